Background: an optimization exercise with open tools, aiming at small area. Do not read the settings as production practice. RTL that was checked went through simulation tests only; none was proved equivalent to the original. Runs are listed by start time; runs that overlapped did not see each other's results, and the first one shown may already differ from the original design. Not every run is shown, and edits may drop behaviour that the tests do not exercise. The RTL of runs 6 to 8 was laid out without a check of its function. No activity file was given, so power comes from the tool's default toggle rates.

`flow/config.mk`:
```
export PLATFORM = sky130hd
export DESIGN_NAME = vga_controller
export DESIGN_NICKNAME = vga_controller
export VERILOG_FILES = /design/flow/design.v
export SDC_FILE = /design/flow/constraint.sdc
export NUM_CORES = 4
export LEC_CHECK = 0
export CAP_MARGIN = 20
export CORE_MARGIN = 2
export CORE_UTILIZATION = 30
export SLEW_MARGIN = 20
```
`flow/design.v`:
```
`timescale 1ns / 1ps
module vga_sync(
    input clk,
    input rst,
    output reg h_sync,
    output reg v_sync,
    output reg valid,
    output reg [10:0] x_counter,
    output reg [9:0] y_counter
    );
reg  x_rst,y_rst;
wire y_en;
always @(posedge clk)
if(rst) begin
x_counter<=11'b0;
y_counter<=10'b0;
end
else begin
if(x_rst) x_counter<=11'b0;
else      x_counter<=x_counter+11'd1;
if(y_rst) y_counter<=10'b0;
  else if(y_en) y_counter<=y_counter+10'd1;
    else           y_counter<=y_counter;
end
always @(posedge clk) 
if(rst) begin
x_rst<=1'b0;
y_rst<=1'b0;
end
else begin
x_rst<=(x_counter==11'd1586);
y_rst<=(y_counter==10'd527 && x_counter==11'd1586);
end
always @(posedge clk) 
if(rst) begin
h_sync<=1'b1;
v_sync<=1'b1;
valid<=1'b0;
end
else begin
h_sync<=~((x_counter>=11'd1304) && (x_counter<=11'd1493));
v_sync<=~((y_counter==10'd493) || (y_counter==10'd494));
valid<=((x_counter==11'd1587) || (y_counter<=10'd479 && x_counter<=11'd1287));
end
assign y_en=x_rst;
endmodule
`timescale 1ns / 1ps
module array_shifter(
    input [15:0] data,
    input en,
	input clk,
	input rst,
    output reg [287:0] SIPO
    );
always @(posedge clk)
if(rst) SIPO<=288'b0;
else if(en) begin
SIPO[287:272]<=data;
SIPO[15:0] <=SIPO[31:16];
SIPO[31:16]<=SIPO[47:32];
SIPO[47:32]<=SIPO[63:48];
SIPO[63:48]<=SIPO[79:64];
SIPO[79:64]<=SIPO[95:80];
SIPO[95:80] <=SIPO[111:96];
SIPO[111:96] <=SIPO[127:112];
SIPO[127:112]<=SIPO[143:128];
SIPO[143:128]<=SIPO[159:144];
SIPO[159:144]<=SIPO[175:160];
SIPO[175:160]<=SIPO[191:176];
SIPO[191:176]<=SIPO[207:192];
SIPO[207:192]<=SIPO[223:208];
SIPO[223:208] <=SIPO[239:224];
SIPO[239:224] <=SIPO[255:240];
SIPO[255:240]<=SIPO[271:256];
SIPO[271:256]<=SIPO[287:272];
end
endmodule
`timescale 1ns / 1ps
module char_pos(
    input clk,
    input rst,
    input [10:0] x_count,
    input [9:0] y_count,
	input [10:0] x_pos,
    input [9:0] y_pos,
    input [3:0] char_add,
    output reg char_green0
    );
reg color;
reg [63:0] char_rom;
reg [7:0] temp;
reg [2:0] incrementer;	
always @(posedge clk) begin
   if(rst) begin
      color<=1'b0;
      temp<=8'b0;
   end
   else if(x_count==x_pos) begin  
      if(y_count==y_pos) begin
         color<=1'b1;
         temp<=char_rom[63:56];
	  end
	  else if(y_count==y_pos+10'd1) begin
         color<=1'b1;
         temp<=char_rom[55:48];
	  end
	  else if(y_count==y_pos+10'd2) begin
         color<=1'b1;
         temp<=char_rom[47:40];
	  end
	  else if(y_count==y_pos+10'd3) begin
         color<=1'b1;
         temp<=char_rom[39:32];
	  end
	  else if(y_count==y_pos+10'd4) begin
         color<=1'b1;
         temp<=char_rom[31:24];
	  end
	  else if(y_count==y_pos+10'd5) begin
         color<=1'b1;
         temp<=char_rom[23:16];
	  end
	  else if(y_count==y_pos+10'd6) begin
         color<=1'b1;
         temp<=char_rom[15:8];
	  end
	  else if(y_count==y_pos+10'd7) begin
         color<=1'b1;
         temp<=char_rom[7:0];
	  end
      else 
         color<=1'b0;
   end
   else 
      color<=1'b0;
end
always@(posedge clk) begin
if(rst) begin char_green0<=1'b0;incrementer<=3'd0;end
else if((color)||(incrementer)) begin char_green0<=(temp[3'd7-incrementer]);incrementer<=incrementer+3'd1;end
else      begin char_green0<=1'b0;end
end
always @(*)
case (char_add)
4'h0: char_rom=64'b0000000000000000000000000000000000000000000110000001100000110000; 
4'h1: char_rom=64'b0001100000111100011001100111111001100110011001100110011000000000; 
4'h2: char_rom=64'b0111111001100000011000000111100001100000011000000111111000000000; 
4'h3: char_rom=64'b0011110000011000000110000001100000011000000110000011110000000000; 
4'h4: char_rom=64'b0110011001110110011111100111111001101110011001100110011000000000; 
4'h5: char_rom=64'b0011110001100110011001100110011001100110011001100011110000000000; 
4'h6: char_rom=64'b0111110001100110011001100111110001111000011011000110011000000000; 
4'h7: char_rom=64'b0011110001100110011000000011110000000110011001100011110000000000; 
4'h8: char_rom=64'b0110011001100110011001100110011001100110011001100011110000000000; 
4'h9: char_rom=64'b0110001101100011011000110110101101111111011101110110001100000000; 
4'ha: char_rom=64'b0110011001100110011001100011110000011000000110000001100000000000; 
4'hb: char_rom=64'b0000000000011000000110000000000000000000000110000001100000000000; 
default: char_rom=64'b0;
endcase	
endmodule
`timescale 1ns / 1ps
module num_pos(
    input clk,
    input rst,
    input [10:0] x_count,
    input [9:0] y_count,
	input [10:0] x_pos,
    input [9:0] y_pos,
    input [3:0] num_add,
    output reg num_green0
    );
reg color;
reg [63:0] num_rom;
reg [7:0] temp;
reg [2:0] incrementer;	
always @(posedge clk) begin
   if(rst) begin
      color<=1'b0;
      temp<=8'b0;
   end
   else if(x_count==x_pos) begin  
      if(y_count==y_pos) begin
         color<=1'b1;
         temp<=num_rom[63:56];
	  end
	  else if(y_count==y_pos+10'd1) begin
         color<=1'b1;
         temp<=num_rom[55:48];
	  end
	  else if(y_count==y_pos+10'd2) begin
         color<=1'b1;
         temp<=num_rom[47:40];
	  end
	  else if(y_count==y_pos+10'd3) begin
         color<=1'b1;
         temp<=num_rom[39:32];
	  end
	  else if(y_count==y_pos+10'd4) begin
         color<=1'b1;
         temp<=num_rom[31:24];
	  end
	  else if(y_count==y_pos+10'd5) begin
         color<=1'b1;
         temp<=num_rom[23:16];
	  end
	  else if(y_count==y_pos+10'd6) begin
         color<=1'b1;
         temp<=num_rom[15:8];
	  end
	  else if(y_count==y_pos+10'd7) begin
         color<=1'b1;
         temp<=num_rom[7:0];
	  end
      else 
         color<=1'b0;
   end
   else 
      color<=1'b0;
end
always@(posedge clk) begin
if(rst) begin num_green0<=1'b0;incrementer<=3'd0;end
else if((color)||(incrementer)) begin num_green0<=(temp[3'd7-incrementer]);incrementer<=incrementer+3'd1;end
else      num_green0<=1'b0;
end
always @(*) 
case(num_add)
4'h0:num_rom=64'b0011110001100110011001100110011001100110011001100011110000000000; 
4'h1:num_rom=64'b0001100000011000001110000001100000011000000110000111111000000000; 
4'h2:num_rom=64'b0011110001100110000001100000110000110000011000000111111000000000; 
4'h3:num_rom=64'b0011110001100110000001100001110000000110011001100011110000000000; 
4'h4:num_rom=64'b0000011000001110000111100110011001111111000001100000011000000000; 
4'h5:num_rom=64'b0111111001100000011111000000011000000110011001100011110000000000; 
4'h6:num_rom=64'b0011110001100110011000000111110001100110011001100011110000000000; 
4'h7:num_rom=64'b0111111001100110000011000001100000011000000110000001100000000000; 
4'h8:num_rom=64'b0011110001100110011001100011110001100110011001100011110000000000; 
4'h9:num_rom=64'b0011110001100110011001100011111000000110011001100011110000000000; 
4'ha:num_rom=64'b0001100000111100011001100111111001100110011001100110011000000000; 
4'hb:num_rom=64'b0111110001100110011001100111110001100110011001100111110000000000; 
4'hc:num_rom=64'b0011110001100110011000000110000001100000011001100011110000000000; 
4'hd:num_rom=64'b0111100001101100011001100110011001100110011011000111100000000000; 
4'he:num_rom=64'b0111111001100000011000000111100001100000011000000111111000000000; 
4'hf:num_rom=64'b0111111001100000011000000111100001100000011000000110000000000000; 
endcase		
endmodule
`timescale 1ns / 1ps
module vga_controller(
    input clk,
    input rst,
	input [15:0] data,
	input en,
    output h_sync,
    output v_sync,
    output red0,
    output red1,
    output green0,
    output green1,
    output blue0,
    output blue1
    );
wire [10:0] x_counter;
wire [9:0] y_counter;	
wire valid;
wire [101:0] t_green0;
wire [287:0] SIPO;
vga_sync    sync_50M(clk,rst,h_sync,v_sync,valid,x_counter,y_counter);
array_shifter  myshift(data,en,clk,rst,SIPO);
char_pos    u1(clk,rst,x_counter,y_counter,11'd114,10'd124,4'ha,t_green0[0]); 
char_pos    u2(clk,rst,x_counter,y_counter,11'd122,10'd124,4'h5,t_green0[1]); 
char_pos    u3(clk,rst,x_counter,y_counter,11'd130,10'd124,4'h8,t_green0[2]); 
char_pos    u4(clk,rst,x_counter,y_counter,11'd138,10'd124,4'h6,t_green0[3]); 
char_pos    u5(clk,rst,x_counter,y_counter,11'd154,10'd124,4'h1,t_green0[4]); 
char_pos    u6(clk,rst,x_counter,y_counter,11'd162,10'd124,4'h4,t_green0[5]); 
char_pos    u7(clk,rst,x_counter,y_counter,11'd170,10'd124,4'h7,t_green0[6]); 
char_pos    u8(clk,rst,x_counter,y_counter,11'd178,10'd124,4'h9,t_green0[7]); 
char_pos    u9(clk,rst,x_counter,y_counter,11'd186,10'd124,4'h2,t_green0[8]); 
char_pos    u10(clk,rst,x_counter,y_counter,11'd194,10'd124,4'h6,t_green0[9]); 
char_pos    u11(clk,rst,x_counter,y_counter,11'd210,10'd124,4'h3,t_green0[10]); 
char_pos    u12(clk,rst,x_counter,y_counter,11'd218,10'd124,4'h7,t_green0[11]); 
char_pos    u13(clk,rst,x_counter,y_counter,11'd226,10'd124,4'hb,t_green0[12]); 
num_pos     u14(clk,rst,x_counter,y_counter,11'd234,10'd124,SIPO[15:12],t_green0[13]); 
num_pos     u15(clk,rst,x_counter,y_counter,11'd242,10'd124,SIPO[11:8],t_green0[14]); 
num_pos     u16(clk,rst,x_counter,y_counter,11'd250,10'd124,SIPO[7:4],t_green0[15]); 
num_pos     u17(clk,rst,x_counter,y_counter,11'd258,10'd124,SIPO[3:0],t_green0[16]); 
char_pos    u18(clk,rst,x_counter,y_counter,11'd266,10'd124,4'h0,t_green0[17]); 
num_pos     u19(clk,rst,x_counter,y_counter,11'd274,10'd124,SIPO[31:28],t_green0[18]); 
num_pos     u20(clk,rst,x_counter,y_counter,11'd282,10'd124,SIPO[27:24],t_green0[19]); 
num_pos     u21(clk,rst,x_counter,y_counter,11'd290,10'd124,SIPO[23:20],t_green0[20]); 
num_pos     u22(clk,rst,x_counter,y_counter,11'd298,10'd124,SIPO[19:16],t_green0[21]); 
char_pos    u23(clk,rst,x_counter,y_counter,11'd306,10'd124,4'h0,t_green0[22]); 
num_pos     u24(clk,rst,x_counter,y_counter,11'd314,10'd124,SIPO[47:44],t_green0[23]); 
num_pos     u25(clk,rst,x_counter,y_counter,11'd322,10'd124,SIPO[43:40],t_green0[24]); 
num_pos     u26(clk,rst,x_counter,y_counter,11'd330,10'd124,SIPO[39:36],t_green0[25]); 
num_pos     u27(clk,rst,x_counter,y_counter,11'd338,10'd124,SIPO[35:32],t_green0[26]); 
char_pos    u28(clk,rst,x_counter,y_counter,11'd346,10'd124,4'h0,t_green0[27]); 
num_pos     u29(clk,rst,x_counter,y_counter,11'd354,10'd124,SIPO[63:60],t_green0[28]); 
num_pos     u30(clk,rst,x_counter,y_counter,11'd362,10'd124,SIPO[59:56],t_green0[29]); 
num_pos     u31(clk,rst,x_counter,y_counter,11'd370,10'd124,SIPO[55:52],t_green0[30]); 
num_pos     u32(clk,rst,x_counter,y_counter,11'd378,10'd124,SIPO[51:48],t_green0[31]); 
char_pos    u33(clk,rst,x_counter,y_counter,11'd386,10'd124,4'h0,t_green0[32]); 
num_pos     u34(clk,rst,x_counter,y_counter,11'd394,10'd124,SIPO[79:76],t_green0[33]); 
num_pos     u35(clk,rst,x_counter,y_counter,11'd402,10'd124,SIPO[75:72],t_green0[34]); 
num_pos     u36(clk,rst,x_counter,y_counter,11'd410,10'd124,SIPO[71:68],t_green0[35]); 
num_pos     u37(clk,rst,x_counter,y_counter,11'd418,10'd124,SIPO[67:64],t_green0[36]); 
char_pos    u38(clk,rst,x_counter,y_counter,11'd426,10'd124,4'h0,t_green0[37]); 
num_pos     u39(clk,rst,x_counter,y_counter,11'd434,10'd124,SIPO[95:92],t_green0[38]); 
num_pos     u40(clk,rst,x_counter,y_counter,11'd442,10'd124,SIPO[91:88],t_green0[39]); 
num_pos     u41(clk,rst,x_counter,y_counter,11'd450,10'd124,SIPO[87:84],t_green0[40]); 
num_pos     u42(clk,rst,x_counter,y_counter,11'd458,10'd124,SIPO[83:80],t_green0[41]); 
char_pos    u43(clk,rst,x_counter,y_counter,11'd466,10'd124,4'h0,t_green0[42]); 
num_pos     u44(clk,rst,x_counter,y_counter,11'd474,10'd124,SIPO[111:108],t_green0[43]); 
num_pos     u45(clk,rst,x_counter,y_counter,11'd482,10'd124,SIPO[107:104],t_green0[44]); 
num_pos     u46(clk,rst,x_counter,y_counter,11'd490,10'd124,SIPO[103:100],t_green0[45]); 
num_pos     u47(clk,rst,x_counter,y_counter,11'd498,10'd124,SIPO[99:96],t_green0[46]); 
char_pos    u48(clk,rst,x_counter,y_counter,11'd506,10'd124,4'h0,t_green0[47]); 
num_pos     u49(clk,rst,x_counter,y_counter,11'd514,10'd124,SIPO[127:124],t_green0[48]); 
num_pos     u50(clk,rst,x_counter,y_counter,11'd522,10'd124,SIPO[123:120],t_green0[49]); 
num_pos     u51(clk,rst,x_counter,y_counter,11'd530,10'd124,SIPO[119:116],t_green0[50]); 
num_pos     u52(clk,rst,x_counter,y_counter,11'd538,10'd124,SIPO[115:112],t_green0[51]); 
char_pos    u53(clk,rst,x_counter,y_counter,11'd546,10'd124,4'h0,t_green0[52]); 
num_pos     u54(clk,rst,x_counter,y_counter,11'd554,10'd124,SIPO[143:140],t_green0[53]); 
num_pos     u55(clk,rst,x_counter,y_counter,11'd562,10'd124,SIPO[139:136],t_green0[54]); 
num_pos     u56(clk,rst,x_counter,y_counter,11'd570,10'd124,SIPO[135:132],t_green0[55]); 
num_pos     u57(clk,rst,x_counter,y_counter,11'd578,10'd124,SIPO[131:128],t_green0[56]); 
char_pos    u58(clk,rst,x_counter,y_counter,11'd586,10'd124,4'h0,t_green0[57]); 
num_pos     u59(clk,rst,x_counter,y_counter,11'd594,10'd124,SIPO[159:156],t_green0[58]); 
num_pos     u60(clk,rst,x_counter,y_counter,11'd602,10'd124,SIPO[155:152],t_green0[59]); 
num_pos     u61(clk,rst,x_counter,y_counter,11'd610,10'd124,SIPO[151:148],t_green0[60]); 
num_pos     u62(clk,rst,x_counter,y_counter,11'd618,10'd124,SIPO[147:144],t_green0[61]); 
char_pos    u63(clk,rst,x_counter,y_counter,11'd626,10'd124,4'h0,t_green0[62]); 
num_pos     u64(clk,rst,x_counter,y_counter,11'd634,10'd124,SIPO[175:172],t_green0[63]); 
num_pos     u65(clk,rst,x_counter,y_counter,11'd642,10'd124,SIPO[171:168],t_green0[64]); 
num_pos     u66(clk,rst,x_counter,y_counter,11'd650,10'd124,SIPO[167:164],t_green0[65]); 
num_pos     u67(clk,rst,x_counter,y_counter,11'd658,10'd124,SIPO[163:160],t_green0[66]); 
char_pos    u68(clk,rst,x_counter,y_counter,11'd666,10'd124,4'h0,t_green0[67]); 
num_pos     u69(clk,rst,x_counter,y_counter,11'd674,10'd124,SIPO[191:188],t_green0[68]); 
num_pos     u70(clk,rst,x_counter,y_counter,11'd682,10'd124,SIPO[187:184],t_green0[69]); 
num_pos     u71(clk,rst,x_counter,y_counter,11'd690,10'd124,SIPO[183:180],t_green0[70]); 
num_pos     u72(clk,rst,x_counter,y_counter,11'd698,10'd124,SIPO[179:176],t_green0[71]); 
char_pos    u73(clk,rst,x_counter,y_counter,11'd706,10'd124,4'h0,t_green0[72]); 
num_pos     u74(clk,rst,x_counter,y_counter,11'd714,10'd124,SIPO[207:204],t_green0[73]); 
num_pos     u75(clk,rst,x_counter,y_counter,11'd722,10'd124,SIPO[203:200],t_green0[74]); 
num_pos     u76(clk,rst,x_counter,y_counter,11'd730,10'd124,SIPO[199:196],t_green0[75]); 
num_pos     u77(clk,rst,x_counter,y_counter,11'd738,10'd124,SIPO[195:192],t_green0[76]); 
char_pos    u78(clk,rst,x_counter,y_counter,11'd746,10'd124,4'h0,t_green0[77]); 
num_pos     u79(clk,rst,x_counter,y_counter,11'd754,10'd124,SIPO[223:220],t_green0[78]); 
num_pos     u80(clk,rst,x_counter,y_counter,11'd762,10'd124,SIPO[219:216],t_green0[79]); 
num_pos     u81(clk,rst,x_counter,y_counter,11'd770,10'd124,SIPO[215:212],t_green0[80]); 
num_pos     u82(clk,rst,x_counter,y_counter,11'd778,10'd124,SIPO[211:208],t_green0[81]); 
char_pos    u83(clk,rst,x_counter,y_counter,11'd786,10'd124,4'h0,t_green0[82]); 
num_pos     u84(clk,rst,x_counter,y_counter,11'd794,10'd124,SIPO[239:236],t_green0[83]); 
num_pos     u85(clk,rst,x_counter,y_counter,11'd802,10'd124,SIPO[235:232],t_green0[84]); 
num_pos     u86(clk,rst,x_counter,y_counter,11'd810,10'd124,SIPO[231:228],t_green0[85]); 
num_pos     u87(clk,rst,x_counter,y_counter,11'd818,10'd124,SIPO[227:224],t_green0[86]); 
char_pos    u88(clk,rst,x_counter,y_counter,11'd826,10'd124,4'h0,t_green0[87]); 
num_pos     u89(clk,rst,x_counter,y_counter,11'd834,10'd124,SIPO[255:252],t_green0[88]); 
num_pos     u90(clk,rst,x_counter,y_counter,11'd842,10'd124,SIPO[251:248],t_green0[89]); 
num_pos     u91(clk,rst,x_counter,y_counter,11'd850,10'd124,SIPO[247:244],t_green0[90]); 
num_pos     u92(clk,rst,x_counter,y_counter,11'd858,10'd124,SIPO[243:240],t_green0[91]); 
char_pos    u93(clk,rst,x_counter,y_counter,11'd866,10'd124,4'h0,t_green0[92]); 
num_pos     u94(clk,rst,x_counter,y_counter,11'd874,10'd124,SIPO[271:268],t_green0[93]); 
num_pos     u95(clk,rst,x_counter,y_counter,11'd882,10'd124,SIPO[267:264],t_green0[94]); 
num_pos     u96(clk,rst,x_counter,y_counter,11'd890,10'd124,SIPO[263:260],t_green0[95]); 
num_pos     u97(clk,rst,x_counter,y_counter,11'd898,10'd124,SIPO[259:256],t_green0[96]); 
char_pos    u98(clk,rst,x_counter,y_counter,11'd906,10'd124,4'h0,t_green0[97]); 
num_pos     u99(clk,rst,x_counter,y_counter,11'd914,10'd124,SIPO[287:284],t_green0[98]); 
num_pos     u100(clk,rst,x_counter,y_counter,11'd922,10'd124,SIPO[283:280],t_green0[99]); 
num_pos     u101(clk,rst,x_counter,y_counter,11'd930,10'd124,SIPO[279:276],t_green0[100]); 
num_pos     u102(clk,rst,x_counter,y_counter,11'd938,10'd124,SIPO[275:272],t_green0[101]); 
assign red1=1'b0;
assign green1=1'b0;
assign blue1=1'b0;
assign green0=((|t_green0) & valid);
assign red0=1'b0;
assign blue0=1'b0;
endmodule
```
`flow/run.sh`:
```
#!/bin/bash
# synth_recipe.tcl (not shown) runs the flow's synth.tcl, then flattens the netlist and writes it again
# the make line also repeats each setting of config.mk as NAME=value (left out here)
make -C /OpenROAD-flow-scripts/flow DESIGN_CONFIG=/design/flow/config.mk WORK_HOME=/design/flow/orfs CLKGATE_MAP_FILE= SYNTH_SCRIPT=/design/flow/synth_recipe.tcl finish
```
`flow/constraint.sdc`:
```
create_clock -name core_clock -period 10.0 [get_ports {clk}]
set_input_delay 2.0000 -clock core_clock [delete_from_list [all_inputs] [get_ports {clk}]]
set_output_delay 2.0000 -clock core_clock [all_outputs]
set_load 0.01 [all_outputs]
```
==> results.yml, run 1 <==
critical_path:
  critPathLaunchType: "flop"
  worst_ep_required_time_ps: 8000
  cp_max_fo: 1
  worstSetupPathType: "flop to output port"
  arrival_ps: 4100
  crit_path_end_kind: "output port"
clock_tree:
  numClockSinks: 4159
  tritoncts: "built"
  h-tree-depth: 5
  post_cts_buffers: 0
  clkTransAtPathRegs_ps: 60
  clk_latency_ps: 1030
  post_cts_resized: 0
  hold_buffers: 0
  clockBufferDepth: 4
  cts_root_buf: "clkbuf_16"
  numCtsBuffers: 433
drt:
  vias_per_cell: 5.50
  finalWirelength_um: 656000
  drt_iter0_drc: 17505
  drc: 0
  wl_per_cell_um: 22.7
  dr.pass1.iters: 7
  via_count: 158940
  ant_nets: 0
final_layout:
  area_delta_synth_final_pct: 11.3
  fill_cells: 63302
  largest_reg_flops: 288
  final_cell_area_mm2: 0.205
  top_register: "myshift.SIPO"
  layout-drive-gt1-share_pct: 8.71
  fin_nets: 21215
yosys:
  synth_area_leaders: "dfxtp_1 (45%), a21oi_1 (5.7%), nand2_1 (5.5%)"
  syn_avg_cell_area_um2: 8.62
  synth_ff_type: "dfxtp_1"
  synth-edff-count: 0
  synth_top_area_share_pct: 45.1
  synth_seq_cells: 4159
  ys_seq_area_share_pct: 45.1
  syn_area_mm2: 0.184
  ys_async_sr_fraction_pct: 0
  yosysWarnings: 4
  synthCells: 21402
  synth_top_area_cell: "dfxtp_1"
  synthDistinctLibCells: 102
timing:
  fin_setup_tns_ps: 0
  rsz0062_at_grt: "no"
  max_freq_mhz: 164
  min_period_ps: 6100
  tightestPinTransition_ps: 1270
  hold_viol_final: 0
  finalCritPeriodShare_pct: 61.0
  drv_slew: 0
  skew_ps: 60.8
  slew_headroom_pct: 15.6
  report.final.setup_viol: 0
die:
  core_area_mm2: 0.614
  rows: 288
  die_w_um: 788
  die-area_mm2: 0.621
  fp.dieH_um: 788
  start_util_pct: 30.0
  io-pin-count: 27
placement:
  gp_congestion: 0.908
  io_buffer_count: 21
  postPlaceCellArea_mm2: 0.190
  dp_hpwl_um: 410000
power:
  cellLeakagePower_nw: 78.5
  power_density_mw_per_mm2: 172
  ir_drop_mv: 0.153
global_routing:
  grt_pass1_vias: 148245
  grt_pass1_wl_um: 966000
  track_usage_pct: 19.9
  antenna_found_initial: 36
  grt-ovfl-total: 0
  grt_max_degree: 152
hold_path:
  worstHoldPathType: "flop to flop"
run:
  cap_violations: 0
outcome:
  status: "no timing/DRC/antenna violations"
[through the flow]
stage	util, %	worst slack, ps	hold slack [ps]	power (mW)	std cells
2_1_floorplan	-	5350	422	18.4	21406
3_3_place_gp	31.0	4300	435	18.7	28089
3_5_place_dp	31.0	4230	439	18.7	28093
4_1_cts	33.4	3850	426	35.4	28889
5_1_grt	33.4	3990	456	36.3	28891
6_report	33.4	3900	429	35.2	28897
[placed cells by master (no fill, tap or decap), types with 155 or more instances in the layout]
master     instances
a31oi_1          188
nand2_1         2719
buf_4            208
ha_1             784
or2_2            342
o22ai_1          350
nor2_1          1988
nor3_1           265
clkbuf_16        440
o211ai_1         177
nand3_1          378
o21ai_0         1248
nand2b_1         199
a22oi_1          267
dfxtp_1         4159
inv_1            733
a221oi_1         363
xnor2_1          198
mux2_2           155
a21oi_1         2087
mux2i_1          506
[routing by layer]
| metal | up-vias | GRT usage, % | share of wire (%) |
|---|---|---|---|
| met4 | 18 | 8.48 | 4.7 |
| met2 | 6739 | 31.2 | 44 |
| met5 | - | 0 | 0.019 |
| li1 | 73488 | - | - |
| met1 | 77321 | 26.8 | 43 |
| met3 | 1374 | 3.52 | 8.3 |
[critical path, stage by stage (launching register included)]
cell             delay, ps
dfxtp_1                330
nor4_1                 960
nand4_1                430
nor3_1                 510
a21boi_1               140
buf_4                  220
clkdlybuf4s50_1        490
[cells in the mapped netlist (126+ instances only)]
cell / instances
and3_1: 153
inv_1: 734
a21boi_0: 126
o22ai_1: 351
ha_1: 788
nand2b_1: 202
o21ai_0: 1249
dfxtp_1: 4159
mux2_2: 155
a31oi_1: 188
nand2_1: 2723
a21oi_1: 2087
a221oi_1: 363
mux2i_1: 506
xnor2_1: 198
a211oi_1: 136
or2_2: 345
nor3_1: 272
clkbuf_1: 1196
buf_2: 334
a22oi_1: 267
a22o_1: 154
o221ai_1: 138
nand3_1: 384
nor2_1: 1991
o211ai_1: 177
[path summary, 6_finish.rpt]
kind,cells after the start,from,to,slack [ps]
setup / recovery,6,u35.num_green0$_SDFF_PP0_,green0,3900
hold / removal,2,u64.num_rom[24]$_SDFF_PP0_,u64.temp[0]$_SDFFE_PP0P_,430
setup reg to reg,9,sync_50M.y_counter[0]$_SDFFE_PP0P_,u30.temp[3]$_SDFFE_PP0P_,4690
hold reg to reg,2,u64.num_rom[24]$_SDFF_PP0_,u64.temp[0]$_SDFFE_PP0P_,430
[power breakdown]
group	total, mW	leakage [nW]	switching (mW)	internal, mW
clock	16.8	7.29	6.98	9.85
combinational	1.34	37.6	0.798	0.540
sequential	17.1	33.6	0.235	16.8
total	35.2	78.5	8.02	27.2
[final cells by class]
class	instances	area, um2	share of cell area (%)
diodes	8	20.0	0.00975
clock buffers	626	12700	6.17
flip-flops and latches	4159	83300	40.6
inverters	781	2970	1.45
multi-input cells	14770	91600	44.6
repair buffers	263	2480	1.21
well taps	8120	10200	4.95
clock inverters	170	2160	1.05
[cells by family (layout without fill, tap and decap cells)]
family,after synthesis,count (layout),share of synthesized area (%)
xor+xnor,209,209,0.992
buf+inv,2477,1840,5.42
fa+ha+maj,788,788,5.34
other cells,1,13,0.00203
mux,736,736,4.60
simple gates,6832,6832,17.0
compound gates,6200,6200,21.5
flops,4159,4159,45.1
==> run 2: changes to the inputs <==
==> flow/design.v (replaced) <==
module vga_sync(
    input clk,
    input rst,
    output reg h_sync,
    output reg v_sync,
    output reg valid,
    output reg [10:0] x_counter,
    output reg [9:0] y_counter
    );
wire x_end = (x_counter == 11'd1587);
wire y_end = (y_counter == 10'd527);
always @(posedge clk)
  if (rst) begin
    x_counter <= 11'd0;
    y_counter <= 10'd0;
    h_sync <= 1'b1;
    v_sync <= 1'b1;
    valid <= 1'b0;
  end else begin
    x_counter <= x_end ? 11'd0 : x_counter + 11'd1;
    if (x_end) y_counter <= y_end ? 10'd0 : y_counter + 10'd1;
    h_sync <= ~((x_counter >= 11'd1304) && (x_counter <= 11'd1493));
    v_sync <= ~((y_counter == 10'd493) || (y_counter == 10'd494));
    valid <= x_end || (y_counter <= 10'd479 && x_counter <= 11'd1287);
  end
endmodule
module array_shifter(
    input [15:0] data,
    input en,
    input clk,
    input rst,
    output reg [287:0] SIPO,
    output reg [4:0] cnt
    );
always @(posedge clk)
  if (en) SIPO <= {data, SIPO[287:16]};
always @(posedge clk)
  if (rst) cnt <= 5'd0;
  else if (en && cnt != 5'd18) cnt <= cnt + 5'd1;
endmodule
module char_pos(input [3:0] c, input [2:0] r, output reg [6:0] g);
always @*
  case ({c, r})
    7'd0: g = 7'b0000000;
    7'd1: g = 7'b0000000;
    7'd2: g = 7'b0000000;
    7'd3: g = 7'b0000000;
    7'd4: g = 7'b0000000;
    7'd5: g = 7'b0011000;
    7'd6: g = 7'b0011000;
    7'd7: g = 7'b0110000;
    7'd8: g = 7'b0011000;
    7'd9: g = 7'b0111100;
    7'd10: g = 7'b1100110;
    7'd11: g = 7'b1111110;
    7'd12: g = 7'b1100110;
    7'd13: g = 7'b1100110;
    7'd14: g = 7'b1100110;
    7'd15: g = 7'b0000000;
    7'd16: g = 7'b1111110;
    7'd17: g = 7'b1100000;
    7'd18: g = 7'b1100000;
    7'd19: g = 7'b1111000;
    7'd20: g = 7'b1100000;
    7'd21: g = 7'b1100000;
    7'd22: g = 7'b1111110;
    7'd23: g = 7'b0000000;
    7'd24: g = 7'b0111100;
    7'd25: g = 7'b0011000;
    7'd26: g = 7'b0011000;
    7'd27: g = 7'b0011000;
    7'd28: g = 7'b0011000;
    7'd29: g = 7'b0011000;
    7'd30: g = 7'b0111100;
    7'd31: g = 7'b0000000;
    7'd32: g = 7'b1100110;
    7'd33: g = 7'b1110110;
    7'd34: g = 7'b1111110;
    7'd35: g = 7'b1111110;
    7'd36: g = 7'b1101110;
    7'd37: g = 7'b1100110;
    7'd38: g = 7'b1100110;
    7'd39: g = 7'b0000000;
    7'd40: g = 7'b0111100;
    7'd41: g = 7'b1100110;
    7'd42: g = 7'b1100110;
    7'd43: g = 7'b1100110;
    7'd44: g = 7'b1100110;
    7'd45: g = 7'b1100110;
    7'd46: g = 7'b0111100;
    7'd47: g = 7'b0000000;
    7'd48: g = 7'b1111100;
    7'd49: g = 7'b1100110;
    7'd50: g = 7'b1100110;
    7'd51: g = 7'b1111100;
    7'd52: g = 7'b1111000;
    7'd53: g = 7'b1101100;
    7'd54: g = 7'b1100110;
    7'd55: g = 7'b0000000;
    7'd56: g = 7'b0111100;
    7'd57: g = 7'b1100110;
    7'd58: g = 7'b1100000;
    7'd59: g = 7'b0111100;
    7'd60: g = 7'b0000110;
    7'd61: g = 7'b1100110;
    7'd62: g = 7'b0111100;
    7'd63: g = 7'b0000000;
    7'd64: g = 7'b1100110;
    7'd65: g = 7'b1100110;
    7'd66: g = 7'b1100110;
    7'd67: g = 7'b1100110;
    7'd68: g = 7'b1100110;
    7'd69: g = 7'b1100110;
    7'd70: g = 7'b0111100;
    7'd71: g = 7'b0000000;
    7'd72: g = 7'b1100011;
    7'd73: g = 7'b1100011;
    7'd74: g = 7'b1100011;
    7'd75: g = 7'b1101011;
    7'd76: g = 7'b1111111;
    7'd77: g = 7'b1110111;
    7'd78: g = 7'b1100011;
    7'd79: g = 7'b0000000;
    7'd80: g = 7'b1100110;
    7'd81: g = 7'b1100110;
    7'd82: g = 7'b1100110;
    7'd83: g = 7'b0111100;
    7'd84: g = 7'b0011000;
    7'd85: g = 7'b0011000;
    7'd86: g = 7'b0011000;
    7'd87: g = 7'b0000000;
    7'd88: g = 7'b0000000;
    7'd89: g = 7'b0011000;
    7'd90: g = 7'b0011000;
    7'd91: g = 7'b0000000;
    7'd92: g = 7'b0000000;
    7'd93: g = 7'b0011000;
    7'd94: g = 7'b0011000;
    7'd95: g = 7'b0000000;
    default: g = 7'b0;
  endcase
endmodule
module num_pos(input [3:0] n, input [2:0] r, output reg [6:0] g);
always @*
  case ({n, r})
    7'd0: g = 7'b0111100;
    7'd1: g = 7'b1100110;
    7'd2: g = 7'b1100110;
    7'd3: g = 7'b1100110;
    7'd4: g = 7'b1100110;
    7'd5: g = 7'b1100110;
    7'd6: g = 7'b0111100;
    7'd7: g = 7'b0000000;
    7'd8: g = 7'b0011000;
    7'd9: g = 7'b0011000;
    7'd10: g = 7'b0111000;
    7'd11: g = 7'b0011000;
    7'd12: g = 7'b0011000;
    7'd13: g = 7'b0011000;
    7'd14: g = 7'b1111110;
    7'd15: g = 7'b0000000;
    7'd16: g = 7'b0111100;
    7'd17: g = 7'b1100110;
    7'd18: g = 7'b0000110;
    7'd19: g = 7'b0001100;
    7'd20: g = 7'b0110000;
    7'd21: g = 7'b1100000;
    7'd22: g = 7'b1111110;
    7'd23: g = 7'b0000000;
    7'd24: g = 7'b0111100;
    7'd25: g = 7'b1100110;
    7'd26: g = 7'b0000110;
    7'd27: g = 7'b0011100;
    7'd28: g = 7'b0000110;
    7'd29: g = 7'b1100110;
    7'd30: g = 7'b0111100;
    7'd31: g = 7'b0000000;
    7'd32: g = 7'b0000110;
    7'd33: g = 7'b0001110;
    7'd34: g = 7'b0011110;
    7'd35: g = 7'b1100110;
    7'd36: g = 7'b1111111;
    7'd37: g = 7'b0000110;
    7'd38: g = 7'b0000110;
    7'd39: g = 7'b0000000;
    7'd40: g = 7'b1111110;
    7'd41: g = 7'b1100000;
    7'd42: g = 7'b1111100;
    7'd43: g = 7'b0000110;
    7'd44: g = 7'b0000110;
    7'd45: g = 7'b1100110;
    7'd46: g = 7'b0111100;
    7'd47: g = 7'b0000000;
    7'd48: g = 7'b0111100;
    7'd49: g = 7'b1100110;
    7'd50: g = 7'b1100000;
    7'd51: g = 7'b1111100;
    7'd52: g = 7'b1100110;
    7'd53: g = 7'b1100110;
    7'd54: g = 7'b0111100;
    7'd55: g = 7'b0000000;
    7'd56: g = 7'b1111110;
    7'd57: g = 7'b1100110;
    7'd58: g = 7'b0001100;
    7'd59: g = 7'b0011000;
    7'd60: g = 7'b0011000;
    7'd61: g = 7'b0011000;
    7'd62: g = 7'b0011000;
    7'd63: g = 7'b0000000;
    7'd64: g = 7'b0111100;
    7'd65: g = 7'b1100110;
    7'd66: g = 7'b1100110;
    7'd67: g = 7'b0111100;
    7'd68: g = 7'b1100110;
    7'd69: g = 7'b1100110;
    7'd70: g = 7'b0111100;
    7'd71: g = 7'b0000000;
    7'd72: g = 7'b0111100;
    7'd73: g = 7'b1100110;
    7'd74: g = 7'b1100110;
    7'd75: g = 7'b0111110;
    7'd76: g = 7'b0000110;
    7'd77: g = 7'b1100110;
    7'd78: g = 7'b0111100;
    7'd79: g = 7'b0000000;
    7'd80: g = 7'b0011000;
    7'd81: g = 7'b0111100;
    7'd82: g = 7'b1100110;
    7'd83: g = 7'b1111110;
    7'd84: g = 7'b1100110;
    7'd85: g = 7'b1100110;
    7'd86: g = 7'b1100110;
    7'd87: g = 7'b0000000;
    7'd88: g = 7'b1111100;
    7'd89: g = 7'b1100110;
    7'd90: g = 7'b1100110;
    7'd91: g = 7'b1111100;
    7'd92: g = 7'b1100110;
    7'd93: g = 7'b1100110;
    7'd94: g = 7'b1111100;
    7'd95: g = 7'b0000000;
    7'd96: g = 7'b0111100;
    7'd97: g = 7'b1100110;
    7'd98: g = 7'b1100000;
    7'd99: g = 7'b1100000;
    7'd100: g = 7'b1100000;
    7'd101: g = 7'b1100110;
    7'd102: g = 7'b0111100;
    7'd103: g = 7'b0000000;
    7'd104: g = 7'b1111000;
    7'd105: g = 7'b1101100;
    7'd106: g = 7'b1100110;
    7'd107: g = 7'b1100110;
    7'd108: g = 7'b1100110;
    7'd109: g = 7'b1101100;
    7'd110: g = 7'b1111000;
    7'd111: g = 7'b0000000;
    7'd112: g = 7'b1111110;
    7'd113: g = 7'b1100000;
    7'd114: g = 7'b1100000;
    7'd115: g = 7'b1111000;
    7'd116: g = 7'b1100000;
    7'd117: g = 7'b1100000;
    7'd118: g = 7'b1111110;
    7'd119: g = 7'b0000000;
    7'd120: g = 7'b1111110;
    7'd121: g = 7'b1100000;
    7'd122: g = 7'b1100000;
    7'd123: g = 7'b1111000;
    7'd124: g = 7'b1100000;
    7'd125: g = 7'b1100000;
    7'd126: g = 7'b1100000;
    7'd127: g = 7'b0000000;
    default: g = 7'b0;
  endcase
endmodule
module vga_controller(
    input clk,
    input rst,
    input [15:0] data,
    input en,
    output h_sync,
    output v_sync,
    output red0,
    output red1,
    output green0,
    output green1,
    output blue0,
    output blue1
    );
wire [10:0] x;
wire [9:0] y;
wire valid;
wire [287:0] SIPO;
wire [4:0] cnt;
vga_sync sync_50M(.clk(clk), .rst(rst), .h_sync(h_sync), .v_sync(v_sync), .valid(valid),
                  .x_counter(x), .y_counter(y));
array_shifter myshift(.data(data), .en(en), .clk(clk), .rst(rst), .SIPO(SIPO), .cnt(cnt));
wire [17:0] wv;
genvar k;
generate for (k = 0; k < 18; k = k + 1) begin : g_wv
  assign wv[k] = (cnt >= 5'd18 - k);
end endgenerate
wire [7:0] q = x[10:3];           
wire [2:0] r = {~y[2], y[1:0]};   
wire text_row = (y >= 10'd124) && (y <= 10'd131);
wire [17:0] ws;   
wire [3:0] js;    
assign ws[0] = (q >= 8'd29) && (q <= 8'd32);
assign ws[1] = (q >= 8'd34) && (q <= 8'd37);
assign ws[2] = (q >= 8'd39) && (q <= 8'd42);
assign ws[3] = (q >= 8'd44) && (q <= 8'd47);
assign ws[4] = (q >= 8'd49) && (q <= 8'd52);
assign ws[5] = (q >= 8'd54) && (q <= 8'd57);
assign ws[6] = (q >= 8'd59) && (q <= 8'd62);
assign ws[7] = (q >= 8'd64) && (q <= 8'd67);
assign ws[8] = (q >= 8'd69) && (q <= 8'd72);
assign ws[9] = (q >= 8'd74) && (q <= 8'd77);
assign ws[10] = (q >= 8'd79) && (q <= 8'd82);
assign ws[11] = (q >= 8'd84) && (q <= 8'd87);
assign ws[12] = (q >= 8'd89) && (q <= 8'd92);
assign ws[13] = (q >= 8'd94) && (q <= 8'd97);
assign ws[14] = (q >= 8'd99) && (q <= 8'd102);
assign ws[15] = (q >= 8'd104) && (q <= 8'd107);
assign ws[16] = (q >= 8'd109) && (q <= 8'd112);
assign ws[17] = (q >= 8'd114) && (q <= 8'd117);
assign js[0] = (q == 8'd29) || (q == 8'd34) || (q == 8'd39) || (q == 8'd44) || (q == 8'd49) || (q == 8'd54) || (q == 8'd59) || (q == 8'd64) || (q == 8'd69) || (q == 8'd74) || (q == 8'd79) || (q == 8'd84) || (q == 8'd89) || (q == 8'd94) || (q == 8'd99) || (q == 8'd104) || (q == 8'd109) || (q == 8'd114);
assign js[1] = (q == 8'd30) || (q == 8'd35) || (q == 8'd40) || (q == 8'd45) || (q == 8'd50) || (q == 8'd55) || (q == 8'd60) || (q == 8'd65) || (q == 8'd70) || (q == 8'd75) || (q == 8'd80) || (q == 8'd85) || (q == 8'd90) || (q == 8'd95) || (q == 8'd100) || (q == 8'd105) || (q == 8'd110) || (q == 8'd115);
assign js[2] = (q == 8'd31) || (q == 8'd36) || (q == 8'd41) || (q == 8'd46) || (q == 8'd51) || (q == 8'd56) || (q == 8'd61) || (q == 8'd66) || (q == 8'd71) || (q == 8'd76) || (q == 8'd81) || (q == 8'd86) || (q == 8'd91) || (q == 8'd96) || (q == 8'd101) || (q == 8'd106) || (q == 8'd111) || (q == 8'd116);
assign js[3] = (q == 8'd32) || (q == 8'd37) || (q == 8'd42) || (q == 8'd47) || (q == 8'd52) || (q == 8'd57) || (q == 8'd62) || (q == 8'd67) || (q == 8'd72) || (q == 8'd77) || (q == 8'd82) || (q == 8'd87) || (q == 8'd92) || (q == 8'd97) || (q == 8'd102) || (q == 8'd107) || (q == 8'd112) || (q == 8'd117);
wire is_num = js[0] || js[1] || js[2] || js[3];
wire is_chr = (q == 8'd14) || (q == 8'd15) || (q == 8'd16) || (q == 8'd17) || (q == 8'd19) || (q == 8'd20) || (q == 8'd21) || (q == 8'd22) || (q == 8'd23) || (q == 8'd24) || (q == 8'd26) || (q == 8'd27) || (q == 8'd28) || (q == 8'd33) || (q == 8'd38) || (q == 8'd43) || (q == 8'd48) || (q == 8'd53) || (q == 8'd58) || (q == 8'd63) || (q == 8'd68) || (q == 8'd73) || (q == 8'd78) || (q == 8'd83) || (q == 8'd88) || (q == 8'd93) || (q == 8'd98) || (q == 8'd103) || (q == 8'd108) || (q == 8'd113);
reg [3:0] fc;    
always @* begin
  fc = 4'h0;
  if (q == 8'd14) fc = 4'ha;
  if (q == 8'd15) fc = 4'h5;
  if (q == 8'd16) fc = 4'h8;
  if (q == 8'd17) fc = 4'h6;
  if (q == 8'd19) fc = 4'h1;
  if (q == 8'd20) fc = 4'h4;
  if (q == 8'd21) fc = 4'h7;
  if (q == 8'd22) fc = 4'h9;
  if (q == 8'd23) fc = 4'h2;
  if (q == 8'd24) fc = 4'h6;
  if (q == 8'd26) fc = 4'h3;
  if (q == 8'd27) fc = 4'h7;
  if (q == 8'd28) fc = 4'hb;
  if (q == 8'd33) fc = 4'h0;
  if (q == 8'd38) fc = 4'h0;
  if (q == 8'd43) fc = 4'h0;
  if (q == 8'd48) fc = 4'h0;
  if (q == 8'd53) fc = 4'h0;
  if (q == 8'd58) fc = 4'h0;
  if (q == 8'd63) fc = 4'h0;
  if (q == 8'd68) fc = 4'h0;
  if (q == 8'd73) fc = 4'h0;
  if (q == 8'd78) fc = 4'h0;
  if (q == 8'd83) fc = 4'h0;
  if (q == 8'd88) fc = 4'h0;
  if (q == 8'd93) fc = 4'h0;
  if (q == 8'd98) fc = 4'h0;
  if (q == 8'd103) fc = 4'h0;
  if (q == 8'd108) fc = 4'h0;
  if (q == 8'd113) fc = 4'h0;
end
reg [15:0] wd;
integer i;
always @* begin
  wd = 16'd0;
  for (i = 0; i < 18; i = i + 1)
    wd = wd | (SIPO[16*i +: 16] & {16{ws[i] & wv[i]}});
end
wire [3:0] nib = (wd[15:12] & {4{js[0]}}) | (wd[11:8] & {4{js[1]}}) |
                 (wd[7:4] & {4{js[2]}}) | (wd[3:0] & {4{js[3]}});
wire [6:0] g_num, g_chr;
num_pos u_num(.n(nib), .r(r), .g(g_num));
char_pos u_chr(.c(fc), .r(r), .g(g_chr));
wire load = text_row && (x[2:0] == 3'd2) && (is_num || is_chr);
wire [6:0] g = is_num ? g_num : g_chr;
reg [6:0] s;
reg s7, pix;
always @(posedge clk)
  if (rst) begin
    s <= 7'd0; s7 <= 1'b0; pix <= 1'b0;
  end else begin
    pix <= s7;
    s7 <= ~load & s[6];
    s <= load ? g : {s[5:0], 1'b0};
  end
assign green0 = pix & valid;
assign red0 = 1'b0;
assign red1 = 1'b0;
assign green1 = 1'b0;
assign blue0 = 1'b0;
assign blue1 = 1'b0;
endmodule
==> run 2 against run 1 <==
Sequential share of layout area up 12 points. Area after synthesis decreased by 91%. Non-clock buffer count shrank 210. Critical endpoint is now s[2]$_SDFF_PP0_. Routed wire length decreased by 93%. Power is 91% lower. Via count decreased by 93%.
==> results.yml, run 2 <==
power:
  cellLeakagePower_nw: 5.75
  ir_drop_mv: 0.120
  total_power_mw: 3.12
  power_density_mw_per_mm2: 175
global_routing:
  grt_pass1_wl_um: 66700
  track_usage_pct: 15.9
  antenna_found_initial: 0
  grt_max_degree: 92
  grt_pass1_vias: 10925
  grt-ovfl-total: 0
final_layout:
  insertedDiodeCount: 0
  area_delta_synth_final_pct: 13.1
  mostFrequentLayoutCell: "edfxtp_1"
  final-instance-count-excl-fill: 2006
  fill_cells: 5088
  reg_top3: "myshift.SIPO: 288 flops, sync_50M.x_counter: 11 flops, sync_50M.y_counter: 10 flops"
  layout-drive-gt1-share_pct: 10.3
  fin_util_pct: 34.1
  largest_reg_flops: 288
  fin_nets: 1325
  top_register: "myshift.SIPO"
  layout_common_cells: "edfxtp_1 (288), nor2_1 (101), nand2_1 (94), a22oi_1 (66), a21oi_1 (59)"
yosys:
  synth_compound_area_share_pct: 18.2
  ys_seq_area_share_pct: 59.7
  yosysMostFrequentCell: "edfxtp_1"
  synthCells: 1305
  ys_async_sr_fraction_pct: 0
  syn_area_mm2: 0.0158
  syn_avg_cell_area_um2: 12.1
  synthTopCellsByCount: "edfxtp_1 (288), nor2_1 (101), nand2_1 (94), a22oi_1 (66), a21oi_1 (60)"
  synth-edff-count: 288
  synth_top_family_by_area: "compound AO/OA/AOI/OAI gates"
  yosys.area_share.xor_xnor_pct: 1.44
  synth_ff_type: "edfxtp_1"
  muxShareOfSynthArea_pct: 1.38
  synth_top_area_cell: "edfxtp_1"
  synth_fa_ha_area_share_pct: 1.35
  synth_seq_cells: 326
  synth_area_leaders: "edfxtp_1 (55%), dfxtp_1 (4.8%), a22oi_1 (3.1%)"
  yosys.area_share.simple_pct: 13.5
  synthDistinctLibCells: 101
  synth_top_area_share_pct: 54.9
  yosysWarnings: 5
die:
  die_w_um: 233
  core_area_mm2: 0.0522
  fp.dieH_um: 233
  start_util_pct: 30.2
  io-pin-count: 27
  die-area_mm2: 0.0544
  rows: 84
drt:
  wl_per_cell_um: 21.8
  drc: 0
  drt_iter0_drc: 1609
  dr.max_layer_used: "met4"
  dr_wl_met3_um: 3870
  ant_nets: 0
  finalWirelength_um: 43700
  dr.pass1.iters: 7
  via_count: 11534
  wl_met1_um: 18600
  met2_length_um: 19900
  vias_per_cell: 5.75
critical_path:
  crit_start: "sync_50M.x_counter[10]$_SDFF_PP0_"
  r2r_slack_ps: 4650
  reg2reg_depth: 12
  crit_path_end_kind: "flop"
  worstSetupPathType: "flop to flop"
  arrival_ps: 5790
  r2r_start: "sync_50M.x_counter[10]$_SDFF_PP0_"
  critPathLaunchType: "flop"
  crit_path_end: "s[2]$_SDFF_PP0_"
  cp_max_fo: 29
  worstReg2RegEnd: "s[2]$_SDFF_PP0_"
  worst_ep_required_time_ps: 10450
run:
  cap_violations: 0
placement:
  dp_hpwl_um: 27000
  gp_congestion: 0.931
  dp_cells: 1937
  io_buffer_count: 21
  dp_slack_ps: 4870
timing:
  hold_viol_final: 0
  finalWorstSetupSlack_ps: 4650
  tightestPinTransition_ps: 1120
  min_period_ps: 5350
  report.final.setup_viol: 0
  drv_slew: 0
  finalCritPeriodShare_pct: 53.5
  max_freq_mhz: 187
  skew_ps: 19.9
  slew_headroom_pct: 25.1
  fin_setup_tns_ps: 0
  rsz0062_at_grt: "no"
clock_tree:
  clkTransAtPathRegs_ps: 60
  clockBufferDepth: 3
  numCtsBuffers: 38
  tritoncts: "built"
  post_cts_buffers: 0
  cts_root_buf: "clkbuf_16"
  hold_buffers: 0
  clk_latency_ps: 550
  numClockSinks: 326
  post_cts_resized: 0
  h-tree-depth: 2
hold_path:
  worstHoldPathType: "flop to flop"
outcome:
  status: "no timing/DRC/antenna violations"
## run 2: critical path: stages (launching register included)
cell	delay (ps)
dfxtp_1	970
nand4bb_1	510
nor2_1	200
and2_1	510
a22oi_1	290
nand4_1	160
o31ai_2	410
and4_1	900
nand2_1	180
and3_1	230
a22o_1	180
or4_1	480
a311oi_2	230
## run 2: cell families (layout without fill, tap and decap cells)
kind of cell | Yosys count | in the layout
compound gates | 374 | 374
mux | 20 | 20
other cells | 1 | 5
simple gates | 405 | 405
buf+inv | 137 | 146
xor+xnor | 25 | 25
flops | 326 | 326
fa+ha+maj | 17 | 17
## run 2: cell type report
type / count / area (um2) / area share (%)
flip-flops and latches: 326 / 9410 / 52.8
multi-input cells: 846 / 5700 / 32.0
clock buffers: 43 / 991 / 5.56
well taps: 688 / 861 / 4.83
repair buffers: 53 / 459 / 2.58
clock inverters: 26 / 314 / 1.76
inverters: 24 / 90.1 / 0.505
## run 2: metrics by stage
step | cell area (um2) | hold WS, ps
6_report | 17800 | 429
5_1_grt | 17800 | 443
4_1_cts | 17800 | 437
3_5_place_dp | 16500 | 430
3_3_place_gp | 16500 | 426
2_1_floorplan | 15800 | 401
## run 2: routing by layer
layer	up-vias	global-route usage, %
li1	5119	-
met1	5684	22.0
met2	646	24.6
met3	85	2.88
met4	0	5.99
met5	-	0
## run 2: worst min-delay path by stage
stage / from / to / slack (ps) / cells past startpoint
detailed placement: s[0]$_SDFF_PP0_ / s[1]$_SDFF_PP0_ / 430 / 2
global placement: s7$_SDFF_PP0_ / pix$_SDFF_PP0_ / 430 / 1
floorplan: s[0]$_SDFF_PP0_ / s[1]$_SDFF_PP0_ / 400 / 2
finish: s[3]$_SDFF_PP0_ / s[4]$_SDFF_PP0_ / 430 / 2
CTS: s[3]$_SDFF_PP0_ / s[4]$_SDFF_PP0_ / 440 / 2
global route: myshift.SIPO[29]$_DFFE_PP_ / myshift.SIPO[13]$_DFFE_PP_ / 440 / 0
## run 2: report_power, final
| part | switching (mW) | internal, mW | leakage, nW |
|---|---|---|---|
| clock network | 0.576 | 0.874 | 0.625 |
| registers | 0.0465 | 1.57 | 3.13 |
| logic | 0.0406 | 0.0159 | 2.00 |
==> run 3: changes to the inputs <==
==> flow/design.v (replaced) <==
module vga_sync(
    input clk,
    input rst,
    output reg h_sync,
    output reg v_sync,
    output reg valid,
    output reg [5:0] a,
    output reg [2:0] b,
    output reg [2:0] p,
    output reg [9:0] y_counter
    );
wire [11:0] xc = {a, b, p};
wire x_end = a[5] & a[2] & a[1] & a[0] & b[2] & ~p[2] & p[1] & p[0];    
wire y_end = y_counter[9] & y_counter[3] & y_counter[2] & y_counter[1] & y_counter[0];   
always @(posedge clk)
  if (rst) begin
    a <= 6'd0; b <= 3'd1; p <= 3'd0;
    y_counter <= 10'd0;
    h_sync <= 1'b1;
    v_sync <= 1'b1;
    valid <= 1'b0;
  end else begin
    if (x_end) begin
      a <= 6'd0; b <= 3'd1; p <= 3'd0;
      y_counter <= y_end ? 10'd0 : y_counter + 10'd1;
    end else begin
      p <= p + 3'd1;
      if (p == 3'd7) begin
        if (b[2]) begin b <= 3'd0; a <= a + 6'd1; end
        else b <= b + 3'd1;
      end
    end
    h_sync <= ~((xc >= 12'd2080) && (xc <= 12'd2389));
    v_sync <= ~((y_counter == 10'd493) || (y_counter == 10'd494));
    valid <= x_end || (y_counter <= 10'd479 && xc <= 12'd2063);
  end
endmodule
module array_shifter(
    input [15:0] data,
    input en,
    input clk,
    input rst,
    output reg [287:0] SIPO,
    output reg [4:0] lim
    );
always @(posedge clk)
  if (en) SIPO <= {data, SIPO[287:16]};
always @(posedge clk)
  if (rst) lim <= 5'd24;
  else if (en && lim != 5'd6) lim <= lim - 5'd1;
endmodule
module char_pos(input [1:0] a, input [2:0] b, output [4:0] code);
assign code[0] = (b[1] & a[1]) | (~b[0] & ~b[2] & a[0]) | (b[2] & a[1]) | (~b[1] & ~b[2] & a[0] & ~a[1]);
assign code[1] = (b[0] & ~a[0]) | (b[0] & b[1] & a[1]) | (~b[1] & ~b[2] & ~a[1]) | (~b[0] & ~b[1] & a[1]) | (b[2] & ~a[0]);
assign code[2] = (b[1] & ~a[0]) | (b[2] & ~a[0]) | (b[0] & a[0] & ~a[1]) | (~b[0] & a[1]);
assign code[3] = (~b[0] & ~b[1] & ~a[0]) | (b[0] & ~b[1] & a[0] & ~a[1]) | (b[2]);
assign code[4] = (b[1]) | (~b[0] & a[0]) | (b[0] & ~a[1]);
endmodule
module num_pos(input [4:0] code, input [2:0] r, input [2:0] c, output pix);
reg [7:0] row;
always @*
  case ({code, r})
    8'd0: row = 8'b00111100;
    8'd1: row = 8'b01100110;
    8'd2: row = 8'b01100110;
    8'd3: row = 8'b01100110;
    8'd4: row = 8'b01100110;
    8'd5: row = 8'b01100110;
    8'd6: row = 8'b00111100;
    8'd7: row = 8'b00000000;
    8'd8: row = 8'b00011000;
    8'd9: row = 8'b00011000;
    8'd10: row = 8'b00111000;
    8'd11: row = 8'b00011000;
    8'd12: row = 8'b00011000;
    8'd13: row = 8'b00011000;
    8'd14: row = 8'b01111110;
    8'd15: row = 8'b00000000;
    8'd16: row = 8'b00111100;
    8'd17: row = 8'b01100110;
    8'd18: row = 8'b00000110;
    8'd19: row = 8'b00001100;
    8'd20: row = 8'b00110000;
    8'd21: row = 8'b01100000;
    8'd22: row = 8'b01111110;
    8'd23: row = 8'b00000000;
    8'd24: row = 8'b00111100;
    8'd25: row = 8'b01100110;
    8'd26: row = 8'b00000110;
    8'd27: row = 8'b00011100;
    8'd28: row = 8'b00000110;
    8'd29: row = 8'b01100110;
    8'd30: row = 8'b00111100;
    8'd31: row = 8'b00000000;
    8'd32: row = 8'b00000110;
    8'd33: row = 8'b00001110;
    8'd34: row = 8'b00011110;
    8'd35: row = 8'b01100110;
    8'd36: row = 8'b01111111;
    8'd37: row = 8'b00000110;
    8'd38: row = 8'b00000110;
    8'd39: row = 8'b00000000;
    8'd40: row = 8'b01111110;
    8'd41: row = 8'b01100000;
    8'd42: row = 8'b01111100;
    8'd43: row = 8'b00000110;
    8'd44: row = 8'b00000110;
    8'd45: row = 8'b01100110;
    8'd46: row = 8'b00111100;
    8'd47: row = 8'b00000000;
    8'd48: row = 8'b00111100;
    8'd49: row = 8'b01100110;
    8'd50: row = 8'b01100000;
    8'd51: row = 8'b01111100;
    8'd52: row = 8'b01100110;
    8'd53: row = 8'b01100110;
    8'd54: row = 8'b00111100;
    8'd55: row = 8'b00000000;
    8'd56: row = 8'b01111110;
    8'd57: row = 8'b01100110;
    8'd58: row = 8'b00001100;
    8'd59: row = 8'b00011000;
    8'd60: row = 8'b00011000;
    8'd61: row = 8'b00011000;
    8'd62: row = 8'b00011000;
    8'd63: row = 8'b00000000;
    8'd64: row = 8'b00111100;
    8'd65: row = 8'b01100110;
    8'd66: row = 8'b01100110;
    8'd67: row = 8'b00111100;
    8'd68: row = 8'b01100110;
    8'd69: row = 8'b01100110;
    8'd70: row = 8'b00111100;
    8'd71: row = 8'b00000000;
    8'd72: row = 8'b00111100;
    8'd73: row = 8'b01100110;
    8'd74: row = 8'b01100110;
    8'd75: row = 8'b00111110;
    8'd76: row = 8'b00000110;
    8'd77: row = 8'b01100110;
    8'd78: row = 8'b00111100;
    8'd79: row = 8'b00000000;
    8'd80: row = 8'b00011000;
    8'd81: row = 8'b00111100;
    8'd82: row = 8'b01100110;
    8'd83: row = 8'b01111110;
    8'd84: row = 8'b01100110;
    8'd85: row = 8'b01100110;
    8'd86: row = 8'b01100110;
    8'd87: row = 8'b00000000;
    8'd88: row = 8'b01111100;
    8'd89: row = 8'b01100110;
    8'd90: row = 8'b01100110;
    8'd91: row = 8'b01111100;
    8'd92: row = 8'b01100110;
    8'd93: row = 8'b01100110;
    8'd94: row = 8'b01111100;
    8'd95: row = 8'b00000000;
    8'd96: row = 8'b00111100;
    8'd97: row = 8'b01100110;
    8'd98: row = 8'b01100000;
    8'd99: row = 8'b01100000;
    8'd100: row = 8'b01100000;
    8'd101: row = 8'b01100110;
    8'd102: row = 8'b00111100;
    8'd103: row = 8'b00000000;
    8'd104: row = 8'b01111000;
    8'd105: row = 8'b01101100;
    8'd106: row = 8'b01100110;
    8'd107: row = 8'b01100110;
    8'd108: row = 8'b01100110;
    8'd109: row = 8'b01101100;
    8'd110: row = 8'b01111000;
    8'd111: row = 8'b00000000;
    8'd112: row = 8'b01111110;
    8'd113: row = 8'b01100000;
    8'd114: row = 8'b01100000;
    8'd115: row = 8'b01111000;
    8'd116: row = 8'b01100000;
    8'd117: row = 8'b01100000;
    8'd118: row = 8'b01111110;
    8'd119: row = 8'b00000000;
    8'd120: row = 8'b01111110;
    8'd121: row = 8'b01100000;
    8'd122: row = 8'b01100000;
    8'd123: row = 8'b01111000;
    8'd124: row = 8'b01100000;
    8'd125: row = 8'b01100000;
    8'd126: row = 8'b01100000;
    8'd127: row = 8'b00000000;
    8'd128: row = 8'b00000000;
    8'd129: row = 8'b00000000;
    8'd130: row = 8'b00000000;
    8'd131: row = 8'b00000000;
    8'd132: row = 8'b00000000;
    8'd133: row = 8'b00011000;
    8'd134: row = 8'b00011000;
    8'd135: row = 8'b00110000;
    8'd136: row = 8'b00111100;
    8'd137: row = 8'b00011000;
    8'd138: row = 8'b00011000;
    8'd139: row = 8'b00011000;
    8'd140: row = 8'b00011000;
    8'd141: row = 8'b00011000;
    8'd142: row = 8'b00111100;
    8'd143: row = 8'b00000000;
    8'd144: row = 8'b01100110;
    8'd145: row = 8'b01110110;
    8'd146: row = 8'b01111110;
    8'd147: row = 8'b01111110;
    8'd148: row = 8'b01101110;
    8'd149: row = 8'b01100110;
    8'd150: row = 8'b01100110;
    8'd151: row = 8'b00000000;
    8'd152: row = 8'b01111100;
    8'd153: row = 8'b01100110;
    8'd154: row = 8'b01100110;
    8'd155: row = 8'b01111100;
    8'd156: row = 8'b01111000;
    8'd157: row = 8'b01101100;
    8'd158: row = 8'b01100110;
    8'd159: row = 8'b00000000;
    8'd160: row = 8'b00111100;
    8'd161: row = 8'b01100110;
    8'd162: row = 8'b01100000;
    8'd163: row = 8'b00111100;
    8'd164: row = 8'b00000110;
    8'd165: row = 8'b01100110;
    8'd166: row = 8'b00111100;
    8'd167: row = 8'b00000000;
    8'd168: row = 8'b01100110;
    8'd169: row = 8'b01100110;
    8'd170: row = 8'b01100110;
    8'd171: row = 8'b01100110;
    8'd172: row = 8'b01100110;
    8'd173: row = 8'b01100110;
    8'd174: row = 8'b00111100;
    8'd175: row = 8'b00000000;
    8'd176: row = 8'b01100011;
    8'd177: row = 8'b01100011;
    8'd178: row = 8'b01100011;
    8'd179: row = 8'b01101011;
    8'd180: row = 8'b01111111;
    8'd181: row = 8'b01110111;
    8'd182: row = 8'b01100011;
    8'd183: row = 8'b00000000;
    8'd184: row = 8'b01100110;
    8'd185: row = 8'b01100110;
    8'd186: row = 8'b01100110;
    8'd187: row = 8'b00111100;
    8'd188: row = 8'b00011000;
    8'd189: row = 8'b00011000;
    8'd190: row = 8'b00011000;
    8'd191: row = 8'b00000000;
    8'd192: row = 8'b00000000;
    8'd193: row = 8'b00011000;
    8'd194: row = 8'b00011000;
    8'd195: row = 8'b00000000;
    8'd196: row = 8'b00000000;
    8'd197: row = 8'b00011000;
    8'd198: row = 8'b00011000;
    8'd199: row = 8'b00000000;
    default: row = 8'b0;
  endcase
assign pix = row[3'd7 - c];
endmodule
module vga_controller(
    input clk,
    input rst,
    input [15:0] data,
    input en,
    output h_sync,
    output v_sync,
    output red0,
    output red1,
    output green0,
    output green1,
    output blue0,
    output blue1
    );
wire [5:0] a;
wire [2:0] b, p;
wire [9:0] y;
wire valid;
wire [287:0] SIPO;
wire [4:0] lim;
vga_sync sync_50M(.clk(clk), .rst(rst), .h_sync(h_sync), .v_sync(v_sync), .valid(valid),
                  .a(a), .b(b), .p(p), .y_counter(y));
array_shifter myshift(.data(data), .en(en), .clk(clk), .rst(rst), .SIPO(SIPO), .lim(lim));
wire text_row = (y >= 10'd124) && (y <= 10'd131);
wire [2:0] r = {~y[2], y[1:0]};   
wire [2:0] c = p - 3'd3;          
wire [17:0] ws;
genvar k;
generate for (k = 0; k < 18; k = k + 1) begin : g_ws
  assign ws[k] = (a == k + 6);
end endgenerate
reg [15:0] wd;
integer i;
always @* begin
  wd = 16'd0;
  for (i = 0; i < 18; i = i + 1)
    wd = wd | (SIPO[16*i +: 16] & {16{ws[i]}});
end
wire [3:0] nib = ((wd[15:12] & {4{b == 3'd0}}) | (wd[11:8] & {4{b == 3'd1}}) |
                  (wd[7:4] & {4{b == 3'd2}}) | (wd[3:0] & {4{b == 3'd3}})) & {4{{1'b0, a} >= lim}};
wire [4:0] fcode;
char_pos u_chr(.a(a[1:0]), .b(b), .code(fcode));
wire in_digits = (a >= 6'd6) && (a <= 6'd23);
wire is_comma = b[2];
wire in_fixed = (a >= 6'd3) && (a <= 6'd5);
wire [4:0] ncode = !text_row ? 5'd31 :
                   in_digits ? (!is_comma ? {1'b0, nib} : (a != 6'd23) ? 5'd16 : 5'd31) :
                   in_fixed ? fcode : 5'd31;
reg [4:0] code;
reg pix;
wire gpix;
num_pos u_num(.code(code), .r(r), .c(c), .pix(gpix));
always @(posedge clk)
  if (rst) begin
    code <= 5'd31; pix <= 1'b0;
  end else begin
    if (p == 3'd2) code <= ncode;
    pix <= gpix;
  end
assign green0 = pix & valid;
assign red0 = 1'b0;
assign red1 = 1'b0;
assign green1 = 1'b0;
assign blue0 = 1'b0;
assign blue1 = 1'b0;
endmodule
==> run 3 against run 2 <==
Still clean on timing, DRC and antenna. Combinational power rose by 9.9%. Critical path depth is 3 lower. Synthesized cell count decreased by 17%. Sequential share of layout area is 5.3 points higher. Area after synthesis decreased by 9.3%. Global-route usage fell by 0.97 points. Flip-flop and latch count shrank 2. Utilization rose by 0.38 points. Largest cell class unchanged.
==> results.yml, run 3 <==
outcome:
  status: "no timing/DRC/antenna violations"
drt:
  dr.pass1.iters: 7
  met2_length_um: 17100
  finalWirelength_um: 37600
  drt_iter0_drc: 1218
  ant_nets: 0
  via_count: 9694
  wl_per_cell_um: 21.9
  vias_per_cell: 5.65
  drc: 0
  wl_met1_um: 16900
  dr.max_layer_used: "met4"
  dr_wl_met3_um: 2590
critical_path:
  worstPathCellList: "inv_1, ha_1, buf_4, and2_1, a22o_1, a221oi_1, nand4_1, a221oi_1, a31oi_1"
  cp_max_fo: 13
  worstSetupPathType: "flop to flop"
  slowest_stage: "dfxtp_1"
  critPathLaunchType: "flop"
  arrival_ps: 4020
  worst_path_most_repeated_cell: "a221oi_1"
  crit_path_end_kind: "flop"
  max_stage_delay_ps: 580
  worst_ep_required_time_ps: 10390
clock_tree:
  numClockSinks: 324
  clk_latency_ps: 530
  h-tree-depth: 2
  post_cts_resized: 0
  clockBufferDepth: 3
  numCtsBuffers: 36
  tritoncts: "built"
  clkTransAtPathRegs_ps: 60
  hold_buffers: 0
  post_cts_buffers: 0
  cts_root_buf: "clkbuf_16"
yosys:
  syn_area_mm2: 0.0143
  synthTopCellsByCount: "edfxtp_1 (288), a22oi_1 (74), nor2_1 (68), nand2_1 (57), a21oi_1 (48)"
  syn_avg_cell_area_um2: 13.2
  yosysWarnings: 4
  synthCells: 1084
  synth_top_area_share_pct: 60.5
  ys_async_sr_fraction_pct: 0
  synth_ff_type: "edfxtp_1"
  synth-edff-count: 288
  synth_area_leaders: "edfxtp_1 (60%), dfxtp_1 (5.0%), a22oi_1 (3.9%)"
  yosysMostFrequentCell: "edfxtp_1"
  synthDistinctLibCells: 77
  synth_top_area_cell: "edfxtp_1"
  synth_seq_cells: 324
  ys_seq_area_share_pct: 65.5
die:
  start_util_pct: 30.6
  core_area_mm2: 0.0468
  rows: 79
  die_w_um: 222
  die-area_mm2: 0.0494
  io-pin-count: 27
  fp.dieH_um: 222
placement:
  dp_slack_ps: 6080
  dp_hpwl_um: 23000
  io_buffer_count: 21
  gp_congestion: 0.898
global_routing:
  grt-ovfl-total: 0
  grt_pass1_vias: 9340
  grt_max_degree: 172
  antenna_found_initial: 0
  track_usage_pct: 14.9
  grt_pass1_wl_um: 57600
final_layout:
  mostFrequentLayoutCell: "edfxtp_1"
  layout-drive-gt1-share_pct: 6.58
  top_register: "myshift.SIPO"
  insertedDiodeCount: 0
  fin_util_pct: 34.5
  reg_top3: "myshift.SIPO: 288 flops, sync_50M.y_counter: 10 flops, sync_50M.a: 6 flops"
  largest_reg_flops: 288
  area_delta_synth_final_pct: 12.9
  fin_nets: 1137
  layout_common_cells: "edfxtp_1 (288), a22oi_1 (74), nor2_1 (67), nand2_1 (57), a21oi_1 (48)"
timing:
  slew_headroom_pct: 33.7
  min_period_ps: 3630
  hold_viol_final: 0
  fin_setup_tns_ps: 0
  tightestPinTransition_ps: 994
  skew_ps: 15.1
  finalWorstSetupSlack_ps: 6370
  finalCritPeriodShare_pct: 36.3
  max_freq_mhz: 275
  drv_slew: 0
  rsz0062_at_grt: "no"
  report.final.setup_viol: 0
power:
  ir_drop_mv: 0.127
  cellLeakagePower_nw: 5.44
  power_density_mw_per_mm2: 180
run:
  cap_violations: 0
hold_path:
  worstHoldPathType: "flop to flop"
## run 3: cell types whose count changed after synthesis, sizes merged, moves of 14 or more
cell and delta:
a222oi -14, nand2 -38, buf -37, nor2 -33
ha +15, and3 -15
## run 3: cells by family (layout without fill, tap and decap cells)
| logic type | Yosys count | in the layout | share of synthesized area [%] |
|---|---|---|---|
| AOI/OAI and AO/OA | 310 | 310 | 16.0 |
| xor gates and xnor gates | 18 | 18 | 1.10 |
| adders and majority gates | 32 | 32 | 2.80 |
| buffers and inverters | 98 | 120 | 3.05 |
| DFF | 324 | 324 | 65.5 |
| muxes | 12 | 12 | 0.840 |
| other | 1 | 5 | 0.0262 |
| and+or+nand+nor | 289 | 289 | 10.6 |
## run 3: per-layer routing
layer / up-vias / global-route usage, %
li1: 4313 / -
met3: 71 / 2.26
met1: 4871 / 21.5
met5: - / 0
met2: 439 / 23.1
met4: 0 / 4.45
## run 3: power by group
| part | total, mW | switching, mW | leakage (nW) | internal, mW |
|---|---|---|---|---|
| sequential | 1.60 | 0.0435 | 3.11 | 1.56 |
| combinational | 0.0620 | 0.0408 | 1.80 | 0.0213 |
| clock | 1.24 | 0.533 | 0.526 | 0.704 |
## run 3: critical path, delay by kind of cell (launching register included)
family | cells | cell delay (ps)
compound gates | 4 | 1220
simple gates | 2 | 700
flops | 1 | 580
buf+inv | 2 | 520
fa+ha+maj | 1 | 470
## run 3: final timing paths
check | from | slack (ps) | depth (start not counted) | end
worst min register to register | myshift.SIPO[262]$_DFFE_PP_ | 440 | 0 | myshift.SIPO[246]$_DFFE_PP_
worst max register to register | sync_50M.a[1]$_SDFFE_PP0P_ | 6370 | 9 | code[1]$_SDFFE_PP1N_
worst min-delay path | myshift.SIPO[262]$_DFFE_PP_ | 440 | 0 | myshift.SIPO[246]$_DFFE_PP_
worst max-delay path | sync_50M.a[1]$_SDFFE_PP0P_ | 6370 | 9 | code[1]$_SDFFE_PP1N_
## run 3: area by class of cell
class                   count  area (um2)
clock buffers              46         958
clock inverters            16         115
fillers                  4540       30600
inverters                  22        82.6
multi-input cells         666        4510
flip-flops and latches    324        9370
well taps                 607         759
repair buffers             36         340
## run 3: per-stage QoR
| step | instances | power (mW) | cell area, um2 | hold slack, ps |
|---|---|---|---|---|
| final | 1717 | 2.90 | 16100 | 441 |
| after floorplan | 1088 | 1.64 | 14300 | 418 |
| after global routing | 1717 | 2.99 | 16100 | 444 |
| after CTS | 1717 | 2.93 | 16100 | 439 |
| after global placement | 1655 | 1.69 | 15100 | 425 |
| after detailed placement | 1655 | 1.69 | 15100 | 424 |
==> run 4: changes to the inputs <==
--- a/flow/config.mk
+++ b/flow/config.mk
@@ -9,3 +9,4 @@
 export CORE_MARGIN = 2
 export CORE_UTILIZATION = 30
+export CTS_BUF_LIST = sky130_fd_sc_hd__clkbuf_4
 export SLEW_MARGIN = 20
==> run 4 against run 3 <==
Still clean. Clock skew increased by 36 ps. Combinational power about the same. Global-route usage increased by 0.31 points. Sequential share of layout area increased by 0.10 points. Non-clock buffer count unchanged. Flip-flop and latch count unchanged. Utilization decreased by 0.059 points. Clock-buffer cell count increased by 70. Design area decreased by 0.17%. Die area unchanged. Routed wire length increased by 1.5%.
==> results.yml, run 4 <==
power:
  cellLeakagePower_nw: 5.53
  ir_drop_mv: 0.0809
  total_power_mw: 2.80
  power_density_mw_per_mm2: 174
yosys:
  yosysWarnings: 4
  synth-edff-count: 288
  yosysMostFrequentCell: "edfxtp_1"
  syn_area_mm2: 0.0143
  synth_seq_cells: 324
  ys_seq_area_share_pct: 65.5
  synth_top_area_cell: "edfxtp_1"
  synthTopCellsByCount: "edfxtp_1 (288), a22oi_1 (74), nor2_1 (68), nand2_1 (57), a21oi_1 (48)"
  synthCells: 1084
  synthDistinctLibCells: 77
  ys_async_sr_fraction_pct: 0
  syn_avg_cell_area_um2: 13.2
  synth_top_area_share_pct: 60.5
  synth_ff_type: "edfxtp_1"
  synth_area_leaders: "edfxtp_1 (60%), dfxtp_1 (5.0%), a22oi_1 (3.9%)"
critical_path:
  arrival_ps: 1730
  critPathBufInv: 1
  r2r_start: "sync_50M.a[1]$_SDFFE_PP0P_"
  max_stage_delay_ps: 530
  worstPathCellList: "and2_1, clkdlybuf4s50_1"
  worstSetupPathType: "flop to output port"
  worst_ep_required_time_ps: 8000
  critPathTopFamily: "buffers and inverters"
  slowest_stage: "clkdlybuf4s50_1"
  worstReg2RegEnd: "code[1]$_SDFFE_PP1N_"
  critPathLaunchType: "flop"
  r2r_slack_ps: 6430
  cp_max_fo: 1
  crit_path_end_kind: "output port"
  reg2reg_depth: 9
die:
  die-area_mm2: 0.0494
  rows: 79
  core_area_mm2: 0.0468
  io-pin-count: 27
  die_w_um: 222
  start_util_pct: 30.6
  fp.dieH_um: 222
drt:
  dr.pass1.iters: 9
  via_count: 10043
  finalWirelength_um: 38200
  ant_nets: 0
  drt_iter0_drc: 1238
  vias_per_cell: 5.56
  drc: 0
  wl_per_cell_um: 21.1
final_layout:
  final_cell_area_mm2: 0.0161
  top_register: "myshift.SIPO"
  largest_reg_flops: 288
  reg_top3: "myshift.SIPO: 288 flops, sync_50M.y_counter: 10 flops, sync_50M.a: 6 flops"
  layout-drive-gt1-share_pct: 12.8
  fill_cells: 4549
  fin_nets: 1186
  layout_common_cells: "edfxtp_1 (288), clkbuf_4 (116), a22oi_1 (74), nor2_1 (67), nand2_1 (57)"
  mostFrequentLayoutCell: "edfxtp_1"
  area_delta_synth_final_pct: 12.7
global_routing:
  grt_pass1_wl_um: 58500
  antenna_found_initial: 1
  grt_max_degree: 172
  track_usage_pct: 15.2
  grt_pass1_vias: 9813
  grt-ovfl-total: 0
clock_tree:
  post_cts_buffers: 0
  numCtsBuffers: 85
  numClockSinks: 324
  h-tree-depth: 3
  post_cts_resized: 0
  clkTransAtPathRegs_ps: 70
  clockBufferDepth: 3
  cts_root_buf: "clkbuf_4"
  clk_latency_ps: 750
  hold_buffers: 0
  tritoncts: "built"
timing:
  finalCritPeriodShare_pct: 37.3
  tightestPinTransition_ps: 1030
  finalWorstSetupSlack_ps: 6270
  report.final.setup_viol: 0
  max_freq_mhz: 268
  min_period_ps: 3730
  drv_slew: 0
  hold_viol_final: 0
  skew_ps: 51.4
  fin_setup_tns_ps: 0
  rsz0062_at_grt: "no"
  slew_headroom_pct: 31.2
placement:
  postPlaceCellArea_mm2: 0.0151
  io_buffer_count: 21
  gp_congestion: 0.898
  dp_hpwl_um: 23000
  dp_slack_ps: 6080
hold_path:
  holdPathStages: 0
  min_to: "myshift.SIPO[13]$_DFFE_PP_"
  worstHoldPathType: "flop to flop"
  hp-start: "myshift.SIPO[29]$_DFFE_PP_"
outcome:
  status: "no timing/DRC/antenna violations"
run:
  cap_violations: 0
-- run 4: cell counts after synthesis --
No cell type changed its count.
-- run 4: per-layer routing --
metal,global-route usage (%),up-vias,routed length [um]
met3,3.57,82,3070
met2,23.1,508,17200
li1,-,4451,-
met5,0,-,0
met1,21.3,5002,16900
met4,4.93,0,908
-- run 4: worst max-delay path by stage --
stage,startpoint,endpoint,cells after the start,slack [ps]
after floorplan,rst,code[0]$_SDFFE_PP1N_,5,7080
after global placement,en,myshift.SIPO[217]$_DFFE_PP_,2,6130
after detailed placement,en,myshift.SIPO[249]$_DFFE_PP_,2,6080
after CTS,pix$_SDFF_PP0_,green0,2,6220
after global routing,pix$_SDFF_PP0_,green0,2,6180
final,pix$_SDFF_PP0_,green0,2,6270
-- run 4: cell families after synthesis --
| logic type | after synthesis | synth area share, % |
|---|---|---|
| buffers and inverters | 98 | 3.05 |
| adder cells (fa/ha/maj) | 32 | 2.80 |
| multiplexers | 12 | 0.840 |
| flip-flops | 324 | 65.5 |
| other | 1 | 0.0262 |
| AO/OA/AOI/OAI | 310 | 16.0 |
| XOR/XNOR | 18 | 1.10 |
| AND/OR/NAND/NOR | 289 | 10.6 |
-- run 4: final cells by class --
class,count,area [um2],share of cell area (%)
multi-input cells,666,4510,28.0
inverters,22,82.6,0.513
clock buffers,116,871,5.41
well taps,607,759,4.72
clock inverters,33,173,1.07
repair buffers,36,340,2.11
flip-flops and latches,324,9370,58.2
diodes,1,2.50,0.0155
-- run 4: where the power goes --
part | total (mW) | switching (mW) | internal (mW)
Sequential | 1.60 | 0.0437 | 1.56
Clock | 1.14 | 0.567 | 0.568
Combinational | 0.0621 | 0.0408 | 0.0213
Total | 2.80 | 0.652 | 2.15
-- run 4: per-stage QoR --
stage / cells / hold slack (ps) / util [%]
detailed placement: 1655 / 424 / 32.2
global route: 1805 / 451 / 34.4
floorplan: 1088 / 418 / -
CTS: 1804 / 435 / 34.4
finish: 1805 / 432 / 34.4
global placement: 1655 / 425 / 32.2
==> run 5: changes to the inputs <==
==> flow/flow/run.sh (new file) <==
#!/bin/bash
# Own flow: the standard layout (standard.sh), except that synthesis maps the logic with
# an area-oriented ABC script. Everything before ABC, and so every register, is the standard
# synthesis's. Each tool's log stays under orfs/logs/; make's output goes to flow_make.log.
set -euo pipefail
W=$PWD
F=$(cd "$(dirname "${BASH_SOURCE[0]}")" && pwd)
export MY_ABC_SCRIPT=$F/abc_area.script
{
  head -n 1 synth_recipe.tcl
  cat <<'TCL'
proc abc {args} {
  set i [lsearch -exact $args -script]
  if {$i >= 0} { set args [lreplace $args [expr {$i + 1}] [expr {$i + 1}] $::env(MY_ABC_SCRIPT)] }
  yosys abc {*}$args
}
TCL
  tail -n +2 synth_recipe.tcl
} > "$W/area_synth.tcl"
sed "s#SYNTH_SCRIPT=[^ ]*#SYNTH_SCRIPT=$W/area_synth.tcl#" standard.sh > "$W/area_standard.sh"
grep -q "SYNTH_SCRIPT=$W/area_synth.tcl" "$W/area_standard.sh"
bash "$W/area_standard.sh" finish > "$W/flow_make.log" 2>&1
test -s out/final.def
==> flow/flow/abc_area.script (new file) <==
&get -n
&st
&dch
&nf -R 1000
&put
==> flow/standard.sh (new file) <==
#!/bin/bash
# synth_recipe.tcl (not shown) runs the flow's synth.tcl, then flattens the netlist and writes it again
# the make line also repeats each setting of config.mk as NAME=value (left out here)
make -C /OpenROAD-flow-scripts/flow DESIGN_CONFIG=/design/flow/config.mk WORK_HOME=/design/flow/orfs CLKGATE_MAP_FILE= SYNTH_SCRIPT=/design/flow/synth_recipe.tcl "${@:-finish}"
removed: flow/run.sh
==> run 5 against run 4 <==
Global-route usage down 1.1 points. Clock skew up 9.8 ps. Clock power about the same. Largest power group unchanged. Highest routed layer unchanged.
==> results.yml, run 5 <==
drt:
  dr.pass1.iters: 7
  dr.max_layer_used: "met4"
  dr_wl_met3_um: 2550
  drc: 0
  vias_per_cell: 5.33
  via_count: 9245
  wl_met1_um: 14100
  drt_iter0_drc: 1302
  finalWirelength_um: 33200
  wl_per_cell_um: 19.1
  ant_nets: 0
  met2_length_um: 15900
die:
  io-pin-count: 27
  rows: 77
  core_area_mm2: 0.0441
  die-area_mm2: 0.0464
  start_util_pct: 30.4
  die_w_um: 215
  fp.dieH_um: 215
yosys:
  synth_top_area_share_pct: 64.6
  yosysWarnings: 4
  synth_ff_type: "edfxtp_1"
  synth-edff-count: 288
  ys_async_sr_fraction_pct: 0
  ys_seq_area_share_pct: 69.9
  synthTopCellsByCount: "edfxtp_1 (288), nand2_1 (97), nor2_1 (77), a222oi_1 (72), o21ai_0 (70)"
  syn_avg_cell_area_um2: 13.8
  synthCells: 968
  synth_seq_cells: 324
  yosysMostFrequentCell: "edfxtp_1"
  synthDistinctLibCells: 53
  synth_top_area_cell: "edfxtp_1"
  syn_area_mm2: 0.0134
  synth_area_leaders: "edfxtp_1 (65%), a222oi_1 (5.4%), dfxtp_1 (5.4%)"
final_layout:
  fin_util_pct: 35.1
  reg_top3: "myshift.SIPO: 288 flops, sync_50M.y_counter: 10 flops, sync_50M.a: 6 flops"
  largest_reg_flops: 288
  top_register: "myshift.SIPO"
  area_delta_synth_final_pct: 15.8
  fin_nets: 1131
  final-instance-count-excl-fill: 1734
  mostFrequentLayoutCell: "edfxtp_1"
  layout_common_cells: "edfxtp_1 (288), clkbuf_4 (121), nand2_1 (97), nor2_1 (73), a222oi_1 (72)"
  layout-drive-gt1-share_pct: 13.1
  fill_cells: 4396
critical_path:
  worstPathCellList: "clkinv_1, ha_1, and3_1, a222oi_1, a21boi_0, nand4_1, o21ai_0, o21ai_0, nor2_1, o21ai_0, nand2_1, o21ai_0, nor3_1, o21ai_0"
  reg2reg_depth: 14
  critPathLaunchType: "flop"
  crit_path_end_kind: "flop"
  max_stage_delay_ps: 560
  crit_start: "sync_50M.a[1]$_SDFFE_PP0P_"
  slowest_stage: "dfxtp_1"
  worstSetupPathType: "flop to flop"
  worst_ep_required_time_ps: 10570
  cp_max_fo: 16
  r2r_start: "sync_50M.a[1]$_SDFFE_PP0P_"
  worst_path_most_repeated_cell: "o21ai_0"
  arrival_ps: 4520
timing:
  slew_headroom_pct: 29.2
  finalWorstSetupSlack_ps: 6050
  hold_viol_final: 0
  drv_slew: 0
  finalCritPeriodShare_pct: 39.5
  max_freq_mhz: 253
  tightestPinTransition_ps: 1060
  skew_ps: 61.3
  rsz0062_at_grt: "no"
  fin_setup_tns_ps: 0
  min_period_ps: 3950
  report.final.setup_viol: 0
hold_path:
  hp-start: "myshift.SIPO[194]$_DFFE_PP_"
  holdPathStages: 0
  worstHoldPathType: "flop to flop"
global_routing:
  grt_max_degree: 169
  track_usage_pct: 14.1
  grt_pass1_wl_um: 52200
  grt_pass1_vias: 9137
  grt-ovfl-total: 0
  antenna_found_initial: 2
clock_tree:
  clk_latency_ps: 720
  hold_buffers: 0
  cts_root_buf: "clkbuf_4"
  numClockSinks: 324
  clockBufferDepth: 3
  post_cts_buffers: 0
  tritoncts: "built"
  numCtsBuffers: 77
  clkTransAtPathRegs_ps: 70
  h-tree-depth: 3
  post_cts_resized: 0
power:
  internal_power_mw: 2.17
  switchingPower_mw: 0.647
  pwr-share-comb_pct: 3.9
  total_power_mw: 2.82
  ir_drop_mv: 0.118
  cellLeakagePower_nw: 5.32
  clock_power_share_pct: 39.3
  p_sw_share_pct: 22.9
  power_frac_seq_pct: 56.9
  power_density_mw_per_mm2: 182
placement:
  gp_congestion: 0.896
  dp_hpwl_um: 20100
  dp_cells: 1593
  dp_slack_ps: 6030
  io_buffer_count: 21
outcome:
  status: "no timing/DRC/antenna violations"
run:
  cap_violations: 0
run 5: changes by cell type after synthesis, sizes merged, moves of 17 or more:
cell    delta
a221oi    -17
nand3     -17
clkinv    +21
buf       -31
inv       -21
a222oi    +60
clkbuf    -40
nand2     +40
a22oi     -52
o21ai     +40
run 5: critical path, delay by kind of cell, from the launching register on:
family / cells / cell delay (ps)
AOI/OAI and AO/OA: 7 / 1470
and+or+nand+nor: 5 / 1160
DFF: 1 / 560
adders and majority gates: 1 / 330
buffers and inverters: 1 / 280
run 5: worst paths after layout:
path | end | slack [ps]
worst max-delay path | code[0]$_SDFFE_PP1N_ | 6050
worst min-delay path | myshift.SIPO[178]$_DFFE_PP_ | 410
worst max register to register | code[0]$_SDFFE_PP1N_ | 6050
worst min register to register | myshift.SIPO[178]$_DFFE_PP_ | 410
run 5: logic make-up (layout without fill, tap and decap cells):
logic type | after synthesis | after routing | share of synthesized area (%)
XOR/XNOR | 8 | 8 | 0.523
buffers and inverters | 27 | 194 | 0.897
AO/OA/AOI/OAI | 297 | 297 | 15.9
flip-flops | 324 | 324 | 69.9
adder cells (fa/ha/maj) | 32 | 32 | 2.99
multiplexers | 1 | 1 | 0.0841
other | 1 | 8 | 0.0280
AND/OR/NAND/NOR | 278 | 278 | 9.63
run 5: power by group through the flow:
stage / logic, mW / registers, mW / clock network [mW]
final: 0.109 / 1.60 / 1.11
after global routing: 0.121 / 1.61 / 1.20
after CTS: 0.108 / 1.60 / 1.13
after detailed placement: 0.108 / 1.63 / 0
after global placement: 0.106 / 1.63 / 0
after floorplan: 0.0510 / 1.62 / 0
run 5: metal layers:
metal  GRT usage (%)  up-vias
li1                -     4247
met1            19.3     4513
met2            22.5      424
met3            2.26       61
met4            5.40        0
met5               0        -
run 5: per-stage QoR:
| stage | instance area (um2) | hold WS, ps |
|---|---|---|
| after CTS | 15500 | 402 |
| after global routing | 15500 | 411 |
| after floorplan | 13400 | 421 |
| after detailed placement | 14500 | 434 |
| final | 15500 | 409 |
| after global placement | 14500 | 428 |
run 5: layout make-up:
| cell class | instances | area, um2 | area share (%) |
|---|---|---|---|
| Antenna cell | 3 | 7.51 | 0.0484 |
| Multi-Input combinational cell | 621 | 3970 | 25.6 |
| Inverter | 22 | 82.6 | 0.532 |
| Sequential cell | 324 | 9370 | 60.4 |
| Tap cell | 592 | 741 | 4.78 |
| Clock buffer | 121 | 908 | 5.86 |
| Clock inverter | 17 | 105 | 0.678 |
| Timing Repair Buffer | 34 | 325 | 2.10 |
==> run 6: changes to the inputs <==
==> flow/design.v (replaced) <==
module vga_sync(
    input clk,
    input rst,
    output reg h_sync,
    output reg v_sync,
    output reg valid,
    output reg [5:0] a,
    output reg [2:0] b,
    output reg [2:0] p,
    output reg [9:0] y_counter
    );
wire [11:0] xc = {a, b, p};
wire x_end = a[5] & a[2] & a[1] & a[0] & b[2] & ~p[2] & p[1] & p[0];    
wire y_end = y_counter[9] & y_counter[3] & y_counter[2] & y_counter[1] & y_counter[0];   
always @(posedge clk)
  if (rst) begin
    a <= 6'd0; b <= 3'd1; p <= 3'd0;
    y_counter <= 10'd0;
    h_sync <= 1'b1;
    v_sync <= 1'b1;
    valid <= 1'b0;
  end else begin
    if (x_end) begin
      a <= 6'd0; b <= 3'd1; p <= 3'd0;
      y_counter <= y_end ? 10'd0 : y_counter + 10'd1;
    end else begin
      p <= p + 3'd1;
      if (p == 3'd7) begin
        if (b[2]) begin b <= 3'd0; a <= a + 6'd1; end
        else b <= b + 3'd1;
      end
    end
    h_sync <= ~((xc >= 12'd2080) && (xc <= 12'd2389));
    v_sync <= ~((y_counter == 10'd493) || (y_counter == 10'd494));
    valid <= x_end || (y_counter <= 10'd479 && xc <= 12'd2063);
  end
endmodule
module array_shifter(
    input [15:0] data,
    input en,
    input clk,
    input rst,
    output reg [287:0] SIPO,
    output reg [4:0] lim
    );
always @(posedge clk)
  if (en) SIPO <= {data, SIPO[287:16]};
always @(posedge clk)
  if (rst) lim <= 5'd24;
  else if (en && lim != 5'd6) lim <= lim - 5'd1;
endmodule
module char_pos(input [1:0] a, input [2:0] b, output [4:0] code);
assign code[0] = (b[1] & a[1]) | (~b[0] & ~b[2] & a[0]) | (b[2] & a[1]) | (~b[1] & ~b[2] & a[0] & ~a[1]);
assign code[1] = (b[0] & ~a[0]) | (b[0] & b[1] & a[1]) | (~b[1] & ~b[2] & ~a[1]) | (~b[0] & ~b[1] & a[1]) | (b[2] & ~a[0]);
assign code[2] = (b[1] & ~a[0]) | (b[2] & ~a[0]) | (b[0] & a[0] & ~a[1]) | (~b[0] & a[1]);
assign code[3] = (~b[0] & ~b[1] & ~a[0]) | (b[0] & ~b[1] & a[0] & ~a[1]) | (b[2]);
assign code[4] = (b[1]) | (~b[0] & a[0]) | (b[0] & ~a[1]);
endmodule
module num_pos(input [4:0] code, input [2:0] yl, input [2:0] pp, output pix);
reg [7:0] row;
always @*
  case ({code, yl})
    8'd0: row = 8'b00110011;
    8'd1: row = 8'b00110011;
    8'd2: row = 8'b11100001;
    8'd3: row = 8'b00000000;
    8'd4: row = 8'b11100001;
    8'd5: row = 8'b00110011;
    8'd6: row = 8'b00110011;
    8'd7: row = 8'b00110011;
    8'd8: row = 8'b11000000;
    8'd9: row = 8'b11000000;
    8'd10: row = 8'b11110011;
    8'd11: row = 8'b00000000;
    8'd12: row = 8'b11000000;
    8'd13: row = 8'b11000000;
    8'd14: row = 8'b11100000;
    8'd15: row = 8'b11000000;
    8'd16: row = 8'b01100000;
    8'd17: row = 8'b00110000;
    8'd18: row = 8'b11110011;
    8'd19: row = 8'b00000000;
    8'd20: row = 8'b11100001;
    8'd21: row = 8'b00110011;
    8'd22: row = 8'b00000011;
    8'd23: row = 8'b10000001;
    8'd24: row = 8'b00000011;
    8'd25: row = 8'b00110011;
    8'd26: row = 8'b11100001;
    8'd27: row = 8'b00000000;
    8'd28: row = 8'b11100001;
    8'd29: row = 8'b00110011;
    8'd30: row = 8'b00000011;
    8'd31: row = 8'b11000001;
    8'd32: row = 8'b11110111;
    8'd33: row = 8'b00000011;
    8'd34: row = 8'b00000011;
    8'd35: row = 8'b00000000;
    8'd36: row = 8'b00000011;
    8'd37: row = 8'b10000011;
    8'd38: row = 8'b11000011;
    8'd39: row = 8'b00110011;
    8'd40: row = 8'b00000011;
    8'd41: row = 8'b00110011;
    8'd42: row = 8'b11100001;
    8'd43: row = 8'b00000000;
    8'd44: row = 8'b11110011;
    8'd45: row = 8'b00110000;
    8'd46: row = 8'b11110001;
    8'd47: row = 8'b00000011;
    8'd48: row = 8'b00110011;
    8'd49: row = 8'b00110011;
    8'd50: row = 8'b11100001;
    8'd51: row = 8'b00000000;
    8'd52: row = 8'b11100001;
    8'd53: row = 8'b00110011;
    8'd54: row = 8'b00110000;
    8'd55: row = 8'b11110001;
    8'd56: row = 8'b11000000;
    8'd57: row = 8'b11000000;
    8'd58: row = 8'b11000000;
    8'd59: row = 8'b00000000;
    8'd60: row = 8'b11110011;
    8'd61: row = 8'b00110011;
    8'd62: row = 8'b10000001;
    8'd63: row = 8'b11000000;
    8'd64: row = 8'b00110011;
    8'd65: row = 8'b00110011;
    8'd66: row = 8'b11100001;
    8'd67: row = 8'b00000000;
    8'd68: row = 8'b11100001;
    8'd69: row = 8'b00110011;
    8'd70: row = 8'b00110011;
    8'd71: row = 8'b11100001;
    8'd72: row = 8'b00000011;
    8'd73: row = 8'b00110011;
    8'd74: row = 8'b11100001;
    8'd75: row = 8'b00000000;
    8'd76: row = 8'b11100001;
    8'd77: row = 8'b00110011;
    8'd78: row = 8'b00110011;
    8'd79: row = 8'b11100011;
    8'd80: row = 8'b00110011;
    8'd81: row = 8'b00110011;
    8'd82: row = 8'b00110011;
    8'd83: row = 8'b00000000;
    8'd84: row = 8'b11000000;
    8'd85: row = 8'b11100001;
    8'd86: row = 8'b00110011;
    8'd87: row = 8'b11110011;
    8'd88: row = 8'b00110011;
    8'd89: row = 8'b00110011;
    8'd90: row = 8'b11110001;
    8'd91: row = 8'b00000000;
    8'd92: row = 8'b11110001;
    8'd93: row = 8'b00110011;
    8'd94: row = 8'b00110011;
    8'd95: row = 8'b11110001;
    8'd96: row = 8'b00110000;
    8'd97: row = 8'b00110011;
    8'd98: row = 8'b11100001;
    8'd99: row = 8'b00000000;
    8'd100: row = 8'b11100001;
    8'd101: row = 8'b00110011;
    8'd102: row = 8'b00110000;
    8'd103: row = 8'b00110000;
    8'd104: row = 8'b00110011;
    8'd105: row = 8'b10110001;
    8'd106: row = 8'b11110000;
    8'd107: row = 8'b00000000;
    8'd108: row = 8'b11110000;
    8'd109: row = 8'b10110001;
    8'd110: row = 8'b00110011;
    8'd111: row = 8'b00110011;
    8'd112: row = 8'b00110000;
    8'd113: row = 8'b00110000;
    8'd114: row = 8'b11110011;
    8'd115: row = 8'b00000000;
    8'd116: row = 8'b11110011;
    8'd117: row = 8'b00110000;
    8'd118: row = 8'b00110000;
    8'd119: row = 8'b11110000;
    8'd120: row = 8'b00110000;
    8'd121: row = 8'b00110000;
    8'd122: row = 8'b00110000;
    8'd123: row = 8'b00000000;
    8'd124: row = 8'b11110011;
    8'd125: row = 8'b00110000;
    8'd126: row = 8'b00110000;
    8'd127: row = 8'b11110000;
    8'd128: row = 8'b00000000;
    8'd129: row = 8'b11000000;
    8'd130: row = 8'b11000000;
    8'd131: row = 8'b01100000;
    8'd132: row = 8'b00000000;
    8'd133: row = 8'b00000000;
    8'd134: row = 8'b00000000;
    8'd135: row = 8'b00000000;
    8'd136: row = 8'b11000000;
    8'd137: row = 8'b11000000;
    8'd138: row = 8'b11100001;
    8'd139: row = 8'b00000000;
    8'd140: row = 8'b11100001;
    8'd141: row = 8'b11000000;
    8'd142: row = 8'b11000000;
    8'd143: row = 8'b11000000;
    8'd144: row = 8'b10110011;
    8'd145: row = 8'b00110011;
    8'd146: row = 8'b00110011;
    8'd147: row = 8'b00000000;
    8'd148: row = 8'b00110011;
    8'd149: row = 8'b01110011;
    8'd150: row = 8'b11110011;
    8'd151: row = 8'b11110011;
    8'd152: row = 8'b11110000;
    8'd153: row = 8'b10110001;
    8'd154: row = 8'b00110011;
    8'd155: row = 8'b00000000;
    8'd156: row = 8'b11110001;
    8'd157: row = 8'b00110011;
    8'd158: row = 8'b00110011;
    8'd159: row = 8'b11110001;
    8'd160: row = 8'b00000011;
    8'd161: row = 8'b00110011;
    8'd162: row = 8'b11100001;
    8'd163: row = 8'b00000000;
    8'd164: row = 8'b11100001;
    8'd165: row = 8'b00110011;
    8'd166: row = 8'b00110000;
    8'd167: row = 8'b11100001;
    8'd168: row = 8'b00110011;
    8'd169: row = 8'b00110011;
    8'd170: row = 8'b11100001;
    8'd171: row = 8'b00000000;
    8'd172: row = 8'b00110011;
    8'd173: row = 8'b00110011;
    8'd174: row = 8'b00110011;
    8'd175: row = 8'b00110011;
    8'd176: row = 8'b11110111;
    8'd177: row = 8'b01110111;
    8'd178: row = 8'b00110110;
    8'd179: row = 8'b00000000;
    8'd180: row = 8'b00110110;
    8'd181: row = 8'b00110110;
    8'd182: row = 8'b00110110;
    8'd183: row = 8'b10110110;
    8'd184: row = 8'b11000000;
    8'd185: row = 8'b11000000;
    8'd186: row = 8'b11000000;
    8'd187: row = 8'b00000000;
    8'd188: row = 8'b00110011;
    8'd189: row = 8'b00110011;
    8'd190: row = 8'b00110011;
    8'd191: row = 8'b11100001;
    8'd192: row = 8'b00000000;
    8'd193: row = 8'b11000000;
    8'd194: row = 8'b11000000;
    8'd195: row = 8'b00000000;
    8'd196: row = 8'b00000000;
    8'd197: row = 8'b11000000;
    8'd198: row = 8'b11000000;
    8'd199: row = 8'b00000000;
    default: row = 8'b0;
  endcase
assign pix = row[pp];
endmodule
module vga_controller(
    input clk,
    input rst,
    input [15:0] data,
    input en,
    output h_sync,
    output v_sync,
    output red0,
    output red1,
    output green0,
    output green1,
    output blue0,
    output blue1
    );
wire [5:0] a;
wire [2:0] b, p;
wire [9:0] y;
wire valid;
wire [287:0] SIPO;
wire [4:0] lim;
vga_sync sync_50M(.clk(clk), .rst(rst), .h_sync(h_sync), .v_sync(v_sync), .valid(valid),
                  .a(a), .b(b), .p(p), .y_counter(y));
array_shifter myshift(.data(data), .en(en), .clk(clk), .rst(rst), .SIPO(SIPO), .lim(lim));
wire text_row = (y >= 10'd124) && (y <= 10'd131);
wire [17:0] ws;
genvar k;
generate for (k = 0; k < 18; k = k + 1) begin : g_ws
  assign ws[k] = (a == k + 6);
end endgenerate
reg [15:0] wd;
integer i;
always @* begin
  wd = 16'd0;
  for (i = 0; i < 18; i = i + 1)
    wd = wd | (SIPO[16*i +: 16] & {16{ws[i]}});
end
wire [3:0] nib = ((wd[15:12] & {4{b == 3'd0}}) | (wd[11:8] & {4{b == 3'd1}}) |
                  (wd[7:4] & {4{b == 3'd2}}) | (wd[3:0] & {4{b == 3'd3}})) & {4{{1'b0, a} >= lim}};
wire [4:0] fcode;
char_pos u_chr(.a(a[1:0]), .b(b), .code(fcode));
wire in_digits = (a >= 6'd6) && (a <= 6'd23);
wire is_comma = b[2];
wire in_fixed = (a >= 6'd3) && (a <= 6'd5);
wire [4:0] ncode = !text_row ? 5'd31 :
                   in_digits ? (!is_comma ? {1'b0, nib} : (a != 6'd23) ? 5'd16 : 5'd31) :
                   in_fixed ? fcode : 5'd31;
reg [4:0] code;
reg pix;
wire gpix;
num_pos u_num(.code(code), .yl(y[2:0]), .pp(p), .pix(gpix));
always @(posedge clk)
  if (rst) begin
    code <= 5'd31; pix <= 1'b0;
  end else begin
    if (p == 3'd2) code <= ncode;
    pix <= gpix;
  end
assign green0 = pix & valid;
assign red0 = 1'b0;
assign red1 = 1'b0;
assign green1 = 1'b0;
assign blue0 = 1'b0;
assign blue1 = 1'b0;
endmodule
--- a/flow/flow/run.sh
+++ b/flow/flow/run.sh
@@ -18,5 +18,5 @@
   tail -n +2 synth_recipe.tcl
 } > "$W/area_synth.tcl"
-sed "s#SYNTH_SCRIPT=[^ ]*#SYNTH_SCRIPT=$W/area_synth.tcl#" standard.sh > "$W/area_standard.sh"
+sed "s#SYNTH_SCRIPT=[^ ]*#SYNTH_SCRIPT=$W/area_synth.tcl ADDER_MAP_FILE=#" standard.sh > "$W/area_standard.sh"
 grep -q "SYNTH_SCRIPT=$W/area_synth.tcl" "$W/area_standard.sh"
 bash "$W/area_standard.sh" finish > "$W/flow_make.log" 2>&1
==> flow/flow/abc_area.script (replaced) <==
&get -n
&st
&dc2
&dch
&nf -R 1000
&put
--- a/flow/config.mk
+++ b/flow/config.mk
@@ -9,4 +9,6 @@
 export CORE_MARGIN = 2
 export CORE_UTILIZATION = 30
-export CTS_BUF_LIST = sky130_fd_sc_hd__clkbuf_4
+export CTS_BUF_LIST = sky130_fd_sc_hd__clkbuf_16
+export CTS_CLUSTER_DIAMETER = 120
+export CTS_CLUSTER_SIZE = 30
 export SLEW_MARGIN = 20
==> run 6 against run 5 <==
Still clean on timing, DRC and antenna. Via count down 7.4%. Critical path depth decreased by 2. Register-to-register slack gained 360 ps. Design area fell by 7.3%. Critical endpoint is now code[2]$_SDFFE_PP1N_.
==> results.yml, run 6 <==
placement:
  postPlaceCellArea_mm2: 0.0140
  gp_congestion: 0.914
  dp_slack_ps: 6060
  dp_hpwl_um: 19500
  io_buffer_count: 21
final_layout:
  layout-drive-gt1-share_pct: 5.02
  largest_reg_flops: 288
  fin_util_pct: 34.1
  layout.area.seq_mm2: 0.00937
  insertedDiodeCount: 0
  multi_input_area_mm2: 0.00347
  final_cell_area_mm2: 0.0144
  layout_common_cells: "edfxtp_1 (288), nor2_1 (78), nand2_1 (76), o21ai_0 (50), a222oi_1 (48)"
  reg_top3: "myshift.SIPO: 288 flops, sync_50M.y_counter: 10 flops, sync_50M.a: 6 flops"
  fin_nets: 988
  mostFrequentLayoutCell: "edfxtp_1"
  area_delta_synth_final_pct: 11.7
  top_register: "myshift.SIPO"
  fill_cells: 4047
die:
  start_util_pct: 30.5
  io-pin-count: 27
  die_w_um: 211
  core_area_mm2: 0.0421
  fp.dieH_um: 211
  rows: 75
  die-area_mm2: 0.0445
critical_path:
  cp_max_fo: 16
  slowest_stage: "dfxtp_1"
  max_stage_delay_ps: 660
  critPathTopFamily: "compound AO/OA/AOI/OAI gates"
  worst_ep_required_time_ps: 10400
  worstSetupPathType: "flop to flop"
  critPathLaunchType: "flop"
  r2r_slack_ps: 6420
  arrival_ps: 3980
  crit_path_end_kind: "flop"
  critPathBufInv: 2
  worstPathCellList: "clkinv_1, nand2_1, nor3_2, buf_4, a22o_1, a221oi_1, nand4_1, nor2_1, o22ai_1, o21ai_0, a31oi_1, a211o_1"
yosys:
  synth_top_family_by_area: "compound AO/OA/AOI/OAI gates"
  yosys.area_share.simple_pct: 10.5
  synth_fa_ha_area_share_pct: 0.156
  ys_seq_area_share_pct: 72.8
  muxShareOfSynthArea_pct: 0
  synth_ff_type: "edfxtp_1"
  synth_top_area_share_pct: 67.2
  yosysWarnings: 4
  synth_top_area_cell: "edfxtp_1"
  synthTopCellsByCount: "edfxtp_1 (288), nor2_1 (80), nand2_1 (76), o21ai_0 (50), a222oi_1 (48)"
  synthDistinctLibCells: 47
  synthCells: 910
  yosys.area_share.xor_xnor_pct: 0.341
  syn_avg_cell_area_um2: 14.1
  syn_area_mm2: 0.0129
  synth-edff-count: 288
  synth_seq_cells: 324
  synth_compound_area_share_pct: 15.5
  ys_async_sr_fraction_pct: 0
  yosysMostFrequentCell: "edfxtp_1"
  synth_area_leaders: "edfxtp_1 (67%), dfxtp_1 (5.6%), a222oi_1 (3.7%)"
timing:
  max_freq_mhz: 279
  min_period_ps: 3580
  hold_viol_final: 0
  skew_ps: 15.9
  rsz0062_at_grt: "no"
  tightestPinTransition_ps: 1110
  slew_headroom_pct: 25.7
  fin_setup_tns_ps: 0
  drv_slew: 0
  report.final.setup_viol: 0
  finalWorstSetupSlack_ps: 6420
  finalCritPeriodShare_pct: 35.8
global_routing:
  grt-ovfl-total: 0
  antenna_found_initial: 0
  track_usage_pct: 14.1
  grt_max_degree: 192
  grt_pass1_wl_um: 48800
  grt_pass1_vias: 8107
drt:
  drt_iter0_drc: 1365
  finalWirelength_um: 32300
  vias_per_cell: 5.65
  via_count: 8561
  dr.pass1.iters: 8
  drc: 0
  ant_nets: 0
  wl_per_cell_um: 21.3
clock_tree:
  clkTransAtPathRegs_ps: 120
  clockBufferDepth: 3
  tritoncts: "built"
  clk_latency_ps: 500
  hold_buffers: 0
  numClockSinks: 324
  h-tree-depth: 1
  cts_root_buf: "clkbuf_16"
  numCtsBuffers: 14
  post_cts_resized: 0
  post_cts_buffers: 0
power:
  ir_drop_mv: 0.143
  power_density_mw_per_mm2: 165
  cellLeakagePower_nw: 4.66
outcome:
  status: "no timing/DRC/antenna violations"
run:
  cap_violations: 0
hold_path:
  worstHoldPathType: "flop to flop"
==> run 6: layout make-up <==
type	instances	share of cell area, %
clock buffers	15	2.61
flip-flops and latches	324	65.2
inverters	10	0.261
clock inverters	9	0.270
well taps	539	4.69
multi-input cells	575	24.2
repair buffers	44	2.79
==> run 6: power by group <==
part / internal [mW] / switching (mW) / total, mW
registers: 1.56 / 0.0477 / 1.61
logic: 0.0290 / 0.0591 / 0.0882
clock network: 0.278 / 0.403 / 0.680
total: 1.86 / 0.509 / 2.37
==> run 6: cell families after synthesis <==
logic type	Yosys count
DFF	324
adders and majority gates	2
AOI/OAI and AO/OA	276
and+or+nand+nor	287
buffers and inverters	15
xor gates and xnor gates	5
other	1
==> run 6: final timing paths <==
check,start,depth (start not counted),endpoint
setup / recovery,sync_50M.a[1]$_SDFFE_PP0P_,12,code[2]$_SDFFE_PP1N_
hold / removal,myshift.SIPO[53]$_DFFE_PP_,0,myshift.SIPO[37]$_DFFE_PP_
setup reg to reg,sync_50M.a[1]$_SDFFE_PP0P_,12,code[2]$_SDFFE_PP1N_
hold reg to reg,myshift.SIPO[53]$_DFFE_PP_,0,myshift.SIPO[37]$_DFFE_PP_
==> run 6: through the flow <==
| step | total power, mW | std cells | hold WS, ps |
|---|---|---|---|
| 3_3_place_gp | 1.72 | 1492 | 429 |
| 2_1_floorplan | 1.66 | 914 | 425 |
| 4_1_cts | 2.39 | 1516 | 449 |
| 3_5_place_dp | 1.72 | 1492 | 435 |
| 5_1_grt | 2.45 | 1516 | 455 |
| 6_report | 2.37 | 1516 | 449 |
==> run 6: per-layer routing <==
| metal | vias to the layer above | track usage (%) | wire length [um] |
|---|---|---|---|
| met5 | - | 0 | 0 |
| met4 | 0 | 2.84 | 523 |
| met3 | 47 | 2.14 | 2510 |
| met2 | 380 | 22.2 | 14900 |
| met1 | 4277 | 20.6 | 14300 |
| li1 | 3857 | - | - |
==> run 7: changes to the inputs <==
==> flow/flow/run.sh (replaced) <==
#!/bin/bash
# Own flow: the standard layout (standard.sh) with three changes:
#  - synthesis maps the logic with an area-oriented ABC script (abc_area.script) and without
#    Yosys's adder extraction; everything before ABC, and so every register, is the standard
#    synthesis's;
#  - clock tree: smaller clusters of clkbuf cells and no dummy loads (cts.args);
#  - port buffers: the cell named in port_buffer.txt.
# Each tool's log stays under orfs/logs/; make's output goes to flow_make.log.
set -euo pipefail
W=$PWD
F=$(cd "$(dirname "${BASH_SOURCE[0]}")" && pwd)
export MY_ABC_SCRIPT=$F/abc_area.script
export CTS_ARGS="$(cat "$F/cts.args")"
export BUFFER_PORTS_ARGS="-buffer_cell $(cat "$F/port_buffer.txt")"
{
  head -n 1 synth_recipe.tcl
  cat <<'TCL'
proc abc {args} {
  set i [lsearch -exact $args -script]
  if {$i >= 0} { set args [lreplace $args [expr {$i + 1}] [expr {$i + 1}] $::env(MY_ABC_SCRIPT)] }
  yosys abc {*}$args
}
TCL
  tail -n +2 synth_recipe.tcl
} > "$W/area_synth.tcl"
sed "s#SYNTH_SCRIPT=[^ ]*#SYNTH_SCRIPT=$W/area_synth.tcl ADDER_MAP_FILE=#" standard.sh > "$W/area_standard.sh"
grep -q "SYNTH_SCRIPT=$W/area_synth.tcl ADDER_MAP_FILE=" "$W/area_standard.sh"
bash "$W/area_standard.sh" finish > "$W/flow_make.log" 2>&1
test -s out/final.def
==> flow/flow/cts.args (new file) <==
-sink_clustering_enable -repair_clock_nets -dont_use_dummy_load -buf_list sky130_fd_sc_hd__clkbuf_4 -sink_clustering_size 10 -sink_clustering_max_diameter 60
==> flow/flow/port_buffer.txt (new file) <==
sky130_fd_sc_hd__buf_2
--- a/flow/config.mk
+++ b/flow/config.mk
@@ -9,6 +9,3 @@
 export CORE_MARGIN = 2
 export CORE_UTILIZATION = 30
-export CTS_BUF_LIST = sky130_fd_sc_hd__clkbuf_16
-export CTS_CLUSTER_DIAMETER = 120
-export CTS_CLUSTER_SIZE = 30
 export SLEW_MARGIN = 20
==> run 7 against run 6 <==
Still clean on timing, DRC and antenna. Power is 4.2% lower. Clock power down 14%. Cell count rose by 1.3%. Critical endpoint is now myshift.SIPO[209]$_DFFE_PP_. Utilization is 0.51 points lower. Largest cell class unchanged. Design area is 1.5% lower. Largest power group unchanged.
==> results.yml, run 7 <==
final_layout:
  final_cell_area_mm2: 0.0142
  reg_top3: "myshift.SIPO: 288 flops, sync_50M.y_counter: 10 flops, sync_50M.a: 6 flops"
  fin_util_pct: 33.6
  mostFrequentLayoutCell: "edfxtp_1"
  layout-drive-gt1-share_pct: 9.36
  top_register: "myshift.SIPO"
  largest_reg_flops: 288
  layout_common_cells: "edfxtp_1 (288), nor2_1 (79), nand2_1 (76), o21ai_0 (50), a222oi_1 (48)"
  area_delta_synth_final_pct: 10.0
  fin_nets: 1015
clock_tree:
  clk_latency_ps: 690
  tritoncts: "built"
  cts_root_buf: "clkbuf_4"
  clockBufferDepth: 3
  clkTransAtPathRegs_ps: 110
  post_cts_buffers: 0
  post_cts_resized: 0
  h-tree-depth: 2
  numCtsBuffers: 38
  hold_buffers: 0
  numClockSinks: 324
timing:
  finalCritPeriodShare_pct: 38.1
  rsz0062_at_grt: "no"
  hold_viol_final: 0
  tightestPinTransition_ps: 1030
  slew_headroom_pct: 31.3
  skew_ps: 70.5
  finalWorstSetupSlack_ps: 6190
  drv_slew: 0
  min_period_ps: 3810
  max_freq_mhz: 262
  fin_setup_tns_ps: 0
  report.final.setup_viol: 0
yosys:
  yosys.area_share.xor_xnor_pct: 0.341
  synth_top_area_share_pct: 67.2
  synth_top_family_by_area: "compound AO/OA/AOI/OAI gates"
  synth_top_area_cell: "edfxtp_1"
  synth_fa_ha_area_share_pct: 0.156
  synthCells: 910
  ys_async_sr_fraction_pct: 0
  synthTopCellsByCount: "edfxtp_1 (288), nor2_1 (80), nand2_1 (76), o21ai_0 (50), a222oi_1 (48)"
  synth_area_leaders: "edfxtp_1 (67%), dfxtp_1 (5.6%), a222oi_1 (3.7%)"
  muxShareOfSynthArea_pct: 0
  synth-edff-count: 288
  synth_compound_area_share_pct: 15.5
  yosysWarnings: 4
  synth_seq_cells: 324
  synth_ff_type: "edfxtp_1"
  syn_avg_cell_area_um2: 14.1
  yosysMostFrequentCell: "edfxtp_1"
  synthDistinctLibCells: 47
  ys_seq_area_share_pct: 72.8
  yosys.area_share.simple_pct: 10.5
  syn_area_mm2: 0.0129
global_routing:
  grt_pass1_vias: 8189
  grt_max_degree: 86
  grt_pass1_wl_um: 49600
  track_usage_pct: 14.5
  antenna_found_initial: 1
  grt-ovfl-total: 0
die:
  core_area_mm2: 0.0421
  io-pin-count: 27
  die-area_mm2: 0.0445
  rows: 75
  start_util_pct: 30.5
  die_w_um: 211
  fp.dieH_um: 211
critical_path:
  r2r_start: "sync_50M.y_counter[0]$_SDFFE_PP0P_"
  critPathBufInv: 3
  worstSetupPathType: "primary input to flop"
  worst_path_most_repeated_cell: "buf_4"
  crit_cells: 3
  worstReg2RegEnd: "pix$_SDFF_PP0_"
  worstPathCellList: "buf_8, buf_4, buf_4"
  r2r_slack_ps: 6580
  worst_ep_required_time_ps: 10250
  critPathLaunchType: "primary input"
  crit_start: "en"
  max_stage_delay_ps: 820
  cp_max_fo: 74
  crit_path_end: "myshift.SIPO[209]$_DFFE_PP_"
  critPathTopFamily: "buffers and inverters"
  arrival_ps: 4070
  reg2reg_depth: 11
  slowest_stage: "buf_4"
  crit_path_end_kind: "flop"
power:
  pwr-share-comb_pct: 3.8
  ir_drop_mv: 0.0873
  total_power_mw: 2.27
  power_frac_seq_pct: 70.6
  internal_power_mw: 1.76
  switchingPower_mw: 0.514
  power_density_mw_per_mm2: 161
  clock_power_share_pct: 25.7
  cellLeakagePower_nw: 4.61
  p_sw_share_pct: 22.6
hold_path:
  worstHoldPathType: "flop to flop"
  hp-start: "myshift.SIPO[259]$_DFFE_PP_"
drt:
  wl_per_cell_um: 21.4
  ant_nets: 0
  vias_per_cell: 5.68
  via_count: 8722
  finalWirelength_um: 32800
  drc: 0
  dr.pass1.iters: 7
  drt_iter0_drc: 1473
placement:
  dp_hpwl_um: 19600
  postPlaceCellArea_mm2: 0.0139
  gp_congestion: 0.938
  dp_slack_ps: 5540
  io_buffer_count: 21
run:
  cap_violations: 0
outcome:
  status: "no timing/DRC/antenna violations"
## run 7: through the flow
stage | hold slack (ps) | cells
after floorplan | 425 | 914
after global routing | 410 | 1535
after global placement | 430 | 1495
after CTS | 395 | 1533
final | 406 | 1535
after detailed placement | 433 | 1495
## run 7: layout make-up
| type | instances | area, um2 |
|---|---|---|
| multi-input cells | 575 | 3470 |
| well taps | 539 | 674 |
| inverters | 10 | 37.5 |
| repair buffers | 47 | 310 |
| fillers | 4126 | 28000 |
| diodes | 2 | 5.00 |
| clock buffers | 38 | 285 |
| flip-flops and latches | 324 | 9370 |
## run 7: worst min-delay path by stage
stage / endpoint / slack, ps / cells past startpoint
6_report: myshift.SIPO[243]$_DFFE_PP_ / 410 / 0
5_1_grt: myshift.SIPO[168]$_DFFE_PP_ / 410 / 0
4_1_cts: myshift.SIPO[243]$_DFFE_PP_ / 390 / 0
3_5_place_dp: myshift.SIPO[148]$_DFFE_PP_ / 430 / 0
3_3_place_gp: myshift.SIPO[176]$_DFFE_PP_ / 430 / 0
2_1_floorplan: myshift.SIPO[101]$_DFFE_PP_ / 430 / 0
## run 7: kinds of logic (layout without fill, tap and decap cells)
kind of cell    Yosys count  after routing
compound gates          276            276
xor+xnor                  5              5
simple gates            287            287
flops                   324            324
other cells               1              7
buf+inv                  15             95
fa+ha+maj                 2              2
## run 7: power groups by stage
stage	logic (mW)	clock network, mW	registers, mW
floorplan	0.0407	0	1.62
global placement	0.0841	0	1.63
detailed placement	0.0848	0	1.63
CTS	0.0851	0.603	1.61
global route	0.0950	0.652	1.61
finish	0.0857	0.584	1.60
## run 7: worst reg2reg max path: cells and delay by family (launching register included)
family / cells / cell delay (ps)
and+or+nand+nor: 7 / 1690
AOI/OAI and AO/OA: 4 / 790
DFF: 1 / 800
## run 7: layer usage
metal,up-vias,routed length (um),GRT usage (%)
met5,-,0,0
met4,0,700,3.98
met3,55,2800,2.41
met2,414,14900,22.2
met1,4343,14500,21.3
li1,3910,-,-
==> run 8: changes to the inputs <==
==> flow/flow/cts.args (replaced) <==
-sink_clustering_enable -repair_clock_nets -dont_use_dummy_load -buf_list sky130_fd_sc_hd__clkbuf_8 -sink_clustering_size 16 -sink_clustering_max_diameter 80
==> flow/flow/port_buffer.txt (replaced) <==
sky130_fd_sc_hd__buf_1
==> run 8 against run 7 <==
Still clean on timing, DRC and antenna. Sequential power barely moved. Critical path depth unchanged. Routed wire length up 0.93%. Cell count decreased by 0.98%. Combinational power down 2%. Via count is 0.29% lower. Design area increased by 0.11%. First-iteration DRC count shrank 8.4%. Critical path type unchanged. Largest power group unchanged.
==> results.yml, run 8 <==
outcome:
  status: "no timing/DRC/antenna violations"
clock_tree:
  tritoncts: "built"
  h-tree-depth: 1
  post_cts_resized: 0
  clk_latency_ps: 580
  cts_root_buf: "clkbuf_8"
  numCtsBuffers: 24
  post_cts_buffers: 0
  hold_buffers: 0
  numClockSinks: 324
  clockBufferDepth: 3
  clkTransAtPathRegs_ps: 90
yosys:
  synthDistinctLibCells: 47
  synthTopCellsByCount: "edfxtp_1 (288), nor2_1 (80), nand2_1 (76), o21ai_0 (50), a222oi_1 (48)"
  synth_top_area_share_pct: 67.2
  synth_ff_type: "edfxtp_1"
  ys_seq_area_share_pct: 72.8
  synth_top_area_cell: "edfxtp_1"
  ys_async_sr_fraction_pct: 0
  synth-edff-count: 288
  syn_avg_cell_area_um2: 14.1
  syn_area_mm2: 0.0129
  yosysMostFrequentCell: "edfxtp_1"
  synthCells: 910
  yosysWarnings: 4
  synth_area_leaders: "edfxtp_1 (67%), dfxtp_1 (5.6%), a222oi_1 (3.7%)"
  synth_seq_cells: 324
final_layout:
  layout_common_cells: "edfxtp_1 (288), nor2_1 (79), nand2_1 (76), o21ai_0 (50), a222oi_1 (48)"
  area_delta_synth_final_pct: 10.2
  fill_cells: 4048
  multi_input_area_mm2: 0.00347
  insertedDiodeCount: 0
  mostFrequentLayoutCell: "edfxtp_1"
  layout-drive-gt1-share_pct: 6.12
  layout.area.seq_mm2: 0.00937
  final_cell_area_mm2: 0.0142
  largest_reg_flops: 288
  fin_nets: 1002
  top_register: "myshift.SIPO"
  reg_top3: "myshift.SIPO: 288 flops, sync_50M.y_counter: 10 flops, sync_50M.a: 6 flops"
critical_path:
  worst_ep_required_time_ps: 10130
  crit_path_end_kind: "flop"
  cp_max_fo: 85
  arrival_ps: 3990
  worstSetupPathType: "primary input to flop"
  critPathLaunchType: "primary input"
global_routing:
  grt_use_met1_pct: 21.5
  busiest_layer: "met2"
  grtUsageMet2_pct: 22.3
  grt-ovfl-total: 0
  grt_pass1_wl_um: 50300
  antenna_found_initial: 0
  track_usage_pct: 14.5
  grt_max_degree: 86
  grt_pass1_vias: 8135
  use_met3_pct: 2.16
power:
  ir_drop_mv: 0.0802
  clock_power_share_pct: 26.5
  switchingPower_mw: 0.504
  p_sw_share_pct: 21.9
  power_frac_seq_pct: 69.8
  power_density_mw_per_mm2: 163
  pwr-share-comb_pct: 3.7
  cellLeakagePower_nw: 4.56
  internal_power_mw: 1.80
placement:
  dp_hpwl_um: 19900
  postPlaceCellArea_mm2: 0.0138
  gp_congestion: 0.928
  io_buffer_count: 21
hold_path:
  worstHoldPathType: "flop to flop"
timing:
  skew_ps: 60.7
  min_period_ps: 3860
  worst_hold_slack_ps: 414
  drv_slew: 0
  finalCritPeriodShare_pct: 38.6
  tightestPinTransition_ps: 1090
  report.final.setup_viol: 0
  hold_viol_final: 0
  rsz0062_at_grt: "no"
  slew_headroom_pct: 27.4
  fin_setup_tns_ps: 0
  max_freq_mhz: 259
die:
  start_util_pct: 30.5
  die_w_um: 211
  rows: 75
  io-pin-count: 27
  fp.dieH_um: 211
  die-area_mm2: 0.0445
  core_area_mm2: 0.0421
drt:
  ant_nets: 0
  wl_per_cell_um: 21.8
  vias_per_cell: 5.72
  dr.pass1.iters: 7
  drt_iter0_drc: 1350
  finalWirelength_um: 33100
  via_count: 8697
  drc: 0
run:
  cap_violations: 0
[run 8: cell counts after synthesis]
Identical to the previous run, type by type.
[run 8: critical path: stages]
cell      delay [ps]
clkbuf_4         160
buf_4            820
buf_4            940
[run 8: stage by stage]
stage,setup slack [ps],std cells,total power [mW],utilization (%)
after global placement,5650,1496,1.72,32.8
after detailed placement,5570,1496,1.72,32.8
final,6140,1520,2.30,33.6
after CTS,6140,1520,2.32,33.6
after floorplan,6970,914,1.66,-
after global routing,5960,1520,2.39,33.6
[run 8: power by group through the flow]
stage	clock network [mW]	registers, mW	logic (mW)
6_report	0.611	1.61	0.0842
5_1_grt	0.679	1.62	0.0940
4_1_cts	0.631	1.61	0.0834
3_5_place_dp	0	1.64	0.0829
3_3_place_gp	0	1.63	0.0822
2_1_floorplan	0	1.62	0.0407
[run 8: cell type report]
class                           count  area share (%)
Sequential cell                   324            66.1
Multi-Input combinational cell    575            24.5
Tap cell                          539            4.76
Clock buffer                       24            2.33
Timing Repair Buffer               48            2.01
Inverter                           10           0.265
[run 8: path summary, 6_finish.rpt]
path	endpoint	start	depth (start not counted)	slack (ps)
worst max-delay path	myshift.SIPO[261]$_DFFE_PP_	en	3	6140
worst min-delay path	myshift.SIPO[69]$_DFFE_PP_	myshift.SIPO[85]$_DFFE_PP_	0	410
worst max register to register	code[1]$_SDFFE_PP1N_	sync_50M.a[1]$_SDFFE_PP0P_	11	6370
worst min register to register	myshift.SIPO[69]$_DFFE_PP_	myshift.SIPO[85]$_DFFE_PP_	0	410
[run 8: cell families (layout without fill, tap and decap cells)]
| group | after synthesis | count (layout) | synth area share, % |
|---|---|---|---|
| AO/OA/AOI/OAI | 276 | 276 | 15.5 |
| XOR/XNOR | 5 | 5 | 0.340 |
| adder cells (fa/ha/maj) | 2 | 2 | 0.156 |
| buffers and inverters | 15 | 82 | 0.584 |
| flip-flops | 324 | 324 | 72.8 |
| other | 1 | 5 | 0.0292 |
| AND/OR/NAND/NOR | 287 | 287 | 10.5 |
[run 8: metal layers]
metal  part of all wire (%)  up-vias
li1                       -     3875
met1                     44     4308
met2                     45      460
met3                    8.8       54
met4                    2.0        0
met5                      0        -
==> run 9: changes to the inputs <==
--- a/flow/design.v
+++ b/flow/design.v
@@ -4,5 +4,4 @@
     output reg h_sync,
     output reg v_sync,
-    output reg valid,
     output reg [5:0] a,
     output reg [2:0] b,
@@ -19,5 +18,4 @@
     h_sync <= 1'b1;
     v_sync <= 1'b1;
-    valid <= 1'b0;
   end else begin
     if (x_end) begin
@@ -33,5 +31,4 @@
     h_sync <= ~((xc >= 12'd2080) && (xc <= 12'd2389));
     v_sync <= ~((y_counter == 10'd493) || (y_counter == 10'd494));
-    valid <= x_end || (y_counter <= 10'd479 && xc <= 12'd2063);
   end
 endmodule
@@ -282,8 +279,7 @@
 wire [2:0] b, p;
 wire [9:0] y;
-wire valid;
 wire [287:0] SIPO;
 wire [4:0] lim;
-vga_sync sync_50M(.clk(clk), .rst(rst), .h_sync(h_sync), .v_sync(v_sync), .valid(valid),
+vga_sync sync_50M(.clk(clk), .rst(rst), .h_sync(h_sync), .v_sync(v_sync),
                   .a(a), .b(b), .p(p), .y_counter(y));
 array_shifter myshift(.data(data), .en(en), .clk(clk), .rst(rst), .SIPO(SIPO), .lim(lim));
@@ -322,5 +318,5 @@
     pix <= gpix;
   end
-assign green0 = pix & valid;
+assign green0 = pix;
 assign red0 = 1'b0;
 assign red1 = 1'b0;
--- a/flow/config.mk
+++ b/flow/config.mk
@@ -6,6 +6,6 @@
 export NUM_CORES = 4
 export LEC_CHECK = 0
-export CAP_MARGIN = 20
+export CAP_MARGIN = 10
 export CORE_MARGIN = 2
 export CORE_UTILIZATION = 30
-export SLEW_MARGIN = 20
+export SLEW_MARGIN = 10
==> run 9 against run 8 <==
Die area shrank 0.44%. Still clean. Global-route usage shrank 0.37 points. Clock skew grew 23 ps. Largest cell class unchanged. Routed wire length shrank 3.5%. Flip-flop and latch count shrank 1. Non-clock buffer count shrank 1. Largest power group unchanged.
==> results.yml, run 9 <==
yosys:
  synth_seq_cells: 323
  syn_avg_cell_area_um2: 14.3
  synthTopCellsByCount: "edfxtp_1 (288), nor2_1 (82), nand2_1 (64), a222oi_1 (48), a21oi_1 (37)"
  ys_seq_area_share_pct: 73.0
  synthCells: 893
  synth_area_leaders: "edfxtp_1 (68%), dfxtp_1 (5.5%), a222oi_1 (3.8%)"
  yosysMostFrequentCell: "edfxtp_1"
  synth_top_area_cell: "edfxtp_1"
  syn_area_mm2: 0.0128
  synth_ff_type: "edfxtp_1"
  synth_top_area_share_pct: 67.5
  synth-edff-count: 288
  synthDistinctLibCells: 51
  ys_async_sr_fraction_pct: 0
  yosysWarnings: 4
timing:
  max_freq_mhz: 253
  finalCritPeriodShare_pct: 39.5
  finalWorstSetupSlack_ps: 6050
  min_period_ps: 3950
  rsz0062_at_grt: "no"
  drv_slew: 0
  fin_setup_tns_ps: 0
  slew_headroom_pct: 31.6
  hold_viol_final: 0
  skew_ps: 83.3
  tightestPinTransition_ps: 1020
  report.final.setup_viol: 0
final_layout:
  top_register: "myshift.SIPO"
  mostFrequentLayoutCell: "edfxtp_1"
  insertedDiodeCount: 0
  layout-drive-gt1-share_pct: 6.13
  area_delta_synth_final_pct: 10.2
  fin_nets: 984
  layout_common_cells: "edfxtp_1 (288), nor2_1 (81), nand2_1 (64), a222oi_1 (48), a21oi_1 (37)"
  reg_top3: "myshift.SIPO: 288 flops, sync_50M.y_counter: 10 flops, sync_50M.a: 6 flops"
  largest_reg_flops: 288
drt:
  drt_iter0_drc: 1209
  ant_nets: 0
  wl_per_cell_um: 21.3
  vias_per_cell: 5.64
  finalWirelength_um: 32000
  drc: 0
  dr.pass1.iters: 5
  via_count: 8469
clock_tree:
  post_cts_resized: 0
  tritoncts: "built"
  hold_buffers: 0
  clkTransAtPathRegs_ps: 100
  numClockSinks: 323
  cts_root_buf: "clkbuf_8"
  clk_latency_ps: 600
  clockBufferDepth: 3
  numCtsBuffers: 24
  post_cts_buffers: 0
  h-tree-depth: 1
critical_path:
  crit_path_end_kind: "flop"
  cp_max_fo: 194
  max_stage_delay_ps: 790
  worstSetupPathType: "primary input to flop"
  critPathBufInv: 3
  critPathTopFamily: "buffers and inverters"
  slowest_stage: "buf_12"
  arrival_ps: 4100
  worstPathCellList: "clkbuf_4, buf_4, buf_12"
  critPathLaunchType: "primary input"
  worst_ep_required_time_ps: 10160
power:
  total_power_mw: 2.29
  power_density_mw_per_mm2: 163
  ir_drop_mv: 0.118
  cellLeakagePower_nw: 4.49
global_routing:
  grt_max_degree: 195
  track_usage_pct: 14.2
  antenna_found_initial: 0
  grt_pass1_vias: 8169
  grt_pass1_wl_um: 49000
  grt-ovfl-total: 0
die:
  fp.dieH_um: 211
  io-pin-count: 27
  start_util_pct: 30.5
  die_w_um: 211
  core_area_mm2: 0.0420
  rows: 75
  die-area_mm2: 0.0443
placement:
  gp_congestion: 0.872
  dp_slack_ps: 5500
  io_buffer_count: 21
  dp_hpwl_um: 18900
outcome:
  status: "no timing/DRC/antenna violations"
hold_path:
  worstHoldPathType: "flop to flop"
run:
  cap_violations: 0
[run 9: changes by cell type after synthesis, moves of 6 or more]
cell,delta
a21oi_1,-7
and2_0,-6
nand2_1,-12
nor3_1,+6
o211ai_1,-7
o21ai_0,-16
o22ai_1,+7
[run 9: report_power, final]
| part | switching (mW) | internal (mW) |
|---|---|---|
| registers | 0.0455 | 1.55 |
| clock network | 0.394 | 0.215 |
| logic | 0.0597 | 0.0249 |
| total | 0.500 | 1.79 |
[run 9: path summary, 6_finish.rpt]
path                            slack, ps                  startpoint  cells after the start                          to
worst max register to register       6470  sync_50M.a[5]$_SDFFE_PP0P_                     12        code[2]$_SDFFE_PP1N_
worst min-delay path                  380  myshift.SIPO[55]$_DFFE_PP_                      0  myshift.SIPO[39]$_DFFE_PP_
worst max-delay path                 6050                          en                      3  myshift.SIPO[18]$_DFFE_PP_
worst min register to register        380  myshift.SIPO[55]$_DFFE_PP_                      0  myshift.SIPO[39]$_DFFE_PP_
[run 9: cell type report]
type / instances / area [um2]
inverter: 13 / 48.8
multi-input combinational: 556 / 3420
clock buffer: 24 / 330
fill: 4115 / 27900
sequential: 323 / 9350
tap: 539 / 674
timing repair buffer: 47 / 290
[run 9: metrics by stage]
stage,area (um2),std cells,hold WS (ps),util [%]
final,14100,1502,382,33.6
after global routing,14100,1502,401,33.6
after CTS,14100,1502,392,33.6
after detailed placement,13800,1478,433,32.8
after global placement,13800,1478,430,32.8
after floorplan,12800,897,425,-
[run 9: routing by layer]
| layer | track usage [%] | vias up | routed length (um) |
|---|---|---|---|
| met5 | 0 | - | 0 |
| met4 | 3.91 | 0 | 850 |
| met3 | 1.68 | 62 | 2550 |
| met2 | 21.5 | 382 | 14300 |
| met1 | 21.4 | 4175 | 14300 |
| li1 | - | 3850 | - |
[run 9: cell families after synthesis]
logic type                 count (synthesis)  synth area share [%]
buffers and inverters                     18                 0.674
AOI/OAI and AO/OA                        269                  15.7
and+or+nand+nor                          278                  10.3
adders and majority gates                  2                 0.156
other                                      1                0.0293
xor gates and xnor gates                   2                 0.137
DFF                                      323                  73.0
[run 9: worst reg2reg max path: stages, from the launching register on]
cell and delay [ps]:
dfxtp_1 460, or2_0 570, or2_0 250, nor2_1 90, buf_4 250, a22o_1 260, a221oi_1 280, nand4_1 130
nor2_1 180, o22ai_1 110, o21ai_0 400, a31oi_1 160, a211o_1 280
==> run 10: changes to the inputs <==
--- a/flow/config.mk
+++ b/flow/config.mk
@@ -6,6 +6,7 @@
 export NUM_CORES = 4
 export LEC_CHECK = 0
-export CAP_MARGIN = 10
+export CAP_MARGIN = 20
 export CORE_MARGIN = 2
-export CORE_UTILIZATION = 30
-export SLEW_MARGIN = 10
+export CORE_UTILIZATION = 55
+export PLACE_DENSITY = 0.7
+export SLEW_MARGIN = 20
==> run 10 against run 9 <==
Still clean on timing, DRC and antenna. Maximum frequency fell by 1.6%. Global-route usage rose by 11 points. Die area down 45%. Via count increased by 1.3%. Non-clock buffer count is the same. Sequential share of layout area rose by 1.4 points. Flip-flop and latch count unchanged. Clock power shrank 1%. Critical path type unchanged. Largest cell class unchanged. Highest routed layer unchanged.
==> results.yml, run 10 <==
outcome:
  status: "no timing/DRC/antenna violations"
final_layout:
  layout-drive-gt1-share_pct: 6.13
  largest_reg_flops: 288
  top_register: "myshift.SIPO"
  final-instance-count-excl-fill: 1276
  reg_top3: "myshift.SIPO: 288 flops, sync_50M.y_counter: 10 flops, sync_50M.a: 6 flops"
  layout_common_cells: "edfxtp_1 (288), nor2_1 (81), nand2_1 (64), a222oi_1 (48), a21oi_1 (37)"
  final_cell_area_mm2: 0.0138
  mostFrequentLayoutCell: "edfxtp_1"
  area_delta_synth_final_pct: 7.93
  insertedDiodeCount: 0
  fin_nets: 984
  fin_util_pct: 60.7
drt:
  ant_nets: 0
  drc: 0
  dr.pass1.iters: 7
  drt_iter0_drc: 1451
  via_count: 8580
  finalWirelength_um: 30200
  wl_per_cell_um: 23.6
  vias_per_cell: 6.72
timing:
  fin_setup_tns_ps: 0
  slew_headroom_pct: 23.4
  skew_ps: 92.4
  report.final.setup_viol: 0
  finalCritPeriodShare_pct: 40.1
  tightestPinTransition_ps: 1150
  hold_viol_final: 0
  max_freq_mhz: 249
  rsz0062_at_grt: "no"
  min_period_ps: 4010
  drv_slew: 0
critical_path:
  max_stage_delay_ps: 870
  worst_path_most_repeated_cell: "buf_4"
  crit_cells: 3
  worst_ep_required_time_ps: 10150
  slowest_stage: "buf_4"
  critPathLaunchType: "primary input"
  arrival_ps: 4160
  worstPathCellList: "clkbuf_4, buf_4, buf_4"
  worstSetupPathType: "primary input to flop"
  reg2reg_depth: 12
  critPathBufInv: 3
  critPathTopFamily: "buffers and inverters"
  cp_max_fo: 76
  crit_path_end_kind: "flop"
yosys:
  syn_area_mm2: 0.0128
  synth_ff_type: "edfxtp_1"
  yosysMostFrequentCell: "edfxtp_1"
  syn_avg_cell_area_um2: 14.3
  synth_area_leaders: "edfxtp_1 (68%), dfxtp_1 (5.5%), a222oi_1 (3.8%)"
  synth_top_area_cell: "edfxtp_1"
  ys_async_sr_fraction_pct: 0
  synthDistinctLibCells: 51
  synth_seq_cells: 323
  synth-edff-count: 288
  synth_top_area_share_pct: 67.5
  synthTopCellsByCount: "edfxtp_1 (288), nor2_1 (82), nand2_1 (64), a222oi_1 (48), a21oi_1 (37)"
  ys_seq_area_share_pct: 73.0
  yosysWarnings: 4
  synthCells: 893
clock_tree:
  clockBufferDepth: 3
  clk_latency_ps: 590
  post_cts_buffers: 0
  hold_buffers: 0
  numClockSinks: 323
  cts_root_buf: "clkbuf_8"
  post_cts_resized: 0
  tritoncts: "built"
  h-tree-depth: 1
  numCtsBuffers: 24
  clkTransAtPathRegs_ps: 100
die:
  die-area_mm2: 0.0245
  fp.dieH_um: 157
  core_area_mm2: 0.0228
  die_w_um: 157
  rows: 55
  io-pin-count: 27
  start_util_pct: 56.2
power:
  power_density_mw_per_mm2: 166
  total_power_mw: 2.29
  cellLeakagePower_nw: 4.48
  ir_drop_mv: 0.171
global_routing:
  grt_pass1_wl_um: 46500
  grt_max_degree: 77
  antenna_found_initial: 0
  track_usage_pct: 25.1
  grt_pass1_vias: 7989
  grt-ovfl-total: 0
hold_path:
  worstHoldPathType: "flop to flop"
  holdPathStages: 0
placement:
  postPlaceCellArea_mm2: 0.0135
  gp_congestion: 0.970
  dp_cells: 1252
  dp_hpwl_um: 18100
  io_buffer_count: 21
run:
  cap_violations: 0
-- run 10: cell counts after synthesis --
No cell type changed its count.
-- run 10: final cells by class --
class	count	area [um2]
clock buffer	24	330
fill	1773	8960
inverter	13	48.8
multi-input combinational	556	3420
sequential	323	9350
tap	313	392
timing repair buffer	47	278
-- run 10: worst paths after layout --
kind / to / start / slack [ps]
min reg2reg: myshift.SIPO[252]$_DFFE_PP_ / myshift.SIPO[268]$_DFFE_PP_ / 380
max reg2reg: code[2]$_SDFFE_PP1N_ / sync_50M.a[4]$_SDFFE_PP0P_ / 6370
min: myshift.SIPO[252]$_DFFE_PP_ / myshift.SIPO[268]$_DFFE_PP_ / 380
max: myshift.SIPO[19]$_DFFE_PP_ / en / 5990
-- run 10: cell families after synthesis --
logic type                 Yosys count  share of synthesized area, %
other                                1                        0.0293
and+or+nand+nor                    278                          10.3
DFF                                323                          73.0
xor gates and xnor gates             2                         0.137
adders and majority gates            2                         0.156
buffers and inverters               18                         0.674
AOI/OAI and AO/OA                  269                          15.7
-- run 10: through the flow --
| stage | setup slack, ps | hold slack (ps) |
|---|---|---|
| 3_5_place_dp | 5450 | 434 |
| 4_1_cts | 6020 | 377 |
| 6_report | 5990 | 381 |
| 2_1_floorplan | 7220 | 425 |
| 5_1_grt | 5820 | 392 |
| 3_3_place_gp | 5510 | 428 |
-- run 10: where the power goes --
group / internal [mW] / leakage (nW) / switching, mW
Clock: 0.215 / 0.173 / 0.389
Sequential: 1.55 / 3.10 / 0.0465
Combinational: 0.0248 / 1.21 / 0.0585
Total: 1.79 / 4.48 / 0.494
-- run 10: layer usage --
layer	up-vias	part of all wire (%)	GRT usage, %
met5	-	0	0
met4	0	2.2	6.16
met3	52	11	3.68
met2	521	45	36.9
met1	4160	42	39.7
li1	3847	-	-
==> run 11: changes to the inputs <==
--- a/flow/config.mk
+++ b/flow/config.mk
@@ -8,5 +8,4 @@
 export CAP_MARGIN = 20
 export CORE_MARGIN = 2
-export CORE_UTILIZATION = 55
-export PLACE_DENSITY = 0.7
+export CORE_UTILIZATION = 30
 export SLEW_MARGIN = 20
==> run 11 against run 10 <==
Still clean on timing, DRC and antenna. First-iteration DRC count down 17%. Synthesized cell count unchanged. Cell count up 18%. Clock power up 1%. Flip-flop and latch count unchanged.
==> results.yml, run 11 <==
die:
  fp.dieH_um: 211
  core_area_mm2: 0.0420
  start_util_pct: 30.5
  rows: 75
  io-pin-count: 27
  die-area_mm2: 0.0443
  die_w_um: 211
timing:
  hold_viol_final: 0
  report.final.setup_viol: 0
  max_freq_mhz: 253
  drv_slew: 0
  fin_setup_tns_ps: 0
  min_period_ps: 3950
  tightestPinTransition_ps: 1020
  rsz0062_at_grt: "no"
  finalCritPeriodShare_pct: 39.5
  skew_ps: 83.3
  slew_headroom_pct: 31.6
yosys:
  synth-edff-count: 288
  synth_top_area_cell: "edfxtp_1"
  yosysMostFrequentCell: "edfxtp_1"
  ys_seq_area_share_pct: 73.0
  synth_ff_type: "edfxtp_1"
  synth_top_area_share_pct: 67.5
  synthTopCellsByCount: "edfxtp_1 (288), nor2_1 (82), nand2_1 (64), a222oi_1 (48), a21oi_1 (37)"
  synth_seq_cells: 323
  synthCells: 893
  yosysWarnings: 4
  syn_area_mm2: 0.0128
  synth_area_leaders: "edfxtp_1 (68%), dfxtp_1 (5.5%), a222oi_1 (3.8%)"
  syn_avg_cell_area_um2: 14.3
  ys_async_sr_fraction_pct: 0
  synthDistinctLibCells: 51
clock_tree:
  h-tree-depth: 1
  clockBufferDepth: 3
  cts_root_buf: "clkbuf_8"
  numClockSinks: 323
  tritoncts: "built"
  clkTransAtPathRegs_ps: 100
  post_cts_resized: 0
  numCtsBuffers: 24
  hold_buffers: 0
  post_cts_buffers: 0
  clk_latency_ps: 600
critical_path:
  max_stage_delay_ps: 790
  r2r_start: "sync_50M.a[5]$_SDFFE_PP0P_"
  slowest_stage: "buf_12"
  cp_max_fo: 194
  critPathLaunchType: "primary input"
  worst_ep_required_time_ps: 10160
  worstPathCellList: "clkbuf_4, buf_4, buf_12"
  critPathBufInv: 3
  crit_path_end_kind: "flop"
  r2r_slack_ps: 6470
  crit_start: "en"
  worstSetupPathType: "primary input to flop"
  arrival_ps: 4100
  critPathTopFamily: "buffers and inverters"
drt:
  drt_iter0_drc: 1209
  vias_per_cell: 5.64
  dr.pass1.iters: 5
  wl_per_cell_um: 21.3
  via_count: 8469
  drc: 0
  finalWirelength_um: 32000
  ant_nets: 0
global_routing:
  track_usage_pct: 14.2
  antenna_found_initial: 0
  grt_pass1_vias: 8169
  grt_pass1_wl_um: 49000
  grt-ovfl-total: 0
  grt_max_degree: 195
power:
  pwr-share-comb_pct: 3.7
  power_density_mw_per_mm2: 163
  cellLeakagePower_nw: 4.49
  internal_power_mw: 1.79
  switchingPower_mw: 0.500
  clock_power_share_pct: 26.6
  ir_drop_mv: 0.118
  p_sw_share_pct: 21.8
  power_frac_seq_pct: 69.7
final_layout:
  fin_nets: 984
  final_cell_area_mm2: 0.0141
  reg_top3: "myshift.SIPO: 288 flops, sync_50M.y_counter: 10 flops, sync_50M.a: 6 flops"
  mostFrequentLayoutCell: "edfxtp_1"
  largest_reg_flops: 288
  insertedDiodeCount: 0
  area_delta_synth_final_pct: 10.2
  top_register: "myshift.SIPO"
  layout_common_cells: "edfxtp_1 (288), nor2_1 (81), nand2_1 (64), a222oi_1 (48), a21oi_1 (37)"
  layout-drive-gt1-share_pct: 6.13
  final-instance-count-excl-fill: 1502
placement:
  dp_hpwl_um: 18900
  io_buffer_count: 21
  postPlaceCellArea_mm2: 0.0138
  dp_cells: 1478
  gp_congestion: 0.872
run:
  cap_violations: 0
hold_path:
  hp-start: "myshift.SIPO[55]$_DFFE_PP_"
  worstHoldPathType: "flop to flop"
outcome:
  status: "no timing/DRC/antenna violations"
[run 11: cell counts after synthesis]
Identical to the previous run, type by type.
[run 11: final timing paths]
| check | end | cells past startpoint |
|---|---|---|
| worst max-delay path | myshift.SIPO[18]$_DFFE_PP_ | 3 |
| worst min-delay path | myshift.SIPO[39]$_DFFE_PP_ | 0 |
| worst max register to register | code[2]$_SDFFE_PP1N_ | 12 |
| worst min register to register | myshift.SIPO[39]$_DFFE_PP_ | 0 |
[run 11: routing by layer]
layer | share of wire [%] | GRT usage, % | up-vias
li1 | - | - | 3850
met1 | 45 | 21.4 | 4175
met2 | 45 | 21.5 | 382
met3 | 8.0 | 1.68 | 62
met4 | 2.7 | 3.91 | 0
met5 | 0 | 0 | -
[run 11: power groups by stage]
stage / Combinational, mW / Sequential (mW) / Clock [mW]
after global routing: 0.0936 / 1.61 / 0.679
final: 0.0846 / 1.60 / 0.610
after floorplan: 0.0401 / 1.61 / 0
after global placement: 0.0833 / 1.63 / 0
after detailed placement: 0.0842 / 1.63 / 0
after CTS: 0.0840 / 1.60 / 0.630
[run 11: area by class of cell]
class                   instances  area (um2)
clock buffers                  24         330
flip-flops and latches        323        9350
multi-input cells             556        3420
fillers                      4115       27900
repair buffers                 47         290
well taps                     539         674
inverters                      13        48.8
[run 11: logic make-up (layout without fill, tap and decap cells)]
group,Yosys count,after routing,share of synthesized area (%)
flops,323,323,73.0
simple gates,278,278,10.3
compound gates,269,269,15.7
buf+inv,18,84,0.674
fa+ha+maj,2,2,0.156
xor+xnor,2,2,0.137
other cells,1,5,0.0293
[run 11: metrics by stage]
stage | power [mW] | util (%) | hold slack (ps) | setup WS, ps
final | 2.29 | 33.6 | 382 | 6050
after global routing | 2.38 | 33.6 | 401 | 5910
after CTS | 2.31 | 33.6 | 392 | 6110
after detailed placement | 1.71 | 32.8 | 433 | 5500
after global placement | 1.71 | 32.8 | 430 | 5590
after floorplan | 1.65 | - | 425 | 7220
==> run 12: changes to the inputs <==
==> flow/flow/cts.args (replaced) <==
-sink_clustering_enable -repair_clock_nets -dont_use_dummy_load -buf_list {sky130_fd_sc_hd__clkbuf_4 sky130_fd_sc_hd__clkbuf_8} -sink_clustering_size 14 -sink_clustering_max_diameter 70
==> run 12 against run 11 <==
Register-to-register slack barely moved. Via count up 0.64%. Setup slack better by 46 ps. Sequential share of layout area is 0.19 points lower. Still clean on timing, DRC and antenna. Synthesized cell count unchanged. Maximum frequency grew 1.2%. Design area is 0.29% higher. Clock-buffer cell count up 3. Power increased by 1.5%. Die area is the same. Combinational power is essentially flat. Clock skew is 35 ps lower.
==> results.yml, run 12 <==
final_layout:
  layout_common_cells: "edfxtp_1 (288), nor2_1 (81), nand2_1 (64), a222oi_1 (48), a21oi_1 (37)"
  top_register: "myshift.SIPO"
  fill_cells: 4113
  area_delta_synth_final_pct: 10.6
  fin_nets: 987
  mostFrequentLayoutCell: "edfxtp_1"
  reg_top3: "myshift.SIPO: 288 flops, sync_50M.y_counter: 10 flops, sync_50M.a: 6 flops"
  multi_input_area_mm2: 0.00342
  largest_reg_flops: 288
  layout-drive-gt1-share_pct: 6.42
  insertedDiodeCount: 0
  layout.area.seq_mm2: 0.00935
placement:
  dp_hpwl_um: 18900
  gp_congestion: 0.872
  io_buffer_count: 21
yosys:
  synthTopCellsByCount: "edfxtp_1 (288), nor2_1 (82), nand2_1 (64), a222oi_1 (48), a21oi_1 (37)"
  synthDistinctLibCells: 51
  synth_seq_cells: 323
  synth_top_area_share_pct: 67.5
  synthCells: 893
  synth-edff-count: 288
  yosysMostFrequentCell: "edfxtp_1"
  ys_async_sr_fraction_pct: 0
  ys_seq_area_share_pct: 73.0
  synth_area_leaders: "edfxtp_1 (68%), dfxtp_1 (5.5%), a222oi_1 (3.8%)"
  synth_ff_type: "edfxtp_1"
  yosysWarnings: 4
  syn_area_mm2: 0.0128
  syn_avg_cell_area_um2: 14.3
  synth_top_area_cell: "edfxtp_1"
critical_path:
  max_stage_delay_ps: 750
  critPathBufInv: 3
  worstPathCellList: "clkbuf_4, buf_4, buf_12"
  worstSetupPathType: "primary input to flop"
  arrival_ps: 4080
  cp_max_fo: 194
  slowest_stage: "buf_4"
  crit_path_end_kind: "flop"
  worst_ep_required_time_ps: 10180
  critPathLaunchType: "primary input"
  critPathTopFamily: "buffers and inverters"
global_routing:
  grt-ovfl-total: 0
  grt_max_degree: 195
  grt_pass1_wl_um: 49200
  track_usage_pct: 14.2
  grt_pass1_vias: 8227
  antenna_found_initial: 0
drt:
  finalWirelength_um: 32100
  wl_per_cell_um: 21.3
  drc: 0
  dr.pass1.iters: 7
  ant_nets: 0
  vias_per_cell: 5.66
  via_count: 8523
  drt_iter0_drc: 1107
timing:
  max_freq_mhz: 256
  finalCritPeriodShare_pct: 39.0
  skew_ps: 47.9
  rsz0062_at_grt: "no"
  slew_headroom_pct: 31.1
  fin_setup_tns_ps: 0
  hold_viol_final: 0
  tightestPinTransition_ps: 1030
  report.final.setup_viol: 0
  drv_slew: 0
  min_period_ps: 3900
clock_tree:
  post_cts_buffers: 0
  clk_latency_ps: 600
  hold_buffers: 0
  clkTransAtPathRegs_ps: 100
  tritoncts: "built"
  h-tree-depth: 1
  numClockSinks: 323
  cts_root_buf: "clkbuf_8"
  post_cts_resized: 0
  numCtsBuffers: 27
  clockBufferDepth: 3
hold_path:
  worstHoldPathType: "flop to flop"
die:
  start_util_pct: 30.5
  core_area_mm2: 0.0420
  fp.dieH_um: 211
  die_w_um: 211
  rows: 75
  io-pin-count: 27
  die-area_mm2: 0.0443
power:
  total_power_mw: 2.33
  clock_power_share_pct: 27.7
  power_frac_seq_pct: 68.7
  power_density_mw_per_mm2: 165
  cellLeakagePower_nw: 4.51
  pwr-share-comb_pct: 3.6
  ir_drop_mv: 0.105
  p_sw_share_pct: 21.9
  internal_power_mw: 1.82
  switchingPower_mw: 0.510
run:
  cap_violations: 0
outcome:
  status: "no timing/DRC/antenna violations"
-- run 12: cell counts after synthesis --
Identical to the previous run, type by type.
-- run 12: power groups by stage --
stage / sequential, mW / clock, mW / combinational (mW)
detailed placement: 1.63 / 0 / 0.0842
global route: 1.61 / 0.712 / 0.0936
global placement: 1.63 / 0 / 0.0833
CTS: 1.60 / 0.666 / 0.0840
finish: 1.60 / 0.645 / 0.0844
floorplan: 1.61 / 0 / 0.0401
-- run 12: path summary, 6_finish.rpt --
kind,startpoint,end,slack (ps),cells after the start
max,en,myshift.SIPO[18]$_DFFE_PP_,6100,3
min,myshift.SIPO[32]$_DFFE_PP_,myshift.SIPO[16]$_DFFE_PP_,420,0
max reg2reg,sync_50M.a[5]$_SDFFE_PP0P_,code[2]$_SDFFE_PP1N_,6480,12
min reg2reg,myshift.SIPO[32]$_DFFE_PP_,myshift.SIPO[16]$_DFFE_PP_,420,0
-- run 12: cell type report --
cell class / count / area share (%)
inverter: 13 / 0.345
sequential: 323 / 66.0
tap: 539 / 4.76
multi-input combinational: 556 / 24.2
clock buffer: 27 / 2.63
timing repair buffer: 47 / 2.05
-- run 12: per-layer routing --
layer / wire [um] / share of wire, % / GRT usage [%]
met5: 0 / 0 / 0
met4: 875 / 2.7 / 4.20
met3: 2640 / 8.2 / 1.91
met2: 14400 / 45 / 21.6
met1: 14200 / 44 / 21.2
-- run 12: kinds of logic (layout without fill, tap and decap cells) --
| group | Yosys count | after routing | synth area share, % |
|---|---|---|---|
| xor+xnor | 2 | 2 | 0.137 |
| buf+inv | 18 | 87 | 0.674 |
| other cells | 1 | 5 | 0.0293 |
| compound gates | 269 | 269 | 15.7 |
| fa+ha+maj | 2 | 2 | 0.156 |
| simple gates | 278 | 278 | 10.3 |
| flops | 323 | 323 | 73.0 |
-- run 12: stage by stage --
stage	setup slack [ps]	std cells	cell area (um2)	hold slack (ps)	util, %
global placement	5590	1478	13800	430	32.8
floorplan	7220	897	12800	425	-
CTS	6140	1505	14200	418	33.7
detailed placement	5500	1478	13800	433	32.8
global route	5950	1505	14200	450	33.7
finish	6100	1505	14200	416	33.7
==> run 13: changes to the inputs <==
==> flow/flow/abc_area.script (replaced) <==
&get -n
&st
&dc2
&deepsyn -T 120
&dch
&nf -R 1000
&put
==> flow/flow/cts.args (replaced) <==
-sink_clustering_enable -repair_clock_nets -dont_use_dummy_load -buf_list sky130_fd_sc_hd__clkbuf_8 -sink_clustering_size 16 -sink_clustering_max_diameter 80
==> run 13 against run 12 <==
Still clean. Global-route usage shrank 0.34 points. Power shrank 3.6%. Combinational power shrank 49%. Clock skew grew 20 ps. Cell count shrank 5.9%. Clock-buffer cell count shrank 3. Worst hold slack lost 3.5 ps. Design area shrank 3.8%. Utilization shrank 0.25 points. First-iteration DRC count shrank 0.90%. Highest routed layer unchanged.
==> results.yml, run 13 <==
outcome:
  status: "no timing/DRC/antenna violations"
timing:
  slew_headroom_pct: 30.5
  report.final.setup_viol: 0
  finalCritPeriodShare_pct: 35.9
  finalWorstSetupSlack_ps: 6410
  hold_viol_final: 0
  rsz0062_at_grt: "no"
  fin_setup_tns_ps: 0
  skew_ps: 68.0
  min_period_ps: 3590
  max_freq_mhz: 279
  tightestPinTransition_ps: 1040
  drv_slew: 0
critical_path:
  arrival_ps: 4040
  worst_ep_required_time_ps: 10450
  critPathTopFamily: "simple AND/OR/NAND/NOR gates"
  crit_path_end_kind: "flop"
  reg2reg_depth: 13
  worstSetupPathType: "primary input to flop"
  max_stage_delay_ps: 420
  crit_cells: 9
  slowest_stage: "nor3_1"
  worst_path_most_repeated_cell: "nor2_1"
  critPathBufInv: 2
  cp_max_fo: 16
  critPathLaunchType: "primary input"
  worstPathCellList: "buf_1, nor2_1, clkinv_1, a2111oi_0, nand4_1, nor3_1, nand2_1, a211oi_1, nor2_1"
drt:
  drc: 0
  finalWirelength_um: 30300
  drt_iter0_drc: 1097
  via_count: 7941
  ant_nets: 0
  vias_per_cell: 5.61
  dr.pass1.iters: 5
  wl_per_cell_um: 21.4
placement:
  dp_hpwl_um: 17700
  gp_congestion: 0.867
  dp_slack_ps: 5810
  dp_cells: 1392
  io_buffer_count: 21
yosys:
  synth-edff-count: 288
  syn_avg_cell_area_um2: 15.1
  syn_area_mm2: 0.0124
  yosysWarnings: 4
  synth_ff_type: "edfxtp_1"
  ys_seq_area_share_pct: 75.7
  ys_async_sr_fraction_pct: 0
  synth_top_area_cell: "edfxtp_1"
  synthCells: 817
  synthDistinctLibCells: 54
  yosysMostFrequentCell: "edfxtp_1"
  synth_seq_cells: 323
  synthTopCellsByCount: "edfxtp_1 (288), nor2_1 (79), nand2_1 (63), a222oi_1 (51), dfxtp_1 (35)"
  synth_top_area_share_pct: 70.0
  synth_area_leaders: "edfxtp_1 (70%), dfxtp_1 (5.7%), a222oi_1 (4.1%)"
clock_tree:
  numCtsBuffers: 24
  tritoncts: "built"
  cts_root_buf: "clkbuf_8"
  post_cts_resized: 0
  clk_latency_ps: 570
  h-tree-depth: 1
  numClockSinks: 323
  clockBufferDepth: 3
  hold_buffers: 0
  clkTransAtPathRegs_ps: 130
  post_cts_buffers: 0
global_routing:
  antenna_found_initial: 0
  track_usage_pct: 13.9
  grt_pass1_vias: 7384
  grt_pass1_wl_um: 45300
  grt_max_degree: 194
  grt-ovfl-total: 0
final_layout:
  top_register: "myshift.SIPO"
  final-instance-count-excl-fill: 1416
  reg_top3: "myshift.SIPO: 288 flops, sync_50M.y_counter: 10 flops, sync_50M.a: 6 flops"
  insertedDiodeCount: 0
  fin_nets: 905
  layout.area.seq_mm2: 0.00935
  fill_cells: 3948
  layout_common_cells: "edfxtp_1 (288), nor2_1 (77), nand2_1 (63), a222oi_1 (51), dfxtp_1 (35)"
  area_delta_synth_final_pct: 10.2
  multi_input_area_mm2: 0.00295
  largest_reg_flops: 288
  mostFrequentLayoutCell: "edfxtp_1"
  layout-drive-gt1-share_pct: 6.00
hold_path:
  worstHoldPathType: "flop to flop"
  holdPathStages: 0
die:
  start_util_pct: 30.3
  die-area_mm2: 0.0428
  die_w_um: 207
  fp.dieH_um: 207
  rows: 74
  core_area_mm2: 0.0407
  io-pin-count: 27
power:
  power_density_mw_per_mm2: 165
  cellLeakagePower_nw: 4.29
  ir_drop_mv: 0.110
run:
  cap_violations: 0
run 13: where the power goes:
part,internal [mW],switching [mW]
registers,1.55,0.0422
clock network,0.216,0.392
logic,0.00967,0.0334
run 13: metrics by stage:
| stage | hold slack, ps | util (%) | area [um2] | total power, mW |
|---|---|---|---|---|
| floorplan | 421 | - | 12400 | 1.62 |
| global placement | 430 | 32.6 | 13300 | 1.67 |
| detailed placement | 434 | 32.6 | 13300 | 1.67 |
| CTS | 407 | 33.4 | 13600 | 2.26 |
| global route | 421 | 33.4 | 13600 | 2.32 |
| finish | 413 | 33.4 | 13600 | 2.25 |
run 13: worst register-to-register path, stage by stage, from the launching register on:
cell	delay, ps
dfxtp_1	770
clkinv_1	280
nand2_1	140
nor2_1	70
nor2_1	130
nor2_1	60
nor4_1	530
o211ai_1	240
o221a_1	290
nor2_1	70
o21ai_0	100
a221oi_1	370
o22ai_1	110
a21oi_1	180
run 13: final timing paths:
kind / start / end / slack (ps)
worst max register to register: code[0]$_SDFFE_PP1N_ / pix$_SDFF_PP0_ / 6570
worst min-delay path: myshift.SIPO[206]$_DFFE_PP_ / myshift.SIPO[190]$_DFFE_PP_ / 410
worst min register to register: myshift.SIPO[206]$_DFFE_PP_ / myshift.SIPO[190]$_DFFE_PP_ / 410
worst max-delay path: rst / code[1]$_SDFFE_PP1N_ / 6410
run 13: cell families after synthesis:
kind of cell               count (synthesis)  share of synthesized area (%)
other                                      1                         0.0304
adders and majority gates                  4                          0.324
and+or+nand+nor                          253                           9.73
AOI/OAI and AO/OA                        208                           12.9
buffers and inverters                     20                          0.759
xor gates and xnor gates                   7                          0.496
muxes                                      1                         0.0810
DFF                                      323                           75.7
run 13: metal layers:
metal | part of all wire (%) | vias to the layer above | global-route usage, %
met5 | 0 | - | 0
met4 | 2.8 | 0 | 4.00
met3 | 10 | 63 | 3.06
met2 | 44 | 430 | 20.6
met1 | 43 | 3951 | 20.4
li1 | - | 3497 | -
run 13: cell type report:
class / count / area share, %
Timing Repair Buffer: 44 / 1.97
Multi-Input combinational cell: 478 / 21.6
Clock buffer: 24 / 2.43
Tap cell: 532 / 4.89
Inverter: 15 / 0.413
Sequential cell: 323 / 68.7
==> run 14: changes to the inputs <==
==> flow/flow/abc_area.script (replaced) <==
&get -n
&st
&dc2
&dch
&nf -R 1000
&put
==> flow/flow/cts.args (replaced) <==
-sink_clustering_enable -repair_clock_nets -dont_use_dummy_load -buf_list sky130_fd_sc_hd__clkbuf_8 -sink_clustering_size 20 -sink_clustering_max_diameter 50
==> run 14 against run 13 <==
Maximum frequency decreased by 8.0%. Routed wire length grew 6.0%. First-iteration DRC count is 9.8% higher. Clock power grew 11%. Synthesized cell count up 9.3%. Power is 5.0% higher. Register-to-register slack got worse by 120 ps. Clock skew decreased by 28 ps. Flip-flop and latch count is the same. Setup slack worse by 310 ps. Clock-buffer cell count up 6. Sequential share of layout area is 2.8 points lower. Largest power group unchanged.
==> results.yml, run 14 <==
die:
  start_util_pct: 30.5
  core_area_mm2: 0.0420
  fp.dieH_um: 211
  io-pin-count: 27
  rows: 75
  die-area_mm2: 0.0443
  die_w_um: 211
clock_tree:
  numClockSinks: 323
  hold_buffers: 0
  tritoncts: "built"
  post_cts_buffers: 0
  clk_latency_ps: 600
  post_cts_resized: 0
  clockBufferDepth: 3
  numCtsBuffers: 30
  h-tree-depth: 1
  clkTransAtPathRegs_ps: 110
  cts_root_buf: "clkbuf_8"
yosys:
  synth_seq_cells: 323
  yosysMostFrequentCell: "edfxtp_1"
  synth_ff_type: "edfxtp_1"
  ys_async_sr_fraction_pct: 0
  synth_area_leaders: "edfxtp_1 (68%), dfxtp_1 (5.5%), a222oi_1 (3.8%)"
  synth_top_area_cell: "edfxtp_1"
  synth_top_area_share_pct: 67.5
  ys_seq_area_share_pct: 73.0
  yosysWarnings: 4
  synth-edff-count: 288
  synthDistinctLibCells: 51
  synthTopCellsByCount: "edfxtp_1 (288), nor2_1 (82), nand2_1 (64), a222oi_1 (48), a21oi_1 (37)"
  syn_area_mm2: 0.0128
  synthCells: 893
  syn_avg_cell_area_um2: 14.3
final_layout:
  fin_util_pct: 33.8
  layout-drive-gt1-share_pct: 6.71
  final_cell_area_mm2: 0.0142
  multi_input_area_mm2: 0.00342
  reg_top3: "myshift.SIPO: 288 flops, sync_50M.y_counter: 10 flops, sync_50M.a: 6 flops"
  largest_reg_flops: 288
  top_register: "myshift.SIPO"
  layout_common_cells: "edfxtp_1 (288), nor2_1 (81), nand2_1 (64), a222oi_1 (48), a21oi_1 (37)"
  fill_cells: 4103
  fin_nets: 990
  insertedDiodeCount: 0
  mostFrequentLayoutCell: "edfxtp_1"
  layout.area.seq_mm2: 0.00935
  area_delta_synth_final_pct: 10.9
timing:
  fin_setup_tns_ps: 0
  hold_viol_final: 0
  skew_ps: 40.2
  finalCritPeriodShare_pct: 39.0
  finalWorstSetupSlack_ps: 6100
  tightestPinTransition_ps: 1020
  max_freq_mhz: 257
  slew_headroom_pct: 31.9
  report.final.setup_viol: 0
  min_period_ps: 3900
  worst_hold_slack_ps: 415
  drv_slew: 0
  rsz0062_at_grt: "no"
critical_path:
  worstSetupPathType: "primary input to flop"
  worstPathCellList: "clkbuf_4, buf_4, buf_12"
  crit_path_end_kind: "flop"
  arrival_ps: 4090
  critPathBufInv: 3
  max_stage_delay_ps: 770
  slowest_stage: "buf_12"
  critPathLaunchType: "primary input"
  critPathTopFamily: "buffers and inverters"
  worst_ep_required_time_ps: 10190
  cp_max_fo: 194
power:
  power_density_mw_per_mm2: 166
  ir_drop_mv: 0.112
  cellLeakagePower_nw: 4.53
drt:
  drt_iter0_drc: 1205
  vias_per_cell: 5.67
  finalWirelength_um: 32100
  ant_nets: 0
  wl_per_cell_um: 21.3
  drc: 0
  via_count: 8555
  dr.pass1.iters: 5
hold_path:
  worstHoldPathType: "flop to flop"
placement:
  postPlaceCellArea_mm2: 0.0138
  gp_congestion: 0.872
  dp_slack_ps: 5500
  dp_hpwl_um: 18900
  io_buffer_count: 21
run:
  cap_violations: 0
global_routing:
  grt-ovfl-total: 0
  grt_pass1_vias: 8268
  antenna_found_initial: 0
  track_usage_pct: 14.2
  grt_max_degree: 195
  grt_pass1_wl_um: 49100
outcome:
  status: "no timing/DRC/antenna violations"
## run 14: layout make-up
class	instances	share of cell area, %
Clock buffer	30	2.91
Inverter	13	0.344
Multi-Input combinational cell	556	24.1
Sequential cell	323	65.9
Tap cell	539	4.75
Timing Repair Buffer	47	2.04
## run 14: worst register-to-register path: cells and delay by family (launching register included)
kind	cells	cell delay, ps
buffers and inverters	1	250
AND/OR/NAND/NOR	5	1220
AO/OA/AOI/OAI	6	1500
flip-flops	1	460
## run 14: cells by family after synthesis
kind of cell	share of synthesized area [%]
DFF	73.0
and+or+nand+nor	10.3
AOI/OAI and AO/OA	15.7
buffers and inverters	0.674
xor gates and xnor gates	0.137
adders and majority gates	0.156
other	0.0293
## run 14: power by group
group / switching, mW / total [mW] / internal [mW]
registers: 0.0456 / 1.60 / 1.55
logic: 0.0595 / 0.0844 / 0.0249
clock network: 0.408 / 0.674 / 0.266
total: 0.513 / 2.36 / 1.84
## run 14: through the flow
stage          cells  power, mW
2_1_floorplan    897       1.65
3_3_place_gp    1478       1.71
3_5_place_dp    1478       1.71
4_1_cts         1508       2.38
5_1_grt         1508       2.44
6_report        1508       2.36
## run 14: layer usage
metal | part of all wire (%) | GRT usage (%) | vias to the layer above | wire (um)
met5 | 0 | 0 | - | 0
met4 | 2.4 | 3.96 | 0 | 761
met3 | 8.4 | 1.91 | 67 | 2680
met2 | 45 | 21.6 | 386 | 14300
met1 | 45 | 21.1 | 4244 | 14300
li1 | - | - | 3858 | -
## run 14: worst paths after layout
| path | start | to | slack, ps | cells after the start |
|---|---|---|---|---|
| max | en | myshift.SIPO[250]$_DFFE_PP_ | 6100 | 3 |
| min | myshift.SIPO[94]$_DFFE_PP_ | myshift.SIPO[78]$_DFFE_PP_ | 420 | 0 |
| max reg2reg | sync_50M.a[5]$_SDFFE_PP0P_ | code[2]$_SDFFE_PP1N_ | 6450 | 12 |
| min reg2reg | myshift.SIPO[94]$_DFFE_PP_ | myshift.SIPO[78]$_DFFE_PP_ | 420 | 0 |
==> run 15: changes to the inputs <==
--- a/flow/design.v
+++ b/flow/design.v
@@ -304,6 +304,5 @@
 wire is_comma = b[2];
 wire in_fixed = (a >= 6'd3) && (a <= 6'd5);
-wire [4:0] ncode = !text_row ? 5'd31 :
-                   in_digits ? (!is_comma ? {1'b0, nib} : (a != 6'd23) ? 5'd16 : 5'd31) :
+wire [4:0] ncode = in_digits ? (!is_comma ? {1'b0, nib} : (a != 6'd23) ? 5'd16 : 5'd31) :
                    in_fixed ? fcode : 5'd31;
 reg [4:0] code;
@@ -312,10 +311,8 @@
 num_pos u_num(.code(code), .yl(y[2:0]), .pp(p), .pix(gpix));
 always @(posedge clk)
-  if (rst) begin
-    code <= 5'd31; pix <= 1'b0;
-  end else begin
-    if (p == 3'd2) code <= ncode;
-    pix <= gpix;
-  end
+  if (p == 3'd2) code <= ncode;
+always @(posedge clk)
+  if (rst) pix <= 1'b0;
+  else pix <= gpix & text_row;
 assign green0 = pix;
 assign red0 = 1'b0;
--- a/flow/flow/run.sh
+++ b/flow/flow/run.sh
@@ -1,5 +1,6 @@
 #!/bin/bash
 # Own flow: the standard layout (standard.sh) with three changes:
-#  - synthesis maps the logic with an area-oriented ABC script (abc_area.script) and without
+#  - synthesis maps the logic with an area-oriented ABC script (abc_area.script: deepsyn for
+#    120 s, then area-recovering mapping) and without
 #    Yosys's adder extraction; everything before ABC, and so every register, is the standard
 #    synthesis's;
==> flow/flow/abc_area.script (replaced) <==
&get -n
&st
&dc2
&deepsyn -T 120
&dch
&nf -R 1000
&put
==> flow/flow/cts.args (replaced) <==
-sink_clustering_enable -repair_clock_nets -dont_use_dummy_load -buf_list sky130_fd_sc_hd__clkbuf_8 -sink_clustering_size 16 -sink_clustering_max_diameter 80
==> run 15 against run 14 <==
Setup slack worse by 330 ps. Combinational power fell by 39%. Clock power decreased by 9.9%. Area after synthesis is 2.7% lower. Sequential share of layout area grew 2.4 points. Design area down 3.1%. Critical path depth unchanged. Clock skew grew 49 ps. Power fell by 4.3%. Clock-buffer cell count decreased by 6. Register-to-register slack got worse by 90 ps. Global-route usage decreased by 0.45 points. Critical endpoint is now myshift.SIPO[28]$_DFFE_PP_. Highest routed layer unchanged.
==> results.yml, run 15 <==
timing:
  slew_headroom_pct: 22.2
  min_period_ps: 4230
  drv_slew: 0
  max_freq_mhz: 237
  tightestPinTransition_ps: 1160
  rsz0062_at_grt: "no"
  fin_setup_tns_ps: 0
  skew_ps: 89.1
  finalCritPeriodShare_pct: 42.3
  report.final.setup_viol: 0
  hold_viol_final: 0
yosys:
  synth-edff-count: 293
  synth_top_area_cell: "edfxtp_1"
  syn_area_mm2: 0.0125
  synthCells: 827
  synth_area_leaders: "edfxtp_1 (71%), dfxtp_1 (4.8%), a22oi_1 (3.6%)"
  ys_async_sr_fraction_pct: 0
  synth_ff_type: "edfxtp_1"
  yosysMostFrequentCell: "edfxtp_1"
  synth_seq_cells: 323
  synth_top_area_share_pct: 70.6
  syn_avg_cell_area_um2: 15.1
  synthTopCellsByCount: "edfxtp_1 (293), nand2_1 (61), a22oi_1 (60), nor3_1 (54), nor2_1 (51)"
  yosysWarnings: 4
  ys_seq_area_share_pct: 75.4
  synthDistinctLibCells: 50
drt:
  finalWirelength_um: 30800
  via_count: 7987
  wl_per_cell_um: 21.6
  vias_per_cell: 5.60
  dr.pass1.iters: 5
  ant_nets: 0
  drc: 0
  drt_iter0_drc: 996
global_routing:
  grt-ovfl-total: 0
  grt_pass1_wl_um: 46500
  antenna_found_initial: 1
  grt_pass1_vias: 7681
  track_usage_pct: 13.7
  grt_max_degree: 91
clock_tree:
  cts_root_buf: "clkbuf_8"
  tritoncts: "built"
  clk_latency_ps: 600
  post_cts_buffers: 0
  numCtsBuffers: 24
  numClockSinks: 323
  clkTransAtPathRegs_ps: 100
  clockBufferDepth: 3
  post_cts_resized: 0
  hold_buffers: 0
  h-tree-depth: 1
critical_path:
  crit_path_end_kind: "flop"
  worstSetupPathType: "primary input to flop"
  max_stage_delay_ps: 920
  slowest_stage: "buf_4"
  arrival_ps: 4380
  worstPathCellList: "clkbuf_4, buf_4, buf_4"
  worst_path_most_repeated_cell: "buf_4"
  worst_ep_required_time_ps: 10160
  reg2reg_depth: 9
  r2r_slack_ps: 6360
  critPathLaunchType: "primary input"
  r2r_start: "sync_50M.a[3]$_SDFFE_PP0P_"
  cp_max_fo: 89
  worstReg2RegEnd: "code[0]$_DFFE_PN_"
final_layout:
  fill_cells: 3994
  layout-drive-gt1-share_pct: 6.60
  mostFrequentLayoutCell: "edfxtp_1"
  fin_nets: 915
  reg_top3: "myshift.SIPO: 288 flops, sync_50M.y_counter: 10 flops, sync_50M.a: 6 flops"
  insertedDiodeCount: 0
  area_delta_synth_final_pct: 10.4
  largest_reg_flops: 288
  top_register: "myshift.SIPO"
  layout_common_cells: "edfxtp_1 (293), nand2_1 (61), a22oi_1 (60), nor2_1 (49), nor3_1 (47)"
power:
  ir_drop_mv: 0.116
  total_power_mw: 2.26
  power_density_mw_per_mm2: 164
  cellLeakagePower_nw: 4.38
die:
  start_util_pct: 30.5
  die_w_um: 208
  core_area_mm2: 0.0409
  io-pin-count: 27
  rows: 74
  fp.dieH_um: 208
  die-area_mm2: 0.0432
hold_path:
  hp-start: "myshift.SIPO[33]$_DFFE_PP_"
  holdPathStages: 0
  worstHoldPathType: "flop to flop"
  min_to: "myshift.SIPO[17]$_DFFE_PP_"
placement:
  gp_congestion: 0.908
  dp_hpwl_um: 17700
  io_buffer_count: 21
run:
  cap_violations: 0
outcome:
  status: "no timing/DRC/antenna violations"
[run 15: cell types whose count changed after synthesis, moves of 6 or more]
cell      previous run  this run
a21oi_1             37        44
nand3_1             28        16
a211o_1              7         1
nand4_1             17        26
a222oi_1            48        30
or2_0                9         1
o22ai_1             16         4
a31oi_1             13         3
nor3_1              33        54
o21ai_0             34        20
nor2_1              82        51
a22oi_1             34        60
[run 15: where the power goes]
group / leakage [nW] / internal [mW] / switching, mW / total, mW
registers: 3.09 / 1.56 / 0.0424 / 1.60
clock network: 0.173 / 0.215 / 0.392 / 0.607
logic: 1.12 / 0.0152 / 0.0363 / 0.0514
total: 4.38 / 1.79 / 0.470 / 2.26
[run 15: critical path, delay by kind of cell]
| family | cells | cell delay [ps] |
|---|---|---|
| buf+inv | 3 | 2210 |
[run 15: how the worst max path moves through the flow]
stage / from / endpoint / slack (ps) / cells past startpoint
floorplan: rst / sync_50M.a[5]$_SDFFE_PP0P_ / 7120 / 5
finish: en / myshift.SIPO[28]$_DFFE_PP_ / 5770 / 3
CTS: en / myshift.SIPO[137]$_DFFE_PP_ / 5820 / 3
detailed placement: en / myshift.SIPO[66]$_DFFE_PP_ / 5200 / 3
global route: en / myshift.SIPO[19]$_DFFE_PP_ / 5630 / 3
global placement: en / myshift.SIPO[66]$_DFFE_PP_ / 5290 / 3
[run 15: area by class of cell]
cell class                      count  area, um2  area share (%)
Tap cell                          532        666            4.84
Timing Repair Buffer               44        275            2.00
Inverter                           11       41.3           0.300
Sequential cell                   323       9400            68.3
Clock buffer                       24        330            2.40
Multi-Input combinational cell    492       3050            22.2
[run 15: cell families after synthesis]
family | count (synthesis) | synth area share [%]
AO/OA/AOI/OAI | 224 | 13.3
XOR/XNOR | 4 | 0.281
adder cells (fa/ha/maj) | 3 | 0.241
buffers and inverters | 16 | 0.633
flip-flops | 323 | 75.4
multiplexers | 1 | 0.0803
other | 1 | 0.0301
AND/OR/NAND/NOR | 255 | 9.99
[run 15: layer usage]
metal | vias up | GRT usage [%] | share of wire (%)
li1 | 3541 | - | -
met1 | 3995 | 19.6 | 42
met2 | 402 | 21.1 | 45
met3 | 49 | 3.12 | 10
met4 | 0 | 3.28 | 1.9
met5 | - | 0 | 0
[run 15: metrics by stage]
step | hold WS (ps) | instances | instance area (um2) | worst slack (ps) | utilization (%)
6_report | 382 | 1426 | 13800 | 5770 | 33.6
5_1_grt | 407 | 1426 | 13800 | 5630 | 33.6
4_1_cts | 383 | 1425 | 13700 | 5820 | 33.6
3_5_place_dp | 433 | 1401 | 13400 | 5200 | 32.8
3_3_place_gp | 427 | 1401 | 13400 | 5290 | 32.7
2_1_floorplan | 388 | 831 | 12500 | 7120 | -
==> run 16: changes to the inputs <==
==> flow/flow/cts.args (replaced) <==
-sink_clustering_enable -repair_clock_nets -dont_use_dummy_load -buf_list sky130_fd_sc_hd__clkbuf_8 -sink_clustering_size 14 -sink_clustering_max_diameter 60
==> run 16 against run 15 <==
Maximum frequency increased by 1.4%. Global-route usage increased by 0.14 points. Clock power increased by 8.1%. Sequential power is essentially flat. Design area increased by 0.40%. Largest power group unchanged. Highest routed layer unchanged.
==> results.yml, run 16 <==
critical_path:
  critPathLaunchType: "primary input"
  cp_max_fo: 89
  worstSetupPathType: "primary input to flop"
  r2r_start: "code[1]$_DFFE_PN_"
  worstReg2RegEnd: "pix$_SDFF_PP0_"
  crit_path_end_kind: "flop"
  reg2reg_depth: 16
  worst_ep_required_time_ps: 10180
  arrival_ps: 4350
  r2r_slack_ps: 6440
  crit_start: "en"
drt:
  drt_iter0_drc: 1068
  via_count: 8038
  vias_per_cell: 5.62
  dr.pass1.iters: 7
  finalWirelength_um: 31000
  drc: 0
  ant_nets: 0
  wl_per_cell_um: 21.7
yosys:
  synth-edff-count: 293
  ys_seq_area_share_pct: 75.4
  yosysWarnings: 4
  syn_avg_cell_area_um2: 15.1
  yosysMostFrequentCell: "edfxtp_1"
  synth_top_area_share_pct: 70.6
  synthCells: 827
  synth_ff_type: "edfxtp_1"
  synth_area_leaders: "edfxtp_1 (71%), dfxtp_1 (4.8%), a22oi_1 (3.6%)"
  synth_seq_cells: 323
  synthTopCellsByCount: "edfxtp_1 (293), nand2_1 (61), a22oi_1 (60), nor3_1 (54), nor2_1 (51)"
  ys_async_sr_fraction_pct: 0
  synth_top_area_cell: "edfxtp_1"
  syn_area_mm2: 0.0125
  synthDistinctLibCells: 50
clock_tree:
  clkTransAtPathRegs_ps: 90
  hold_buffers: 0
  post_cts_resized: 0
  tritoncts: "built"
  cts_root_buf: "clkbuf_8"
  numClockSinks: 323
  numCtsBuffers: 28
  clk_latency_ps: 650
  clockBufferDepth: 3
  post_cts_buffers: 0
  h-tree-depth: 1
final_layout:
  insertedDiodeCount: 0
  layout_common_cells: "edfxtp_1 (293), nand2_1 (61), a22oi_1 (60), nor2_1 (49), nor3_1 (47)"
  fin_nets: 919
  top_register: "myshift.SIPO"
  fin_util_pct: 33.8
  mostFrequentLayoutCell: "edfxtp_1"
  layout-drive-gt1-share_pct: 7.02
  area_delta_synth_final_pct: 10.9
  reg_top3: "myshift.SIPO: 288 flops, sync_50M.y_counter: 10 flops, sync_50M.a: 6 flops"
  final-instance-count-excl-fill: 1430
  largest_reg_flops: 288
  final_cell_area_mm2: 0.0138
die:
  die-area_mm2: 0.0432
  rows: 74
  fp.dieH_um: 208
  start_util_pct: 30.5
  core_area_mm2: 0.0409
  io-pin-count: 27
  die_w_um: 208
global_routing:
  grt_pass1_wl_um: 46700
  grt_pass1_vias: 7708
  antenna_found_initial: 0
  grt_max_degree: 91
  grt-ovfl-total: 0
  track_usage_pct: 13.9
power:
  total_power_mw: 2.31
  switchingPower_mw: 0.487
  p_sw_share_pct: 21.1
  internal_power_mw: 1.82
  power_density_mw_per_mm2: 167
  power_frac_seq_pct: 69.3
  clock_power_share_pct: 28.5
  pwr-share-comb_pct: 2.2
  ir_drop_mv: 0.148
  cellLeakagePower_nw: 4.41
outcome:
  status: "no timing/DRC/antenna violations"
run:
  cap_violations: 0
timing:
  skew_ps: 143
  report.final.setup_viol: 0
  worst_hold_slack_ps: 312
  slew_headroom_pct: 20.0
  finalWorstSetupSlack_ps: 5830
  max_freq_mhz: 240
  finalCritPeriodShare_pct: 41.7
  tightestPinTransition_ps: 1190
  min_period_ps: 4170
  drv_slew: 0
  hold_viol_final: 0
  fin_setup_tns_ps: 0
  rsz0062_at_grt: "no"
placement:
  io_buffer_count: 21
  dp_hpwl_um: 17700
  dp_slack_ps: 5200
  gp_congestion: 0.908
  dp_cells: 1401
  postPlaceCellArea_mm2: 0.0134
hold_path:
  holdPathStages: 0
  worstHoldPathType: "flop to flop"
  hp-start: "myshift.SIPO[33]$_DFFE_PP_"
  min_to: "myshift.SIPO[17]$_DFFE_PP_"
-- run 16: how the worst max path moves through the flow --
stage,end,cells past startpoint
global placement,myshift.SIPO[66]$_DFFE_PP_,3
global route,myshift.SIPO[211]$_DFFE_PP_,3
floorplan,sync_50M.a[5]$_SDFFE_PP0P_,5
CTS,myshift.SIPO[211]$_DFFE_PP_,3
finish,myshift.SIPO[204]$_DFFE_PP_,3
detailed placement,myshift.SIPO[66]$_DFFE_PP_,3
-- run 16: power groups by stage --
stage	Sequential, mW	Combinational (mW)	Clock (mW)
finish	1.60	0.0516	0.656
floorplan	1.61	0.0213	0
global route	1.61	0.0573	0.724
CTS	1.60	0.0505	0.682
detailed placement	1.63	0.0509	0
global placement	1.63	0.0498	0
-- run 16: worst max-delay path, cell delays in order --
cell	delay, ps
clkbuf_4	530
buf_4	760
buf_4	950
-- run 16: logic make-up after synthesis --
| logic type | after synthesis | synth area share (%) |
|---|---|---|
| XOR/XNOR | 4 | 0.281 |
| flip-flops | 323 | 75.4 |
| AND/OR/NAND/NOR | 255 | 9.99 |
| other | 1 | 0.0301 |
| multiplexers | 1 | 0.0803 |
| buffers and inverters | 16 | 0.633 |
| AO/OA/AOI/OAI | 224 | 13.3 |
| adder cells (fa/ha/maj) | 3 | 0.241 |
-- run 16: area by class of cell --
| cell class | count | area (um2) |
|---|---|---|
| clock buffers | 28 | 385 |
| fillers | 3983 | 27100 |
| inverters | 11 | 41.3 |
| multi-input cells | 492 | 3050 |
| flip-flops and latches | 323 | 9400 |
| well taps | 532 | 666 |
| repair buffers | 44 | 275 |
-- run 16: routing by layer --
metal	vias to the layer above	routed length, um	track usage [%]
li1	3556	-	-
met1	3977	13000	19.8
met2	429	13800	20.9
met3	76	3250	3.46
met4	0	973	3.77
met5	-	0	0
==> run 17: changes to the inputs <==
--- a/flow/design.v
+++ b/flow/design.v
@@ -304,5 +304,6 @@
 wire is_comma = b[2];
 wire in_fixed = (a >= 6'd3) && (a <= 6'd5);
-wire [4:0] ncode = in_digits ? (!is_comma ? {1'b0, nib} : (a != 6'd23) ? 5'd16 : 5'd31) :
+wire [4:0] ncode = !text_row ? 5'd31 :
+                   in_digits ? (!is_comma ? {1'b0, nib} : (a != 6'd23) ? 5'd16 : 5'd31) :
                    in_fixed ? fcode : 5'd31;
 reg [4:0] code;
@@ -311,8 +312,10 @@
 num_pos u_num(.code(code), .yl(y[2:0]), .pp(p), .pix(gpix));
 always @(posedge clk)
-  if (p == 3'd2) code <= ncode;
-always @(posedge clk)
-  if (rst) pix <= 1'b0;
-  else pix <= gpix & text_row;
+  if (rst) begin
+    code <= 5'd31; pix <= 1'b0;
+  end else begin
+    if (p == 3'd2) code <= ncode;
+    pix <= gpix;
+  end
 assign green0 = pix;
 assign red0 = 1'b0;
==> run 17 against run 16 <==
Cell count is 0.70% lower. Global-route usage is 0.14 points higher. Critical endpoint is now code[1]$_SDFFE_PP1N_. Die area is 0.84% lower. Largest cell class unchanged. Maximum frequency is 16% higher. Sequential power hardly changed. First-iteration DRC count is 6.6% higher. Combinational power is 17% lower.
==> results.yml, run 17 <==
outcome:
  status: "no timing/DRC/antenna violations"
timing:
  fin_setup_tns_ps: 0
  skew_ps: 73.9
  tightestPinTransition_ps: 1040
  slew_headroom_pct: 30.5
  report.final.setup_viol: 0
  drv_slew: 0
  min_period_ps: 3600
  max_freq_mhz: 278
  rsz0062_at_grt: "no"
  hold_viol_final: 0
  finalCritPeriodShare_pct: 36.0
drt:
  drc: 0
  drt_iter0_drc: 1139
  wl_per_cell_um: 21.4
  dr.pass1.iters: 9
  finalWirelength_um: 30400
  via_count: 7952
  ant_nets: 0
  vias_per_cell: 5.60
critical_path:
  slowest_stage: "nor3_1"
  crit_cells: 9
  r2r_slack_ps: 6650
  arrival_ps: 4050
  worst_ep_required_time_ps: 10450
  cp_max_fo: 16
  critPathLaunchType: "primary input"
  worst_path_most_repeated_cell: "nor2_1"
  critPathTopFamily: "simple AND/OR/NAND/NOR gates"
  crit_path_end_kind: "flop"
  max_stage_delay_ps: 420
  worstPathCellList: "buf_1, nor2_1, clkinv_1, a2111oi_0, nand4_1, nor3_1, nand2_1, a211oi_1, nor2_1"
  critPathBufInv: 2
  reg2reg_depth: 13
  worstSetupPathType: "primary input to flop"
final_layout:
  layout-drive-gt1-share_pct: 6.42
  final_cell_area_mm2: 0.0137
  largest_reg_flops: 288
  insertedDiodeCount: 0
  top_register: "myshift.SIPO"
  area_delta_synth_final_pct: 10.7
  layout_common_cells: "edfxtp_1 (288), nor2_1 (77), nand2_1 (63), a222oi_1 (51), dfxtp_1 (35)"
  reg_top3: "myshift.SIPO: 288 flops, sync_50M.y_counter: 10 flops, sync_50M.a: 6 flops"
  mostFrequentLayoutCell: "edfxtp_1"
  fin_nets: 909
power:
  p_sw_share_pct: 21.2
  power_density_mw_per_mm2: 168
  ir_drop_mv: 0.137
  internal_power_mw: 1.81
  cellLeakagePower_nw: 4.32
  power_frac_seq_pct: 69.4
  pwr-share-comb_pct: 1.9
  switchingPower_mw: 0.486
  clock_power_share_pct: 28.7
placement:
  io_buffer_count: 21
  gp_congestion: 0.867
  dp_hpwl_um: 17700
  postPlaceCellArea_mm2: 0.0133
die:
  die-area_mm2: 0.0428
  fp.dieH_um: 207
  die_w_um: 207
  io-pin-count: 27
  core_area_mm2: 0.0407
  start_util_pct: 30.3
  rows: 74
global_routing:
  track_usage_pct: 14.0
  grt-ovfl-total: 0
  antenna_found_initial: 0
  grt_pass1_vias: 7444
  grt_pass1_wl_um: 45500
  grt_max_degree: 194
clock_tree:
  cts_root_buf: "clkbuf_8"
  numClockSinks: 323
  tritoncts: "built"
  h-tree-depth: 1
  clkTransAtPathRegs_ps: 90
  numCtsBuffers: 28
  post_cts_buffers: 0
  clockBufferDepth: 3
  hold_buffers: 0
  post_cts_resized: 0
  clk_latency_ps: 620
yosys:
  synthDistinctLibCells: 54
  yosysWarnings: 4
  synth_area_leaders: "edfxtp_1 (70%), dfxtp_1 (5.7%), a222oi_1 (4.1%)"
  synth_seq_cells: 323
  ys_async_sr_fraction_pct: 0
  synthTopCellsByCount: "edfxtp_1 (288), nor2_1 (79), nand2_1 (63), a222oi_1 (51), dfxtp_1 (35)"
  syn_area_mm2: 0.0124
  syn_avg_cell_area_um2: 15.1
  synth-edff-count: 288
  synthCells: 817
  yosysMostFrequentCell: "edfxtp_1"
  synth_ff_type: "edfxtp_1"
  ys_seq_area_share_pct: 75.7
  synth_top_area_share_pct: 70.0
  synth_top_area_cell: "edfxtp_1"
hold_path:
  holdPathStages: 0
  worstHoldPathType: "flop to flop"
run:
  cap_violations: 0
-- run 17: cell count changes after synthesis, moves of 9 or more --
cell      change
nor3_1       -32
a22oi_1      -29
a21oi_1      -13
a222oi_1     +21
a31oi_1       +9
nor2_1       +28
-- run 17: area by class of cell --
cell class / count / area [um2]
flip-flops and latches: 323 / 9350
well taps: 532 / 666
fillers: 3930 / 27100
inverters: 15 / 56.3
clock buffers: 28 / 385
repair buffers: 44 / 268
multi-input cells: 478 / 2950
-- run 17: cells by family after synthesis --
group / Yosys count / synth area share (%)
DFF: 323 / 75.7
and+or+nand+nor: 253 / 9.73
AOI/OAI and AO/OA: 208 / 12.9
buffers and inverters: 20 / 0.759
xor gates and xnor gates: 7 / 0.496
adders and majority gates: 4 / 0.324
other: 1 / 0.0304
muxes: 1 / 0.0810
-- run 17: path summary, 6_finish.rpt --
kind | from | endpoint
worst max-delay path | rst | code[1]$_SDFFE_PP1N_
worst min-delay path | myshift.SIPO[123]$_DFFE_PP_ | myshift.SIPO[107]$_DFFE_PP_
worst max register to register | code[0]$_SDFFE_PP1N_ | pix$_SDFF_PP0_
worst min register to register | myshift.SIPO[123]$_DFFE_PP_ | myshift.SIPO[107]$_DFFE_PP_
-- run 17: per-layer routing --
layer | global-route usage (%) | part of all wire, % | up-vias | routed length, um
met4 | 3.93 | 2.2 | 0 | 677
li1 | - | - | 3508 | -
met2 | 21.0 | 45 | 419 | 13600
met1 | 20.4 | 43 | 3974 | 13100
met5 | 0 | 0 | - | 0
met3 | 3.16 | 10 | 51 | 3070
-- run 17: worst reg2reg max path: stages (launching register included) --
cell and delay, ps:
dfxtp_1 750, clkinv_1 280, nand2_1 140, nor2_1 70, nor2_1 130, nor2_1 50, nor4_1 500, o211ai_1 230
o221a_1 290, nor2_1 80, o21ai_0 100, a221oi_1 370, o22ai_1 110, a21oi_1 180
-- run 17: stage by stage --
step           std cells  utilization, %  total power [mW]  setup WS (ps)  hold slack, ps
5_1_grt             1420            33.6              2.37           6050             416
2_1_floorplan        821               -              1.62           6560             421
4_1_cts             1420            33.6              2.31           6370             400
3_5_place_dp        1392            32.6              1.67           5810             434
3_3_place_gp        1392            32.6              1.67           5860             430
6_report            1420            33.6              2.30           6400             412
-- run 17: power by group through the flow --
| stage | sequential (mW) | combinational [mW] | clock, mW |
|---|---|---|---|
| after floorplan | 1.60 | 0.0153 | 0 |
| after CTS | 1.60 | 0.0434 | 0.671 |
| after global routing | 1.60 | 0.0483 | 0.718 |
| final | 1.59 | 0.0430 | 0.659 |
| after detailed placement | 1.62 | 0.0438 | 0 |
| after global placement | 1.62 | 0.0427 | 0 |

[re-timing with driven ports]
The results above use ideal ports. As a check the final layouts listed here were re-extracted and re-timed, cells and wires unchanged. Step 1: set_driving_cell puts a clkbuf_16 on clk and a buf_2 on each other input, an assumption about the parent block. Step 2 times the ports against the registers' clock, not the clock port: input delays grow and output delays shrink by t, the midpoint of the rising clock arrivals with the driver on. Slacks: ideal ports / drivers / drivers and shift; pairs: ideal ports / drivers.
run | t, ns | setup WS [ns] | clock arrival spread, ns | worst register clock-pin slew, ns | pins driven straight from the clock port
run 1 | 1.130 | 3.903 / 3.773 / 3.993 | 0.062 / 0.062 | 0.07 / 0.07 | 1
run 2 | 0.597 | 4.652 / 4.652 / 4.652 | 0.025 / 0.025 | 0.07 / 0.07 | 1
run 3 | 0.573 | 6.365 / 6.365 / 5.991 | 0.019 / 0.019 | 0.06 / 0.06 | 1
run 4 | 0.774 | 6.269 / 6.222 / 5.961 | 0.051 / 0.051 | 0.08 / 0.08 | 1
run 5 | 0.742 | 6.054 / 6.054 / 6.028 | 0.074 / 0.073 | 0.08 / 0.08 | 1
run 6 | 0.539 | 6.415 / 6.394 / 6.032 | 0.023 / 0.022 | 0.12 / 0.12 | 1
run 7 | 0.674 | 6.188 / 6.179 / 5.505 | 0.104 / 0.105 | 0.12 / 0.12 | 1
run 8 | 0.593 | 6.143 / 6.165 / 5.572 | 0.062 / 0.062 | 0.11 / 0.11 | 1
run 9 | 0.593 | 6.054 / 6.076 / 5.483 | 0.096 / 0.096 | 0.10 / 0.10 | 1
run 10 | 0.585 | 5.988 / 6.004 / 5.419 | 0.096 / 0.096 | 0.10 / 0.10 | 1
run 11 | 0.593 | 6.054 / 6.076 / 5.483 | 0.096 / 0.096 | 0.10 / 0.10 | 1
run 12 | 0.610 | 6.100 / 6.122 / 5.512 | 0.068 / 0.068 | 0.10 / 0.10 | 1
run 13 | 0.590 | 6.414 / 6.435 / 5.845 | 0.076 / 0.076 | 0.13 / 0.13 | 1
run 14 | 0.625 | 6.102 / 6.124 / 5.499 | 0.052 / 0.052 | 0.11 / 0.11 | 1
run 15 | 0.605 | 5.773 / 5.797 / 5.192 | 0.093 / 0.094 | 0.11 / 0.11 | 1
run 16 | 0.627 | 5.832 / 5.853 / 5.227 | 0.149 / 0.149 | 0.09 / 0.09 | 1
run 17 | 0.613 | 6.397 / 6.417 / 5.804 | 0.115 / 0.115 | 0.09 / 0.09 | 1
After both steps every run listed still meets setup and hold. For run 7, which loses most, drivers alone change the setup slack by -0.009 ns; drivers and shift together by -0.683 ns.
